From an optimization exercise on the open Yosys and OpenROAD flow, aimed at a short achievable clock period and few clock cycles; shortcuts taken in it are not production practice.
Function was checked by simulation only, so behaviour that the tests miss may differ from the original.
The runs stand in the order in which they began. Some may have run side by side, so a run need not build on the results above it, and the first need not be the original design.
Some runs may be left out. An edit can pass the tests and still lose a function that they never use.
No activity file was given, so power comes from the tool's default toggle rates.

--- design.v ---
module ALU #(parameter WIDTH = 12) (ALUop, A, B, result);
input wire [2:0] ALUop;
input wire [WIDTH-1:0] A,B;
output reg [WIDTH-1:0] result;
localparam [2:0] 
clr  =  3'd0,    
pass =  3'd1,    
add  =  3'd2,    
sub  =  3'd3,    
mul  =  3'd4,    
inc  =  3'd5,    
idle =  3'd6;    
always @(*) begin
    case (ALUop)
        clr: result = {WIDTH{1'b0}};  
        pass: result = B;
        add: result = A + B;
        sub: result = A - B;
        mul: result = A * B;
        inc: result = A + 1'b1;  
        idle: result = {WIDTH{1'b0}};
        default: result = {WIDTH{1'b0}};
    endcase
end
endmodule
module Bus #(
    parameter MEM_WIDTH = 12,
    parameter INS_WIDTH = 8
) (
    input wire [3:0] selectIn,  
    input wire [MEM_WIDTH-1:0] DataMem, R, RL, RC, RP, RQ, R1, ACC,
    input wire [INS_WIDTH-1:0] IR,
    output reg [MEM_WIDTH-1:0] busOut
);
localparam  [3:0]
    DataMem_sel = 4'b0, 
    R_sel    = 4'd1,
    IR_sel   = 4'd2,
    RL_sel   = 4'd3,
    RC_sel   = 4'd4,
    RP_sel   = 4'd5,
    RQ_sel   = 4'd6,
    R1_sel   = 4'd7,
    ACC_sel   = 4'd8,
    idle     = 4'd9;
always @(*) begin
    case (selectIn)
        DataMem_sel: busOut = DataMem;
        R_sel:  busOut = R;
        IR_sel: busOut =  {{(MEM_WIDTH-INS_WIDTH){1'b0}},IR};  
        RL_sel: busOut =  RL;
        RC_sel: busOut =  RC;
        RP_sel: busOut =  RP;
        RQ_sel: busOut =  RQ;
        R1_sel: busOut =  R1;
        ACC_sel: busOut =  ACC;   
        default: busOut = {(MEM_WIDTH){1'b0}};
    endcase
end
endmodule
module Register #(
    parameter WIDTH = 12
) 
(
    input wire clock,
    input wire rst,
    input wire writeEn,
    input wire [WIDTH-1:0] dataIn,
    output wire [WIDTH-1:0] dataOut
);
reg [WIDTH-1:0] temp;
    always @(posedge clock) begin
        if (rst == 1) temp <= 0;
        else if (writeEn) temp <= dataIn;
    end
assign dataOut = temp;
endmodule
module incRegister 
#(parameter WIDTH = 12 )   
(
    input [WIDTH-1:0]dataIn,
    input writeEn,rst,clock,incEn,
    output [WIDTH-1:0]dataOut
);
reg [WIDTH-1:0]value;
always @(posedge clock) begin
    if (rst)
        value <= 0;
    else if (writeEn)
        value <= dataIn;
    else if (incEn)
        value <= value + 1'b1;
end
assign dataOut = value;
endmodule  
module isZeroReg 
#(parameter WIDTH = 12)
(
    input wire clock,
    input wire rst,
    input wire writeEn,
    input wire [WIDTH-1:0] dataIn,
    output wire dataOut
);
reg temp;
    always @(posedge clock) begin
        if (rst == 1) temp <= 1'b0;
        else if (writeEn == 1) begin
            if (dataIn == 0) temp <= 1;
            else temp <= 0;
        end
        else temp <= dataOut;
    end
assign dataOut = temp;
endmodule
module ControlUnit 
#(
    parameter INS_WIDTH = 8
)
(
    input clk,reset,start,Zout,
    input [INS_WIDTH-1:0]ins,
    output reg [2:0]aluOp,
    output reg [3:0]incReg,     
    output reg [9:0]wrEnReg,    
    output reg [3:0]busSel,
    output reg DataMemWrEn,ZWrEn,
    output done,ready
);
localparam  IDLE = 6'd0,   
            NOP1 = 6'd1,
            ENDOP1 = 6'd2,
            CLAC1 = 6'd3,
            FETCH_DELAY1 = 6'd37,      
            FETCH1 = 6'd4,
            FETCH2 = 6'd5,
            LDIAC_DELAY1 =  6'd38,      
            LDIAC1 = 6'd6,
            LDIAC2 = 6'd7,
            LDIAC_DELAY2 = 6'd39,        
            LDIAC3 = 6'd8,
            LDAC1 = 6'd9,
            LDAC_DELAY1 = 6'd40,        
            LDAC2 = 6'd10,
            STIR_DELAY1 = 6'd41,        
            STIR1 = 6'd11,
            STIR2 = 6'd12,
            STIR_DELAY2 = 6'd42,        
            STIR3 = 6'd13,
            STR1 = 6'd14,
            STR_DELAY1 = 6'd43,          
            STR2 = 6'd15,
            JUMP_DELAY1 = 6'd44,         
            JUMP1 = 6'd16,
            JUMP2 = 6'd17,
            JMPNZY_DILAY1 = 6'd45,       
            JMPNZY1 = 6'd18,
            JMPNZY2 = 6'd19,
            JMPNZN1 = 6'd20,
            JMPZY_DELAY1 = 6'd46,        
            JMPZY1 = 6'd21,
            JMPZY2 = 6'd22,
            JMPZN1 = 6'd23,
            MUL1 = 6'd24,
            ADD1 = 6'd25,
            SUB1 = 6'd26,
            INCAC1 = 6'd27,
            MV_RL_AC1 = 6'd28,
            MV_RP_AC1 = 6'd29,
            MV_RQ_AC1 = 6'd30,
            MV_RC_AC1 = 6'd31,
            MV_R_AC1 = 6'd32,
            MV_R1_AC1 = 6'd33,
            MV_AC_RP1 = 6'd34,
            MV_AC_RQ1 = 6'd35,
            MV_AC_RL1 = 6'd36;
localparam  clr_alu  =  3'd0,    
            pass_alu =  3'd1,
            add_alu  =  3'd2,
            sub_alu  =  3'd3,
            mul_alu  =  3'd4,
            inc_alu  =  3'd5,
            idle_alu =  3'd6;
localparam  DMem_bus = 4'b0,    
            R_bus    = 4'd1,
            IR_bus   = 4'd2,
            RL_bus   = 4'd3,
            RC_bus   = 4'd4,
            RP_bus   = 4'd5,
            RQ_bus   = 4'd6,
            R1_bus   = 4'd7,
            AC_bus   = 4'd8,
            idle_bus = 4'd9;
localparam    
            NOP	     =  8'd0,
            ENDOP    =	8'd1,
            CLAC     =	8'd2,
            LDIAC    =	8'd3,
            LDAC     =	8'd4,
            STR      =	8'd5,
            STIR     =	8'd6,
            JUMP     =	8'd7,
            JMPNZ    =	8'd8,
            JMPZ     =	8'd9,
            MUL	     =  8'd10,
            ADD	     =  8'd11,
            SUB	     =  8'd12,
            INCAC    =  8'd13,
            MV_RL_AC =	{4'd1,4'd15},
            MV_RP_AC =	{4'd2,4'd15},
            MV_RQ_AC =	{4'd3,4'd15},
            MV_RC_AC =	{4'd4,4'd15},
            MV_R_AC  =	{4'd5,4'd15},
            MV_R1_AC =	{4'd6,4'd15},
            MV_AC_RP =	{4'd7,4'd15},
            MV_AC_RQ =	{4'd8,4'd15},
            MV_AC_RL =	{4'd9,4'd15};
localparam [9:0]
    no_wrEn = 10'b0000000000,
    AR_wrEn = 10'b1000000000,
    R_wrEn  = 10'b0100000000,
    PC_wrEn = 10'b0010000000,
    IR_wrEn = 10'b0001000000,
    RL_wrEn = 10'b0000100000,
    RC_wrEn = 10'b0000010000,
    RP_wrEn = 10'b0000001000,
    RQ_wrEn = 10'b0000000100,
    R1_wrEn = 10'b0000000010,
    AC_wrEn = 10'b0000000001;
localparam [3:0]
    no_inc = 4'b0000,
    PC_inc = 4'b1000,
    RC_inc = 4'b0100,
    RP_inc = 4'b0010,
    RQ_inc = 4'b0001,
    RC_RP_RQ_inc = 4'b0111;
reg [5:0]currentState, nextState;
always @(posedge clk) begin
    if (reset) begin
        currentState <= IDLE;
    end
    else begin
        currentState <= nextState;
    end
end
always @(start, Zout, ins, currentState) begin
    case (currentState)    
        IDLE: begin
            aluOp <= idle_alu;
            incReg <= 4'd0;
            wrEnReg <= 10'd0;
            busSel <= idle_bus;
            DataMemWrEn <= 1'b0;
            ZWrEn <= 1'b0;
            if (start)
                nextState <= FETCH1;
            else
                nextState <= IDLE;
        end
        NOP1: begin
            aluOp <= idle_alu;
            incReg <= 4'd0;
            wrEnReg <= 10'd0;
            busSel <= idle_bus;
            DataMemWrEn <= 1'b0;
            ZWrEn <= 1'b0;
            nextState <= FETCH1;
        end
        ENDOP1: begin
            aluOp <= idle_alu;
            incReg <= 4'd0;
            wrEnReg <= 10'd0;
            busSel <= DMem_bus;
            DataMemWrEn <= 1'b0;
            ZWrEn <= 1'b0;
            nextState <= ENDOP1;
        end
        CLAC1: begin
            aluOp <= clr_alu;
            incReg <= 4'd0;
            wrEnReg <= 10'd1;
            busSel <= idle_bus;
            DataMemWrEn <= 1'b0;
            ZWrEn <= 1'b1;
            nextState <= FETCH1;
        end
        FETCH_DELAY1: begin
            aluOp <= idle_alu;
            incReg <= 4'd0;
            wrEnReg <= IR_wrEn;
            busSel <= idle_bus;
            DataMemWrEn <= 1'b0;
            ZWrEn <= 1'b0;
            nextState <= FETCH1;
        end
        FETCH1: begin
            aluOp <= idle_alu;
            incReg <= 4'd0;
            wrEnReg <= IR_wrEn;
            busSel <= idle_bus;
            DataMemWrEn <= 1'b0;
            ZWrEn <= 1'b0;
            nextState <= FETCH2;
        end
        FETCH2: begin
            aluOp <= idle_alu;
            incReg <= PC_inc;
            wrEnReg <= 10'd0;
            busSel <= 4'd0;
            DataMemWrEn <= 1'b0;
            ZWrEn <= 1'b0;
            case (ins)    
                NOP: nextState <= NOP1;
                ENDOP: nextState <= ENDOP1;
                CLAC: nextState <= CLAC1;
                LDIAC: nextState <= LDIAC_DELAY1; 
                LDAC: nextState <= LDAC1;
                STR: nextState <= STR1;
                STIR: nextState <= STIR_DELAY1;   
                JUMP: nextState <= JUMP_DELAY1;  
                JMPNZ: nextState <= (Zout == 0)? JMPNZY_DILAY1 : JMPNZN1; 
                JMPZ: nextState <= (Zout == 1)? JMPZY_DELAY1 : JMPZN1;  
                MUL: nextState <= MUL1;
                ADD: nextState <= ADD1;
                SUB: nextState <= SUB1;
                INCAC: nextState <= INCAC1;
                MV_RL_AC: nextState <= MV_RL_AC1;
                MV_RP_AC: nextState <= MV_RP_AC1;
                MV_RQ_AC: nextState <= MV_RQ_AC1;
                MV_RC_AC: nextState <= MV_RC_AC1;
                MV_R_AC: nextState <= MV_R_AC1;
                MV_R1_AC: nextState <= MV_R1_AC1;
                MV_AC_RP: nextState <= MV_AC_RP1;
                MV_AC_RQ: nextState <= MV_AC_RQ1;
                MV_AC_RL: nextState <= MV_AC_RL1;
                default : nextState <= IDLE;                    
            endcase
        end
        LDIAC_DELAY1: begin
            aluOp <= idle_alu;
            incReg <= 4'd0;
            wrEnReg <= IR_wrEn;
            busSel <= idle_bus;
            DataMemWrEn <= 1'b0;
            ZWrEn <= 1'b0;
            nextState <= LDIAC1;
        end
        LDIAC1: begin
            aluOp <= idle_alu;
            incReg <= 4'd0;
            wrEnReg <= IR_wrEn;
            busSel <= idle_bus;
            DataMemWrEn <= 1'b0;
            ZWrEn <= 1'b0;
            nextState <= LDIAC2;
        end
        LDIAC2: begin
            aluOp <= idle_alu;
            incReg <= PC_inc;
            wrEnReg <= AR_wrEn;
            busSel <= IR_bus;
            DataMemWrEn <= 1'b0;
            ZWrEn <= 1'b0;
            nextState <= LDIAC_DELAY2;
        end
        LDIAC_DELAY2: begin
            aluOp <= pass_alu;
            incReg <= no_inc;
            wrEnReg <= AC_wrEn;
            busSel <= DMem_bus;
            DataMemWrEn <= 1'b0;
            ZWrEn <= 1'b1;
            nextState <= LDIAC3;
        end
        LDIAC3: begin
            aluOp <= pass_alu;
            incReg <= no_inc;
            wrEnReg <= AC_wrEn;
            busSel <= DMem_bus;
            DataMemWrEn <= 1'b0;
            ZWrEn <= 1'b1;
            nextState <= FETCH_DELAY1;
        end
        LDAC1: begin
            aluOp <= idle_alu;
            incReg <= no_inc;
            wrEnReg <= AR_wrEn;
            busSel <= AC_bus;
            DataMemWrEn <= 1'b0;
            ZWrEn <= 1'b0;
            nextState <= LDAC_DELAY1;
        end
        LDAC_DELAY1: begin
            aluOp <= pass_alu;
            incReg <= no_inc;
            wrEnReg <= AC_wrEn;
            busSel <= DMem_bus;
            DataMemWrEn <= 1'b0;
            ZWrEn <= 1'b1;
            nextState <= LDAC2;
        end
        LDAC2: begin
            aluOp <= pass_alu;
            incReg <= no_inc;
            wrEnReg <= AC_wrEn;
            busSel <= DMem_bus;
            DataMemWrEn <= 1'b0;
            ZWrEn <= 1'b1;
            nextState <= FETCH_DELAY1;
        end
        STR1: begin
            aluOp <= idle_alu;
            incReg <= no_inc;
            wrEnReg <= AR_wrEn;
            busSel <= AC_bus;
            DataMemWrEn <= 1'b0;
            ZWrEn <= 1'b0;
            nextState <= STR_DELAY1;
        end
        STR_DELAY1: begin
            aluOp <= idle_alu;
            incReg <= no_inc;
            wrEnReg <= no_wrEn;
            busSel <= idle_bus;
            DataMemWrEn <= 1'b1;
            ZWrEn <= 1'b0;
            nextState <= STR2;
        end
        STR2: begin
            aluOp <= idle_alu;
            incReg <= no_inc;
            wrEnReg <= no_wrEn;
            busSel <= idle_bus;
            DataMemWrEn <= 1'b1;
            ZWrEn <= 1'b0;
            nextState <= FETCH1;
        end
        STIR_DELAY1: begin
            aluOp <= idle_alu;
            incReg <= no_inc;
            wrEnReg <= IR_wrEn;
            busSel <= idle_bus;
            DataMemWrEn <= 1'b0;
            ZWrEn <= 1'b0;
            nextState <= STIR1;
        end
        STIR1: begin
            aluOp <= idle_alu;
            incReg <= no_inc;
            wrEnReg <= IR_wrEn;
            busSel <= idle_bus;
            DataMemWrEn <= 1'b0;
            ZWrEn <= 1'b0;
            nextState <= STIR2;
        end
        STIR2: begin
            aluOp <= idle_alu;
            incReg <= PC_inc;
            wrEnReg <= AR_wrEn;
            busSel <= IR_bus;
            DataMemWrEn <= 1'b0;
            ZWrEn <= 1'b0;
            nextState <= STIR_DELAY2;
        end
        STIR_DELAY2: begin
            aluOp <= idle_alu;
            incReg <= no_inc;
            wrEnReg <= no_wrEn;
            busSel <= idle_bus;
            DataMemWrEn <= 1'b1;
            ZWrEn <= 1'b0;
            nextState <= STIR3;
        end
        STIR3: begin
            aluOp <= idle_alu;
            incReg <= no_inc;
            wrEnReg <= no_wrEn;
            busSel <= idle_bus;
            DataMemWrEn <= 1'b1;
            ZWrEn <= 1'b0;
            nextState <= FETCH_DELAY1;
        end
        JUMP_DELAY1: begin
            aluOp <= idle_alu;
            incReg <= 4'd0;
            wrEnReg <= IR_wrEn;
            busSel <= 4'd0;
            DataMemWrEn <= 1'b0;
            ZWrEn <= 1'b0;
            nextState <= JUMP1;
        end
        JUMP1: begin
            aluOp <= idle_alu;
            incReg <= 4'd0;
            wrEnReg <= IR_wrEn;
            busSel <= 4'd0;
            DataMemWrEn <= 1'b0;
            ZWrEn <= 1'b0;
            nextState <= JUMP2;
        end
        JUMP2: begin
            aluOp <= idle_alu;
            incReg <= 4'd0;
            wrEnReg <= PC_wrEn;
            busSel <= IR_bus;
            DataMemWrEn <= 1'b0;
            ZWrEn <= 1'b0;
            nextState <= FETCH_DELAY1;
        end
        JMPNZY_DILAY1: begin
            aluOp <= idle_alu;
            incReg <= 4'd0;
            wrEnReg <= IR_wrEn;
            busSel <= 4'd0;
            DataMemWrEn <= 1'b0;
            ZWrEn <= 1'b0;
            nextState <= JMPNZY1;
        end
        JMPNZY1: begin
            aluOp <= idle_alu;
            incReg <= 4'd0;
            wrEnReg <= IR_wrEn;
            busSel <= 4'd0;
            DataMemWrEn <= 1'b0;
            ZWrEn <= 1'b0;
            nextState <= JMPNZY2;
        end
        JMPNZY2: begin
            aluOp <= idle_alu;
            incReg <= 4'd0;
            wrEnReg <= PC_wrEn;
            busSel <= IR_bus;
            DataMemWrEn <= 1'b0;
            ZWrEn <= 1'b0;
            nextState <= FETCH_DELAY1;
        end
        JMPNZN1: begin
            aluOp <= idle_alu;
            incReg <= PC_inc;
            wrEnReg <= no_wrEn;
            busSel <= idle_bus;
            DataMemWrEn <= 1'b0;
            ZWrEn <= 1'b0;
            nextState <= FETCH_DELAY1;
        end
        JMPZY_DELAY1: begin
            aluOp <= idle_alu;
            incReg <= 4'd0;
            wrEnReg <= IR_wrEn;
            busSel <= 4'd0;
            DataMemWrEn <= 1'b0;
            ZWrEn <= 1'b0;
            nextState <= JMPZY1;
        end
        JMPZY1: begin
            aluOp <= idle_alu;
            incReg <= 4'd0;
            wrEnReg <= IR_wrEn;
            busSel <= 4'd0;
            DataMemWrEn <= 1'b0;
            ZWrEn <= 1'b0;
            nextState <= JMPZY2;
        end
        JMPZY2: begin
            aluOp <= idle_alu;
            incReg <= 4'd0;
            wrEnReg <= PC_wrEn;
            busSel <= IR_bus;
            DataMemWrEn <= 1'b0;
            ZWrEn <= 1'b0;
            nextState <= FETCH_DELAY1;
        end
        JMPZN1: begin
            aluOp <= idle_alu;
            incReg <= PC_inc;
            wrEnReg <= no_wrEn;
            busSel <= idle_bus;
            DataMemWrEn <= 1'b0;
            ZWrEn <= 1'b0;
            nextState <= FETCH_DELAY1;
        end
        MUL1: begin
            aluOp <= mul_alu;
            incReg <= RC_RP_RQ_inc;
            wrEnReg <= AC_wrEn;
            busSel <= R1_bus;
            DataMemWrEn <= 1'b0;
            ZWrEn <= 1'b1;
            nextState <= FETCH_DELAY1;
        end
        ADD1: begin
            aluOp <= add_alu;
            incReg <= no_inc;
            wrEnReg <= AC_wrEn;
            busSel <= R_bus;
            DataMemWrEn <= 1'b0;
            ZWrEn <= 1'b1;
            nextState <= FETCH_DELAY1;
        end
        SUB1: begin
            aluOp <= sub_alu;
            incReg <= no_inc;
            wrEnReg <= AC_wrEn;
            busSel <= RC_bus;
            DataMemWrEn <= 1'b0;
            ZWrEn <= 1'b1;
            nextState <= FETCH_DELAY1;
        end
        INCAC1: begin
            aluOp <= inc_alu;
            incReg <= no_inc;
            wrEnReg <= AC_wrEn;
            busSel <= idle_bus;
            DataMemWrEn <= 1'b0;
            ZWrEn <= 1'b1;
            nextState <= FETCH_DELAY1;
        end
        MV_RL_AC1: begin
            aluOp <= idle_alu;
            incReg <= no_inc;
            wrEnReg <= RL_wrEn;
            busSel <= AC_bus;
            DataMemWrEn <= 1'b0;
            ZWrEn <= 1'b0;
            nextState <= FETCH_DELAY1;
        end
        MV_RP_AC1: begin
            aluOp <= idle_alu;
            incReg <= no_inc;
            wrEnReg <= RP_wrEn;
            busSel <= AC_bus;
            DataMemWrEn <= 1'b0;
            ZWrEn <= 1'b0;
            nextState <= FETCH_DELAY1;
        end
        MV_RQ_AC1: begin
            aluOp <= idle_alu;
            incReg <= no_inc;
            wrEnReg <= RQ_wrEn;
            busSel <= AC_bus;
            DataMemWrEn <= 1'b0;
            ZWrEn <= 1'b0;
            nextState <= FETCH_DELAY1;
        end
        MV_RC_AC1: begin
            aluOp <= idle_alu;
            incReg <= no_inc;
            wrEnReg <= RC_wrEn;
            busSel <= AC_bus;
            DataMemWrEn <= 1'b0;
            ZWrEn <= 1'b0;
            nextState <= FETCH_DELAY1;
        end
        MV_R_AC1: begin
            aluOp <= idle_alu;
            incReg <= no_inc;
            wrEnReg <= R_wrEn;
            busSel <= AC_bus;
            DataMemWrEn <= 1'b0;
            ZWrEn <= 1'b0;
            nextState <= FETCH_DELAY1;
        end
        MV_R1_AC1: begin
            aluOp <= idle_alu;
            incReg <= no_inc;
            wrEnReg <= R1_wrEn;
            busSel <= AC_bus;
            DataMemWrEn <= 1'b0;
            ZWrEn <= 1'b0;
            nextState <= FETCH_DELAY1;
        end
        MV_AC_RP1: begin
            aluOp <= pass_alu;
            incReg <= no_inc;
            wrEnReg <= AC_wrEn;
            busSel <= RP_bus;
            DataMemWrEn <= 1'b0;
            ZWrEn <= 1'b1;
            nextState <= FETCH_DELAY1;
        end
        MV_AC_RQ1: begin
            aluOp <= pass_alu;
            incReg <= no_inc;
            wrEnReg <= AC_wrEn;
            busSel <= RQ_bus;
            DataMemWrEn <= 1'b0;
            ZWrEn <= 1'b1;
            nextState <= FETCH_DELAY1;
        end
        MV_AC_RL1: begin
            aluOp <= pass_alu;
            incReg <= no_inc;
            wrEnReg <= AC_wrEn;
            busSel <= RL_bus;
            DataMemWrEn <= 1'b0;
            ZWrEn <= 1'b1;
            nextState <= FETCH_DELAY1;
        end
        default : begin
            aluOp <= idle_alu;
            incReg <= 4'd0;
            wrEnReg <= 10'd0;
            busSel <= 4'd0;
            DataMemWrEn <= 1'b0;
            ZWrEn <= 1'b0;
            nextState <= IDLE;
        end            
    endcase
end
assign done = (currentState == ENDOP1)?1'b1:1'b0;
assign ready = (currentState == IDLE)? 1'b1:1'b0;
endmodule  
module Processor #(
    parameter MEM_WIDTH = 12,
    parameter INS_WIDTH = 8,
    parameter MEM_ADDR = 12,
    parameter INS_ADDR = 8
) (
    input wire clock,reset,start,
    input wire [MEM_WIDTH-1:0] fromDataMem,
    input wire [INS_WIDTH-1:0] fromInsMem,
    output wire [MEM_WIDTH-1:0] toDataMem,
    output wire [MEM_ADDR-1:0] MemAddr,
    output wire [INS_ADDR-1:0] InsAddr,
    output wire DataMemoryWriteEnable,
    output wire done,ready
);
wire [MEM_WIDTH-1:0] aluA, aluB, aluOUT;
wire [2:0] aluOP;
wire [3:0] busSel;
wire [MEM_WIDTH-1:0] busOut;
wire [INS_WIDTH-1:0] IRout;
wire [MEM_WIDTH-1:0] Rout, RLout, RCout, RPout, RQout, R1out, ACCout;
wire Zout, ZWrEn;
wire [3:0]  incReg;     
wire [9:0]  wrEnReg;    
ControlUnit #(.INS_WIDTH(INS_WIDTH)) controlUnit(
    .clk(clock), .reset(reset), .start(start), 
    .Zout(Zout), 
    .ins(IRout), 
    .aluOp(aluOP), 
    .incReg(incReg), 
    .wrEnReg(wrEnReg), 
    .busSel(busSel), 
    .DataMemWrEn(DataMemoryWriteEnable), 
    .ZWrEn(ZWrEn), 
    .done(done), .ready(ready)
    );
ALU #(.WIDTH(MEM_WIDTH)) alu(
    .A(aluA), .B(aluB), 
    .ALUop(aluOP), 
    .result(aluOUT)
    );
Bus #(.MEM_WIDTH(MEM_WIDTH), .INS_WIDTH(INS_WIDTH)) bus(
    .selectIn(busSel), 
    .DataMem(fromDataMem), 
    .R(Rout), .RL(RLout), .RC(RCout), .RP(RPout), .RQ(RQout), .R1(R1out), 
    .ACC(ACCout), .IR(IRout), 
    .busOut(busOut)
    );
Register #(.WIDTH(MEM_WIDTH)) AR(
    .dataIn(busOut), 
    .writeEn(wrEnReg[9]), .rst(reset), .clock(clock),
    .dataOut(MemAddr)
    );
Register #(.WIDTH(MEM_WIDTH)) R(
    .dataIn(busOut),
    .writeEn(wrEnReg[8]), .rst(reset), .clock(clock),
    .dataOut(Rout)
    );
incRegister #(.WIDTH(INS_WIDTH)) PC(
    .dataIn(IRout), 
    .writeEn(wrEnReg[7]), .rst(reset), .clock(clock), 
    .incEn(incReg[3]), 
    .dataOut(InsAddr)
    );
Register #(.WIDTH(INS_WIDTH)) IR(
    .dataIn(fromInsMem), 
    .writeEn(wrEnReg[6]), .rst(reset), .clock(clock),
    .dataOut(IRout)
    );    
Register #(.WIDTH(MEM_WIDTH)) RL(
    .dataIn(busOut), 
    .writeEn(wrEnReg[5]), .rst(reset), .clock(clock),
    .dataOut(RLout)
    );
incRegister #(.WIDTH(MEM_WIDTH)) RC(
    .dataIn(busOut), 
    .writeEn(wrEnReg[4]), .rst(reset), .clock(clock), 
    .incEn(incReg[2]), 
    .dataOut(RCout)
    );
incRegister #(.WIDTH(MEM_WIDTH)) RP(
    .dataIn(busOut), 
    .writeEn(wrEnReg[3]), .rst(reset), .clock(clock),
    .incEn(incReg[1]), 
    .dataOut(RPout)
    );
incRegister #(.WIDTH(MEM_WIDTH)) RQ(
    .dataIn(busOut), 
    .writeEn(wrEnReg[2]), .rst(reset), .clock(clock), 
    .incEn(incReg[0]), 
    .dataOut(RQout)
    );
Register #(.WIDTH(MEM_WIDTH)) R1(
    .dataIn(busOut), 
    .writeEn(wrEnReg[1]), .rst(reset), .clock(clock), 
    .dataOut(R1out)
    );
Register #(.WIDTH(MEM_WIDTH)) ACC(
    .dataIn(aluOUT), 
    .writeEn(wrEnReg[0]), .rst(reset), .clock(clock), 
    .dataOut(ACCout)
    );
isZeroReg #(.WIDTH(MEM_WIDTH)) Z(
    .dataIn(aluOUT), 
    .clock(clock), .rst(reset), .writeEn(ZWrEn), 
    .dataOut(Zout)
    );
assign toDataMem = Rout;
assign aluA = ACCout;
assign aluB = busOut;
endmodule
module MultiCore #(
    parameter CORE_COUNT = 3,
    parameter MEM_WIDTH = 12,
    parameter INS_WIDTH = 8,
    parameter MEM_ADDR = 11,
    parameter INS_ADDR = 8
)
(
    input clock,reset,start,
    input [MEM_WIDTH*CORE_COUNT-1:0] ProcessorDataIn,
    input [INS_WIDTH-1:0] InsMemOut,
    output [MEM_WIDTH*CORE_COUNT-1:0] ProcessorDataOut,
    output [INS_ADDR-1:0] InsAddr,
    output [MEM_ADDR-1:0] MemAddr,
    output DataMemoryWriteEnable, ready, done
);
wire core_DataMemWrEn[0:CORE_COUNT-1]; 
wire core_done[0:CORE_COUNT-1];
wire core_ready[0:CORE_COUNT-1];
wire [MEM_ADDR-1:0] core_dataMemAddr[0:CORE_COUNT-1];
wire [INS_ADDR-1:0] core_InsMemAddr[0:CORE_COUNT-1];
genvar i;
generate
    for (i=0;i<CORE_COUNT; i=i+1) begin:core
        Processor #(
            .MEM_WIDTH(MEM_WIDTH), 
            .INS_WIDTH(INS_WIDTH), 
            .MEM_ADDR(MEM_ADDR),
            .INS_ADDR(INS_ADDR) 
            )
             CPU(
            .clock(clock), .reset(reset), .start(start), 
            .fromDataMem(ProcessorDataIn[MEM_WIDTH*i+:MEM_WIDTH]), 
            .fromInsMem(InsMemOut),  
            .MemAddr(core_dataMemAddr[i]), 
            .InsAddr(core_InsMemAddr[i]), 
            .toDataMem(ProcessorDataOut[MEM_WIDTH*i+:MEM_WIDTH]), 
            .DataMemoryWriteEnable(core_DataMemWrEn[i]), 
            .done(core_done[i]), .ready(core_ready[i]) ); 
    end
endgenerate
assign MemAddr = core_dataMemAddr[0];
assign DataMemoryWriteEnable = core_DataMemWrEn[0];
assign InsAddr = core_InsMemAddr[0];
assign ready = core_ready[0];
assign done = core_done[0];
endmodule  
--- run.sh ---
#!/bin/bash
# synth_recipe.tcl (not shown) runs the flow's synth.tcl, then flattens the netlist and writes it again
# the make line also repeats each setting of config.mk as NAME=value (left out here)
make -C /OpenROAD-flow-scripts/flow DESIGN_CONFIG=/design/flow/config.mk WORK_HOME=/design/flow/orfs CLKGATE_MAP_FILE= SYNTH_SCRIPT=/design/flow/synth_recipe.tcl finish
--- config.mk ---
export PLATFORM = sky130hd
export DESIGN_NAME = MultiCore
export DESIGN_NICKNAME = MultiCore
export VERILOG_FILES = /design/flow/design.v
export SDC_FILE = /design/flow/constraint.sdc
export NUM_CORES = 4
export LEC_CHECK = 0
export CAP_MARGIN = 20
export CORE_MARGIN = 2
export CORE_UTILIZATION = 40
export SLEW_MARGIN = 20
--- constraint.sdc ---
create_clock -name core_clock -period 9.0 [get_ports {clock}]
set_input_delay 1.8000 -clock core_clock [delete_from_list [all_inputs] [get_ports {clock}]]
set_output_delay 1.8000 -clock core_clock [all_outputs]
set_load 0.01 [all_outputs]
==> summary.txt, run 1 <==
status=finished clean; WS Path Type=flop to flop; DRC errors left=0; cts bufs inserted=41; P_leak=12.46 nW; pre-CTS setup slack=1.028 ns; Commonest cells post-synth=nor2_1, nand2_1, dfxtp_1; initial antenna violation count=0; placer congestion estimate=0.9640; f_max=0.1242 GHz; WP data required=9.51 ns; DR WL/cell=20.92 um; Pwr Density=145.7 nW/um^2; H-tree levels=2; Mapped Avg Cell Area=7.666 sq um; Die W=267.1 um; critical path fanouts, max=18; fillers=6,865; CTS Root Cell=clkbuf_16; sum of negative setup slack=0 ns; EDFF count, synth=0; top-count cell post-synth=nor2_1; clk slew on worst S/H paths=0.06 ns; critical path endpoint category=flop; Mapped Area=27,680 sq um; warnings from Yosys=10; synthesis-to-layout area growth=12.34%; Clock Skew=0.03219 ns; first-pass GRT wire length=150,200 um; sequential area share after synthesis=0.2285; RSZ-0062 raised after global routing=no; Detailed Place HPWL=69,660 um; CP startpoint kind=flop; worst vdd ir=0.1282 mV; share of cells above drive strength 1=0.06122; Layout Nets=3,893; placed cells=4,481; hold buffers post-CTS=0; CTS tree=yes; fin area=31,100 sq um; post-layout min period=8.051 ns; grt peak-use layer=met2; CP Data Arrival Time=8.56 ns; WHS=0.4816 ns; setup violators final=0; setup bufs post-CTS=0; Unique masters post-synth=97; Most used DFF post-synth=dfxtp_1; PortBufs=104; final period utilization=0.8946; DR vias=26,796; Vias/cell=5.880; Hold Fails Final Rpt=0; relative slew slack=0.1907; drt pass-1 iters=6; GR Util met3=0.04634; DIE AREA=71,320 sq um; total global routing overflow=0; cell count after synthesis=3,611; Clock Tree Buf Depth=3; Clock Sinks=316; final wirelength=95,350 um; Die Ht=267.1 um; Area after DPL=29,650 sq um; ANT cells=0; grt met2 use=0.4063; Initial Util=0.4036; Yosys top cell area share=0.2285; Worst Tran Pin Value=1.183 ns; Worst-Skew Late Latency=0.60 ns; number of global-route vias before repair=25,207; Antenna Nets Post-Route=0; non-filler instance count after layout=4,557; Hold Crit Class=flop to flop; DRT iter0 DRCs=3,249; Core Rows=96; area leader, netlist=dfxtp_1; post_cts resized=0; number of max-cap violations=0; Pins Over Slew Limit=0; final worst setup slack=0.9490 ns; Total GRT Usage=0.2660; largest net degree at the start of global routing=97; core area=68,590 sq um; Async SR Flop Fraction=0; number of synthesized register bits=316; Ports=105; grt met1 use=0.3794; top post-synthesis cells by area=dfxtp_1, fa_1, nor2_1, ha_1, a211oi_1; Syn Nets=3,911
## flip-flops by register name, indices dropped and copies added, names as in the netlist
| name | count |
|---|---|
| core.CPU.R.temp | 36 |
| core.CPU.ACC.temp | 36 |
| core.CPU.RC.value | 36 |
| core.CPU.PC.value | 8 |
| core.CPU.IR.temp | 24 |
| core.CPU.RQ.value | 36 |
| core.CPU.Z.temp | 3 |
| core.CPU.controlUnit.currentState | 18 |
| core.CPU.RP.value | 36 |
| core.CPU.RL.temp | 36 |
| core.CPU.AR.temp | 11 |
| core.CPU.R1.temp | 36 |
## report_power, final
group	leakage [nW]	internal [mW]	switching (mW)	total [mW]
Clock	0.711	1.05	0.732	1.78
Sequential	2.55	1.45	0.139	1.59
Combinational	9.19	0.415	0.740	1.15
## stage by stage
step / util / power [mW]
after floorplan: - / 2.379
after CTS: 0.4534 / 4.524
after global placement: 0.4323 / 2.750
final: 0.4534 / 4.532
after detailed placement: 0.4323 / 2.746
after global routing: 0.4534 / 4.718
## cells in the final DEF, fill, tap and decap left out, types with 13 or more instances in the layout
cell type        synthesis  layout
a2111o_1                17      17
a211oi_1               184     184
a21o_1                  18      18
a21oi_1                182     182
a221oi_1                27      27
a22o_1                  34      34
a22oi_1                 49      49
a311oi_1                14      14
a31oi_1                 52      52
and2_1                  65      65
and3_1                  69      69
buf_4                    3     108
clkbuf_16                0      42
clkdlybuf4s50_1          0     103
dfxtp_1                316     316
fa_1                   120     120
ha_1                   133     133
inv_1                  238     238
mux2i_1                 55      55
nand2_1                361     361
nand2b_1                30      30
nand3_1                 90      90
nand4_1                 45      45
nor2_1                 474     472
nor2b_1                 37      37
nor3_1                  66      66
nor4_1                  18      16
o21a_1                  13      13
o21ai_0                132     132
o22ai_1                 21      21
o31ai_1                 16      16
or3_1                   14      14
xnor2_1                125     125
xor2_1                  71      71
## routing by layer
metal,routed length [um],up-vias
met4,2980,0
met1,42610,12735
met5,0,-
met3,8150,200
met2,41600,1171
li1,-,12690
## worst max-delay path, stage by stage, from the launching register on
cell       delay (ns)
dfxtp_1          0.73
buf_4            0.31
nand2b_1         0.19
nor3_1           0.06
buf_4            0.17
a2111oi_0        1.04
o2111ai_1        0.34
or2_2            0.59
and2_1           0.27
fa_1             0.41
ha_1             0.29
ha_1             0.27
inv_1            0.05
fa_1             0.53
inv_1            0.04
ha_1             0.22
fa_1             0.43
a211oi_1         0.29
o21bai_1         0.13
a21oi_1          0.20
xor2_1           0.30
o22ai_1          0.13
a221oi_1         0.34
nand3_1          0.13
nor3_1           0.20
o311a_1          0.19
a32o_1           0.11
## logic make-up after synthesis
family | count (synthesis) | share of synthesized area
AND/OR/NAND/NOR | 1353 | 0.2299
multiplexers | 58 | 0.02111
XOR/XNOR | 209 | 0.07264
adder cells (fa/ha/maj) | 254 | 0.1473
flip-flops | 316 | 0.2285
buffers and inverters | 517 | 0.07295
AO/OA/AOI/OAI | 904 | 0.2276
## final timing paths
check | startpoint | to | slack [ns] | cells after the start
setup / recovery | core[0].CPU.controlUnit.currentState[4] | core[0].CPU.Z.temp | 0.95 | 26
setup reg to reg | core[0].CPU.controlUnit.currentState[4] | core[0].CPU.Z.temp | 0.95 | 26
hold reg to reg | core[2].CPU.R1.temp[6] | core[2].CPU.R1.temp[6] | 0.48 | 2
hold / removal | core[2].CPU.R1.temp[6] | core[2].CPU.R1.temp[6] | 0.48 | 2
## cell type report
class | instances | area (sq um) | share of cell area
multi-input cells | 2778 | 19390 | 0.6234
flip-flops and latches | 316 | 6326 | 0.2034
repair buffers | 212 | 1857 | 0.05971
clock buffers | 56 | 1184 | 0.03806
well taps | 931 | 1165 | 0.03746
inverters | 244 | 915.9 | 0.02945
clock inverters | 20 | 264.0 | 0.008489
Testbench counts, summed over its fixed seeds: cycles 191,492.
==> inputs of run 2 (changes only) <==
--- a/design.v
+++ b/design.v
@@ -838,33 +838,121 @@
     output DataMemoryWriteEnable, ready, done
 );
-wire core_DataMemWrEn[0:CORE_COUNT-1]; 
-wire core_done[0:CORE_COUNT-1];
-wire core_ready[0:CORE_COUNT-1];
-wire [MEM_ADDR-1:0] core_dataMemAddr[0:CORE_COUNT-1];
-wire [INS_ADDR-1:0] core_InsMemAddr[0:CORE_COUNT-1];
+localparam [7:0]
+    NOP = 8'h00, ENDOP = 8'h01, CLAC = 8'h02, LDIAC = 8'h03, LDAC = 8'h04,
+    STR = 8'h05, STIR = 8'h06, JUMP = 8'h07, JMPNZ = 8'h08, JMPZ = 8'h09,
+    MUL = 8'h0a, ADD = 8'h0b, SUB = 8'h0c, INCAC = 8'h0d,
+    MV_RL_AC = 8'h1f, MV_RP_AC = 8'h2f, MV_RQ_AC = 8'h3f, MV_RC_AC = 8'h4f,
+    MV_R_AC = 8'h5f, MV_R1_AC = 8'h6f, MV_AC_RP = 8'h7f, MV_AC_RQ = 8'h8f,
+    MV_AC_RL = 8'h9f;
+reg [7:0] FA;         
+reg [7:0] IR;         
+reg IRv;              
+reg IRo;              
+reg IRoLd, IRoSt;     
+reg stall_q;          
+reg squash_q;         
+reg LP;               
+reg zv;               
+reg run, rdy, dn;
+wire [7:0] IB = InsMemOut;
+wire op_valid = run & IRv & ~IRo;
+wire ex = op_valid & ~stall_q;
+wire dENDOP = (IR == ENDOP);
+wire dCLAC  = (IR == CLAC);
+wire dLDIAC = (IR == LDIAC);
+wire dLDAC  = (IR == LDAC);
+wire dSTR   = (IR == STR);
+wire dSTIR  = (IR == STIR);
+wire dJUMP  = (IR == JUMP);
+wire dJMPNZ = (IR == JMPNZ);
+wire dJMPZ  = (IR == JMPZ);
+wire dMUL   = (IR == MUL);
+wire dADD   = (IR == ADD);
+wire dSUB   = (IR == SUB);
+wire dINC   = (IR == INCAC);
+wire dRL_AC = (IR == MV_RL_AC);
+wire dRP_AC = (IR == MV_RP_AC);
+wire dRQ_AC = (IR == MV_RQ_AC);
+wire dRC_AC = (IR == MV_RC_AC);
+wire dR_AC  = (IR == MV_R_AC);
+wire dR1_AC = (IR == MV_R1_AC);
+wire dAC_RP = (IR == MV_AC_RP);
+wire dAC_RQ = (IR == MV_AC_RQ);
+wire dAC_RL = (IR == MV_AC_RL);
+wire is2 = dLDIAC | dSTIR | dJUMP | dJMPNZ | dJMPZ;
+wire [11:0] AC0;
+wire Z = zv & (AC0 == 12'd0);
+wire taken = ex & (dJUMP | (dJMPNZ & ~Z) | (dJMPZ & Z));
+wire ir2 = op_valid & is2;                  
+wire ib_opc = ~squash_q & ~ir2;             
+wire load_issue = (ex & dLDAC) | (run & IRv & IRo & IRoLd);
+wire ib_hazard = (IB == LDAC) | (IB == STR) | (IB == MUL) | (IB == ADD) |
+                 (IB == SUB) | (IB == INCAC) | (IB == JMPNZ) | (IB == JMPZ);
+wire stall_n = load_issue & ib_opc & ib_hazard;
+always @(posedge clock) begin
+    if (reset) begin
+        FA <= 8'd0; IR <= 8'd0; IRv <= 1'b0; IRo <= 1'b0; IRoLd <= 1'b0; IRoSt <= 1'b0;
+        stall_q <= 1'b0; squash_q <= 1'b0; LP <= 1'b0; zv <= 1'b0;
+        run <= 1'b0; rdy <= 1'b1; dn <= 1'b0;
+    end else begin
+        if (rdy) begin
+            FA <= start ? 8'd1 : 8'd0;
+            if (start) begin rdy <= 1'b0; run <= 1'b1; end
+        end else if (run) begin
+            if (stall_n) FA <= FA;
+            else if (taken) FA <= IB;
+            else FA <= FA + 8'd1;
+            if (!stall_q) begin
+                IR <= IB;
+                IRv <= ~squash_q;
+                IRo <= ir2;
+                IRoLd <= ir2 & dLDIAC;
+                IRoSt <= ir2 & dSTIR;
+            end
+            if (ex & dENDOP) begin run <= 1'b0; dn <= 1'b1; end
+        end
+        stall_q <= run & stall_n;
+        squash_q <= taken;
+        LP <= load_issue;
+        if ((ex & (dCLAC | dMUL | dADD | dSUB | dINC | dAC_RP | dAC_RQ | dAC_RL)) | LP)
+            zv <= 1'b1;
+    end
+end
 genvar i;
 generate
-    for (i=0;i<CORE_COUNT; i=i+1) begin:core
-        Processor #(
-            .MEM_WIDTH(MEM_WIDTH), 
-            .INS_WIDTH(INS_WIDTH), 
-            .MEM_ADDR(MEM_ADDR),
-            .INS_ADDR(INS_ADDR) 
-            )
-             CPU(
-            .clock(clock), .reset(reset), .start(start), 
-            .fromDataMem(ProcessorDataIn[MEM_WIDTH*i+:MEM_WIDTH]), 
-            .fromInsMem(InsMemOut),  
-            .MemAddr(core_dataMemAddr[i]), 
-            .InsAddr(core_InsMemAddr[i]), 
-            .toDataMem(ProcessorDataOut[MEM_WIDTH*i+:MEM_WIDTH]), 
-            .DataMemoryWriteEnable(core_DataMemWrEn[i]), 
-            .done(core_done[i]), .ready(core_ready[i]) ); 
+    for (i = 0; i < CORE_COUNT; i = i + 1) begin : lane
+        reg [11:0] AC, R, RL, RC, RP, RQ, R1;
+        wire [11:0] DI = ProcessorDataIn[12*i +: 12];
+        wire [11:0] ACc = LP ? DI : AC;
+        always @(posedge clock) begin
+            if (reset) begin
+                AC <= 12'd0; R <= 12'd0; RL <= 12'd0; RC <= 12'd0;
+                RP <= 12'd0; RQ <= 12'd0; R1 <= 12'd0;
+            end else begin
+                if (ex & dCLAC) AC <= 12'd0;
+                else if (ex & dMUL) AC <= AC * R1;
+                else if (ex & dADD) AC <= AC + R;
+                else if (ex & dSUB) AC <= AC - RC;
+                else if (ex & dINC) AC <= AC + 12'd1;
+                else if (ex & dAC_RP) AC <= RP;
+                else if (ex & dAC_RQ) AC <= RQ;
+                else if (ex & dAC_RL) AC <= RL;
+                else if (LP) AC <= DI;
+                if (ex & dRL_AC) RL <= ACc;
+                if (ex & dR_AC) R <= ACc;
+                if (ex & dR1_AC) R1 <= ACc;
+                if (ex & dRC_AC) RC <= ACc; else if (ex & dMUL) RC <= RC + 12'd1;
+                if (ex & dRP_AC) RP <= ACc; else if (ex & dMUL) RP <= RP + 12'd1;
+                if (ex & dRQ_AC) RQ <= ACc; else if (ex & dMUL) RQ <= RQ + 12'd1;
+            end
+        end
+        assign ProcessorDataOut[12*i +: 12] = R;
     end
 endgenerate
-assign MemAddr = core_dataMemAddr[0];
-assign DataMemoryWriteEnable = core_DataMemWrEn[0];
-assign InsAddr = core_InsMemAddr[0];
-assign ready = core_ready[0];
-assign done = core_done[0];
-endmodule  
+assign AC0 = lane[0].AC;
+assign InsAddr = FA;
+assign MemAddr = (IRv & IRo & (IRoLd | IRoSt)) ? {3'b000, IR} : AC0[10:0];
+assign DataMemoryWriteEnable = (ex & dSTR) | (run & IRv & IRo & IRoSt);
+assign ready = rdy;
+assign done = dn;
+endmodule
--- a/config.mk
+++ b/config.mk
@@ -6,6 +6,8 @@
 export NUM_CORES = 4
 export LEC_CHECK = 0
+export ABC_CLOCK_PERIOD_IN_PS = 3500
 export CAP_MARGIN = 20
 export CORE_MARGIN = 2
 export CORE_UTILIZATION = 40
+export SETUP_SLACK_MARGIN = 5
 export SLEW_MARGIN = 20
==> summary.txt, run 2 <==
Ports=105 (unchanged); Pins Over Slew Limit=0 (unchanged); Die Ht=247.8 um (was 267.1 um); WS Path Type=flop to flop (unchanged); Unique masters post-synth=74 (was 97); hold buffers post-CTS=0 (unchanged); CTS Root Cell=clkbuf_16 (unchanged); Mapped Avg Cell Area=7.887 sq um (was 7.666 sq um); Antenna Nets Post-Route=0 (unchanged); cell count after synthesis=3,014 (was 3,611); clk slew on worst S/H paths=0.06 ns (about the same); cts bufs inserted=34 (was 41); share of cells above drive strength 1=0.1355 (was 0.06122); number of global-route vias before repair=22,697 (was 25,207); Mapped Area=23,770 sq um (was 27,680 sq um); EDFF count, synth=0 (unchanged); Vias/cell=5.940 (was 5.880); status=finished clean (unchanged); number of synthesized register bits=279 (was 316); H-tree levels=2 (unchanged); drt pass-1 iters=6 (unchanged); Most used DFF post-synth=dfxtp_1 (unchanged); placer congestion estimate=0.9155 (was 0.9640); relative slew slack=0.2277 (was 0.1907); Syn Nets=3,351 (was 3,911); total global routing overflow=0 (unchanged); commonest non-fill, non-tap cell in the layout=nor2_1 (unchanged); synthesis-to-layout area growth=18.27% (was 12.34%); Clock Skew=0.02358 ns (was 0.03219 ns); DRC errors left=0 (unchanged); Initial Util=0.4036 (about the same); top post-synthesis cells by area=dfxtp_1, fa_1, ha_1, a211oi_1, nor2_1 (was dfxtp_1, fa_1, nor2_1, ha_1, a211oi_1); first-pass GRT wire length=134,100 um (was 150,200 um); Layout Nets=3,432 (was 3,893); top-count cell post-synth=nor2_1 (unchanged); Clock Tree Buf Depth=3 (unchanged); final period utilization=0.4810 (was 0.8946); initial antenna violation count=0 (unchanged); Core Rows=89 (was 96); Clock Sinks=279 (was 316); Hold Fails Final Rpt=0 (unchanged); final wirelength=87,630 um (was 95,350 um); post-layout min period=4.329 ns (was 8.051 ns); Async SR Flop Fraction=0 (unchanged); Worst-Skew Late Latency=0.57 ns (was 0.60 ns); DR vias=23,136 (was 26,796); DRT iter0 DRCs=2,023 (was 3,249); sum of negative setup slack=0 ns (unchanged); DR WL/cell=22.50 um (was 20.92 um); setup violators final=0 (unchanged); f_max=0.2310 GHz (was 0.1242 GHz); Commonest cells post-synth=nor2_1, nand2_1, dfxtp_1 (unchanged); Total GRT Usage=0.2817 (was 0.2660); number of max-cap violations=0 (unchanged); warnings from Yosys=1 (was 10); CP Data Arrival Time=4.73 ns (was 8.56 ns); critical path fanouts, max=2 (was 18); critical path endpoint category=flop (unchanged); Yosys top cell area share=0.2349 (was 0.2285); CTS tree=yes (unchanged); RSZ-0062 raised after global routing=yes (was no); Worst Tran Pin Value=1.126 ns (was 1.183 ns); Die W=247.8 um (was 267.1 um); CP startpoint kind=flop (unchanged); PortBufs=104 (unchanged); WP data required=9.40 ns (was 9.51 ns); area leader, netlist=dfxtp_1 (unchanged); sequential area share after synthesis=0.2349 (was 0.2285); core area=58,910 sq um (was 68,590 sq um); Detailed Place HPWL=59,240 um (was 69,660 um); largest net degree at the start of global routing=102 (was 97); Hold Crit Class=flop to flop (unchanged); most frequent cells in the layout=nor2_1, nand2_1, inv_1 (was nor2_1, nand2_1, dfxtp_1); DIE AREA=61,400 sq um (was 71,320 sq um)
[run 2: cell types whose count changed after synthesis, sizes merged, moves of 29 or more]
cell / previous run / this run
nand2: 361 / 300
a22o: 34 / 1
nor2: 477 / 345
ha: 133 / 167
a31oi: 52 / 12
clkbuf: 217 / 157
dfxtp: 316 / 279
a22oi: 49 / 4
nand3: 91 / 62
[run 2: metal layers]
layer  part of all wire  up-vias  global-route usage
li1                   -    10632                   -
met1               0.43    11257              0.3766
met2               0.45     1037              0.4487
met3              0.076      210             0.04487
met4              0.046        0              0.1213
met5                  0        -                   0
[run 2: final timing paths]
check | startpoint | to | slack (ns) | depth (start not counted)
max | lane[1].AC[7] | lane[1].AC[11] | 4.67 | 16
min | squash_q | IRv | 0.44 | 1
max reg2reg | lane[1].AC[7] | lane[1].AC[11] | 4.67 | 16
min reg2reg | squash_q | IRv | 0.44 | 1
[run 2: what timing repair did]
action | in CTS | in global routing
gates cloned | 0 | 1
buffers inserted | 75 | 19
endpoints found under the setup margin | 27 | 27
pin swaps | 76 | 39
resized for setup | 140 | 51
[run 2: kinds of logic (layout without fill, tap and decap cells)]
group | count (synthesis) | after routing | share of synthesized area
simple gates | 997 | 997 | 0.1956
compound gates | 736 | 736 | 0.2037
buf+inv | 448 | 555 | 0.07332
fa+ha+maj | 290 | 290 | 0.1915
flops | 279 | 279 | 0.2349
xor+xnor | 209 | 209 | 0.07700
mux | 55 | 55 | 0.02400
other cells | 0 | 1 | 0
[run 2: cell type report]
type | count | area [sq um]
antenna | 1 | 2.502
clock buffer | 50 | 1055
clock inverter | 12 | 96.34
fill | 5582 | 30790
inverter | 244 | 920.9
multi-input combinational | 2287 | 17080
sequential | 279 | 5761
tap | 773 | 967.2
timing repair buffer | 249 | 2231
[run 2: per-stage QoR]
stage / instance area [sq um] / setup WS (ns) / cells / util / hold WS [ns]
floorplan: 24210 / 4.848 / 3014 / - / 0.4144
global placement: 25570 / 4.366 / 3737 / 0.4341 / 0.4416
detailed placement: 25580 / 4.356 / 3737 / 0.4342 / 0.4387
CTS: 27740 / 4.696 / 3874 / 0.4709 / 0.4486
global route: 28110 / 4.546 / 3894 / 0.4773 / 0.4663
finish: 28120 / 4.671 / 3895 / 0.4773 / 0.4415
[run 2: worst max-delay path: stages, from the launching register on]
cell,delay (ns)
dfxtp_4,0.38
nand2_2,0.07
fa_1,0.48
fa_1,0.50
inv_1,0.06
fa_1,0.44
fa_1,0.49
inv_1,0.05
fa_2,0.35
xnor2_2,0.15
xnor2_1,0.14
xnor2_1,0.20
xnor2_1,0.16
xnor2_1,0.16
xnor2_1,0.11
xnor2_1,0.31
o32ai_2,0.14
Testbench counts for the RTL of run 2, summed over its fixed seeds: cycles 54,952.
Power of run 2 is not shown: the default activity estimate is doubtful for this run.
==> inputs of run 3 (changes only) <==
--- a/config.mk
+++ b/config.mk
@@ -6,8 +6,6 @@
 export NUM_CORES = 4
 export LEC_CHECK = 0
-export ABC_CLOCK_PERIOD_IN_PS = 3500
 export CAP_MARGIN = 20
 export CORE_MARGIN = 2
 export CORE_UTILIZATION = 40
-export SETUP_SLACK_MARGIN = 5
 export SLEW_MARGIN = 20
==> summary.txt, run 3 <==
Mapped Area=23,770 sq um (unchanged); CP startpoint kind=flop (unchanged); Worst-Skew Late Latency=0.56 ns (was 0.57 ns); grt peak-use layer=met2 (unchanged); most frequent cells in the layout=nor2_1, nand2_1, dfxtp_1 (was nor2_1, nand2_1, inv_1); Pins Over Slew Limit=0 (unchanged); DIE AREA=61,400 sq um (unchanged); Mapped Avg Cell Area=7.887 sq um (unchanged); Syn Nets=3,351 (unchanged); WS Path Type=flop to flop (unchanged); Core Rows=89 (unchanged); CTS tree=yes (unchanged); share of cells above drive strength 1=0.05380 (was 0.1355); clk slew on worst S/H paths=0.06 ns (about the same); most frequent CP cell=xnor2_1 (unchanged); area leader, netlist=dfxtp_1 (unchanged); sequential area share after synthesis=0.2349 (unchanged); core area=58,910 sq um (unchanged); final wirelength=84,550 um (was 87,630 um); post_cts resized=0 (was 140); Layout Nets=3,343 (was 3,432); Unique masters post-synth=74 (unchanged); largest net degree at the start of global routing=88 (was 102); DR WL/cell=22.23 um (was 22.50 um); Hold Crit Start=squash_q (unchanged); critical path, cell by cell=nand2_1, fa_1, fa_1, inv_1, fa_1, fa_1, inv_1, fa_1, xnor2_1, xnor2_1, xnor2_1, xnor2_1, xnor2_1, xnor2_1, xnor2_1, o32ai_1 (was nand2_2, fa_1, fa_1, inv_1, fa_1, fa_1, inv_1, fa_2, xnor2_2, xnor2_1, xnor2_1, xnor2_1, xnor2_1, xnor2_1, xnor2_1, o32ai_2); cts bufs inserted=36 (was 34); worst reg2reg setup slack=3.98 ns (was 4.67 ns); critical path endpoint category=flop (unchanged); commonest non-fill, non-tap cell in the layout=nor2_1 (unchanged); total global routing overflow=0 (unchanged); RR Endpoint=lane[1].AC[11] (unchanged); number of max-cap violations=0 (unchanged); number of global-route vias before repair=21,973 (was 22,697); RSZ-0062 raised after global routing=no (was yes); first-pass GRT wire length=130,300 um (was 134,100 um); Initial Util=0.4036 (unchanged); Clock Tree Buf Depth=3 (unchanged); Ports=105 (unchanged); initial antenna violation count=0 (unchanged); Die W=247.8 um (unchanged); ANT cells=0 (was 1); grt met1 use=0.3689 (was 0.3766); GR Util met3=0.03914 (was 0.04487); Detailed Place HPWL=60,290 um (was 59,240 um); number of synthesized register bits=279 (unchanged); drt pass-1 iters=5 (was 6); grt met2 use=0.4404 (was 0.4487); Antenna Nets Post-Route=0 (unchanged); Die Ht=247.8 um (unchanged); Total GRT Usage=0.2743 (was 0.2817); EDFF count, synth=0 (unchanged); DRC errors left=0 (unchanged); Commonest cells post-synth=nor2_1, nand2_1, dfxtp_1 (unchanged); relative slew slack=0.2785 (was 0.2277); final period utilization=0.5578 (was 0.4810); Min-Delay Path Depth=1 (unchanged); Most used DFF post-synth=dfxtp_1 (unchanged); hold buffers post-CTS=0 (unchanged); post-layout min period=5.020 ns (was 4.329 ns); Worst Tran Pin Value=1.078 ns (was 1.126 ns); Hold Fails Final Rpt=0 (unchanged); sum of negative setup slack=0 ns (unchanged); Clock Skew=0.01885 ns (was 0.02358 ns); CP Data Arrival Time=5.42 ns (was 4.73 ns); Yosys top cell area share=0.2349 (unchanged); Clock Sinks=279 (unchanged); Async SR Flop Fraction=0 (unchanged); CTS Root Cell=clkbuf_16 (unchanged); DR vias=22,545 (was 23,136); WP data required=9.40 ns (about the same); Vias/cell=5.928 (was 5.940); status=finished clean (unchanged); DRT iter0 DRCs=2,187 (was 2,023); Hold Crit Class=flop to flop (unchanged); setup bufs post-CTS=0 (was 75); setup violators final=0 (unchanged); f_max=0.1992 GHz (was 0.2310 GHz); top-count cell post-synth=nor2_1 (unchanged); cell count after synthesis=3,014 (unchanged); placer congestion estimate=0.9326 (was 0.9155); r2r startpoint=lane[1].AC[2] (was lane[1].AC[7]); WHS Endpoint=IRv (unchanged); max incr delay on CP=0.87 ns (was 0.50 ns); r2r worst-path depth=16 (unchanged); critical path fanouts, max=19 (was 2); PortBufs=104 (unchanged); slowest CP cell=dfxtp_1 (was fa_1); H-tree levels=2 (unchanged); top post-synthesis cells by area=dfxtp_1, fa_1, ha_1, a211oi_1, nor2_1 (unchanged); synthesis-to-layout area growth=12.22% (was 18.27%); warnings from Yosys=1 (unchanged)
run 3: worst max path at each step:
stage               depth (start not counted)           from        endpoint  slack (ns)
floorplan                                  18  lane[1].AC[2]  lane[1].AC[11]        4.28
CTS                                        16  lane[1].AC[2]  lane[1].AC[11]        4.02
global route                               16  lane[1].AC[2]  lane[1].AC[11]        3.75
global placement                           16  lane[1].AC[2]  lane[1].AC[11]        4.13
detailed placement                         16  lane[1].AC[2]  lane[1].AC[11]        4.04
finish                                     16  lane[1].AC[2]  lane[1].AC[11]        3.98
run 3: worst max-delay path, delay by kind of cell (launching register included):
kind | cells | cell delay [ns]
adders and majority gates | 5 | 2.48
xor gates and xnor gates | 7 | 1.10
DFF | 1 | 0.87
and+or+nand+nor | 1 | 0.17
AOI/OAI and AO/OA | 1 | 0.12
buffers and inverters | 2 | 0.10
run 3: final cells by class:
type | instances | area (sq um)
clock buffer | 50 | 1065
clock inverter | 12 | 170.2
fill | 5784 | 32230
inverter | 244 | 915.9
multi-input combinational | 2287 | 16520
sequential | 279 | 5587
tap | 773 | 967.2
timing repair buffer | 158 | 1450
run 3: through the flow:
step,utilization,worst slack (ns),std cells,hold WS [ns],area (sq um)
after floorplan,-,4.285,3014,0.4144,23770
after global placement,0.4318,4.125,3741,0.4346,25440
after detailed placement,0.4319,4.036,3741,0.4481,25440
after CTS,0.4528,4.019,3803,0.4566,26680
after global routing,0.4529,3.747,3803,0.4705,26680
final,0.4529,3.980,3803,0.4573,26680
run 3: layer usage:
metal	vias to the layer above	share of wire	routed length (um)
met5	-	0	0
met4	0	0.044	3698
met3	211	0.074	6237
met2	945	0.45	38360
met1	10924	0.43	36260
li1	10465	-	-
run 3: cells by family (layout without fill, tap and decap cells):
kind of cell | Yosys count | in the layout | share of synthesized area
adders and majority gates | 290 | 290 | 0.1915
AOI/OAI and AO/OA | 736 | 736 | 0.2037
and+or+nand+nor | 997 | 997 | 0.1956
buffers and inverters | 448 | 464 | 0.07332
DFF | 279 | 279 | 0.2349
muxes | 55 | 55 | 0.02400
xor gates and xnor gates | 209 | 209 | 0.07700
Power of run 3 is not shown: the default activity estimate is doubtful for this run.
==> inputs of run 4 (changes only) <==
--- a/design.v
+++ b/design.v
@@ -1,26 +1,46 @@
-module ALU #(parameter WIDTH = 12) (ALUop, A, B, result);
-input wire [2:0] ALUop;
-input wire [WIDTH-1:0] A,B;
-output reg [WIDTH-1:0] result;
-localparam [2:0] 
-clr  =  3'd0,    
-pass =  3'd1,    
-add  =  3'd2,    
-sub  =  3'd3,    
-mul  =  3'd4,    
-inc  =  3'd5,    
-idle =  3'd6;    
-always @(*) begin
-    case (ALUop)
-        clr: result = {WIDTH{1'b0}};  
-        pass: result = B;
-        add: result = A + B;
-        sub: result = A - B;
-        mul: result = A * B;
-        inc: result = A + 1'b1;  
-        idle: result = {WIDTH{1'b0}};
-        default: result = {WIDTH{1'b0}};
-    endcase
-end
+module add12 (input [11:0] a, input [11:0] b, input cin, output [11:0] s);
+    wire [11:0] p = a ^ b;
+    reg [11:0] G, P;
+    integer i, d;
+    always @(*) begin
+        G = a & b;
+        P = p;
+        G[0] = G[0] | (p[0] & cin);
+        for (d = 1; d < 12; d = d * 2)
+            for (i = 11; i >= d; i = i - 1) begin
+                G[i] = G[i] | (P[i] & G[i-d]);
+                P[i] = P[i] & P[i-d];
+            end
+    end
+    assign s = p ^ {G[10:0], cin};
+endmodule
+module mul12 (input [11:0] a, input [11:0] r1, input [11:0] m3, input [11:0] m5,
+              input [11:0] m7, output [11:0] p);
+    function [11:0] msel(input [2:0] d, input [11:0] x1, input [11:0] x3,
+                         input [11:0] x5, input [11:0] x7);
+        case (d)
+            3'd0: msel = 12'd0;
+            3'd1: msel = x1;
+            3'd2: msel = {x1[10:0], 1'b0};
+            3'd3: msel = x3;
+            3'd4: msel = {x1[9:0], 2'b0};
+            3'd5: msel = x5;
+            3'd6: msel = {x3[10:0], 1'b0};
+            default: msel = x7;
+        endcase
+    endfunction
+    wire [11:0] t0 = msel(a[2:0], r1, m3, m5, m7);
+    wire [11:0] t1 = msel(a[5:3], r1, m3, m5, m7);
+    wire [11:0] t2 = msel(a[8:6], r1, m3, m5, m7);
+    wire [11:0] t3 = msel(a[11:9], r1, m3, m5, m7);
+    wire [11:0] x0 = t0;
+    wire [11:0] x1 = {t1[8:0], 3'b0};
+    wire [11:0] x2 = {t2[5:0], 6'b0};
+    wire [11:0] x3 = {t3[2:0], 9'b0};
+    wire [11:0] s1 = x0 ^ x1 ^ x2;
+    wire [11:0] c1 = {((x0[10:0] & x1[10:0]) | (x0[10:0] & x2[10:0]) | (x1[10:0] & x2[10:0])), 1'b0};
+    wire [11:0] s2 = s1 ^ c1 ^ x3;
+    wire [11:0] c2 = {((s1[10:0] & c1[10:0]) | (s1[10:0] & x3[10:0]) | (c1[10:0] & x3[10:0])), 1'b0};
+    add12 fin (.a(s2), .b(c2), .cin(1'b0), .s(p));
 endmodule
 module Bus #(
@@ -889,5 +909,5 @@
 wire ib_hazard = (IB == LDAC) | (IB == STR) | (IB == MUL) | (IB == ADD) |
                  (IB == SUB) | (IB == INCAC) | (IB == JMPNZ) | (IB == JMPZ);
-wire stall_n = load_issue & ib_opc & ib_hazard;
+wire stall_n = ib_opc & ((load_issue & ib_hazard) | (ex & dR1_AC & (IB == MUL)));
 always @(posedge clock) begin
     if (reset) begin
@@ -923,6 +943,18 @@
     for (i = 0; i < CORE_COUNT; i = i + 1) begin : lane
         reg [11:0] AC, R, RL, RC, RP, RQ, R1;
+        reg [11:0] M3, M5, M7;
         wire [11:0] DI = ProcessorDataIn[12*i +: 12];
         wire [11:0] ACc = LP ? DI : AC;
+        wire [11:0] m3n, m5n, m7n, prod, sum, dif, inc;
+        add12 a3 (.a(R1), .b({R1[10:0], 1'b0}), .cin(1'b0), .s(m3n));
+        add12 a5 (.a(R1), .b({R1[9:0], 2'b0}), .cin(1'b0), .s(m5n));
+        add12 a7 (.a({R1[8:0], 3'b0}), .b(~R1), .cin(1'b1), .s(m7n));
+        mul12 mu (.a(AC), .r1(R1), .m3(M3), .m5(M5), .m7(M7), .p(prod));
+        add12 aa (.a(AC), .b(R), .cin(1'b0), .s(sum));
+        add12 as (.a(AC), .b(~RC), .cin(1'b1), .s(dif));
+        add12 ai (.a(AC), .b(12'd0), .cin(1'b1), .s(inc));
+        always @(posedge clock) begin
+            M3 <= m3n; M5 <= m5n; M7 <= m7n;
+        end
         always @(posedge clock) begin
             if (reset) begin
@@ -931,8 +963,8 @@
             end else begin
                 if (ex & dCLAC) AC <= 12'd0;
-                else if (ex & dMUL) AC <= AC * R1;
-                else if (ex & dADD) AC <= AC + R;
-                else if (ex & dSUB) AC <= AC - RC;
-                else if (ex & dINC) AC <= AC + 12'd1;
+                else if (ex & dMUL) AC <= prod;
+                else if (ex & dADD) AC <= sum;
+                else if (ex & dSUB) AC <= dif;
+                else if (ex & dINC) AC <= inc;
                 else if (ex & dAC_RP) AC <= RP;
                 else if (ex & dAC_RQ) AC <= RQ;
--- a/config.mk
+++ b/config.mk
@@ -6,6 +6,8 @@
 export NUM_CORES = 4
 export LEC_CHECK = 0
+export ABC_CLOCK_PERIOD_IN_PS = 3500
 export CAP_MARGIN = 20
 export CORE_MARGIN = 2
 export CORE_UTILIZATION = 40
+export SETUP_SLACK_MARGIN = 5
 export SLEW_MARGIN = 20
==> summary.txt, run 4 <==
final wirelength=106,000 um (was 84,550 um); DR vias=28,453 (was 22,545); CP startpoint kind=flop (unchanged); Mapped Avg Cell Area=7.870 sq um (was 7.887 sq um); final worst setup slack=5.066 ns (was 3.980 ns); CP Data Arrival Time=2.13 ns (was 5.42 ns); drt pass-1 iters=6 (was 5); RSZ-0062 raised after global routing=yes (was no); Vias/cell=6.072 (was 5.928); r2r startpoint=lane[0].AC[1] (was lane[1].AC[2]); Syn Nets=3,965 (was 3,351); sum of negative setup slack=0 ns (unchanged); Hold Crit Start=squash_q (unchanged); Core Rows=98 (was 89); PortBufs=104 (unchanged); Ports=105 (unchanged); Area after DPL=30,690 sq um (was 25,440 sq um); Clock Skew=0.02885 ns (was 0.01885 ns); Unique masters post-synth=84 (was 74); clk slew on worst S/H paths=0.06 ns (about the same); Yosys top cell area share=0.2626 (was 0.2349); Pins Over Slew Limit=0 (unchanged); critical path endpoint category=primary output (was flop); Clock Sinks=378 (was 279); EDFF count, synth=0 (unchanged); Hold Fails Final Rpt=0 (unchanged); top-count cell post-synth=nor2_1 (unchanged); most frequent cells in the layout=nor2_1, dfxtp_1, nand2_1 (was nor2_1, nand2_1, dfxtp_1); WS Path Type=flop to primary output (was flop to flop); area leader, netlist=dfxtp_1 (unchanged); sequential area share after synthesis=0.2626 (was 0.2349); f_max=0.2542 GHz (was 0.1992 GHz); first-pass GRT wire length=160,500 um (was 130,300 um); Detailed Place HPWL=72,740 um (was 60,290 um); final period utilization=0.4371 (was 0.5578); number of global-route vias before repair=26,283 (was 21,973); Clock Tree Buf Depth=3 (unchanged); Commonest cells post-synth=nor2_1, dfxtp_1, nand2_1 (was nor2_1, nand2_1, dfxtp_1); number of synthesized register bits=378 (was 279); relative slew slack=0.05604 (was 0.2785); slowest CP cell=mux2_2 (was dfxtp_1); CTS tree=yes (unchanged); ANT cells=0 (unchanged); hold buffers post-CTS=0 (unchanged); warnings from Yosys=3 (was 1); critical path, cell by cell=o211ai_1, buf_6, buf_4, mux2_2, dlygate4sd2_1 (was nand2_1, fa_1, fa_1, inv_1, fa_1, fa_1, inv_1, fa_1, xnor2_1, xnor2_1, xnor2_1, xnor2_1, xnor2_1, xnor2_1, xnor2_1, o32ai_1); Worst Tran Pin Value=1.414 ns (was 1.078 ns); Hold Crit Class=flop to flop (unchanged); setup violators final=0 (unchanged); DRC errors left=0 (unchanged); Worst-Skew Late Latency=0.62 ns (was 0.56 ns); worst reg2reg setup slack=5.11 ns (was 3.98 ns); cell family with most CP delay=buffers and inverters (was adder cells); initial antenna violation count=0 (unchanged); Buf/Inv on CP=3 (was 2); top post-synthesis cells by area=dfxtp_1, ha_1, a211oi_1, nor2_1, xnor2_1 (was dfxtp_1, fa_1, ha_1, a211oi_1, nor2_1); total global routing overflow=0 (unchanged); Initial Util=0.4039 (was 0.4036); number of max-cap violations=0 (unchanged); H-tree levels=2 (unchanged); Die W=272.4 um (was 247.8 um); pre-CTS setup slack=4.311 ns (was 4.036 ns); Mapped Area=28,820 sq um (was 23,770 sq um); status=finished clean (unchanged); largest net degree at the start of global routing=90 (was 88); share of cells above drive strength 1=0.1012 (was 0.05380); WHS Endpoint=IRv (unchanged); commonest non-fill, non-tap cell in the layout=nor2_1 (unchanged); DR WL/cell=22.62 um (was 22.23 um); max incr delay on CP=0.37 ns (was 0.87 ns); Die Ht=272.4 um (was 247.8 um); Most used DFF post-synth=dfxtp_1 (unchanged); Antenna Nets Post-Route=0 (unchanged); fin area=33,070 sq um (was 26,680 sq um); cell count after synthesis=3,662 (was 3,014); CTS Root Cell=clkbuf_16 (unchanged); critical path fanouts, max=6 (was 19); r2r worst-path depth=15 (was 16); RR Endpoint=lane[0].AC[11] (was lane[1].AC[11]); DIE AREA=74,210 sq um (was 61,400 sq um); Crit. path cell count=5 (was 16); synthesis-to-layout area growth=14.76% (was 12.22%); DRT iter0 DRCs=3,092 (was 2,187); Async SR Flop Fraction=0 (unchanged); WP data required=7.20 ns (was 9.40 ns); placer congestion estimate=0.9387 (was 0.9326); core area=71,360 sq um (was 58,910 sq um); Layout Nets=4,006 (was 3,343); Min-Delay Path Depth=1 (unchanged); post-layout min period=3.934 ns (was 5.020 ns); cts bufs inserted=45 (was 36); Total GRT Usage=0.2742 (was 0.2743)
-- run 4: changes by cell type in the layout (fill, tap and decap cells not counted), moves of 61 or more --
| cell | delta |
|---|---|
| a21oi_1 | +90 |
| buf_4 | +61 |
| dfxtp_1 | +64 |
| fa_1 | -91 |
| inv_1 | -84 |
| nor2_1 | +67 |
| o21ai_0 | +113 |
-- run 4: worst max path at each step --
stage	startpoint	to	slack [ns]
floorplan	lane[1].AC[2]	lane[1].AC[11]	4.91
CTS	lane[0].AC[1]	lane[0].AC[11]	4.95
detailed placement	lane[0].AC[2]	lane[0].AC[11]	4.31
global route	lane[2].AC[0]	lane[2].AC[11]	4.94
finish	IRoLd	MemAddr[0]	5.07
global placement	lane[0].AC[2]	lane[0].AC[11]	4.31
-- run 4: per-layer routing --
metal  global-route usage  vias up  wire [um]
met5                    0        -          0
met2               0.4332     1264      46760
li1                     -    13516          -
met1               0.3844    13482      47270
met3              0.03597      191       8520
met4              0.09037        0       3444
-- run 4: area by class of cell --
cell class | instances | area (sq um)
Fill cell | 7085 | 38290
Multi-Input combinational cell | 2875 | 20030
Sequential cell | 378 | 7642
Timing Repair Buffer | 234 | 2105
Clock buffer | 62 | 1303
Tap cell | 950 | 1189
Inverter | 169 | 650.6
Clock inverter | 18 | 153.9
-- run 4: kinds of logic (layout without fill, tap and decap cells) --
logic type | count (synthesis) | in the layout | synth area share
AOI/OAI and AO/OA | 1186 | 1186 | 0.2731
and+or+nand+nor | 1101 | 1103 | 0.1773
buffers and inverters | 411 | 483 | 0.05696
DFF | 378 | 378 | 0.2626
adders and majority gates | 256 | 256 | 0.1205
xor gates and xnor gates | 235 | 235 | 0.07142
muxes | 95 | 95 | 0.03812
-- run 4: per-stage QoR --
step                cells  hold slack (ns)  utilization
global route         4686           0.4729       0.4634
floorplan            3662           0.3861            -
detailed placement   4546           0.4407       0.4301
global placement     4546           0.4354       0.4300
CTS                  4641           0.4500       0.4556
finish               4686           0.4463       0.4634
-- run 4: timing repair --
| item | in CTS | in global routing |
|---|---|---|
| gates cloned | 1 | 3 |
| pin swaps | 6 | 24 |
| endpoints found under the setup margin | 27 | 17 |
| resized for setup | 79 | 66 |
| buffers inserted | 14 | 42 |
Testbench counts for the RTL of run 4, summed over its fixed seeds: cycles 54,952.
Power of run 4 is not shown: the default activity estimate is doubtful for this run.
==> inputs of run 5 (changes only) <==
--- a/design.v
+++ b/design.v
@@ -15,6 +15,7 @@
     assign s = p ^ {G[10:0], cin};
 endmodule
-module mul12 (input [11:0] a, input [11:0] r1, input [11:0] m3, input [11:0] m5,
-              input [11:0] m7, output [11:0] p);
+module mulsel (input [11:0] a, input [11:0] r1, input [11:0] m3, input [11:0] m5,
+               input [11:0] m7, output [11:0] t0, output [11:0] t1, output [11:0] t2,
+               output [11:0] t3);
     function [11:0] msel(input [2:0] d, input [11:0] x1, input [11:0] x3,
                          input [11:0] x5, input [11:0] x7);
@@ -30,8 +31,11 @@
         endcase
     endfunction
-    wire [11:0] t0 = msel(a[2:0], r1, m3, m5, m7);
-    wire [11:0] t1 = msel(a[5:3], r1, m3, m5, m7);
-    wire [11:0] t2 = msel(a[8:6], r1, m3, m5, m7);
-    wire [11:0] t3 = msel(a[11:9], r1, m3, m5, m7);
+    assign t0 = msel(a[2:0], r1, m3, m5, m7);
+    assign t1 = msel(a[5:3], r1, m3, m5, m7);
+    assign t2 = msel(a[8:6], r1, m3, m5, m7);
+    assign t3 = msel(a[11:9], r1, m3, m5, m7);
+endmodule
+module mulsum (input [11:0] t0, input [11:0] t1, input [11:0] t2, input [11:0] t3,
+               input [11:0] c, output [11:0] p);
     wire [11:0] x0 = t0;
     wire [11:0] x1 = {t1[8:0], 3'b0};
@@ -42,5 +46,47 @@
     wire [11:0] s2 = s1 ^ c1 ^ x3;
     wire [11:0] c2 = {((s1[10:0] & c1[10:0]) | (s1[10:0] & x3[10:0]) | (c1[10:0] & x3[10:0])), 1'b0};
-    add12 fin (.a(s2), .b(c2), .cin(1'b0), .s(p));
+    wire [11:0] s3 = s2 ^ c2 ^ c;
+    wire [11:0] c3 = {((s2[10:0] & c2[10:0]) | (s2[10:0] & c[10:0]) | (c2[10:0] & c[10:0])), 1'b0};
+    add12 fin (.a(s3), .b(c3), .cin(1'b0), .s(p));
+endmodule
+module boothpp (input [11:0] a, input [11:0] b, output [11:0] q0, output [11:0] q1,
+                output [11:0] q2, output [11:0] q3, output [11:0] qn);
+    function [11:0] pp(input [2:0] t, input [11:0] x);
+        case (t)
+            3'd1, 3'd2: pp = x;
+            3'd3: pp = {x[10:0], 1'b0};
+            3'd4: pp = ~{x[10:0], 1'b0};
+            3'd5, 3'd6: pp = ~x;
+            default: pp = 12'd0;
+        endcase
+    endfunction
+    wire [12:0] ae = {a, 1'b0};
+    wire [11:0] p0 = pp(ae[2:0], b);
+    wire [11:0] p1 = {pp(ae[4:2], b), 2'b0};
+    wire [11:0] p2 = {pp(ae[6:4], b), 4'b0};
+    wire [11:0] p3 = {pp(ae[8:6], b), 6'b0};
+    wire [11:0] p4 = {pp(ae[10:8], b), 8'b0};
+    wire [11:0] p5 = {pp(ae[12:10], b), 10'b0};
+    function ng(input [2:0] t); ng = t[2] & ~(t[1] & t[0]); endfunction
+    assign qn = {1'b0, ng(ae[12:10]), 1'b0, ng(ae[10:8]), 1'b0, ng(ae[8:6]), 1'b0, ng(ae[6:4]),
+                 1'b0, ng(ae[4:2]), 1'b0, ng(ae[2:0])};
+    assign q0 = p0 ^ p1 ^ p2;
+    assign q1 = {((p0[10:0] & p1[10:0]) | (p0[10:0] & p2[10:0]) | (p1[10:0] & p2[10:0])), 1'b0};
+    assign q2 = p3 ^ p4 ^ p5;
+    assign q3 = {((p3[10:0] & p4[10:0]) | (p3[10:0] & p5[10:0]) | (p4[10:0] & p5[10:0])), 1'b0};
+endmodule
+module boothsum (input [11:0] q0, input [11:0] q1, input [11:0] q2, input [11:0] q3,
+                 input [11:0] qn, input [11:0] c, output [11:0] p);
+    function [11:0] cs(input [11:0] x, input [11:0] y, input [11:0] z);
+        cs = x ^ y ^ z;
+    endfunction
+    function [11:0] cc(input [11:0] x, input [11:0] y, input [11:0] z);
+        cc = {((x[10:0] & y[10:0]) | (x[10:0] & z[10:0]) | (y[10:0] & z[10:0])), 1'b0};
+    endfunction
+    wire [11:0] s1 = cs(q0, q1, q2), c1 = cc(q0, q1, q2);
+    wire [11:0] s2 = cs(q3, qn, c), c2 = cc(q3, qn, c);
+    wire [11:0] s3 = cs(s1, c1, s2), c3 = cc(s1, c1, s2);
+    wire [11:0] s4 = cs(s3, c3, c2), c4 = cc(s3, c3, c2);
+    add12 fin (.a(s4), .b(c4), .cin(1'b0), .s(p));
 endmodule
 module Bus #(
@@ -865,76 +911,239 @@
     MV_R_AC = 8'h5f, MV_R1_AC = 8'h6f, MV_AC_RP = 8'h7f, MV_AC_RQ = 8'h8f,
     MV_AC_RL = 8'h9f;
-reg [7:0] FA;         
-reg [7:0] IR;         
-reg IRv;              
-reg IRo;              
-reg IRoLd, IRoSt;     
-reg stall_q;          
-reg squash_q;         
+function is2 (input [7:0] o); is2 = (o == LDIAC) | (o == STIR) | (o == JUMP) | (o == JMPNZ) | (o == JMPZ); endfunction
+function isW (input [7:0] o); isW = (o == MV_RL_AC) | (o == MV_RP_AC) | (o == MV_RQ_AC) | (o == MV_RC_AC) | (o == MV_R_AC) | (o == MV_R1_AC); endfunction
+function isA (input [7:0] o); isA = (o == CLAC) | (o == MV_AC_RP) | (o == MV_AC_RQ) | (o == MV_AC_RL); endfunction
+function isF (input [7:0] o); isF = (o == MUL) | (o == ADD) | (o == SUB) | (o == INCAC); endfunction
+function isL (input [7:0] o); isL = (o == LDIAC) | (o == LDAC); endfunction
+function isS (input [7:0] o); isS = (o == STR) | (o == STIR); endfunction
+function isCB(input [7:0] o); isCB = (o == JMPNZ) | (o == JMPZ); endfunction
+function isN (input [7:0] o); isN = ~(is2(o) | isW(o) | isA(o) | isF(o) | isL(o) | isS(o) | (o == ENDOP)); endfunction
+function slowL(input [7:0] o); slowL = (o == ADD) | (o == SUB) | (o == INCAC) | (o == LDAC) | (o == STR) | isCB(o); endfunction
+function slowM(input [7:0] o); slowM = slowL(o) | (o == MUL); endfunction
+function wconf(input [7:0] a, input [7:0] b);
+    case (a)
+        MV_RL_AC: wconf = (b == MV_AC_RL) | (b == MV_RL_AC);
+        MV_RP_AC: wconf = (b == MUL) | (b == MV_AC_RP) | (b == MV_RP_AC);
+        MV_RQ_AC: wconf = (b == MUL) | (b == MV_AC_RQ) | (b == MV_RQ_AC);
+        MV_RC_AC: wconf = (b == MUL) | (b == SUB) | (b == MV_RC_AC);
+        MV_R_AC:  wconf = (b == ADD) | (b == STR) | (b == STIR) | (b == MV_R_AC);
+        default:  wconf = (b == MUL) | (b == MV_R1_AC);
+    endcase
+endfunction
+function triple(input [7:0] a, input [7:0] b, input [7:0] c);
+    triple = ~is2(a) & ~isL(a) & ~isS(a) & isA(b) & pairable(a, b) &
+             ((c == LDAC) | ((c == STR) & (a != MV_R_AC)));
+endfunction
+function pairable(input [7:0] a, input [7:0] b);
+    if (b == JUMP) pairable = ~((a == ENDOP) | isCB(a) | (a == JUMP));
+    else if ((a == ENDOP) | isCB(a) | (a == JUMP) | isL(a)) pairable = 1'b0;
+    else if (isW(a)) pairable = ~wconf(a, b);
+    else if (isA(a)) pairable = (b != MUL);
+    else if (isS(a)) pairable = ~(isL(b) | isS(b));
+    else if (a == MUL) pairable = (b == ADD) | isN(b) | (b == STIR) | (b == ENDOP);
+    else if (isF(a)) pairable = isN(b) | isW(b) | (b == ENDOP) | (b == STIR) | (b == LDIAC) | isA(b) | isCB(b);
+    else pairable = 1'b1;    
+endfunction
+reg run, rdy, dn;
 reg LP;               
 reg zv;               
-reg run, rdy, dn;
-wire [7:0] IB = InsMemOut;
-wire op_valid = run & IRv & ~IRo;
-wire ex = op_valid & ~stall_q;
-wire dENDOP = (IR == ENDOP);
-wire dCLAC  = (IR == CLAC);
-wire dLDIAC = (IR == LDIAC);
-wire dLDAC  = (IR == LDAC);
-wire dSTR   = (IR == STR);
-wire dSTIR  = (IR == STIR);
-wire dJUMP  = (IR == JUMP);
-wire dJMPNZ = (IR == JMPNZ);
-wire dJMPZ  = (IR == JMPZ);
-wire dMUL   = (IR == MUL);
-wire dADD   = (IR == ADD);
-wire dSUB   = (IR == SUB);
-wire dINC   = (IR == INCAC);
-wire dRL_AC = (IR == MV_RL_AC);
-wire dRP_AC = (IR == MV_RP_AC);
-wire dRQ_AC = (IR == MV_RQ_AC);
-wire dRC_AC = (IR == MV_RC_AC);
-wire dR_AC  = (IR == MV_R_AC);
-wire dR1_AC = (IR == MV_R1_AC);
-wire dAC_RP = (IR == MV_AC_RP);
-wire dAC_RQ = (IR == MV_AC_RQ);
-wire dAC_RL = (IR == MV_AC_RL);
-wire is2 = dLDIAC | dSTIR | dJUMP | dJMPNZ | dJMPZ;
-wire [11:0] AC0;
-wire Z = zv & (AC0 == 12'd0);
-wire taken = ex & (dJUMP | (dJMPNZ & ~Z) | (dJMPZ & Z));
-wire ir2 = op_valid & is2;                  
-wire ib_opc = ~squash_q & ~ir2;             
-wire load_issue = (ex & dLDAC) | (run & IRv & IRo & IRoLd);
-wire ib_hazard = (IB == LDAC) | (IB == STR) | (IB == MUL) | (IB == ADD) |
-                 (IB == SUB) | (IB == INCAC) | (IB == JMPNZ) | (IB == JMPZ);
-wire stall_n = ib_opc & ((load_issue & ib_hazard) | (ex & dR1_AC & (IB == MUL)));
+reg [7:0] icd [0:63];
+reg [1:0] ict [0:63];
+reg [63:0] icv;       
+reg [63:0] icl;       
+reg [63:0] icj;       
+reg [63:0] icc;       
+reg [63:0] icp;       
+reg [63:0] icq, ics;  
+reg [7:0] hA1, hA2, hA3, hB1, hB2, hB3;    
+reg hv1, hv2, hv3;
+reg [7:0] FP;         
+reg [7:0] FA1;        
+reg fv1;
+reg [7:0] PC;
+reg [1:0] bht [0:15];   
+reg G0v, G1v;
+reg GslowL, GslowM, Gmul, Gst, GsK, GsAC, GsRP, GsRQ, GsRL;
+reg [7:0] Gk;
+reg [5:0] X0W, X1W;           
+reg [2:0] X0S, X1S;           
+reg X0A, X1A, X0F, X1F, XMAC, XF1, XFA, XADD, XSUB, XINC;
+reg Xld, Xend, Xr1, Xzv;
+reg Xbr, Xbnz, Xbp;           
+reg [7:0] Xalt;
+reg [3:0] Xbpc;
+reg [7:0] XZ;                 
+wire [7:0] p1 = PC + 8'd1, p2 = PC + 8'd2, p3 = PC + 8'd3, p4 = PC + 8'd4;
+wire [5:0] i0 = PC[5:0], i1 = p1[5:0], i2 = p2[5:0], i3 = p3[5:0];
+wire [7:0] w0 = icd[i0], w1 = icd[i1], w2 = icd[i2], w3 = icd[i3];
+wire v0 = icv[i0] & (ict[i0] == PC[7:6]);
+wire v1 = icv[i1] & (ict[i1] == p1[7:6]);
+wire v2 = icv[i2] & (ict[i2] == p2[7:6]);
+wire v3 = icv[i3] & (ict[i3] == p3[7:6]);
+wire l0 = icl[i0];
+wire [7:0] op1 = l0 ? w2 : w1;
+wire [7:0] k1 = l0 ? w3 : w2;
+wire vop1 = l0 ? v2 : v1;
+wire vk1 = l0 ? v3 : v2;
+wire l1 = l0 ? icl[i2] : icl[i1];
+wire j1 = l0 ? icj[i2] : icj[i1];
+wire c1 = l0 ? icc[i2] : icc[i1];
+wire ok0 = v0 & (~l0 | v1);
+wire ok1 = ok0 & vop1 & (~l1 | vk1);
+wire [7:0] pc1 = l0 ? p2 : p1;
+wire [7:0] pc1n = l0 ? p4 : p3;           
+wire pred0 = icj[i0] | (icc[i0] & bht[PC[3:0]][1]);
+wire pred1 = j1 | (c1 & bht[pc1[3:0]][1]);
+wire pair = icp[i0];                       
+wire tq = icq[i0], ts = ics[i0];           
+wire trip = tq | ts;
+wire issue = ok0 & (~pair | ok1) & (~trip | v2);
+reg [7:0] ng;
+always @(*) begin
+    if (pred0) ng = w1;
+    else if (!pair) ng = l0 ? p2 : p1;
+    else if (trip) ng = p3;
+    else if (pred1) ng = k1;
+    else case ({l0, l1})
+        2'b00: ng = p2;
+        2'b11: ng = p4;
+        default: ng = p3;
+    endcase
+end
+wire fm1 = pair & (isL(op1) | isS(op1));      
+wire [7:0] fmop = fm1 ? op1 : w0;
+wire fsK = (fmop == LDIAC) | (fmop == STIR);
+wire fa0 = fm1 & isA(w0);
+wire fslowL = slowL(w0) | (pair & ~isA(w0) & (w0 != MUL) & slowL(op1));
+wire fslowM = slowM(w0) | (pair & ~isA(w0) & (w0 != MUL) & slowM(op1));
+wire fmul = (w0 == MUL) | (pair & (op1 == MUL));
+wire fst = isS(w0) | (pair & isS(op1)) | ts;
+function [5:0] wsel(input [7:0] o);
+    wsel = {o == MV_RL_AC, o == MV_R_AC, o == MV_R1_AC, o == MV_RC_AC, o == MV_RP_AC, o == MV_RQ_AC};
+endfunction
+function [2:0] ssel(input [7:0] o);
+    ssel = {o == MV_AC_RP, o == MV_AC_RQ, o == MV_AC_RL};
+endfunction
+wire s1 = pair & ~pred0;
+wire fmac = s1 & (w0 == MUL) & (op1 == ADD);
+wire ff1 = s1 & isF(op1);
+wire [7:0] ffop = ff1 ? op1 : w0;
+wire fbr1 = s1 & isCB(op1);
+reg [7:0] fZ;
+always @(*) begin
+    fZ = 8'b00000001;
+    if (fbr1) case (w0)
+        CLAC: fZ = 8'b00000010;
+        MV_AC_RP: fZ = 8'b00000100;
+        MV_AC_RQ: fZ = 8'b00001000;
+        MV_AC_RL: fZ = 8'b00010000;
+        ADD: fZ = 8'b00100000;
+        SUB: fZ = 8'b01000000;
+        INCAC: fZ = 8'b10000000;
+        default: fZ = 8'b00000001;
+    endcase
+end
+wire miss = run & ~(v0 & v1 & v2 & v3);
+wire [7:0] M = ~v0 ? PC : ~v1 ? p1 : ~v2 ? p2 : p3;
+reg missq;
+reg [7:0] Mq, FA2;
+reg fv2;
+wire redirect_fp = missq & ~(fv1 & (FA1 == Mq)) & ~(fv2 & (FA2 == Mq)) & (FP != Mq);
+wire [7:0] fdist = FP - PC;
+wire fp_adv = redirect_fp | (fdist < 8'd16);
+wire g0 = run & G0v;
+wire g1 = run & G1v;
+wire a0A = X0A;
+reg macp;             
+wire hazard = run & G0v & ((LP & GslowL) | (macp & GslowM));
+wire ex = run & ~hazard;
+wire e0 = ex & G0v;
+wire e1 = ex & G1v;
+wire [11:0] AC0, RP0, RQ0, RL0, R0, RC0;
+wire Zbase = zv & (AC0 == 12'd0);
+wire Zb = (XZ[0] & Zbase) | XZ[1] | (XZ[2] & (RP0 == 12'd0)) | (XZ[3] & (RQ0 == 12'd0)) |
+          (XZ[4] & (RL0 == 12'd0)) | (XZ[5] & ((AC0 ^ R0) == {AC0[10:0] | R0[10:0], 1'b0})) |
+          (XZ[6] & (AC0 == RC0)) | (XZ[7] & (AC0 == 12'hfff));
+wire bex = e0 & Xbr;
+wire bact = Xbnz ? ~Zb : Zb;
+wire bpred = Xbp;
+wire mis = bex & (bact != bpred);
+wire [7:0] balt = Xalt;
+wire [3:0] bpc = Xbpc;
+wire endx = e0 & Xend;
+wire ldx = e0 & Xld;
+wire stx = run & G0v & Gst & ~hazard;
+wire mac = XMAC;
+wire fa = XFA;                                
+integer bi;
 always @(posedge clock) begin
     if (reset) begin
-        FA <= 8'd0; IR <= 8'd0; IRv <= 1'b0; IRo <= 1'b0; IRoLd <= 1'b0; IRoSt <= 1'b0;
-        stall_q <= 1'b0; squash_q <= 1'b0; LP <= 1'b0; zv <= 1'b0;
-        run <= 1'b0; rdy <= 1'b1; dn <= 1'b0;
+        run <= 1'b0; rdy <= 1'b1; dn <= 1'b0; LP <= 1'b0; zv <= 1'b0; macp <= 1'b0;
+        icv <= 64'd0; icp <= 64'd0; icq <= 64'd0; ics <= 64'd0; hv1 <= 1'b0; hv2 <= 1'b0; hv3 <= 1'b0; FP <= 8'd0; FA1 <= 8'd0; fv1 <= 1'b0; missq <= 1'b0; Mq <= 8'd0; FA2 <= 8'd0; fv2 <= 1'b0;
+        PC <= 8'd0;
+        G0v <= 1'b0; G1v <= 1'b0;
+        GslowL <= 1'b0; GslowM <= 1'b0; Gmul <= 1'b0; Gst <= 1'b0; GsK <= 1'b0; GsAC <= 1'b0; GsRP <= 1'b0;
+        GsRQ <= 1'b0; GsRL <= 1'b0; Gk <= 8'd0; 
+        for (bi = 0; bi < 16; bi = bi + 1) bht[bi] <= 2'b10;
     end else begin
-        if (rdy) begin
-            FA <= start ? 8'd1 : 8'd0;
-            if (start) begin rdy <= 1'b0; run <= 1'b1; end
-        end else if (run) begin
-            if (stall_n) FA <= FA;
-            else if (taken) FA <= IB;
-            else FA <= FA + 8'd1;
-            if (!stall_q) begin
-                IR <= IB;
-                IRv <= ~squash_q;
-                IRo <= ir2;
-                IRoLd <= ir2 & dLDIAC;
-                IRoSt <= ir2 & dSTIR;
+        if (fv1) begin
+            icd[FA1[5:0]] <= InsMemOut; ict[FA1[5:0]] <= FA1[7:6]; icv[FA1[5:0]] <= 1'b1;
+            icl[FA1[5:0]] <= is2(InsMemOut); icj[FA1[5:0]] <= (InsMemOut == JUMP); icc[FA1[5:0]] <= isCB(InsMemOut);
+            hA1 <= FA1; hB1 <= InsMemOut; hA2 <= hA1; hB2 <= hB1; hA3 <= hA2; hB3 <= hB2;
+        end
+        hv1 <= fv1; hv2 <= hv1 & fv1; hv3 <= hv2 & fv1;
+        if (hv1 & hv2 & (hA2 == hA1 - 8'd1) & ~is2(hB2)) icp[hA2[5:0]] <= pairable(hB2, hB1);
+        if (hv1 & hv2 & hv3 & (hA2 == hA1 - 8'd1) & (hA3 == hA1 - 8'd2) & is2(hB3)) icp[hA3[5:0]] <= pairable(hB3, hB1);
+        if (hv1 & hv2 & hv3 & (hA2 == hA1 - 8'd1) & (hA3 == hA1 - 8'd2)) begin
+            icq[hA3[5:0]] <= triple(hB3, hB2, hB1) & (hB1 == LDAC);
+            ics[hA3[5:0]] <= triple(hB3, hB2, hB1) & (hB1 == STR);
+        end
+        if (fv1) begin icp[FA1[5:0]] <= 1'b0; icq[FA1[5:0]] <= 1'b0; ics[FA1[5:0]] <= 1'b0; end
+        FA1 <= FP;
+        fv1 <= 1'b1;
+        if (fp_adv) FP <= redirect_fp ? Mq : FP + 8'd1;
+        missq <= miss; Mq <= M; FA2 <= FA1; fv2 <= fv1;
+        if (rdy & start) begin rdy <= 1'b0; run <= 1'b1; end
+        if (endx) begin run <= 1'b0; dn <= 1'b1; end
+        LP <= ldx;
+        macp <= e0 & Gmul;
+        if (LP | (e0 & Xzv)) zv <= 1'b1;
+        if (bex) begin
+            if (bact & (bht[bpc] != 2'b11)) bht[bpc] <= bht[bpc] + 2'd1;
+            if (~bact & (bht[bpc] != 2'b00)) bht[bpc] <= bht[bpc] - 2'd1;
+        end
+        if (run) begin
+            if (mis) begin
+                PC <= balt;
+                G0v <= 1'b0; G1v <= 1'b0;
+            end else if (!hazard) begin
+                G0v <= issue & ~endx;
+                G1v <= issue & pair & ~pred0 & ~endx;
+                if (issue) PC <= ng;
+            end
+            if (!hazard) begin
+                GslowL <= fslowL; GslowM <= fslowM; Gmul <= fmul; Gst <= fst;
+                GsK <= fsK & ~trip; GsAC <= ~fsK & ~fa0 & ~trip;
+                GsRP <= trip ? (op1 == MV_AC_RP) : (~fsK & fa0 & (w0 == MV_AC_RP));
+                GsRQ <= trip ? (op1 == MV_AC_RQ) : (~fsK & fa0 & (w0 == MV_AC_RQ));
+                GsRL <= trip ? (op1 == MV_AC_RL) : (~fsK & fa0 & (w0 == MV_AC_RL));
+                Gk <= fm1 ? k1 : w1;
+                X0W <= wsel(w0); X1W <= wsel(op1); X0S <= ssel(w0); X1S <= ssel(op1);
+                X0A <= isA(w0); X1A <= isA(op1);
+                X0F <= isF(w0) & (w0 != MUL); X1F <= isF(op1) & (op1 != MUL) & ~fmac;
+                XMAC <= fmac; XF1 <= ff1; XFA <= ff1 & isA(w0);
+                XADD <= (ffop == ADD); XSUB <= (ffop == SUB); XINC <= (ffop == INCAC);
+                Xld <= isL(w0) | (s1 & isL(op1)) | tq;
+                Xend <= (w0 == ENDOP) | (s1 & (op1 == ENDOP));
+                Xr1 <= (w0 == MV_R1_AC) | (s1 & (op1 == MV_R1_AC));
+                Xzv <= isA(w0) | isF(w0) | (s1 & (isA(op1) | isF(op1)));
+                Xbr <= isCB(w0) | fbr1;
+                Xbnz <= fbr1 ? (op1 == JMPNZ) : (w0 == JMPNZ);
+                Xbp <= fbr1 ? pred1 : pred0;
+                Xalt <= fbr1 ? (pred1 ? pc1n : k1) : (pred0 ? p2 : w1);
+                Xbpc <= fbr1 ? pc1[3:0] : PC[3:0];
+                XZ <= fZ;
             end
-            if (ex & dENDOP) begin run <= 1'b0; dn <= 1'b1; end
         end
-        stall_q <= run & stall_n;
-        squash_q <= taken;
-        LP <= load_issue;
-        if ((ex & (dCLAC | dMUL | dADD | dSUB | dINC | dAC_RP | dAC_RQ | dAC_RL)) | LP)
-            zv <= 1'b1;
     end
 end
@@ -943,38 +1152,45 @@
     for (i = 0; i < CORE_COUNT; i = i + 1) begin : lane
         reg [11:0] AC, R, RL, RC, RP, RQ, R1;
-        reg [11:0] M3, M5, M7;
         wire [11:0] DI = ProcessorDataIn[12*i +: 12];
-        wire [11:0] ACc = LP ? DI : AC;
-        wire [11:0] m3n, m5n, m7n, prod, sum, dif, inc;
-        add12 a3 (.a(R1), .b({R1[10:0], 1'b0}), .cin(1'b0), .s(m3n));
-        add12 a5 (.a(R1), .b({R1[9:0], 2'b0}), .cin(1'b0), .s(m5n));
-        add12 a7 (.a({R1[8:0], 3'b0}), .b(~R1), .cin(1'b1), .s(m7n));
-        mul12 mu (.a(AC), .r1(R1), .m3(M3), .m5(M5), .m7(M7), .p(prod));
-        add12 aa (.a(AC), .b(R), .cin(1'b0), .s(sum));
-        add12 as (.a(AC), .b(~RC), .cin(1'b1), .s(dif));
-        add12 ai (.a(AC), .b(12'd0), .cin(1'b1), .s(inc));
-        always @(posedge clock) begin
-            M3 <= m3n; M5 <= m5n; M7 <= m7n;
-        end
+        wire [11:0] macres;
+        wire [11:0] ACc = LP ? DI : macp ? macres : AC;
+        wire [11:0] src0 = ({12{X0S[2]}} & RP) | ({12{X0S[1]}} & RQ) | ({12{X0S[0]}} & RL);
+        wire [11:0] src1 = ({12{X1S[2]}} & RP) | ({12{X1S[1]}} & RQ) | ({12{X1S[0]}} & RL);
+        wire [11:0] aa = fa ? src0 : AC;
+        wire [11:0] sum, dif, inc;
+        wire [11:0] t0n, t1n, t2n, t3n, tnn;
+        reg [11:0] T0, T1, T2, T3, TN, TC;
+        wire [11:0] ACm = LP ? DI : AC;
+        boothpp ms (.a(ACm), .b(R1), .q0(t0n), .q1(t1n), .q2(t2n), .q3(t3n), .qn(tnn));
+        boothsum mm (.q0(T0), .q1(T1), .q2(T2), .q3(T3), .qn(TN), .c(TC), .p(macres));
+        add12 aa_ (.a(aa), .b(R), .cin(1'b0), .s(sum));
+        add12 as_ (.a(aa), .b(~RC), .cin(1'b1), .s(dif));
+        add12 ai_ (.a(aa), .b(12'd0), .cin(1'b1), .s(inc));
+        wire [11:0] fres = ({12{XADD}} & sum) | ({12{XSUB}} & dif) | ({12{XINC}} & inc);
+        wire [11:0] v1 = a0A ? src0 : X0F ? fres : ACc;
+        wire w1AC = e1 & (X1A | X1F);
+        wire w0AC = e0 & (X0A | X0F);
+        wire incr = e0 & Gmul;
         always @(posedge clock) begin
+            if (incr) begin
+                T0 <= t0n; T1 <= t1n; T2 <= t2n; T3 <= t3n; TN <= tnn; TC <= mac ? R : 12'd0;
+            end
             if (reset) begin
                 AC <= 12'd0; R <= 12'd0; RL <= 12'd0; RC <= 12'd0;
                 RP <= 12'd0; RQ <= 12'd0; R1 <= 12'd0;
             end else begin
-                if (ex & dCLAC) AC <= 12'd0;
-                else if (ex & dMUL) AC <= prod;
-                else if (ex & dADD) AC <= sum;
-                else if (ex & dSUB) AC <= dif;
-                else if (ex & dINC) AC <= inc;
-                else if (ex & dAC_RP) AC <= RP;
-                else if (ex & dAC_RQ) AC <= RQ;
-                else if (ex & dAC_RL) AC <= RL;
+                if (w1AC) AC <= X1A ? src1 : fres;
+                else if (w0AC) AC <= X0A ? src0 : fres;
                 else if (LP) AC <= DI;
-                if (ex & dRL_AC) RL <= ACc;
-                if (ex & dR_AC) R <= ACc;
-                if (ex & dR1_AC) R1 <= ACc;
-                if (ex & dRC_AC) RC <= ACc; else if (ex & dMUL) RC <= RC + 12'd1;
-                if (ex & dRP_AC) RP <= ACc; else if (ex & dMUL) RP <= RP + 12'd1;
-                if (ex & dRQ_AC) RQ <= ACc; else if (ex & dMUL) RQ <= RQ + 12'd1;
+                else if (macp) AC <= macres;
+                if (e1 & X1W[5]) RL <= v1; else if (e0 & X0W[5]) RL <= ACc;
+                if (e1 & X1W[4]) R <= v1; else if (e0 & X0W[4]) R <= ACc;
+                if (e1 & X1W[3]) R1 <= v1; else if (e0 & X0W[3]) R1 <= ACc;
+                if (e1 & X1W[2]) RC <= v1; else if (e0 & X0W[2]) RC <= ACc;
+                else if (incr) RC <= RC + 12'd1;
+                if (e1 & X1W[1]) RP <= v1; else if (e0 & X0W[1]) RP <= ACc;
+                else if (incr) RP <= RP + 12'd1;
+                if (e1 & X1W[0]) RQ <= v1; else if (e0 & X0W[0]) RQ <= ACc;
+                else if (incr) RQ <= RQ + 12'd1;
             end
         end
@@ -983,7 +1199,13 @@
 endgenerate
 assign AC0 = lane[0].AC;
-assign InsAddr = FA;
-assign MemAddr = (IRv & IRo & (IRoLd | IRoSt)) ? {3'b000, IR} : AC0[10:0];
-assign DataMemoryWriteEnable = (ex & dSTR) | (run & IRv & IRo & IRoSt);
+assign RP0 = lane[0].RP;
+assign RQ0 = lane[0].RQ;
+assign RL0 = lane[0].RL;
+assign R0 = lane[0].R;
+assign RC0 = lane[0].RC;
+assign MemAddr = ({11{GsK}} & {3'd0, Gk}) | ({11{GsAC}} & AC0[10:0]) | ({11{GsRP}} & RP0[10:0]) |
+                 ({11{GsRQ}} & RQ0[10:0]) | ({11{GsRL}} & RL0[10:0]);
+assign DataMemoryWriteEnable = stx;
+assign InsAddr = FP;
 assign ready = rdy;
 assign done = dn;
--- a/config.mk
+++ b/config.mk
@@ -6,8 +6,7 @@
 export NUM_CORES = 4
 export LEC_CHECK = 0
-export ABC_CLOCK_PERIOD_IN_PS = 3500
 export CAP_MARGIN = 20
 export CORE_MARGIN = 2
-export CORE_UTILIZATION = 40
+export CORE_UTILIZATION = 30
 export SETUP_SLACK_MARGIN = 5
 export SLEW_MARGIN = 20
==> summary.txt, run 5 <==
top-count cell post-synth=nand2_1 (was nor2_1); largest net degree at the start of global routing=168 (was 90); final worst setup slack=4.006 ns (was 5.066 ns); cts bufs inserted=195 (was 45); relative slew slack=0.1430 (was 0.05604); Layout Nets=10,995 (was 4,006); clk slew on worst S/H paths=0.07 ns (was 0.06 ns); CP Data Arrival Time=5.83 ns (was 2.13 ns); grt met2 use=0.3451 (was 0.4332); Worst-Skew Late Latency=0.98 ns (was 0.62 ns); Initial Util=0.3007 (was 0.4039); DRC errors left=0 (unchanged); Area after DPL=121,000 sq um (was 30,690 sq um); Min-Delay Path Depth=2 (was 1); total global routing overflow=0 (unchanged); grt met1 use=0.3002 (was 0.3844); Worst Tran Pin Value=1.276 ns (was 1.414 ns); warnings from Yosys=4 (was 3); number of synthesized register bits=1,697 (was 378); initial antenna violation count=36 (was 0); r2r worst-path depth=20 (was 15); Vias/cell=6.259 (was 6.072); Total GRT Usage=0.2355 (was 0.2742); WP data required=9.84 ns (was 7.20 ns); slowest CP cell=mux4_2 (was mux2_2); Commonest cells post-synth=nand2_1, edfxtp_1, mux4_2 (was nor2_1, dfxtp_1, nand2_1); sequential area share after synthesis=0.3929 (was 0.2626); synthesis-to-layout area growth=21.29% (was 14.76%); DR WL/cell=30.22 um (was 22.62 um); top post-synthesis cells by area=edfxtp_1, mux4_2, dfxtp_1, nand2_1, nor2_1 (was dfxtp_1, ha_1, a211oi_1, nor2_1, xnor2_1); f_max=0.2003 GHz (was 0.2542 GHz); Detailed Place HPWL=302,200 um (was 72,740 um); commonest non-fill, non-tap cell in the layout=nand2_1 (was nor2_1); critical path endpoint category=flop (was primary output); DR vias=99,250 (was 28,453); GR Util met3=0.07891 (was 0.03597); non-filler instance count after layout=15,858 (was 4,686); sum of negative setup slack=0 ns (unchanged); post-layout min period=4.994 ns (was 3.934 ns); Pins Over Slew Limit=0 (unchanged); Die W=622.4 um (was 272.4 um); Hold Crit Class=flop to flop (unchanged); Most used DFF post-synth=edfxtp_1 (was dfxtp_1); Pwr Density=146.8 nW/um^2; CTS Root Cell=clkbuf_16 (unchanged); WS Path Type=flop to flop (was flop to primary output); fin area=139,100 sq um (was 33,070 sq um); DRT iter0 DRCs=15,846 (was 3,092); setup violators final=0 (unchanged); final wirelength=479,200 um (was 106,000 um); drt pass-1 iters=10 (was 6); Ports=105 (unchanged); RSZ-0062 raised after global routing=yes (unchanged); most frequent cells in the layout=nand2_1, edfxtp_1, mux4_2 (was nor2_1, dfxtp_1, nand2_1); Mapped Avg Cell Area=11.07 sq um (was 7.870 sq um); placed cells=14,941 (was 4,546); first-pass GRT wire length=677,000 um (was 160,500 um); grt peak-use layer=met2 (unchanged); Core Rows=227 (was 98); Hold Fails Final Rpt=0 (unchanged); Clock Skew=0.1657 ns (was 0.02885 ns); Mapped Area=114,700 sq um (was 28,820 sq um); status=finished clean (unchanged); critical path fanouts, max=7 (was 6); number of global-route vias before repair=92,726 (was 26,283); number of max-cap violations=0 (unchanged); Die Ht=622.4 um (was 272.4 um); EDFF count, synth=1,109 (was 0); hold buffers post-CTS=0 (unchanged); core area=381,400 sq um (was 71,360 sq um); Crit. path cell count=20 (was 5); final period utilization=0.5549 (was 0.4371); cell family with most CP delay=multiplexers (was buffers and inverters); Yosys top cell area share=0.2903 (was 0.2626); share of cells above drive strength 1=0.2836 (was 0.1012); critical path, cell by cell=buf_12, buf_16, mux4_2, mux4_2, nand2_2, a22oi_2, buf_12, mux2i_4, mux2i_1, mux2_4, o2111a_2, a31oi_4, inv_2, ha_4, nor2_2, mux2_2, mux2_4, o311a_1, nand4_1, nand3_2 (was o211ai_1, buf_6, buf_4, mux2_2, dlygate4sd2_1); placer congestion estimate=0.9737 (was 0.9387); P_leak=45.50 nW; Antenna Nets Post-Route=0 (unchanged); Power, Total=20.43 mW; Buf/Inv on CP=4 (was 3); area leader, netlist=edfxtp_1 (was dfxtp_1); cell count after synthesis=10,367 (was 3,662); CP startpoint kind=flop (unchanged); PortBufs=104 (unchanged); Unique masters post-synth=112 (was 84); Syn Nets=10,714 (was 3,965); Async SR Flop Fraction=0 (unchanged); DIE AREA=387,300 sq um (was 74,210 sq um); Largest register FFs=512; fillers=36,552 (was 7,085); Clock Tree Buf Depth=4 (was 3); final core occ=0.3648 (was 0.4634); H-tree levels=4 (was 2); pre-CTS setup slack=2.418 ns (was 4.311 ns); WHS=0.4488 ns (was 0.4463 ns); worst vdd ir=0.1585 mV; CTS tree=yes (unchanged); Clock Sinks=1,697 (was 378); max incr delay on CP=0.57 ns (was 0.37 ns)
run 5: changes by cell type in the layout (fill, tap and decap cells not counted), moves of 113 or more:
cell       before   now
clkbuf_16      48   211
a22o_1          4   191
xnor2_1       168   326
dfxtp_1       342   537
buf_4         115   523
a21oi_1       246   507
o211ai_1       26   139
mux2i_1        61   287
edfxtp_1        0  1109
nand3_1        71   220
nand2_1       282  1189
nor2_1        410   852
mux4_2          9  1037
run 5: cells by family (layout without fill, tap and decap cells):
kind of cell	after synthesis	after routing	share of synthesized area
and+or+nand+nor	3114	3117	0.1192
AOI/OAI and AO/OA	2210	2210	0.1298
DFF	1697	1697	0.3929
muxes	1425	1427	0.2383
buffers and inverters	1117	1550	0.04258
xor gates and xnor gates	503	503	0.03847
adders and majority gates	301	301	0.03870
other	0	15	0
run 5: layout make-up:
type                            instances  area (sq um)  area share
Antenna cell                           15         37.54   0.0002698
Clock buffer                          249          5515     0.03964
Clock inverter                        105          1353    0.009721
Inverter                              260          1039    0.007464
Multi-Input combinational cell       7558         69000      0.4959
Sequential cell                      1697         45170      0.3247
Tap cell                             5038          6304     0.04531
Timing Repair Buffer                  934         10690     0.07684
Timing Repair inverter                  2         17.52   0.0001259
run 5: routing by layer:
metal  wire (um)  up-vias
met5         186        -
met4       35930       24
met1      171600    48860
li1            -    40473
met3       68640     1812
met2      202800     8081
run 5: path summary, 6_finish.rpt:
check	from	slack, ns	endpoint
worst max-delay path	PC[0]	4.01	flop
worst min-delay path	rdy	0.45	run
worst max register to register	PC[0]	4.01	flop
worst min register to register	rdy	0.45	run
run 5: what timing repair did:
action	CTS	global route
gates resized for setup	808	487
pin swaps	282	292
buffers inserted	324	150
endpoints found under the setup margin	645	637
cloned	66	5
run 5: worst min-delay path, delay by kind of cell, from the launching register on:
family | cells | cell delay, ns
AOI/OAI and AO/OA | 2 | 0.20
DFF | 1 | 0.32
run 5: report_power, final:
part	leakage, nW	switching (mW)	total, mW	internal (mW)
sequential	15.0	0.168	8.57	8.40
clock	3.33	3.64	8.79	5.15
combinational	27.2	1.96	3.07	1.11
total	45.5	5.77	20.4	14.7
Testbench counts for the RTL of run 5, summed over its fixed seeds: cycles 23,784.
==> inputs of run 6 (changes only) <==
--- a/design.v
+++ b/design.v
@@ -90,4 +90,29 @@
     add12 fin (.a(s4), .b(c4), .cin(1'b0), .s(p));
 endmodule
+module ALU #(parameter WIDTH = 12) (ALUop, A, B, result);
+input wire [2:0] ALUop;
+input wire [WIDTH-1:0] A,B;
+output reg [WIDTH-1:0] result;
+localparam [2:0] 
+clr  =  3'd0,    
+pass =  3'd1,    
+add  =  3'd2,    
+sub  =  3'd3,    
+mul  =  3'd4,    
+inc  =  3'd5,    
+idle =  3'd6;    
+always @(*) begin
+    case (ALUop)
+        clr: result = {WIDTH{1'b0}};  
+        pass: result = B;
+        add: result = A + B;
+        sub: result = A - B;
+        mul: result = A * B;
+        inc: result = A + 1'b1;  
+        idle: result = {WIDTH{1'b0}};
+        default: result = {WIDTH{1'b0}};
+    endcase
+end
+endmodule
 module Bus #(
     parameter MEM_WIDTH = 12,
@@ -935,4 +960,8 @@
              ((c == LDAC) | ((c == STR) & (a != MV_R_AC)));
 endfunction
+function quad(input [7:0] a, input [7:0] b, input [7:0] c, input [7:0] d);
+    quad = ~is2(a) & (isW(a) | isN(a)) & isA(b) & pairable(a, b) &
+           ((c == ADD) | (c == SUB) | (c == INCAC)) & ~wconf(a, c) & isCB(d);
+endfunction
 function pairable(input [7:0] a, input [7:0] b);
     if (b == JUMP) pairable = ~((a == ENDOP) | isCB(a) | (a == JUMP));
@@ -956,6 +985,7 @@
 reg [63:0] icp;       
 reg [63:0] icq, ics;  
-reg [7:0] hA1, hA2, hA3, hB1, hB2, hB3;    
-reg hv1, hv2, hv3;
+reg [63:0] icr;       
+reg [7:0] hA1, hA2, hA3, hA4, hB1, hB2, hB3, hB4;    
+reg hv1, hv2, hv3, hv4;
 reg [7:0] FP;         
 reg [7:0] FA1;        
@@ -969,12 +999,15 @@
 reg [2:0] X0S, X1S;           
 reg X0A, X1A, X0F, X1F, XMAC, XF1, XFA, XADD, XSUB, XINC;
+reg XQ;                       
 reg Xld, Xend, Xr1, Xzv;
 reg Xbr, Xbnz, Xbp;           
-reg [7:0] Xalt;
+reg [7:0] Xtgt, Xft;         
 reg [3:0] Xbpc;
 reg [7:0] XZ;                 
-wire [7:0] p1 = PC + 8'd1, p2 = PC + 8'd2, p3 = PC + 8'd3, p4 = PC + 8'd4;
+wire [7:0] p1 = PC + 8'd1, p2 = PC + 8'd2, p3 = PC + 8'd3, p4 = PC + 8'd4, p5 = PC + 8'd5;
 wire [5:0] i0 = PC[5:0], i1 = p1[5:0], i2 = p2[5:0], i3 = p3[5:0];
-wire [7:0] w0 = icd[i0], w1 = icd[i1], w2 = icd[i2], w3 = icd[i3];
+wire [5:0] i4 = p4[5:0];
+wire [7:0] w0 = icd[i0], w1 = icd[i1], w2 = icd[i2], w3 = icd[i3], w4 = icd[i4];
+wire v4 = icv[i4] & (ict[i4] == p4[7:6]);
 wire v0 = icv[i0] & (ict[i0] == PC[7:6]);
 wire v1 = icv[i1] & (ict[i1] == p1[7:6]);
@@ -994,9 +1027,12 @@
 wire [7:0] pc1n = l0 ? p4 : p3;           
 wire pred0 = icj[i0] | (icc[i0] & bht[PC[3:0]][1]);
-wire pred1 = j1 | (c1 & bht[pc1[3:0]][1]);
+wire bh1 = bht[p1[3:0]][1], bh2 = bht[p2[3:0]][1];    
+wire pred1 = j1 | (c1 & (l0 ? bh2 : bh1));
 wire pair = icp[i0];                       
 wire tq = icq[i0], ts = ics[i0];           
 wire trip = tq | ts;
-wire issue = ok0 & (~pair | ok1) & (~trip | v2);
+wire qd = icr[i0];                         
+wire pred3 = bht[p3[3:0]][1];
+wire issue = ok0 & (~pair | ok1) & (~trip | v2) & (~qd | (v2 & v3 & v4));
 reg [7:0] ng;
 always @(*) begin
@@ -1004,4 +1040,5 @@
     else if (!pair) ng = l0 ? p2 : p1;
     else if (trip) ng = p3;
+    else if (qd) ng = pred3 ? w4 : p5;
     else if (pred1) ng = k1;
     else case ({l0, l1})
@@ -1028,5 +1065,5 @@
 wire fmac = s1 & (w0 == MUL) & (op1 == ADD);
 wire ff1 = s1 & isF(op1);
-wire [7:0] ffop = ff1 ? op1 : w0;
+wire [7:0] ffop = qd ? w2 : ff1 ? op1 : w0;
 wire fbr1 = s1 & isCB(op1);
 reg [7:0] fZ;
@@ -1060,14 +1097,14 @@
 wire e0 = ex & G0v;
 wire e1 = ex & G1v;
-wire [11:0] AC0, RP0, RQ0, RL0, R0, RC0;
+wire [11:0] AC0, RP0, RQ0, RL0, R0, RC0, AA0;
 wire Zbase = zv & (AC0 == 12'd0);
 wire Zb = (XZ[0] & Zbase) | XZ[1] | (XZ[2] & (RP0 == 12'd0)) | (XZ[3] & (RQ0 == 12'd0)) |
-          (XZ[4] & (RL0 == 12'd0)) | (XZ[5] & ((AC0 ^ R0) == {AC0[10:0] | R0[10:0], 1'b0})) |
-          (XZ[6] & (AC0 == RC0)) | (XZ[7] & (AC0 == 12'hfff));
+          (XZ[4] & (RL0 == 12'd0)) | (XZ[5] & ((AA0 ^ R0) == {AA0[10:0] | R0[10:0], 1'b0})) |
+          (XZ[6] & (AA0 == RC0)) | (XZ[7] & (AA0 == 12'hfff));
 wire bex = e0 & Xbr;
 wire bact = Xbnz ? ~Zb : Zb;
 wire bpred = Xbp;
 wire mis = bex & (bact != bpred);
-wire [7:0] balt = Xalt;
+wire [7:0] balt = Xbp ? Xft : Xtgt;
 wire [3:0] bpc = Xbpc;
 wire endx = e0 & Xend;
@@ -1080,5 +1117,5 @@
     if (reset) begin
         run <= 1'b0; rdy <= 1'b1; dn <= 1'b0; LP <= 1'b0; zv <= 1'b0; macp <= 1'b0;
-        icv <= 64'd0; icp <= 64'd0; icq <= 64'd0; ics <= 64'd0; hv1 <= 1'b0; hv2 <= 1'b0; hv3 <= 1'b0; FP <= 8'd0; FA1 <= 8'd0; fv1 <= 1'b0; missq <= 1'b0; Mq <= 8'd0; FA2 <= 8'd0; fv2 <= 1'b0;
+        icv <= 64'd0; icp <= 64'd0; icq <= 64'd0; ics <= 64'd0; icr <= 64'd0; hv4 <= 1'b0; hv1 <= 1'b0; hv2 <= 1'b0; hv3 <= 1'b0; FP <= 8'd0; FA1 <= 8'd0; fv1 <= 1'b0; missq <= 1'b0; Mq <= 8'd0; FA2 <= 8'd0; fv2 <= 1'b0;
         PC <= 8'd0;
         G0v <= 1'b0; G1v <= 1'b0;
@@ -1090,7 +1127,9 @@
             icd[FA1[5:0]] <= InsMemOut; ict[FA1[5:0]] <= FA1[7:6]; icv[FA1[5:0]] <= 1'b1;
             icl[FA1[5:0]] <= is2(InsMemOut); icj[FA1[5:0]] <= (InsMemOut == JUMP); icc[FA1[5:0]] <= isCB(InsMemOut);
-            hA1 <= FA1; hB1 <= InsMemOut; hA2 <= hA1; hB2 <= hB1; hA3 <= hA2; hB3 <= hB2;
+            hA1 <= FA1; hB1 <= InsMemOut; hA2 <= hA1; hB2 <= hB1; hA3 <= hA2; hB3 <= hB2; hA4 <= hA3; hB4 <= hB3;
         end
-        hv1 <= fv1; hv2 <= hv1 & fv1; hv3 <= hv2 & fv1;
+        hv1 <= fv1; hv2 <= hv1 & fv1; hv3 <= hv2 & fv1; hv4 <= hv3 & fv1;
+        if (hv1 & hv2 & hv3 & hv4 & (hA2 == hA1 - 8'd1) & (hA3 == hA1 - 8'd2) & (hA4 == hA1 - 8'd3))
+            icr[hA4[5:0]] <= quad(hB4, hB3, hB2, hB1);
         if (hv1 & hv2 & (hA2 == hA1 - 8'd1) & ~is2(hB2)) icp[hA2[5:0]] <= pairable(hB2, hB1);
         if (hv1 & hv2 & hv3 & (hA2 == hA1 - 8'd1) & (hA3 == hA1 - 8'd2) & is2(hB3)) icp[hA3[5:0]] <= pairable(hB3, hB1);
@@ -1099,5 +1138,5 @@
             ics[hA3[5:0]] <= triple(hB3, hB2, hB1) & (hB1 == STR);
         end
-        if (fv1) begin icp[FA1[5:0]] <= 1'b0; icq[FA1[5:0]] <= 1'b0; ics[FA1[5:0]] <= 1'b0; end
+        if (fv1) begin icp[FA1[5:0]] <= 1'b0; icq[FA1[5:0]] <= 1'b0; ics[FA1[5:0]] <= 1'b0; icr[FA1[5:0]] <= 1'b0; end
         FA1 <= FP;
         fv1 <= 1'b1;
@@ -1132,5 +1171,5 @@
                 X0A <= isA(w0); X1A <= isA(op1);
                 X0F <= isF(w0) & (w0 != MUL); X1F <= isF(op1) & (op1 != MUL) & ~fmac;
-                XMAC <= fmac; XF1 <= ff1; XFA <= ff1 & isA(w0);
+                XMAC <= fmac; XF1 <= ff1; XFA <= ff1 & isA(w0); XQ <= qd;
                 XADD <= (ffop == ADD); XSUB <= (ffop == SUB); XINC <= (ffop == INCAC);
                 Xld <= isL(w0) | (s1 & isL(op1)) | tq;
@@ -1138,10 +1177,11 @@
                 Xr1 <= (w0 == MV_R1_AC) | (s1 & (op1 == MV_R1_AC));
                 Xzv <= isA(w0) | isF(w0) | (s1 & (isA(op1) | isF(op1)));
-                Xbr <= isCB(w0) | fbr1;
-                Xbnz <= fbr1 ? (op1 == JMPNZ) : (w0 == JMPNZ);
-                Xbp <= fbr1 ? pred1 : pred0;
-                Xalt <= fbr1 ? (pred1 ? pc1n : k1) : (pred0 ? p2 : w1);
-                Xbpc <= fbr1 ? pc1[3:0] : PC[3:0];
-                XZ <= fZ;
+                Xbr <= isCB(w0) | fbr1 | qd;
+                Xbnz <= qd ? (w3 == JMPNZ) : fbr1 ? (op1 == JMPNZ) : (w0 == JMPNZ);
+                Xbp <= qd ? pred3 : fbr1 ? pred1 : pred0;
+                Xtgt <= qd ? w4 : fbr1 ? k1 : w1;
+                Xft <= qd ? p5 : fbr1 ? pc1n : p2;
+                Xbpc <= qd ? p3[3:0] : fbr1 ? pc1[3:0] : PC[3:0];
+                XZ <= qd ? ((w2 == ADD) ? 8'b00100000 : (w2 == SUB) ? 8'b01000000 : 8'b10000000) : fZ;
             end
         end
@@ -1157,5 +1197,5 @@
         wire [11:0] src0 = ({12{X0S[2]}} & RP) | ({12{X0S[1]}} & RQ) | ({12{X0S[0]}} & RL);
         wire [11:0] src1 = ({12{X1S[2]}} & RP) | ({12{X1S[1]}} & RQ) | ({12{X1S[0]}} & RL);
-        wire [11:0] aa = fa ? src0 : AC;
+        wire [11:0] aa = ({12{fa}} & src0) | ({12{XQ}} & src1) | ({12{~fa & ~XQ}} & AC);
         wire [11:0] sum, dif, inc;
         wire [11:0] t0n, t1n, t2n, t3n, tnn;
@@ -1180,5 +1220,6 @@
                 RP <= 12'd0; RQ <= 12'd0; R1 <= 12'd0;
             end else begin
-                if (w1AC) AC <= X1A ? src1 : fres;
+                if (e0 & XQ) AC <= fres;
+                else if (w1AC) AC <= X1A ? src1 : fres;
                 else if (w0AC) AC <= X0A ? src0 : fres;
                 else if (LP) AC <= DI;
@@ -1204,4 +1245,5 @@
 assign R0 = lane[0].R;
 assign RC0 = lane[0].RC;
+assign AA0 = lane[0].aa;
 assign MemAddr = ({11{GsK}} & {3'd0, Gk}) | ({11{GsAC}} & AC0[10:0]) | ({11{GsRP}} & RP0[10:0]) |
                  ({11{GsRQ}} & RQ0[10:0]) | ({11{GsRL}} & RL0[10:0]);
--- a/config.mk
+++ b/config.mk
@@ -9,4 +9,5 @@
 export CORE_MARGIN = 2
 export CORE_UTILIZATION = 30
+export PLACE_DENSITY = 0.45
 export SETUP_SLACK_MARGIN = 5
 export SLEW_MARGIN = 20
==> summary.txt, run 6 <==
relative slew slack=0.1354 (was 0.1430); Flop pwr share=0.393 (was 0.419); Clock Sinks=1,786 (was 1,697); grt met1 use=0.3574 (was 0.3002); number of max-cap violations=0 (unchanged); Post-Synth Simple-Gate Area=0.1232 (was 0.1192); GR Util met3=0.06974 (was 0.07891); P_leak=51.96 nW (was 45.50 nW); Die W=652.3 um (was 622.4 um); Vias/cell=6.346 (was 6.259); total global routing overflow=0 (unchanged); setup violators final=0 (unchanged); Hold Fails Final Rpt=0 (unchanged); internal power=15.91 mW (was 14.66 mW); CP startpoint kind=flop (unchanged); Power, Total=22.89 mW (was 20.43 mW); hold buffers post-CTS=0 (unchanged); clk slew on worst S/H paths=0.07 ns (about the same); DRC errors left=0 (unchanged); Clock Skew=0.09180 ns (was 0.1657 ns); largest net degree at the start of global routing=175 (was 168); WS Path Type=flop to flop (unchanged); Yosys top cell area share=0.2699 (was 0.2903); Unique masters post-synth=102 (was 112); Worst-Skew Late Latency=1.01 ns (was 0.98 ns); RSZ-0062 raised after global routing=yes (unchanged); grt met2 use=0.4249 (was 0.3451); top-count cell post-synth=nand2_1 (unchanged); top post-synthesis cells by area=edfxtp_1, mux4_2, dfxtp_1, nand2_1, nor2_1 (unchanged); grt peak-use layer=met2 (unchanged); drt pass-1 iters=9 (was 10); Hold Crit Start=ics[63] (was rdy); share of cells above drive strength 1=0.3341 (was 0.2836); cell count after synthesis=11,609 (was 10,367); critical path fanouts, max=8 (was 7); commonest non-fill, non-tap cell in the layout=nand2_1 (unchanged); post-synthesis compound-gate area fraction=0.1387 (was 0.1298); area leader, netlist=edfxtp_1 (unchanged); Ports=105 (unchanged); Pins Over Slew Limit=0 (unchanged); Clock Tree Buf Depth=4 (unchanged); EDFF count, synth=1,133 (was 1,109); WHS=0.4466 ns (was 0.4488 ns); post-layout min period=4.892 ns (was 4.994 ns); final wirelength=619,500 um (was 479,200 um); crit path launch=X1S[1] (was PC[0]); Commonest cells post-synth=nand2_1, mux4_2, edfxtp_1 (was nand2_1, edfxtp_1, mux4_2); worst reg2reg setup slack=4.11 ns (was 4.01 ns); Initial Util=0.3007 (about the same); DIE AREA=425,500 sq um (was 387,300 sq um); Total GRT Usage=0.2786 (was 0.2355); Worst Tran Pin Value=1.283 ns (was 1.276 ns); Antenna Nets Post-Route=0 (unchanged); sum of negative setup slack=0 ns (unchanged); Pwr Density=144.4 nW/um^2 (was 146.8 nW/um^2); Largest register FFs=512 (unchanged); clock power share=0.414 (was 0.430); largest family of logic cells by synthesized area=multiplexers (unchanged); Core Rows=238 (was 227); post-synthesis xor/xnor area fraction=0.03408 (was 0.03847); most frequent cells in the layout=nand2_1, mux4_2, edfxtp_1 (was nand2_1, edfxtp_1, mux4_2); Syn Nets=11,964 (was 10,714); Hold Crit Class=flop to flop (unchanged); Mapped Avg Cell Area=10.86 sq um (was 11.07 sq um); WP data required=9.65 ns (was 9.84 ns); number of synthesized register bits=1,786 (was 1,697); DRT iter0 DRCs=16,068 (was 15,846); switching share of power=0.3047 (was 0.2822); CP Data Arrival Time=5.54 ns (was 5.83 ns); H-tree levels=4 (unchanged); Synth Area in Adders=0.03601 (was 0.03870); CTS tree=yes (unchanged); first-pass GRT wire length=855,900 um (was 677,000 um); Detailed Place HPWL=388,800 um (was 302,200 um); PortBufs=104 (unchanged); critical path endpoint category=flop (unchanged); r2r startpoint=X1S[1] (was PC[0]); cts bufs inserted=223 (was 195); f_max=0.2044 GHz (was 0.2003 GHz); Sw Pwr=6.974 mW (was 5.766 mW); Mapped Area=126,100 sq um (was 114,700 sq um); mux contribution to synthesized area=0.2484 (was 0.2383); final core occ=0.3781 (was 0.3648); number of global-route vias before repair=108,325 (was 92,726); synthesis-to-layout area growth=25.74% (was 21.29%); Comb pwr share=0.192 (was 0.150); CTS Root Cell=clkbuf_16 (unchanged); DR vias=113,763 (was 99,250); Most used DFF post-synth=edfxtp_1 (unchanged); sequential area share after synthesis=0.3735 (was 0.3929); initial antenna violation count=21 (was 36); core area=419,300 sq um (was 381,400 sq um); Layout Nets=12,561 (was 10,995); final period utilization=0.5436 (was 0.5549); placer congestion estimate=0.9456 (was 0.9737); warnings from Yosys=4 (unchanged); Die Ht=652.3 um (was 622.4 um); worst vdd ir=0.1592 mV (was 0.1585 mV); status=finished clean (unchanged); DR WL/cell=34.56 um (was 30.22 um); Async SR Flop Fraction=0 (unchanged)
run 6: cell count changes after synthesis, moves of 31 or more:
cell,change
dfxtp_1,+65
a311oi_1,+36
o211ai_1,-67
o21ai_0,+358
a211oi_1,+39
clkbuf_1,+89
a21oi_1,+34
buf_4,+36
mux2i_1,-31
mux4_2,+159
nand2_1,+133
nand4_1,+54
nor3_1,+42
run 6: final cells by class:
cell class,count,area [sq um]
flip-flops and latches,1786,47190
well taps,5520,6907
diodes,13,32.53
clock inverters,118,1315
fillers,40235,260800
clock buffers,295,6150
repair buffers,1377,15450
inverters,289,1195
repair inverters,2,17.52
multi-input cells,8527,80270
run 6: kinds of logic (layout without fill, tap and decap cells):
group | after synthesis | after routing
other | 0 | 13
XOR/XNOR | 488 | 488
AND/OR/NAND/NOR | 3460 | 3464
adder cells (fa/ha/maj) | 309 | 309
buffers and inverters | 1300 | 2081
flip-flops | 1786 | 1786
AO/OA/AOI/OAI | 2684 | 2684
multiplexers | 1582 | 1582
run 6: final timing paths:
check	to	cells after the start
worst max register to register	bht[8][0]	18
worst min-delay path	ics[63]	2
worst max-delay path	bht[8][0]	18
worst min register to register	ics[63]	2
run 6: worst max-delay path: stages, from the launching register on:
cell	delay, ns
edfxtp_1	0.53
buf_12	0.22
a222oi_1	0.35
nor2_1	0.10
a221o_2	0.39
inv_2	0.11
ha_4	0.22
xnor2_4	0.14
nor4_4	0.30
nand4_1	0.18
nor4_2	0.23
a211oi_2	0.20
xnor2_2	0.23
buf_4	0.18
a2111o_1	0.53
buf_6	0.17
nor3_4	0.26
nand2_1	0.11
nand2_2	0.11
run 6: stage by stage:
step | setup WS (ns) | instance area [sq um] | std cells
2_1_floorplan | 3.459 | 126800 | 11609
3_3_place_gp | 1.918 | 133300 | 16593
3_5_place_dp | 1.749 | 133400 | 16598
4_1_cts | 4.274 | 153500 | 17668
5_1_grt | 4.038 | 158500 | 17916
6_report | 4.108 | 158500 | 17927
run 6: timing repair:
action,4_1_cts,5_1_grt
gates cloned,75,15
pin swaps,436,341
setup endpoints to repair,901,784
resized for setup,1388,658
buffers inserted,582,230
run 6: metal layers:
metal / vias to the layer above / wire [um]
met5: - / 79
met4: 12 / 46000
met3: 1852 / 69970
met2: 8113 / 271200
met1: 57553 / 232300
li1: 46233 / -
run 6: power by group through the flow:
stage	registers, mW	clock network [mW]	logic, mW
5_1_grt	9.01	9.87	4.51
3_3_place_gp	9.20	0	3.28
4_1_cts	9.00	9.58	4.04
3_5_place_dp	9.20	0	3.30
2_1_floorplan	9.08	0	2.16
6_report	9.00	9.48	4.40
Testbench counts for the RTL of run 6, summed over its fixed seeds: cycles 21,662.
==> inputs of run 7 (changes only) <==
--- a/design.v
+++ b/design.v
@@ -992,5 +992,10 @@
 reg fv1;
 reg [7:0] PC;
-reg [1:0] bht [0:15];   
+reg [7:0] P1, P2, P3, P4;     
+reg [1:0] bht [0:15];
+reg [3:0] lcnt [0:15];    
+reg [3:0] ltrip [0:15];   
+reg [15:0] ltv;           
+reg [15:0] ptk;           
 reg G0v, G1v;
 reg GslowL, GslowM, Gmul, Gst, GsK, GsAC, GsRP, GsRQ, GsRL;
@@ -1000,4 +1005,7 @@
 reg X0A, X1A, X0F, X1F, XMAC, XF1, XFA, XADD, XSUB, XINC;
 reg XQ;                       
+reg aF, aRP, aRQ, aRL, aN;    
+reg oAC, oRP, oRQ, oRL;       
+reg [5:0] wS0, wF, wA;        
 reg Xld, Xend, Xr1, Xzv;
 reg Xbr, Xbnz, Xbp;           
@@ -1005,5 +1013,6 @@
 reg [3:0] Xbpc;
 reg [7:0] XZ;                 
-wire [7:0] p1 = PC + 8'd1, p2 = PC + 8'd2, p3 = PC + 8'd3, p4 = PC + 8'd4, p5 = PC + 8'd5;
+wire [7:0] p1 = P1, p2 = P2, p3 = P3, p4 = P4, p5 = PC + 8'd5;
+wire [7:0] p6 = PC + 8'd6, p7 = PC + 8'd7, p8 = PC + 8'd8, p9 = PC + 8'd9;
 wire [5:0] i0 = PC[5:0], i1 = p1[5:0], i2 = p2[5:0], i3 = p3[5:0];
 wire [5:0] i4 = p4[5:0];
@@ -1026,6 +1035,6 @@
 wire [7:0] pc1 = l0 ? p2 : p1;
 wire [7:0] pc1n = l0 ? p4 : p3;           
-wire pred0 = icj[i0] | (icc[i0] & bht[PC[3:0]][1]);
-wire bh1 = bht[p1[3:0]][1], bh2 = bht[p2[3:0]][1];    
+wire pred0 = icj[i0] | (icc[i0] & ptk[PC[3:0]]);
+wire bh1 = ptk[p1[3:0]], bh2 = ptk[p2[3:0]];    
 wire pred1 = j1 | (c1 & (l0 ? bh2 : bh1));
 wire pair = icp[i0];                       
@@ -1033,27 +1042,30 @@
 wire trip = tq | ts;
 wire qd = icr[i0];                         
-wire pred3 = bht[p3[3:0]][1];
+wire pred3 = ptk[p3[3:0]];
 wire issue = ok0 & (~pair | ok1) & (~trip | v2) & (~qd | (v2 & v3 & v4));
-reg [7:0] ng;
-always @(*) begin
-    if (pred0) ng = w1;
-    else if (!pair) ng = l0 ? p2 : p1;
-    else if (trip) ng = p3;
-    else if (qd) ng = pred3 ? w4 : p5;
-    else if (pred1) ng = k1;
-    else case ({l0, l1})
-        2'b00: ng = p2;
-        2'b11: ng = p4;
-        default: ng = p3;
-    endcase
-end
-wire fm1 = pair & (isL(op1) | isS(op1));      
-wire [7:0] fmop = fm1 ? op1 : w0;
-wire fsK = (fmop == LDIAC) | (fmop == STIR);
+wire pr2 = pair & ~trip & ~qd;             
+wire ngw1 = pred0, ngp1 = ~pred0 & ~pair & ~l0;
+wire ngp2 = (~pred0 & ~pair & l0) | (pr2 & ~pred1 & ~l0 & ~l1);
+wire ngp3 = (pair & trip) | (pr2 & ~pred1 & (l0 ^ l1));
+wire ngp4 = pr2 & ~pred1 & l0 & l1;
+wire ngp5 = pair & qd & ~pred3, ngw4 = pair & qd & pred3, ngk1 = pr2 & pred1;
+function [7:0] ngd(input [7:0] q1, input [7:0] q2, input [7:0] q3, input [7:0] q4,
+                   input [7:0] q5, input [7:0] x1, input [7:0] x4, input [7:0] xk);
+    ngd = ({8{ngw1}} & x1) | ({8{ngp1}} & q1) | ({8{ngp2}} & q2) | ({8{ngp3}} & q3) |
+          ({8{ngp4}} & q4) | ({8{ngp5}} & q5) | ({8{ngw4}} & x4) | ({8{ngk1}} & xk);
+endfunction
+wire [7:0] ng  = ngd(p1, p2, p3, p4, p5, w1, w4, k1);
+wire [7:0] ng1 = ngd(p2, p3, p4, p5, p6, w1 + 8'd1, w4 + 8'd1, k1 + 8'd1);
+wire [7:0] ng2 = ngd(p3, p4, p5, p6, p7, w1 + 8'd2, w4 + 8'd2, k1 + 8'd2);
+wire [7:0] ng3 = ngd(p4, p5, p6, p7, p8, w1 + 8'd3, w4 + 8'd3, k1 + 8'd3);
+wire [7:0] ng4 = ngd(p5, p6, p7, p8, p9, w1 + 8'd4, w4 + 8'd4, k1 + 8'd4);
+wire fm1 = pair & ((l0 ? isL(w2) : isL(w1)) | (l0 ? isS(w2) : isS(w1)));      
+wire fsK = fm1 ? (l0 ? ((w2 == LDIAC) | (w2 == STIR)) : ((w1 == LDIAC) | (w1 == STIR))) :
+                  ((w0 == LDIAC) | (w0 == STIR));
 wire fa0 = fm1 & isA(w0);
-wire fslowL = slowL(w0) | (pair & ~isA(w0) & (w0 != MUL) & slowL(op1));
-wire fslowM = slowM(w0) | (pair & ~isA(w0) & (w0 != MUL) & slowM(op1));
-wire fmul = (w0 == MUL) | (pair & (op1 == MUL));
-wire fst = isS(w0) | (pair & isS(op1)) | ts;
+wire fslowL = slowL(w0) | (pair & ~isA(w0) & (w0 != MUL) & (l0 ? slowL(w2) : slowL(w1)));
+wire fslowM = slowM(w0) | (pair & ~isA(w0) & (w0 != MUL) & (l0 ? slowM(w2) : slowM(w1)));
+wire fmul = (w0 == MUL) | (pair & (l0 ? (w2 == MUL) : (w1 == MUL)));
+wire fst = isS(w0) | (pair & (l0 ? isS(w2) : isS(w1))) | ts;
 function [5:0] wsel(input [7:0] o);
     wsel = {o == MV_RL_AC, o == MV_R_AC, o == MV_R1_AC, o == MV_RC_AC, o == MV_RP_AC, o == MV_RQ_AC};
@@ -1062,9 +1074,18 @@
     ssel = {o == MV_AC_RP, o == MV_AC_RQ, o == MV_AC_RL};
 endfunction
-wire s1 = pair & ~pred0;
-wire fmac = s1 & (w0 == MUL) & (op1 == ADD);
-wire ff1 = s1 & isF(op1);
-wire [7:0] ffop = qd ? w2 : ff1 ? op1 : w0;
-wire fbr1 = s1 & isCB(op1);
+wire s1 = pair;                           
+wire fmac = s1 & (w0 == MUL) & (l0 ? (w2 == ADD) : (w1 == ADD));
+wire ff1 = s1 & (l0 ? isF(w2) : isF(w1));
+wire fbr1 = s1 & (l0 ? isCB(w2) : isCB(w1));
+wire fx1A = s1 & (l0 ? isA(w2) : isA(w1));
+wire fx1F = s1 & (l0 ? isF(w2) : isF(w1)) & (l0 ? (w2 != MUL) : (w1 != MUL)) & ~fmac;
+wire fx0A = isA(w0);
+wire fx0F = isF(w0) & (w0 != MUL);
+wire faF = qd | fx1F | (fx0F & ~fx1A);
+wire faS1 = fx1A & ~qd;
+wire faS0 = fx0A & ~fx1A & ~fx1F & ~qd;
+wire ffa = ff1 & isA(w0);
+wire [5:0] fwv1 = {6{s1}} & (l0 ? wsel(w2) : wsel(w1));
+wire [5:0] fwv0 = wsel(w0) & ~fwv1;
 reg [7:0] fZ;
 always @(*) begin
@@ -1108,7 +1129,17 @@
 wire [7:0] balt = Xbp ? Xft : Xtgt;
 wire [3:0] bpc = Xbpc;
+wire [1:0] obht = bht[bpc];
+wire [3:0] ocnt = lcnt[bpc];
+wire [1:0] nbht = bact ? ((obht == 2'b11) ? 2'b11 : obht + 2'd1) : ((obht == 2'b00) ? 2'b00 : obht - 2'd1);
+wire [3:0] ncnt = bact ? ((ocnt == 4'hf) ? 4'hf : ocnt + 4'd1) : 4'd0;
+wire [3:0] ntrip = bact ? ltrip[bpc] : ocnt;
+wire ntv = bact ? (ltv[bpc] & (ocnt != 4'hf)) : (ocnt != 4'hf);
 wire endx = e0 & Xend;
 wire ldx = e0 & Xld;
 wire stx = run & G0v & Gst & ~hazard;
+reg WEq;
+wire we_next = run & ~endx & ~mis &
+               (hazard ? (G0v & Gst) :
+                         (issue & fst & ~(ldx & fslowL) & ~(e0 & Gmul & fslowM)));
 wire mac = XMAC;
 wire fa = XFA;                                
@@ -1116,11 +1147,12 @@
 always @(posedge clock) begin
     if (reset) begin
-        run <= 1'b0; rdy <= 1'b1; dn <= 1'b0; LP <= 1'b0; zv <= 1'b0; macp <= 1'b0;
+        run <= 1'b0; rdy <= 1'b1; dn <= 1'b0; LP <= 1'b0; WEq <= 1'b0; zv <= 1'b0; macp <= 1'b0;
         icv <= 64'd0; icp <= 64'd0; icq <= 64'd0; ics <= 64'd0; icr <= 64'd0; hv4 <= 1'b0; hv1 <= 1'b0; hv2 <= 1'b0; hv3 <= 1'b0; FP <= 8'd0; FA1 <= 8'd0; fv1 <= 1'b0; missq <= 1'b0; Mq <= 8'd0; FA2 <= 8'd0; fv2 <= 1'b0;
-        PC <= 8'd0;
+        PC <= 8'd0; P1 <= 8'd1; P2 <= 8'd2; P3 <= 8'd3; P4 <= 8'd4;
         G0v <= 1'b0; G1v <= 1'b0;
         GslowL <= 1'b0; GslowM <= 1'b0; Gmul <= 1'b0; Gst <= 1'b0; GsK <= 1'b0; GsAC <= 1'b0; GsRP <= 1'b0;
         GsRQ <= 1'b0; GsRL <= 1'b0; Gk <= 8'd0; 
-        for (bi = 0; bi < 16; bi = bi + 1) bht[bi] <= 2'b10;
+        for (bi = 0; bi < 16; bi = bi + 1) begin bht[bi] <= 2'b10; lcnt[bi] <= 4'd0; ltrip[bi] <= 4'd0; end
+        ltv <= 16'd0; ptk <= 16'hffff;
     end else begin
         if (fv1) begin
@@ -1146,37 +1178,55 @@
         if (endx) begin run <= 1'b0; dn <= 1'b1; end
         LP <= ldx;
+        WEq <= we_next;
         macp <= e0 & Gmul;
         if (LP | (e0 & Xzv)) zv <= 1'b1;
         if (bex) begin
-            if (bact & (bht[bpc] != 2'b11)) bht[bpc] <= bht[bpc] + 2'd1;
-            if (~bact & (bht[bpc] != 2'b00)) bht[bpc] <= bht[bpc] - 2'd1;
+            bht[bpc] <= nbht;
+            lcnt[bpc] <= ncnt;
+            ltrip[bpc] <= ntrip;
+            ltv[bpc] <= ntv;
+            ptk[bpc] <= nbht[1] & ~(ntv & (ncnt == ntrip));
         end
         if (run) begin
             if (mis) begin
-                PC <= balt;
+                PC <= balt; P1 <= balt + 8'd1; P2 <= balt + 8'd2; P3 <= balt + 8'd3; P4 <= balt + 8'd4;
                 G0v <= 1'b0; G1v <= 1'b0;
             end else if (!hazard) begin
                 G0v <= issue & ~endx;
                 G1v <= issue & pair & ~pred0 & ~endx;
-                if (issue) PC <= ng;
+                if (issue) begin PC <= ng; P1 <= ng1; P2 <= ng2; P3 <= ng3; P4 <= ng4; end
             end
             if (!hazard) begin
                 GslowL <= fslowL; GslowM <= fslowM; Gmul <= fmul; Gst <= fst;
                 GsK <= fsK & ~trip; GsAC <= ~fsK & ~fa0 & ~trip;
-                GsRP <= trip ? (op1 == MV_AC_RP) : (~fsK & fa0 & (w0 == MV_AC_RP));
-                GsRQ <= trip ? (op1 == MV_AC_RQ) : (~fsK & fa0 & (w0 == MV_AC_RQ));
-                GsRL <= trip ? (op1 == MV_AC_RL) : (~fsK & fa0 & (w0 == MV_AC_RL));
+                GsRP <= trip ? (l0 ? (w2 == MV_AC_RP) : (w1 == MV_AC_RP)) : (~fsK & fa0 & (w0 == MV_AC_RP));
+                GsRQ <= trip ? (l0 ? (w2 == MV_AC_RQ) : (w1 == MV_AC_RQ)) : (~fsK & fa0 & (w0 == MV_AC_RQ));
+                GsRL <= trip ? (l0 ? (w2 == MV_AC_RL) : (w1 == MV_AC_RL)) : (~fsK & fa0 & (w0 == MV_AC_RL));
                 Gk <= fm1 ? k1 : w1;
-                X0W <= wsel(w0); X1W <= wsel(op1); X0S <= ssel(w0); X1S <= ssel(op1);
-                X0A <= isA(w0); X1A <= isA(op1);
-                X0F <= isF(w0) & (w0 != MUL); X1F <= isF(op1) & (op1 != MUL) & ~fmac;
+                X0W <= wsel(w0); X1W <= (l0 ? wsel(w2) : wsel(w1)); X0S <= ssel(w0); X1S <= (l0 ? ssel(w2) : ssel(w1));
+                X0A <= isA(w0); X1A <= (l0 ? isA(w2) : isA(w1));
+                X0F <= isF(w0) & (w0 != MUL); X1F <= (l0 ? isF(w2) : isF(w1)) & (l0 ? (w2 != MUL) : (w1 != MUL)) & ~fmac;
                 XMAC <= fmac; XF1 <= ff1; XFA <= ff1 & isA(w0); XQ <= qd;
-                XADD <= (ffop == ADD); XSUB <= (ffop == SUB); XINC <= (ffop == INCAC);
-                Xld <= isL(w0) | (s1 & isL(op1)) | tq;
-                Xend <= (w0 == ENDOP) | (s1 & (op1 == ENDOP));
-                Xr1 <= (w0 == MV_R1_AC) | (s1 & (op1 == MV_R1_AC));
-                Xzv <= isA(w0) | isF(w0) | (s1 & (isA(op1) | isF(op1)));
+                aF <= faF;
+                aRP <= (faS1 & (l0 ? (w2 == MV_AC_RP) : (w1 == MV_AC_RP))) | (faS0 & (w0 == MV_AC_RP));
+                aRQ <= (faS1 & (l0 ? (w2 == MV_AC_RQ) : (w1 == MV_AC_RQ))) | (faS0 & (w0 == MV_AC_RQ));
+                aRL <= (faS1 & (l0 ? (w2 == MV_AC_RL) : (w1 == MV_AC_RL))) | (faS0 & (w0 == MV_AC_RL));
+                aN <= ~(faF | faS1 | faS0);
+                oAC <= ~ffa & ~qd;
+                oRP <= (ffa & (w0 == MV_AC_RP)) | (qd & (l0 ? (w2 == MV_AC_RP) : (w1 == MV_AC_RP)));
+                oRQ <= (ffa & (w0 == MV_AC_RQ)) | (qd & (l0 ? (w2 == MV_AC_RQ) : (w1 == MV_AC_RQ)));
+                oRL <= (ffa & (w0 == MV_AC_RL)) | (qd & (l0 ? (w2 == MV_AC_RL) : (w1 == MV_AC_RL)));
+                wS0 <= fwv1 & {6{fx0A}};
+                wF <= fwv1 & {6{fx0F}};
+                wA <= (fwv1 & {6{~fx0A & ~fx0F}}) | fwv0;
+                XADD <= qd ? (w2 == ADD) : ff1 ? (l0 ? (w2 == ADD) : (w1 == ADD)) : (w0 == ADD);
+                XSUB <= qd ? (w2 == SUB) : ff1 ? (l0 ? (w2 == SUB) : (w1 == SUB)) : (w0 == SUB);
+                XINC <= qd ? (w2 == INCAC) : ff1 ? (l0 ? (w2 == INCAC) : (w1 == INCAC)) : (w0 == INCAC);
+                Xld <= isL(w0) | (s1 & (l0 ? isL(w2) : isL(w1))) | tq;
+                Xend <= (w0 == ENDOP) | (s1 & (l0 ? (w2 == ENDOP) : (w1 == ENDOP)));
+                Xr1 <= (w0 == MV_R1_AC) | (s1 & (l0 ? (w2 == MV_R1_AC) : (w1 == MV_R1_AC)));
+                Xzv <= isA(w0) | isF(w0) | (s1 & ((l0 ? isA(w2) : isA(w1)) | (l0 ? isF(w2) : isF(w1))));
                 Xbr <= isCB(w0) | fbr1 | qd;
-                Xbnz <= qd ? (w3 == JMPNZ) : fbr1 ? (op1 == JMPNZ) : (w0 == JMPNZ);
+                Xbnz <= qd ? (w3 == JMPNZ) : fbr1 ? (l0 ? (w2 == JMPNZ) : (w1 == JMPNZ)) : (w0 == JMPNZ);
                 Xbp <= qd ? pred3 : fbr1 ? pred1 : pred0;
                 Xtgt <= qd ? w4 : fbr1 ? k1 : w1;
@@ -1194,8 +1244,7 @@
         wire [11:0] DI = ProcessorDataIn[12*i +: 12];
         wire [11:0] macres;
-        wire [11:0] ACc = LP ? DI : macp ? macres : AC;
+        wire [11:0] ACc = ({12{LP}} & DI) | ({12{macp & ~LP}} & macres) | ({12{~LP & ~macp}} & AC);
         wire [11:0] src0 = ({12{X0S[2]}} & RP) | ({12{X0S[1]}} & RQ) | ({12{X0S[0]}} & RL);
-        wire [11:0] src1 = ({12{X1S[2]}} & RP) | ({12{X1S[1]}} & RQ) | ({12{X1S[0]}} & RL);
-        wire [11:0] aa = ({12{fa}} & src0) | ({12{XQ}} & src1) | ({12{~fa & ~XQ}} & AC);
+        wire [11:0] aa = ({12{oAC}} & AC) | ({12{oRP}} & RP) | ({12{oRQ}} & RQ) | ({12{oRL}} & RL);
         wire [11:0] sum, dif, inc;
         wire [11:0] t0n, t1n, t2n, t3n, tnn;
@@ -1208,8 +1257,12 @@
         add12 ai_ (.a(aa), .b(12'd0), .cin(1'b1), .s(inc));
         wire [11:0] fres = ({12{XADD}} & sum) | ({12{XSUB}} & dif) | ({12{XINC}} & inc);
-        wire [11:0] v1 = a0A ? src0 : X0F ? fres : ACc;
-        wire w1AC = e1 & (X1A | X1F);
-        wire w0AC = e0 & (X0A | X0F);
         wire incr = e0 & Gmul;
+        wire [11:0] acn = ({12{e0 & aF}} & fres) | ({12{e0 & aRP}} & RP) | ({12{e0 & aRQ}} & RQ) |
+                          ({12{e0 & aRL}} & RL) | ({12{~e0 | aN}} & ACc);
+        function [11:0] wn(input [11:0] x, input s0, input f, input a, input inc1);
+            wn = ({12{e0 & s0}} & src0) | ({12{e0 & f}} & fres) | ({12{e0 & a}} & ACc) |
+                 ({12{inc1 & ~(e0 & (s0 | f | a))}} & (x + 12'd1)) |
+                 ({12{~(e0 & (s0 | f | a)) & ~inc1}} & x);
+        endfunction
         always @(posedge clock) begin
             if (incr) begin
@@ -1220,18 +1273,11 @@
                 RP <= 12'd0; RQ <= 12'd0; R1 <= 12'd0;
             end else begin
-                if (e0 & XQ) AC <= fres;
-                else if (w1AC) AC <= X1A ? src1 : fres;
-                else if (w0AC) AC <= X0A ? src0 : fres;
-                else if (LP) AC <= DI;
-                else if (macp) AC <= macres;
-                if (e1 & X1W[5]) RL <= v1; else if (e0 & X0W[5]) RL <= ACc;
-                if (e1 & X1W[4]) R <= v1; else if (e0 & X0W[4]) R <= ACc;
-                if (e1 & X1W[3]) R1 <= v1; else if (e0 & X0W[3]) R1 <= ACc;
-                if (e1 & X1W[2]) RC <= v1; else if (e0 & X0W[2]) RC <= ACc;
-                else if (incr) RC <= RC + 12'd1;
-                if (e1 & X1W[1]) RP <= v1; else if (e0 & X0W[1]) RP <= ACc;
-                else if (incr) RP <= RP + 12'd1;
-                if (e1 & X1W[0]) RQ <= v1; else if (e0 & X0W[0]) RQ <= ACc;
-                else if (incr) RQ <= RQ + 12'd1;
+                AC <= acn;
+                RL <= wn(RL, wS0[5], wF[5], wA[5], 1'b0);
+                R  <= wn(R,  wS0[4], wF[4], wA[4], 1'b0);
+                R1 <= wn(R1, wS0[3], wF[3], wA[3], 1'b0);
+                RC <= wn(RC, wS0[2], wF[2], wA[2], incr);
+                RP <= wn(RP, wS0[1], wF[1], wA[1], incr);
+                RQ <= wn(RQ, wS0[0], wF[0], wA[0], incr);
             end
         end
@@ -1248,5 +1294,5 @@
 assign MemAddr = ({11{GsK}} & {3'd0, Gk}) | ({11{GsAC}} & AC0[10:0]) | ({11{GsRP}} & RP0[10:0]) |
                  ({11{GsRQ}} & RQ0[10:0]) | ({11{GsRL}} & RL0[10:0]);
-assign DataMemoryWriteEnable = stx;
+assign DataMemoryWriteEnable = WEq;
 assign InsAddr = FP;
 assign ready = rdy;
==> summary.txt, run 7 <==
Worst-Skew Late Latency=0.99 ns (was 1.01 ns); clk slew on worst S/H paths=0.07 ns (about the same); placer congestion estimate=0.9542 (was 0.9456); Detailed Place HPWL=431,400 um (was 388,800 um); top-count cell post-synth=mux4_2 (was nand2_1); Async SR Flop Fraction=0 (unchanged); r2r startpoint=PC[2] (was X1S[1]); DRC errors left=0 (unchanged); Power, Total=25.40 mW (was 22.89 mW); sum of negative setup slack=0 ns (unchanged); Ports=105 (unchanged); initial antenna violation count=49 (was 21); core area=447,800 sq um (was 419,300 sq um); Vias/cell=6.303 (was 6.346); Most used DFF post-synth=edfxtp_1 (unchanged); final period utilization=0.5740 (was 0.5436); Die W=674 um (was 652.3 um); DRT iter0 DRCs=17,165 (was 16,068); Largest register FFs=512 (unchanged); cts bufs inserted=265 (was 223); switching share of power=0.2968 (was 0.3047); sequential area share after synthesis=0.3929 (was 0.3735); worst vdd ir=0.1345 mV (was 0.1592 mV); Area after DPL=142,900 sq um (was 133,400 sq um); number of global-route vias before repair=111,593 (was 108,325); Core Rows=246 (was 238); hold buffers post-CTS=0 (unchanged); Clock Skew=0.08890 ns (was 0.09180 ns); P_leak=55.16 nW (was 51.96 nW); Hold Fails Final Rpt=0 (unchanged); Yosys top cell area share=0.2827 (was 0.2699); Commonest cells post-synth=mux4_2, edfxtp_1, nor2_1 (was nand2_1, mux4_2, edfxtp_1); fin area=167,300 sq um (was 158,500 sq um); number of max-cap violations=0 (unchanged); r2r worst-path depth=19 (was 18); final core occ=0.3735 (was 0.3781); Hold Crit Start=GslowM (was ics[63]); clock power share=0.434 (was 0.414); cell count after synthesis=11,919 (was 11,609); final wirelength=658,000 um (was 619,500 um); Hold Crit Class=flop to flop (unchanged); Worst Tran Pin Value=1.294 ns (was 1.283 ns); Antenna Nets Post-Route=0 (unchanged); Pins Over Slew Limit=0 (unchanged); WS Path Type=flop to flop (unchanged); Die Ht=674 um (was 652.3 um); f_max=0.1936 GHz (was 0.2044 GHz); Initial Util=0.3007 (about the same); Syn Nets=12,307 (was 11,964); DR vias=117,607 (was 113,763); Total GRT Usage=0.2777 (was 0.2786); total global routing overflow=0 (unchanged); Mapped Avg Cell Area=11.30 sq um (was 10.86 sq um); area leader, netlist=edfxtp_1 (unchanged); final worst setup slack=3.834 ns (was 4.108 ns); CP Data Arrival Time=6.04 ns (was 5.54 ns); most frequent cells in the layout=mux4_2, edfxtp_1, nand2_1 (was nand2_1, mux4_2, edfxtp_1); DIE AREA=454,300 sq um (was 425,500 sq um); largest net degree at the start of global routing=162 (was 175); WHS Endpoint=GslowM (was ics[63]); DR WL/cell=35.27 um (was 34.56 um); CTS tree=yes (unchanged); CP startpoint kind=flop (unchanged); status=finished clean (unchanged); Clock Tree Buf Depth=4 (unchanged); WP data required=9.87 ns (was 9.65 ns); synthesis-to-layout area growth=24.19% (was 25.74%); pre-CTS setup slack=0.9863 ns (was 1.749 ns); setup violators final=0 (unchanged); Pwr Density=151.8 nW/um^2 (was 144.4 nW/um^2); grt met1 use=0.3698 (was 0.3574); grt met2 use=0.4201 (was 0.4249); Mapped Area=134,700 sq um (was 126,100 sq um); Clock Sinks=2,009 (was 1,786); commonest non-fill, non-tap cell in the layout=mux4_2 (was nand2_1); Comb pwr share=0.166 (was 0.192); drt pass-1 iters=10 (was 9); Sw Pwr=7.537 mW (was 6.974 mW); share of cells above drive strength 1=0.3263 (was 0.3341); GR Util met3=0.07722 (was 0.06974); warnings from Yosys=4 (unchanged); post-layout min period=5.166 ns (was 4.892 ns); first-pass GRT wire length=901,000 um (was 855,900 um); Min-Delay Path Depth=2 (unchanged); worst reg2reg setup slack=3.83 ns (was 4.11 ns); H-tree levels=5 (was 4); Unique masters post-synth=98 (was 102); CTS Root Cell=clkbuf_16 (unchanged); critical path endpoint category=flop (unchanged); RSZ-0062 raised after global routing=yes (unchanged); top post-synthesis cells by area=edfxtp_1, mux4_2, dfxtp_1, nor2_1, nand2_1 (was edfxtp_1, mux4_2, dfxtp_1, nand2_1, nor2_1); grt peak-use layer=met2 (unchanged); number of synthesized register bits=2,009 (was 1,786); internal power=17.86 mW (was 15.91 mW); relative slew slack=0.1281 (was 0.1354); Layout Nets=12,860 (was 12,561); critical path fanouts, max=23 (was 8); Flop pwr share=0.400 (was 0.393); EDFF count, synth=1,268 (was 1,133); PortBufs=104 (unchanged)
==> run 7: stage by stage <==
step | instances | hold WS, ns
4_1_cts | 18381 | 0.4553
2_1_floorplan | 11919 | 0.4244
3_3_place_gp | 17368 | 0.4450
6_report | 18658 | 0.4517
5_1_grt | 18638 | 0.4723
3_5_place_dp | 17371 | 0.4429
==> run 7: kinds of logic (layout without fill, tap and decap cells) <==
family / Yosys count / in the layout / synth area share
buffers and inverters: 1294 / 2044 / 0.03859
other: 0 / 23 / 0
flip-flops: 2009 / 2009 / 0.3929
AND/OR/NAND/NOR: 3290 / 3300 / 0.1082
adder cells (fa/ha/maj): 343 / 343 / 0.03685
XOR/XNOR: 515 / 515 / 0.03349
AO/OA/AOI/OAI: 2755 / 2756 / 0.1373
multiplexers: 1713 / 1716 / 0.2526
==> run 7: worst max path at each step <==
stage | from | endpoint | slack (ns) | cells after the start
3_3_place_gp | PC[0] | flop | 0.97 | 16
3_5_place_dp | PC[0] | flop | 0.99 | 16
5_1_grt | PC[0] | P2[5] | 3.79 | 22
6_report | PC[2] | flop | 3.83 | 19
2_1_floorplan | flop | P4[7] | 4.44 | 18
4_1_cts | PC[0] | P2[5] | 3.94 | 21
==> run 7: critical path, cell delays in order (launching register included) <==
cell and delay, ns:
dfxtp_4 0.53, buf_4 0.35, buf_4 0.57, mux4_2 0.54
mux4_2 0.54, buf_12 0.17, nor2_4 0.14, buf_12 0.15
nand2_4 0.07, buf_12 0.13, or3_4 0.35, o32ai_4 0.26
a21oi_2 0.10, o32ai_4 0.30, buf_12 0.16, buf_12 0.13
buf_4 0.11, mux2i_2 0.07, and3_4 0.18, a21oi_4 0.12
==> run 7: power by group through the flow <==
| stage | registers [mW] | clock network (mW) | logic, mW |
|---|---|---|---|
| 3_3_place_gp | 10.4 | 0 | 3.13 |
| 6_report | 10.2 | 11.0 | 4.21 |
| 4_1_cts | 10.2 | 11.2 | 3.86 |
| 2_1_floorplan | 10.2 | 0 | 1.85 |
| 5_1_grt | 10.2 | 11.5 | 4.30 |
| 3_5_place_dp | 10.4 | 0 | 3.14 |
==> run 7: layout make-up <==
cell class | count | area (sq um)
diodes | 23 | 57.56
flip-flops and latches | 2009 | 53110
repair buffers | 1269 | 14040
inverters | 297 | 1180
fillers | 42994 | 280600
clock inverters | 133 | 1530
clock buffers | 345 | 7247
well taps | 5952 | 7447
multi-input cells | 8630 | 82630
==> run 7: what timing repair did <==
item                                     CTS  global route
endpoints found under the setup margin  1438          1127
gates cloned                              61            12
gates resized for setup                 1066           717
endpoints found under the hold margin      0             0
pin swaps                                242           355
buffers inserted                         471           237
==> run 7: per-layer routing <==
layer  wire length [um]  vias up
li1                   -    47711
met1             259100    60047
met2             284700     8068
met3              75410     1751
met4              38550       30
met5                255        -
Testbench counts for the RTL of run 7, summed over its fixed seeds: cycles 21,157.
==> inputs of run 8 (changes only) <==
--- a/design.v
+++ b/design.v
@@ -984,4 +984,6 @@
 reg [63:0] icc;       
 reg [63:0] icp;       
+reg [63:0] ipl3, ipl4;    
+reg [63:0] isj, isc;      
 reg [63:0] icq, ics;  
 reg [63:0] icr;       
@@ -1017,5 +1019,5 @@
 wire [5:0] i0 = PC[5:0], i1 = p1[5:0], i2 = p2[5:0], i3 = p3[5:0];
 wire [5:0] i4 = p4[5:0];
-wire [7:0] w0 = icd[i0], w1 = icd[i1], w2 = icd[i2], w3 = icd[i3], w4 = icd[i4];
+wire [7:0] a_w0 = icd[i0], a_w1 = icd[i1], a_w2 = icd[i2], a_w3 = icd[i3], a_w4 = icd[i4];
 wire v4 = icv[i4] & (ict[i4] == p4[7:6]);
 wire v0 = icv[i0] & (ict[i0] == PC[7:6]);
@@ -1023,31 +1025,33 @@
 wire v2 = icv[i2] & (ict[i2] == p2[7:6]);
 wire v3 = icv[i3] & (ict[i3] == p3[7:6]);
-wire l0 = icl[i0];
-wire [7:0] op1 = l0 ? w2 : w1;
-wire [7:0] k1 = l0 ? w3 : w2;
-wire vop1 = l0 ? v2 : v1;
-wire vk1 = l0 ? v3 : v2;
-wire l1 = l0 ? icl[i2] : icl[i1];
-wire j1 = l0 ? icj[i2] : icj[i1];
-wire c1 = l0 ? icc[i2] : icc[i1];
-wire ok0 = v0 & (~l0 | v1);
-wire ok1 = ok0 & vop1 & (~l1 | vk1);
-wire [7:0] pc1 = l0 ? p2 : p1;
-wire [7:0] pc1n = l0 ? p4 : p3;           
-wire pred0 = icj[i0] | (icc[i0] & ptk[PC[3:0]]);
+wire a_l0 = icl[i0];
+wire [7:0] a_op1 = a_l0 ? a_w2 : a_w1;
+wire [7:0] a_k1 = a_l0 ? a_w3 : a_w2;
+wire vop1 = a_l0 ? v2 : v1;
+wire vk1 = a_l0 ? v3 : v2;
+wire a_l1 = a_l0 ? icl[i2] : icl[i1];
+wire a_j1 = a_l0 ? icj[i2] : icj[i1];
+wire a_c1 = a_l0 ? icc[i2] : icc[i1];
+wire ok0 = v0 & (~a_l0 | v1);
+wire ok1 = ok0 & vop1 & (~a_l1 | vk1);
+wire [7:0] a_pc1 = a_l0 ? p2 : p1;
+wire [7:0] a_pc1n = a_l0 ? p4 : p3;           
+wire a_pred0 = icj[i0] | (icc[i0] & ptk[PC[3:0]]);
 wire bh1 = ptk[p1[3:0]], bh2 = ptk[p2[3:0]];    
-wire pred1 = j1 | (c1 & (l0 ? bh2 : bh1));
-wire pair = icp[i0];                       
-wire tq = icq[i0], ts = ics[i0];           
-wire trip = tq | ts;
-wire qd = icr[i0];                         
-wire pred3 = ptk[p3[3:0]];
-wire issue = ok0 & (~pair | ok1) & (~trip | v2) & (~qd | (v2 & v3 & v4));
-wire pr2 = pair & ~trip & ~qd;             
-wire ngw1 = pred0, ngp1 = ~pred0 & ~pair & ~l0;
-wire ngp2 = (~pred0 & ~pair & l0) | (pr2 & ~pred1 & ~l0 & ~l1);
-wire ngp3 = (pair & trip) | (pr2 & ~pred1 & (l0 ^ l1));
-wire ngp4 = pr2 & ~pred1 & l0 & l1;
-wire ngp5 = pair & qd & ~pred3, ngw4 = pair & qd & pred3, ngk1 = pr2 & pred1;
+wire pl3 = ipl3[i0], pl4 = ipl4[i0];
+wire a_pred1 = isj[i0] | (isc[i0] & (a_l0 ? bh2 : bh1));
+wire a_pair = icp[i0];                       
+wire a_tq = icq[i0], a_ts = ics[i0];           
+wire a_trip = a_tq | a_ts;
+wire a_qd = icr[i0];                         
+wire a_pred3 = ptk[p3[3:0]];
+wire a_issue = v0 & (~a_l0 | v1) & (~a_pair | (v1 & (~(pl3 | pl4) | v2) & (~pl4 | v3))) &
+               (~a_trip | v2) & (~a_qd | (v2 & v3 & v4));
+wire a_pr2 = a_pair & ~a_trip & ~a_qd;             
+wire ngw1 = a_pred0, ngp1 = ~a_pred0 & ~a_pair & ~a_l0;
+wire ngp2 = (~a_pred0 & ~a_pair & a_l0) | (a_pr2 & ~a_pred1 & ~pl3 & ~pl4);
+wire ngp3 = (a_pair & a_trip) | (a_pr2 & ~a_pred1 & pl3);
+wire ngp4 = a_pr2 & ~a_pred1 & pl4;
+wire ngp5 = a_pair & a_qd & ~a_pred3, ngw4 = a_pair & a_qd & a_pred3, ngk1 = a_pr2 & a_pred1;
 function [7:0] ngd(input [7:0] q1, input [7:0] q2, input [7:0] q3, input [7:0] q4,
                    input [7:0] q5, input [7:0] x1, input [7:0] x4, input [7:0] xk);
@@ -1055,9 +1059,19 @@
           ({8{ngp4}} & q4) | ({8{ngp5}} & q5) | ({8{ngw4}} & x4) | ({8{ngk1}} & xk);
 endfunction
-wire [7:0] ng  = ngd(p1, p2, p3, p4, p5, w1, w4, k1);
-wire [7:0] ng1 = ngd(p2, p3, p4, p5, p6, w1 + 8'd1, w4 + 8'd1, k1 + 8'd1);
-wire [7:0] ng2 = ngd(p3, p4, p5, p6, p7, w1 + 8'd2, w4 + 8'd2, k1 + 8'd2);
-wire [7:0] ng3 = ngd(p4, p5, p6, p7, p8, w1 + 8'd3, w4 + 8'd3, k1 + 8'd3);
-wire [7:0] ng4 = ngd(p5, p6, p7, p8, p9, w1 + 8'd4, w4 + 8'd4, k1 + 8'd4);
+wire [7:0] ng  = ngd(p1, p2, p3, p4, p5, a_w1, a_w4, a_k1);
+wire [7:0] ng1 = ngd(p2, p3, p4, p5, p6, a_w1 + 8'd1, a_w4 + 8'd1, a_k1 + 8'd1);
+wire [7:0] ng2 = ngd(p3, p4, p5, p6, p7, a_w1 + 8'd2, a_w4 + 8'd2, a_k1 + 8'd2);
+wire [7:0] ng3 = ngd(p4, p5, p6, p7, p8, a_w1 + 8'd3, a_w4 + 8'd3, a_k1 + 8'd3);
+wire [7:0] ng4 = ngd(p5, p6, p7, p8, p9, a_w1 + 8'd4, a_w4 + 8'd4, a_k1 + 8'd4);
+reg Dv;
+reg [7:0] Dw0, Dw1, Dw2, Dw3, Dw4, DPC;
+reg Dl0, Dpair, Dtq, Dts, Dqd, Dp0, Dp1, Dp3;
+wire [7:0] w0 = Dw0, w1 = Dw1, w2 = Dw2, w3 = Dw3, w4 = Dw4;
+wire l0 = Dl0, pair = Dpair, tq = Dtq, ts = Dts, trip = Dtq | Dts, qd = Dqd;
+wire pred0 = Dp0, pred1 = Dp1, pred3 = Dp3;
+wire [7:0] k1 = l0 ? w3 : w2;
+wire [7:0] dp1 = DPC + 8'd1, dp2 = DPC + 8'd2, dp3 = DPC + 8'd3, dp4 = DPC + 8'd4, dp5 = DPC + 8'd5;
+wire [7:0] pc1 = l0 ? dp2 : dp1;
+wire [7:0] pc1n = l0 ? dp4 : dp3;           
 wire fm1 = pair & ((l0 ? isL(w2) : isL(w1)) | (l0 ? isS(w2) : isS(w1)));      
 wire fsK = fm1 ? (l0 ? ((w2 == LDIAC) | (w2 == STIR)) : ((w1 == LDIAC) | (w1 == STIR))) :
@@ -1141,5 +1155,5 @@
 wire we_next = run & ~endx & ~mis &
                (hazard ? (G0v & Gst) :
-                         (issue & fst & ~(ldx & fslowL) & ~(e0 & Gmul & fslowM)));
+                         (Dv & fst & ~(ldx & fslowL) & ~(e0 & Gmul & fslowM)));
 wire mac = XMAC;
 wire fa = XFA;                                
@@ -1150,5 +1164,5 @@
         icv <= 64'd0; icp <= 64'd0; icq <= 64'd0; ics <= 64'd0; icr <= 64'd0; hv4 <= 1'b0; hv1 <= 1'b0; hv2 <= 1'b0; hv3 <= 1'b0; FP <= 8'd0; FA1 <= 8'd0; fv1 <= 1'b0; missq <= 1'b0; Mq <= 8'd0; FA2 <= 8'd0; fv2 <= 1'b0;
         PC <= 8'd0; P1 <= 8'd1; P2 <= 8'd2; P3 <= 8'd3; P4 <= 8'd4;
-        G0v <= 1'b0; G1v <= 1'b0;
+        G0v <= 1'b0; G1v <= 1'b0; Dv <= 1'b0;
         GslowL <= 1'b0; GslowM <= 1'b0; Gmul <= 1'b0; Gst <= 1'b0; GsK <= 1'b0; GsAC <= 1'b0; GsRP <= 1'b0;
         GsRQ <= 1'b0; GsRL <= 1'b0; Gk <= 8'd0; 
@@ -1164,6 +1178,14 @@
         if (hv1 & hv2 & hv3 & hv4 & (hA2 == hA1 - 8'd1) & (hA3 == hA1 - 8'd2) & (hA4 == hA1 - 8'd3))
             icr[hA4[5:0]] <= quad(hB4, hB3, hB2, hB1);
-        if (hv1 & hv2 & (hA2 == hA1 - 8'd1) & ~is2(hB2)) icp[hA2[5:0]] <= pairable(hB2, hB1);
-        if (hv1 & hv2 & hv3 & (hA2 == hA1 - 8'd1) & (hA3 == hA1 - 8'd2) & is2(hB3)) icp[hA3[5:0]] <= pairable(hB3, hB1);
+        if (hv1 & hv2 & (hA2 == hA1 - 8'd1) & ~is2(hB2)) begin
+            icp[hA2[5:0]] <= pairable(hB2, hB1);
+            ipl3[hA2[5:0]] <= is2(hB1); ipl4[hA2[5:0]] <= 1'b0;
+            isj[hA2[5:0]] <= (hB1 == JUMP); isc[hA2[5:0]] <= isCB(hB1);
+        end
+        if (hv1 & hv2 & hv3 & (hA2 == hA1 - 8'd1) & (hA3 == hA1 - 8'd2) & is2(hB3)) begin
+            icp[hA3[5:0]] <= pairable(hB3, hB1);
+            ipl3[hA3[5:0]] <= ~is2(hB1); ipl4[hA3[5:0]] <= is2(hB1);
+            isj[hA3[5:0]] <= (hB1 == JUMP); isc[hA3[5:0]] <= isCB(hB1);
+        end
         if (hv1 & hv2 & hv3 & (hA2 == hA1 - 8'd1) & (hA3 == hA1 - 8'd2)) begin
             icq[hA3[5:0]] <= triple(hB3, hB2, hB1) & (hB1 == LDAC);
@@ -1191,11 +1213,15 @@
             if (mis) begin
                 PC <= balt; P1 <= balt + 8'd1; P2 <= balt + 8'd2; P3 <= balt + 8'd3; P4 <= balt + 8'd4;
-                G0v <= 1'b0; G1v <= 1'b0;
+                G0v <= 1'b0; G1v <= 1'b0; Dv <= 1'b0;
             end else if (!hazard) begin
-                G0v <= issue & ~endx;
-                G1v <= issue & pair & ~pred0 & ~endx;
-                if (issue) begin PC <= ng; P1 <= ng1; P2 <= ng2; P3 <= ng3; P4 <= ng4; end
+                G0v <= Dv & ~endx;
+                G1v <= Dv & pair & ~pred0 & ~endx;
+                Dv <= a_issue & ~endx;
+                if (a_issue) begin PC <= ng; P1 <= ng1; P2 <= ng2; P3 <= ng3; P4 <= ng4; end
             end
             if (!hazard) begin
+                Dw0 <= a_w0; Dw1 <= a_w1; Dw2 <= a_w2; Dw3 <= a_w3; Dw4 <= a_w4; DPC <= PC;
+                Dl0 <= a_l0; Dpair <= a_pair; Dtq <= a_tq; Dts <= a_ts; Dqd <= a_qd;
+                Dp0 <= a_pred0; Dp1 <= a_pred1; Dp3 <= a_pred3;
                 GslowL <= fslowL; GslowM <= fslowM; Gmul <= fmul; Gst <= fst;
                 GsK <= fsK & ~trip; GsAC <= ~fsK & ~fa0 & ~trip;
@@ -1231,6 +1257,6 @@
                 Xbp <= qd ? pred3 : fbr1 ? pred1 : pred0;
                 Xtgt <= qd ? w4 : fbr1 ? k1 : w1;
-                Xft <= qd ? p5 : fbr1 ? pc1n : p2;
-                Xbpc <= qd ? p3[3:0] : fbr1 ? pc1[3:0] : PC[3:0];
+                Xft <= qd ? dp5 : fbr1 ? pc1n : dp2;
+                Xbpc <= qd ? dp3[3:0] : fbr1 ? pc1[3:0] : DPC[3:0];
                 XZ <= qd ? ((w2 == ADD) ? 8'b00100000 : (w2 == SUB) ? 8'b01000000 : 8'b10000000) : fZ;
             end
==> summary.txt, run 8 <==
Largest register FFs=512 (unchanged); Total GRT Usage=0.2739 (was 0.2777); PortBufs=104 (unchanged); Ports=105 (unchanged); Hold Crit Class=flop to flop (unchanged); CTS Root Cell=clkbuf_16 (unchanged); Async SR Flop Fraction=0 (unchanged); WS Path Type=flop to flop (unchanged); RSZ-0062 raised after global routing=yes (unchanged); WHS=0.4459 ns (was 0.4517 ns); Vias/cell=6.298 (was 6.303); most frequent cells in the layout=edfxtp_1, mux4_2, nand2_1 (was mux4_2, edfxtp_1, nand2_1); Worst Tran Pin Value=1.377 ns (was 1.294 ns); drt pass-1 iters=9 (was 10); clk slew on worst S/H paths=0.06 ns (was 0.07 ns); total global routing overflow=0 (unchanged); DR WL/cell=35.27 um (about the same); number of synthesized register bits=2,321 (was 2,009); Area after DPL=158,900 sq um (was 142,900 sq um); Pins Over Slew Limit=0 (unchanged); Yosys top cell area share=0.3163 (was 0.2827); WP data required=9.90 ns (was 9.87 ns); cell count after synthesis=13,441 (was 11,919); Buf/Inv on CP=3 (was 8); DIE AREA=505,300 sq um (was 454,300 sq um); Layout Nets=14,284 (was 12,860); Power, Total=27.45 mW (was 25.40 mW); pre-CTS setup slack=2.067 ns (was 0.9863 ns); critical path endpoint category=flop (unchanged); Die W=710.9 um (was 674 um); share of cells above drive strength 1=0.3204 (was 0.3263); Core Rows=259 (was 246); core area=497,800 sq um (was 447,800 sq um); Commonest cells post-synth=edfxtp_1, nand2_1, mux4_2 (was mux4_2, edfxtp_1, nor2_1); CP Data Arrival Time=5.73 ns (was 6.04 ns); number of global-route vias before repair=122,202 (was 111,593); warnings from Yosys=4 (unchanged); Worst-Skew Late Latency=1.02 ns (was 0.99 ns); cts bufs inserted=290 (was 265); final core occ=0.3742 (was 0.3735); sequential area share after synthesis=0.4154 (was 0.3929); EDFF count, synth=1,579 (was 1,268); non-filler instance count after layout=20,799 (was 18,658); Mapped Area=149,900 sq um (was 134,700 sq um); DR vias=131,001 (was 117,607); final period utilization=0.5362 (was 0.5740); final wirelength=733,500 um (was 658,000 um); number of max-cap violations=0 (unchanged); Clock Skew=0.09537 ns (was 0.08890 ns); sum of negative setup slack=0 ns (unchanged); f_max=0.2072 GHz (was 0.1936 GHz); setup violators final=0 (unchanged); CP startpoint kind=flop (unchanged); DRC errors left=0 (unchanged); P_leak=61.65 nW (was 55.16 nW); worst vdd ir=0.1379 mV (was 0.1345 mV); final worst setup slack=4.174 ns (was 3.834 ns); status=finished clean (unchanged); commonest non-fill, non-tap cell in the layout=edfxtp_1 (was mux4_2); critical path fanouts, max=8 (was 23); critical path, cell by cell=inv_2, nor2_1, a32oi_1, and3_1, o21ai_0, nor4b_4, nand4_1, a221oi_4, and2_4, buf_12, nor2_4, a22oi_1, a311oi_2, buf_4 (was buf_4, buf_4, mux4_2, mux4_2, buf_12, nor2_4, buf_12, nand2_4, buf_12, or3_4, o32ai_4, a21oi_2, o32ai_4, buf_12, buf_12, buf_4, mux2i_2, and3_4, a21oi_4); post-layout min period=4.826 ns (was 5.166 ns); fin area=186,200 sq um (was 167,300 sq um); synthesis-to-layout area growth=24.25% (was 24.19%); Initial Util=0.3012 (was 0.3007); top post-synthesis cells by area=edfxtp_1, mux4_2, dfxtp_1, nand2_1, nor2_1 (was edfxtp_1, mux4_2, dfxtp_1, nor2_1, nand2_1); Antenna Nets Post-Route=0 (unchanged); initial antenna violation count=39 (was 49); Clock Tree Buf Depth=4 (unchanged); placed cells=19,537 (was 17,371); DRT iter0 DRCs=19,076 (was 17,165); max incr delay on CP=0.98 ns (was 0.57 ns); largest net degree at the start of global routing=155 (was 162); Hold Fails Final Rpt=0 (unchanged); Unique masters post-synth=104 (was 98); placer congestion estimate=0.9686 (was 0.9542); first-pass GRT wire length=997,700 um (was 901,000 um); Die Ht=710.9 um (was 674 um); top-count cell post-synth=edfxtp_1 (was mux4_2); Syn Nets=13,830 (was 12,307); Mapped Avg Cell Area=11.15 sq um (was 11.30 sq um); CTS tree=yes (unchanged); Pwr Density=147.4 nW/um^2 (was 151.8 nW/um^2); area leader, netlist=edfxtp_1 (unchanged); hold buffers post-CTS=0 (unchanged); cell family with most CP delay=simple AND/OR/NAND/NOR gates (was buffers and inverters); relative slew slack=0.07994 (was 0.1281); Clock Sinks=2,321 (was 2,009); Most used DFF post-synth=edfxtp_1 (unchanged); Detailed Place HPWL=482,700 um (was 431,400 um); H-tree levels=5 (unchanged); slowest CP cell=nor2_1 (was buf_4)
[run 8: changes by cell type after synthesis, moves of 90 or more]
cell       change
mux4_2       -122
edfxtp_1     +311
mux2i_1      +122
a22oi_1       -90
o2bb2ai_1    +102
nand2_1      +349
o21ai_0      +232
a21oi_1      +117
[run 8: logic make-up (layout without fill, tap and decap cells)]
logic type	count (synthesis)	in the layout	share of synthesized area
AOI/OAI and AO/OA	3356	3356	0.1509
xor gates and xnor gates	479	479	0.02809
adders and majority gates	344	344	0.03319
buffers and inverters	1425	2098	0.03901
DFF	2321	2321	0.4154
muxes	1730	1730	0.2208
other	0	13	0
and+or+nand+nor	3786	3803	0.1126
[run 8: what timing repair did]
item / CTS / global route
buffers inserted: 414 / 226
gates cloned: 52 / 25
hold endpoints to repair: 0 / 0
setup endpoints to repair: 1340 / 1286
pin swaps: 351 / 579
resized for setup: 1421 / 1405
[run 8: report_power, final]
group	total (mW)	switching [mW]	internal (mW)
logic	3.35	2.20	1.16
registers	11.9	0.255	11.6
clock network	12.2	5.24	6.99
total	27.4	7.70	19.8
[run 8: metal layers]
| layer | GRT usage | share of wire | vias up | routed length (um) |
|---|---|---|---|---|
| met1 | 0.3723 | 0.40 | 66655 | 290100 |
| met4 | 0.1287 | 0.060 | 18 | 43850 |
| met2 | 0.4100 | 0.43 | 8831 | 316600 |
| met3 | 0.06678 | 0.11 | 2055 | 82870 |
| li1 | - | - | 53442 | - |
| met5 | 0 | 0.00017 | - | 127 |
[run 8: worst reg2reg max path, cell delays in order, from the launching register on]
cell      delay (ns)
dfxtp_1         0.45
inv_2           0.28
nor2_1          0.99
a32oi_1         0.22
and3_1          0.31
o21ai_0         0.21
nor4b_4         0.44
nand4_1         0.37
a221oi_4        0.43
and2_4          0.28
buf_12          0.15
nor2_4          0.07
a22oi_1         0.20
a311oi_2        0.12
buf_4           0.19
[run 8: path summary, 6_finish.rpt]
path              start  slack (ns)     to  depth (start not counted)
hold / removal      hv2        0.45    hv3                          1
hold reg to reg     hv2        0.45    hv3                          1
setup reg to reg   flop        4.17  PC[0]                         14
setup / recovery   flop        4.17  PC[0]                         14
[run 8: cell type report]
type	instances	area (sq um)
diodes	13	32.53
repair buffers	1230	14200
well taps	6655	8327
multi-input cells	9712	90330
fillers	48366	311500
clock buffers	391	8123
flip-flops and latches	2321	62430
clock inverters	137	1473
inverters	340	1339
Testbench counts for the RTL of run 8, summed over its fixed seeds: cycles 21,337.
==> inputs of run 9 (changes only) <==
--- a/design.v
+++ b/design.v
@@ -988,4 +988,7 @@
 reg [63:0] icq, ics;  
 reg [63:0] icr;       
+reg [63:0] df1, df2, df3, df4, df5, db0, db1, db3, dbj;
+reg uQv, uQval, uPv, uPval, uPl, uPj, uPc, uPg, uRv, uRval, uTv, uTq, uTs, uCv;
+reg [5:0] uQi, uPi, uRi, uCi;
 reg [7:0] hA1, hA2, hA3, hA4, hB1, hB2, hB3, hB4;    
 reg hv1, hv2, hv3, hv4;
@@ -1026,32 +1029,16 @@
 wire v3 = icv[i3] & (ict[i3] == p3[7:6]);
 wire a_l0 = icl[i0];
-wire [7:0] a_op1 = a_l0 ? a_w2 : a_w1;
-wire [7:0] a_k1 = a_l0 ? a_w3 : a_w2;
-wire vop1 = a_l0 ? v2 : v1;
-wire vk1 = a_l0 ? v3 : v2;
-wire a_l1 = a_l0 ? icl[i2] : icl[i1];
-wire a_j1 = a_l0 ? icj[i2] : icj[i1];
-wire a_c1 = a_l0 ? icc[i2] : icc[i1];
-wire ok0 = v0 & (~a_l0 | v1);
-wire ok1 = ok0 & vop1 & (~a_l1 | vk1);
-wire [7:0] a_pc1 = a_l0 ? p2 : p1;
-wire [7:0] a_pc1n = a_l0 ? p4 : p3;           
-wire a_pred0 = icj[i0] | (icc[i0] & ptk[PC[3:0]]);
 wire bh1 = ptk[p1[3:0]], bh2 = ptk[p2[3:0]];    
-wire pl3 = ipl3[i0], pl4 = ipl4[i0];
-wire a_pred1 = isj[i0] | (isc[i0] & (a_l0 ? bh2 : bh1));
 wire a_pair = icp[i0];                       
 wire a_tq = icq[i0], a_ts = ics[i0];           
-wire a_trip = a_tq | a_ts;
 wire a_qd = icr[i0];                         
-wire a_pred3 = ptk[p3[3:0]];
-wire a_issue = v0 & (~a_l0 | v1) & (~a_pair | (v1 & (~(pl3 | pl4) | v2) & (~pl4 | v3))) &
-               (~a_trip | v2) & (~a_qd | (v2 & v3 & v4));
-wire a_pr2 = a_pair & ~a_trip & ~a_qd;             
-wire ngw1 = a_pred0, ngp1 = ~a_pred0 & ~a_pair & ~a_l0;
-wire ngp2 = (~a_pred0 & ~a_pair & a_l0) | (a_pr2 & ~a_pred1 & ~pl3 & ~pl4);
-wire ngp3 = (a_pair & a_trip) | (a_pr2 & ~a_pred1 & pl3);
-wire ngp4 = a_pr2 & ~a_pred1 & pl4;
-wire ngp5 = a_pair & a_qd & ~a_pred3, ngw4 = a_pair & a_qd & a_pred3, ngk1 = a_pr2 & a_pred1;
+wire f1 = df1[i0], f2 = df2[i0], f3 = df3[i0], f4 = df4[i0], f5 = df5[i0];
+wire b0 = db0[i0], b1 = db1[i0], b3 = db3[i0], bj = dbj[i0];
+wire taken = bj | (b0 & ptk[PC[3:0]]) | (b1 & (a_l0 ? bh2 : bh1)) | (b3 & ptk[p3[3:0]]);
+wire a_pred0 = b0 & taken, a_pred1 = b1 & taken, a_pred3 = b3 & taken;
+wire a_issue = v0 & (v1 | f1) & (v2 | f1 | f2) & (v3 | ~(f4 | f5)) & (v4 | ~f5);
+wire [7:0] a_k1 = a_l0 ? a_w3 : a_w2;
+wire ngw1 = taken & b0, ngk1 = taken & b1, ngw4 = taken & b3;
+wire ngp1 = ~taken & f1, ngp2 = ~taken & f2, ngp3 = ~taken & f3, ngp4 = ~taken & f4, ngp5 = ~taken & f5;
 function [7:0] ngd(input [7:0] q1, input [7:0] q2, input [7:0] q3, input [7:0] q4,
                    input [7:0] q5, input [7:0] x1, input [7:0] x4, input [7:0] xk);
@@ -1116,4 +1103,9 @@
     endcase
 end
+wire fresh = fv1 & ~(hv1 & (FA1 == hA1));
+wire heldF = icv[FA1[5:0]] & (ict[FA1[5:0]] == FA1[7:6]);
+wire held2 = icv[hA2[5:0]] & (ict[hA2[5:0]] == hA2[7:6]);
+wire held3 = icv[hA3[5:0]] & (ict[hA3[5:0]] == hA3[7:6]);
+wire held4 = icv[hA4[5:0]] & (ict[hA4[5:0]] == hA4[7:6]);
 wire miss = run & ~(v0 & v1 & v2 & v3);
 wire [7:0] M = ~v0 ? PC : ~v1 ? p1 : ~v2 ? p2 : p3;
@@ -1162,5 +1154,6 @@
     if (reset) begin
         run <= 1'b0; rdy <= 1'b1; dn <= 1'b0; LP <= 1'b0; WEq <= 1'b0; zv <= 1'b0; macp <= 1'b0;
-        icv <= 64'd0; icp <= 64'd0; icq <= 64'd0; ics <= 64'd0; icr <= 64'd0; hv4 <= 1'b0; hv1 <= 1'b0; hv2 <= 1'b0; hv3 <= 1'b0; FP <= 8'd0; FA1 <= 8'd0; fv1 <= 1'b0; missq <= 1'b0; Mq <= 8'd0; FA2 <= 8'd0; fv2 <= 1'b0;
+        icv <= 64'd0; icp <= 64'd0; icq <= 64'd0; ics <= 64'd0; icr <= 64'd0; hv4 <= 1'b0; hv1 <= 1'b0; hv2 <= 1'b0; hv3 <= 1'b0;
+        uQv <= 1'b0; uPv <= 1'b0; uRv <= 1'b0; uTv <= 1'b0; uCv <= 1'b0; FP <= 8'd0; FA1 <= 8'd0; fv1 <= 1'b0; missq <= 1'b0; Mq <= 8'd0; FA2 <= 8'd0; fv2 <= 1'b0;
         PC <= 8'd0; P1 <= 8'd1; P2 <= 8'd2; P3 <= 8'd3; P4 <= 8'd4;
         G0v <= 1'b0; G1v <= 1'b0; Dv <= 1'b0;
@@ -1173,24 +1166,59 @@
             icd[FA1[5:0]] <= InsMemOut; ict[FA1[5:0]] <= FA1[7:6]; icv[FA1[5:0]] <= 1'b1;
             icl[FA1[5:0]] <= is2(InsMemOut); icj[FA1[5:0]] <= (InsMemOut == JUMP); icc[FA1[5:0]] <= isCB(InsMemOut);
+        end
+        if (fresh) begin
             hA1 <= FA1; hB1 <= InsMemOut; hA2 <= hA1; hB2 <= hB1; hA3 <= hA2; hB3 <= hB2; hA4 <= hA3; hB4 <= hB3;
+            hv1 <= 1'b1; hv2 <= hv1; hv3 <= hv2; hv4 <= hv3;
+        end
+        uQv <= hv1 & hv2 & hv3 & hv4 & (hA2 == hA1 - 8'd1) & (hA3 == hA1 - 8'd2) & (hA4 == hA1 - 8'd3) & held4;
+        uQi <= hA4[5:0]; uQval <= quad(hB4, hB3, hB2, hB1);
+        uPv <= hv1 & hv2 & (hA2 == hA1 - 8'd1) & ~is2(hB2) & held2;
+        uPi <= hA2[5:0]; uPval <= pairable(hB2, hB1); uPl <= is2(hB1);
+        uPj <= (hB1 == JUMP); uPc <= isCB(hB1);
+        uPg <= ~(icq[hA2[5:0]] | ics[hA2[5:0]] | icr[hA2[5:0]]);
+        uRv <= hv1 & hv2 & hv3 & (hA2 == hA1 - 8'd1) & (hA3 == hA1 - 8'd2) & is2(hB3) & held3;
+        uTv <= hv1 & hv2 & hv3 & (hA2 == hA1 - 8'd1) & (hA3 == hA1 - 8'd2) & held3;
+        uRi <= hA3[5:0]; uRval <= pairable(hB3, hB1);
+        uTq <= triple(hB3, hB2, hB1) & (hB1 == LDAC); uTs <= triple(hB3, hB2, hB1) & (hB1 == STR);
+        uCv <= fv1 & ~heldF; uCi <= FA1[5:0];
+        if (uQv & ~(uCv & (uCi == uQi))) begin
+            icr[uQi] <= uQval;
+            if (uQval) begin
+                df1[uQi] <= 1'b0; df2[uQi] <= 1'b0; df3[uQi] <= 1'b0; df4[uQi] <= 1'b0; df5[uQi] <= 1'b1;
+                db0[uQi] <= 1'b0; db1[uQi] <= 1'b0; db3[uQi] <= 1'b1; dbj[uQi] <= 1'b0;
+            end
+        end
+        if (uPv & ~(uCv & (uCi == uPi))) begin
+            icp[uPi] <= uPval;
+            ipl3[uPi] <= uPl; ipl4[uPi] <= 1'b0;
+            isj[uPi] <= uPj; isc[uPi] <= uPc;
+            if (uPval & uPg) begin
+                df1[uPi] <= 1'b0; df2[uPi] <= ~uPl; df3[uPi] <= uPl; df4[uPi] <= 1'b0; df5[uPi] <= 1'b0;
+                db0[uPi] <= 1'b0; db1[uPi] <= uPj | uPc; db3[uPi] <= 1'b0; dbj[uPi] <= uPj;
+            end
+        end
+        if (uRv & ~(uCv & (uCi == uRi))) begin
+            icp[uRi] <= uRval;
+            ipl3[uRi] <= ~uPl; ipl4[uRi] <= uPl;
+            isj[uRi] <= uPj; isc[uRi] <= uPc;
+            if (uRval) begin
+                df1[uRi] <= 1'b0; df2[uRi] <= 1'b0; df3[uRi] <= ~uPl; df4[uRi] <= uPl; df5[uRi] <= 1'b0;
+                db0[uRi] <= 1'b0; db1[uRi] <= uPj | uPc; db3[uRi] <= 1'b0; dbj[uRi] <= uPj;
+            end
+        end
+        if (uTv & ~(uCv & (uCi == uRi))) begin
+            icq[uRi] <= uTq; ics[uRi] <= uTs;
+            if (uTq | uTs) begin
+                df1[uRi] <= 1'b0; df2[uRi] <= 1'b0; df3[uRi] <= 1'b1; df4[uRi] <= 1'b0; df5[uRi] <= 1'b0;
+                db0[uRi] <= 1'b0; db1[uRi] <= 1'b0; db3[uRi] <= 1'b0; dbj[uRi] <= 1'b0;
+            end
         end
-        hv1 <= fv1; hv2 <= hv1 & fv1; hv3 <= hv2 & fv1; hv4 <= hv3 & fv1;
-        if (hv1 & hv2 & hv3 & hv4 & (hA2 == hA1 - 8'd1) & (hA3 == hA1 - 8'd2) & (hA4 == hA1 - 8'd3))
-            icr[hA4[5:0]] <= quad(hB4, hB3, hB2, hB1);
-        if (hv1 & hv2 & (hA2 == hA1 - 8'd1) & ~is2(hB2)) begin
-            icp[hA2[5:0]] <= pairable(hB2, hB1);
-            ipl3[hA2[5:0]] <= is2(hB1); ipl4[hA2[5:0]] <= 1'b0;
-            isj[hA2[5:0]] <= (hB1 == JUMP); isc[hA2[5:0]] <= isCB(hB1);
-        end
-        if (hv1 & hv2 & hv3 & (hA2 == hA1 - 8'd1) & (hA3 == hA1 - 8'd2) & is2(hB3)) begin
-            icp[hA3[5:0]] <= pairable(hB3, hB1);
-            ipl3[hA3[5:0]] <= ~is2(hB1); ipl4[hA3[5:0]] <= is2(hB1);
-            isj[hA3[5:0]] <= (hB1 == JUMP); isc[hA3[5:0]] <= isCB(hB1);
-        end
-        if (hv1 & hv2 & hv3 & (hA2 == hA1 - 8'd1) & (hA3 == hA1 - 8'd2)) begin
-            icq[hA3[5:0]] <= triple(hB3, hB2, hB1) & (hB1 == LDAC);
-            ics[hA3[5:0]] <= triple(hB3, hB2, hB1) & (hB1 == STR);
+        if (fv1 & ~heldF) begin
+            icp[FA1[5:0]] <= 1'b0; icq[FA1[5:0]] <= 1'b0; ics[FA1[5:0]] <= 1'b0; icr[FA1[5:0]] <= 1'b0;
+            df1[FA1[5:0]] <= ~is2(InsMemOut); df2[FA1[5:0]] <= is2(InsMemOut); df3[FA1[5:0]] <= 1'b0;
+            df4[FA1[5:0]] <= 1'b0; df5[FA1[5:0]] <= 1'b0;
+            db0[FA1[5:0]] <= (InsMemOut == JUMP) | isCB(InsMemOut); db1[FA1[5:0]] <= 1'b0;
+            db3[FA1[5:0]] <= 1'b0; dbj[FA1[5:0]] <= (InsMemOut == JUMP);
         end
-        if (fv1) begin icp[FA1[5:0]] <= 1'b0; icq[FA1[5:0]] <= 1'b0; ics[FA1[5:0]] <= 1'b0; icr[FA1[5:0]] <= 1'b0; end
         FA1 <= FP;
         fv1 <= 1'b1;
==> summary.txt, run 9 <==
top post-synthesis cells by area=edfxtp_1, mux4_2, dfxtp_1, nor2_1, nand2_1 (was edfxtp_1, mux4_2, dfxtp_1, nand2_1, nor2_1); Yosys top cell area share=0.3147 (was 0.3163); EDFF count, synth=1,804 (was 1,579); final period utilization=0.5388 (was 0.5362); core area=572,500 sq um (was 497,800 sq um); sum of negative setup slack=0 ns (unchanged); Min-Delay Path Depth=2 (was 1); sequential area share after synthesis=0.4038 (was 0.4154); final worst setup slack=4.151 ns (was 4.174 ns); WS Path Type=flop to flop (unchanged); final wirelength=959,700 um (was 733,500 um); placed cells=22,547 (was 19,537); fillers=55,524 (was 48,366); area leader, netlist=edfxtp_1 (unchanged); DR WL/cell=39.88 um (was 35.27 um); P_leak=70.70 nW (was 61.65 nW); Core Rows=278 (was 259); WP data required=9.90 ns (about the same); RSZ-0062 raised after global routing=yes (unchanged); Clock Tree Buf Depth=4 (unchanged); drt pass-1 iters=11 (was 9); DR vias=160,726 (was 131,001); Pins Over Slew Limit=0 (unchanged); CP Data Arrival Time=5.75 ns (was 5.73 ns); worst reg2reg setup slack=4.15 ns (was 4.17 ns); DIE AREA=579,800 sq um (was 505,300 sq um); status=finished clean (unchanged); Total GRT Usage=0.3140 (was 0.2739); Pwr Density=158.7 nW/um^2 (was 147.4 nW/um^2); Hold Crit Class=flop to flop (unchanged); cell count after synthesis=15,500 (was 13,441); Worst-Skew Late Latency=1.12 ns (was 1.02 ns); Commonest cells post-synth=edfxtp_1, nor2_1, mux4_2 (was edfxtp_1, nand2_1, mux4_2); critical path endpoint category=flop (unchanged); Metal-1 WL=356,600 um (was 290,100 um); Clock Sinks=2,570 (was 2,321); setup violators final=0 (unchanged); largest net degree at the start of global routing=160 (was 155); commonest non-fill, non-tap cell in the layout=edfxtp_1 (unchanged); Initial Util=0.3006 (was 0.3012); Mapped Area=172,100 sq um (was 149,900 sq um); initial antenna violation count=92 (was 39); Hold Fails Final Rpt=0 (unchanged); total global routing overflow=0 (unchanged); crit path launch=PC[1]; synthesis-to-layout area growth=24.25% (about the same); met2 wire length=393,200 um (was 316,600 um); Vias/cell=6.679 (was 6.298); Ports=105 (unchanged); Largest register FFs=512 (unchanged); Most used DFF post-synth=edfxtp_1 (unchanged); Unique masters post-synth=97 (was 104); Async SR Flop Fraction=0 (unchanged); WHS Endpoint=GslowL (was hv3); metal3 WL=139,000 um (was 82,870 um); Mapped Avg Cell Area=11.11 sq um (was 11.15 sq um); post-layout min period=4.849 ns (was 4.826 ns); warnings from Yosys=4 (unchanged); number of synthesized register bits=2,570 (was 2,321); Die Ht=761.5 um (was 710.9 um); Layout Nets=16,551 (was 14,284); critical path fanouts, max=6 (was 8); r2r startpoint=PC[1]; Power, Total=33.94 mW (was 27.45 mW); DRT iter0 DRCs=27,815 (was 19,076); PortBufs=104 (unchanged); cts bufs inserted=325 (was 290); number of max-cap violations=0 (unchanged); top-count cell post-synth=edfxtp_1 (unchanged); Detailed Place HPWL=640,200 um (was 482,700 um); Worst Tran Pin Value=1.412 ns (was 1.377 ns); r2r worst-path depth=14 (unchanged); highest routed metal layer=met5 (unchanged); CTS Root Cell=clkbuf_16 (unchanged); worst vdd ir=0.1640 mV (was 0.1379 mV); CTS tree=yes (unchanged); CP startpoint kind=flop (unchanged); most frequent cells in the layout=edfxtp_1, mux4_2, nor2_1 (was edfxtp_1, mux4_2, nand2_1); Hold Crit Start=GslowL (was hv2); share of cells above drive strength 1=0.3152 (was 0.3204); clk slew on worst S/H paths=0.06 ns (about the same); pre-CTS setup slack=2.231 ns (was 2.067 ns); non-filler instance count after layout=24,065 (was 20,799); number of global-route vias before repair=147,374 (was 122,202); placer congestion estimate=1.058 (was 0.9686); f_max=0.2062 GHz (was 0.2072 GHz); H-tree levels=5 (unchanged); DRC errors left=0 (unchanged); first-pass GRT wire length=1,280,000 um (was 997,700 um); relative slew slack=0.05518 (was 0.07994); Antenna Nets Post-Route=0 (unchanged); WHS=0.4579 ns (was 0.4459 ns); Syn Nets=15,888 (was 13,830); Clock Skew=0.1473 ns (was 0.09537 ns); Die W=761.5 um (was 710.9 um)
## run 9: changes by cell type after synthesis, sizes merged, moves of 56 or more
cell     change
clkbuf     +141
a22oi      +326
mux2i      -104
nor2       +544
mux4       +318
a21oi      +109
nand2      -141
buf         +57
edfxtp     +225
o2bb2ai     -92
o22ai       +56
nor3       +159
## run 9: layout make-up
class	instances	area (sq um)	area share
antenna	64	160.2	0.0007488
inverter	346	1399	0.006540
timing repair buffer	1601	17480	0.08174
clock buffer	417	8859	0.04142
sequential	2570	69730	0.3260
tap	7560	9459	0.04423
multi-input combinational	11318	104800	0.4902
timing repair inverter	1	7.507	0.00003510
clock inverter	188	1946	0.009097
## run 9: per-layer routing
metal | vias up | global-route usage
li1 | 62735 | -
met1 | 81432 | 0.4078
met2 | 13399 | 0.4466
met3 | 3072 | 0.1212
met4 | 88 | 0.1736
met5 | - | 0.004014
## run 9: repair_timing
| action | in CTS | in global routing |
|---|---|---|
| hold buffers | 0 | 0 |
| pin swaps | 267 | 590 |
| cloned | 60 | 20 |
| resized for setup | 1506 | 1118 |
| hold endpoints to repair | 0 | 0 |
| setup endpoints to repair | 2104 | 1536 |
| setup buffers | 477 | 288 |
## run 9: cell families after synthesis
group	Yosys count	synth area share
AO/OA/AOI/OAI	4016	0.1600
XOR/XNOR	515	0.02628
adder cells (fa/ha/maj)	343	0.02883
buffers and inverters	1629	0.03777
flip-flops	2570	0.4038
multiplexers	1933	0.2266
AND/OR/NAND/NOR	4494	0.1167
## run 9: worst max-delay path by stage
stage | to | slack, ns | depth (start not counted)
3_3_place_gp | PC[2] | 2.26 | 13
4_1_cts | PC[2] | 4.34 | 16
6_report | flop | 4.15 | 14
5_1_grt | flop | 4.19 | 15
3_5_place_dp | df1[33] | 2.23 | 14
2_1_floorplan | bht[10][0] | 4.19 | 6
## run 9: critical path: stages (launching register included)
cell and delay (ns):
dfxtp_4 0.39, buf_16 0.19, buf_4 0.16, buf_16 0.17, mux4_2 0.63, mux4_2 0.51, mux4_2 0.70, o21bai_4 0.29
a21oi_4 0.20, inv_4 0.10, o211a_4 0.28, buf_12 0.14, a22o_1 0.21, or4_4 0.50, a22o_1 0.21
## run 9: per-stage QoR
stage	instance area, sq um	util
detailed placement	183400	0.3203
floorplan	172200	-
global placement	183300	0.3201
CTS	206200	0.3601
global route	213700	0.3733
finish	213900	0.3736
## run 9: power breakdown
part           switching (mW)  internal [mW]
combinational            4.17           2.55
clock                    6.02           7.74
sequential              0.442           13.0
Testbench counts for the RTL of run 9, summed over its fixed seeds: cycles 20,810.
==> inputs of run 10 (changes only) <==
--- a/design.v
+++ b/design.v
@@ -944,6 +944,6 @@
 function isCB(input [7:0] o); isCB = (o == JMPNZ) | (o == JMPZ); endfunction
 function isN (input [7:0] o); isN = ~(is2(o) | isW(o) | isA(o) | isF(o) | isL(o) | isS(o) | (o == ENDOP)); endfunction
-function slowL(input [7:0] o); slowL = (o == ADD) | (o == SUB) | (o == INCAC) | (o == LDAC) | (o == STR) | isCB(o); endfunction
-function slowM(input [7:0] o); slowM = slowL(o) | (o == MUL); endfunction
+function slowL(input [7:0] o); slowL = (o == ADD) | (o == SUB) | (o == LDAC) | (o == STR) | isCB(o); endfunction
+function slowM(input [7:0] o); slowM = slowL(o) | (o == INCAC) | (o == MUL); endfunction
 function wconf(input [7:0] a, input [7:0] b);
     case (a)
@@ -997,5 +997,6 @@
 reg fv1;
 reg [7:0] PC;
-reg [7:0] P1, P2, P3, P4;     
+reg [7:0] P1, P2, P3, P4;
+reg [5:0] PCa, PCb;     
 reg [1:0] bht [0:15];
 reg [3:0] lcnt [0:15];    
@@ -1022,17 +1023,18 @@
 wire [5:0] i0 = PC[5:0], i1 = p1[5:0], i2 = p2[5:0], i3 = p3[5:0];
 wire [5:0] i4 = p4[5:0];
-wire [7:0] a_w0 = icd[i0], a_w1 = icd[i1], a_w2 = icd[i2], a_w3 = icd[i3], a_w4 = icd[i4];
+wire [5:0] ia = PCa ^ 6'h2a, ib = PCb ^ 6'h15;
+wire [7:0] a_w0 = icd[ib], a_w1 = icd[i1], a_w2 = icd[i2], a_w3 = icd[i3], a_w4 = icd[i4];
 wire v4 = icv[i4] & (ict[i4] == p4[7:6]);
-wire v0 = icv[i0] & (ict[i0] == PC[7:6]);
+wire v0 = icv[ia] & (ict[ia] == PC[7:6]);
 wire v1 = icv[i1] & (ict[i1] == p1[7:6]);
 wire v2 = icv[i2] & (ict[i2] == p2[7:6]);
 wire v3 = icv[i3] & (ict[i3] == p3[7:6]);
-wire a_l0 = icl[i0];
+wire a_l0 = icl[ia];
 wire bh1 = ptk[p1[3:0]], bh2 = ptk[p2[3:0]];    
-wire a_pair = icp[i0];                       
-wire a_tq = icq[i0], a_ts = ics[i0];           
-wire a_qd = icr[i0];                         
-wire f1 = df1[i0], f2 = df2[i0], f3 = df3[i0], f4 = df4[i0], f5 = df5[i0];
-wire b0 = db0[i0], b1 = db1[i0], b3 = db3[i0], bj = dbj[i0];
+wire a_pair = icp[ib];                       
+wire a_tq = icq[ib], a_ts = ics[ib];           
+wire a_qd = icr[ib];                         
+wire f1 = df1[ia], f2 = df2[ia], f3 = df3[ia], f4 = df4[ia], f5 = df5[ia];
+wire b0 = db0[ia], b1 = db1[ia], b3 = db3[ia], bj = dbj[ia];
 wire taken = bj | (b0 & ptk[PC[3:0]]) | (b1 & (a_l0 ? bh2 : bh1)) | (b3 & ptk[p3[3:0]]);
 wire a_pred0 = b0 & taken, a_pred1 = b1 & taken, a_pred3 = b3 & taken;
@@ -1043,6 +1045,10 @@
 function [7:0] ngd(input [7:0] q1, input [7:0] q2, input [7:0] q3, input [7:0] q4,
                    input [7:0] q5, input [7:0] x1, input [7:0] x4, input [7:0] xk);
-    ngd = ({8{ngw1}} & x1) | ({8{ngp1}} & q1) | ({8{ngp2}} & q2) | ({8{ngp3}} & q3) |
-          ({8{ngp4}} & q4) | ({8{ngp5}} & q5) | ({8{ngw4}} & x4) | ({8{ngk1}} & xk);
+    reg [7:0] ft, tg;
+    begin
+        ft = ({8{f1}} & q1) | ({8{f2}} & q2) | ({8{f3}} & q3) | ({8{f4}} & q4) | ({8{f5}} & q5);
+        tg = ({8{b0}} & x1) | ({8{b1}} & xk) | ({8{b3}} & x4);
+        ngd = taken ? tg : ft;
+    end
 endfunction
 wire [7:0] ng  = ngd(p1, p2, p3, p4, p5, a_w1, a_w4, a_k1);
@@ -1124,5 +1130,5 @@
 wire e0 = ex & G0v;
 wire e1 = ex & G1v;
-wire [11:0] AC0, RP0, RQ0, RL0, R0, RC0, AA0;
+wire [11:0] AC0, RP0, RQ0, RL0, R0, RC0, AA0, AI0;
 wire Zbase = zv & (AC0 == 12'd0);
 wire Zb = (XZ[0] & Zbase) | XZ[1] | (XZ[2] & (RP0 == 12'd0)) | (XZ[3] & (RQ0 == 12'd0)) |
@@ -1135,10 +1141,12 @@
 wire [7:0] balt = Xbp ? Xft : Xtgt;
 wire [3:0] bpc = Xbpc;
-wire [1:0] obht = bht[bpc];
-wire [3:0] ocnt = lcnt[bpc];
-wire [1:0] nbht = bact ? ((obht == 2'b11) ? 2'b11 : obht + 2'd1) : ((obht == 2'b00) ? 2'b00 : obht - 2'd1);
-wire [3:0] ncnt = bact ? ((ocnt == 4'hf) ? 4'hf : ocnt + 4'd1) : 4'd0;
-wire [3:0] ntrip = bact ? ltrip[bpc] : ocnt;
-wire ntv = bact ? (ltv[bpc] & (ocnt != 4'hf)) : (ocnt != 4'hf);
+reg ubex, ubact;
+reg [3:0] ubpc;
+wire [1:0] obht = bht[ubpc];
+wire [3:0] ocnt = lcnt[ubpc];
+wire [1:0] nbht = ubact ? ((obht == 2'b11) ? 2'b11 : obht + 2'd1) : ((obht == 2'b00) ? 2'b00 : obht - 2'd1);
+wire [3:0] ncnt = ubact ? ((ocnt == 4'hf) ? 4'hf : ocnt + 4'd1) : 4'd0;
+wire [3:0] ntrip = ubact ? ltrip[ubpc] : ocnt;
+wire ntv = ubact ? (ltv[ubpc] & (ocnt != 4'hf)) : (ocnt != 4'hf);
 wire endx = e0 & Xend;
 wire ldx = e0 & Xld;
@@ -1156,10 +1164,10 @@
         icv <= 64'd0; icp <= 64'd0; icq <= 64'd0; ics <= 64'd0; icr <= 64'd0; hv4 <= 1'b0; hv1 <= 1'b0; hv2 <= 1'b0; hv3 <= 1'b0;
         uQv <= 1'b0; uPv <= 1'b0; uRv <= 1'b0; uTv <= 1'b0; uCv <= 1'b0; FP <= 8'd0; FA1 <= 8'd0; fv1 <= 1'b0; missq <= 1'b0; Mq <= 8'd0; FA2 <= 8'd0; fv2 <= 1'b0;
-        PC <= 8'd0; P1 <= 8'd1; P2 <= 8'd2; P3 <= 8'd3; P4 <= 8'd4;
+        PC <= 8'd0; PCa <= 6'h2a; PCb <= 6'h15; P1 <= 8'd1; P2 <= 8'd2; P3 <= 8'd3; P4 <= 8'd4;
         G0v <= 1'b0; G1v <= 1'b0; Dv <= 1'b0;
         GslowL <= 1'b0; GslowM <= 1'b0; Gmul <= 1'b0; Gst <= 1'b0; GsK <= 1'b0; GsAC <= 1'b0; GsRP <= 1'b0;
         GsRQ <= 1'b0; GsRL <= 1'b0; Gk <= 8'd0; 
         for (bi = 0; bi < 16; bi = bi + 1) begin bht[bi] <= 2'b10; lcnt[bi] <= 4'd0; ltrip[bi] <= 4'd0; end
-        ltv <= 16'd0; ptk <= 16'hffff;
+        ltv <= 16'd0; ptk <= 16'hffff; ubex <= 1'b0;
     end else begin
         if (fv1) begin
@@ -1231,14 +1239,15 @@
         macp <= e0 & Gmul;
         if (LP | (e0 & Xzv)) zv <= 1'b1;
-        if (bex) begin
-            bht[bpc] <= nbht;
-            lcnt[bpc] <= ncnt;
-            ltrip[bpc] <= ntrip;
-            ltv[bpc] <= ntv;
-            ptk[bpc] <= nbht[1] & ~(ntv & (ncnt == ntrip));
+        ubex <= bex; ubact <= bact; ubpc <= bpc;
+        if (ubex) begin
+            bht[ubpc] <= nbht;
+            lcnt[ubpc] <= ncnt;
+            ltrip[ubpc] <= ntrip;
+            ltv[ubpc] <= ntv;
+            ptk[ubpc] <= nbht[1] & ~(ntv & (ncnt == ntrip));
         end
         if (run) begin
             if (mis) begin
-                PC <= balt; P1 <= balt + 8'd1; P2 <= balt + 8'd2; P3 <= balt + 8'd3; P4 <= balt + 8'd4;
+                PC <= balt; PCa <= balt[5:0] ^ 6'h2a; PCb <= balt[5:0] ^ 6'h15; P1 <= balt + 8'd1; P2 <= balt + 8'd2; P3 <= balt + 8'd3; P4 <= balt + 8'd4;
                 G0v <= 1'b0; G1v <= 1'b0; Dv <= 1'b0;
             end else if (!hazard) begin
@@ -1246,5 +1255,5 @@
                 G1v <= Dv & pair & ~pred0 & ~endx;
                 Dv <= a_issue & ~endx;
-                if (a_issue) begin PC <= ng; P1 <= ng1; P2 <= ng2; P3 <= ng3; P4 <= ng4; end
+                if (a_issue) begin PC <= ng; PCa <= ng[5:0] ^ 6'h2a; PCb <= ng[5:0] ^ 6'h15; P1 <= ng1; P2 <= ng2; P3 <= ng3; P4 <= ng4; end
             end
             if (!hazard) begin
@@ -1301,13 +1310,14 @@
         wire [11:0] src0 = ({12{X0S[2]}} & RP) | ({12{X0S[1]}} & RQ) | ({12{X0S[0]}} & RL);
         wire [11:0] aa = ({12{oAC}} & AC) | ({12{oRP}} & RP) | ({12{oRQ}} & RQ) | ({12{oRL}} & RL);
+        wire [11:0] ACm = LP ? DI : AC;
+        wire [11:0] ai = ({12{oAC}} & ACm) | ({12{oRP}} & RP) | ({12{oRQ}} & RQ) | ({12{oRL}} & RL);
         wire [11:0] sum, dif, inc;
         wire [11:0] t0n, t1n, t2n, t3n, tnn;
         reg [11:0] T0, T1, T2, T3, TN, TC;
-        wire [11:0] ACm = LP ? DI : AC;
         boothpp ms (.a(ACm), .b(R1), .q0(t0n), .q1(t1n), .q2(t2n), .q3(t3n), .qn(tnn));
         boothsum mm (.q0(T0), .q1(T1), .q2(T2), .q3(T3), .qn(TN), .c(TC), .p(macres));
         add12 aa_ (.a(aa), .b(R), .cin(1'b0), .s(sum));
         add12 as_ (.a(aa), .b(~RC), .cin(1'b1), .s(dif));
-        add12 ai_ (.a(aa), .b(12'd0), .cin(1'b1), .s(inc));
+        add12 ai_ (.a(ai), .b(12'd0), .cin(1'b1), .s(inc));
         wire [11:0] fres = ({12{XADD}} & sum) | ({12{XSUB}} & dif) | ({12{XINC}} & inc);
         wire incr = e0 & Gmul;
@@ -1346,4 +1356,5 @@
 assign RC0 = lane[0].RC;
 assign AA0 = lane[0].aa;
+assign AI0 = lane[0].ai;
 assign MemAddr = ({11{GsK}} & {3'd0, Gk}) | ({11{GsAC}} & AC0[10:0]) | ({11{GsRP}} & RP0[10:0]) |
                  ({11{GsRQ}} & RQ0[10:0]) | ({11{GsRL}} & RL0[10:0]);
==> summary.txt, run 10 <==
status=finished clean (unchanged); DIE AREA=581,800 sq um (was 579,800 sq um); top post-synthesis cells by area=edfxtp_1, mux4_2, dfxtp_1, nor2_1, nand2_1 (unchanged); largest net degree at the start of global routing=145 (was 160); register area=69,890 sq um (was 69,730 sq um); Worst-Skew Late Latency=1.07 ns (was 1.12 ns); Layout Nets=16,523 (was 16,551); CTS Root Cell=clkbuf_16 (unchanged); non-filler instance count after layout=24,013 (was 24,065); sequential area share after synthesis=0.4034 (was 0.4038); post-synthesis compound-gate area fraction=0.1599 (was 0.1600); Most used DFF post-synth=edfxtp_1 (unchanged); critical path, cell by cell=buf_4, nor2_1, a22oi_1, nand3b_1, a21oi_4, a221oi_1, xor2_1, a211o_1, or4_4, buf_6, nor3_4, a32o_2, a221o_1 (was buf_16, buf_4, buf_16, mux4_2, mux4_2, mux4_2, o21bai_4, a21oi_4, inv_4, o211a_4, buf_12, a22o_1, or4_4, a22o_1); number of max-cap violations=0 (unchanged); Largest register FFs=512 (unchanged); Yosys top cell area share=0.3145 (was 0.3147); critical path fanouts, max=26 (was 6); total global routing overflow=0 (unchanged); grt met2 use=0.4428 (was 0.4466); max incr delay on CP=0.82 ns (was 0.70 ns); placer congestion estimate=1.034 (was 1.058); Clock Tree Buf Depth=4 (unchanged); Mapped Area=172,700 sq um (was 172,100 sq um); Core Rows=278 (unchanged); DRC errors left=0 (unchanged); Buf/Inv on CP=2 (was 5); Clock Sinks=2,576 (was 2,570); first-pass GRT wire length=1,259,000 um (was 1,280,000 um); H-tree levels=5 (unchanged); number of global-route vias before repair=147,219 (was 147,374); DRT iter0 DRCs=26,313 (was 27,815); grt met1 use=0.4007 (was 0.4078); mux contribution to synthesized area=0.2253 (was 0.2266); Area after DPL=184,200 sq um (was 183,400 sq um); largest family of logic cells by synthesized area=multiplexers (unchanged); Pins Over Slew Limit=0 (unchanged); DR WL/cell=38.94 um (was 39.88 um); Vias/cell=6.616 (was 6.679); Hold Fails Final Rpt=0 (unchanged); number of synthesized register bits=2,576 (was 2,570); CP Data Arrival Time=5.58 ns (was 5.75 ns); Synth Area in Adders=0.02886 (was 0.02883); initial antenna violation count=66 (was 92); setup violators final=0 (unchanged); CP startpoint kind=flop (unchanged); top-count cell post-synth=edfxtp_1 (unchanged); Worst Tran Pin Value=1.363 ns (was 1.412 ns); final worst setup slack=4.295 ns (was 4.151 ns); f_max=0.2125 GHz (was 0.2062 GHz); commonest non-fill, non-tap cell in the layout=edfxtp_1 (unchanged); cts bufs inserted=325 (unchanged); Clock Skew=0.1217 ns (was 0.1473 ns); cell count after synthesis=15,600 (was 15,500); P_leak=70.46 nW (was 70.70 nW); warnings from Yosys=4 (unchanged); Initial Util=0.3013 (was 0.3006); RSZ-0062 raised after global routing=yes (unchanged); Ports=105 (unchanged); Hold Crit Class=flop to flop (unchanged); fin area=210,200 sq um (was 213,900 sq um); pre-CTS setup slack=2.665 ns (was 2.231 ns); final wirelength=935,100 um (was 959,700 um); core area=573,200 sq um (was 572,500 sq um); EDFF count, synth=1,809 (was 1,804); fillers=56,213 (was 55,524); area leader, netlist=edfxtp_1 (unchanged); CTS tree=yes (unchanged); multi-input logic area=103,300 sq um (was 104,800 sq um); Antenna Nets Post-Route=0 (unchanged); WS Path Type=flop to flop (unchanged); grt peak-use layer=met2 (unchanged); most frequent cells in the layout=edfxtp_1, nor2_1, mux4_2 (was edfxtp_1, mux4_2, nor2_1); final period utilization=0.5228 (was 0.5388); worst vdd ir=0.1418 mV (was 0.1640 mV); Die W=762.8 um (was 761.5 um); slowest CP cell=nor2_1 (was mux4_2); Total GRT Usage=0.3066 (was 0.3140); Unique masters post-synth=95 (was 97); Commonest cells post-synth=edfxtp_1, nor2_1, mux4_2 (unchanged); Async SR Flop Fraction=0 (unchanged); Syn Nets=15,989 (was 15,888); DR vias=158,878 (was 160,726); Mapped Avg Cell Area=11.07 sq um (was 11.11 sq um); share of cells above drive strength 1=0.2944 (was 0.3152); critical path endpoint category=flop (unchanged); cell family with most CP delay=simple AND/OR/NAND/NOR gates (was multiplexers); relative slew slack=0.09012 (was 0.05518); Post-Synth Simple-Gate Area=0.1206 (was 0.1167); clk slew on worst S/H paths=0.06 ns (about the same); WP data required=9.87 ns (was 9.90 ns); synthesis-to-layout area growth=21.69% (was 24.25%); Die Ht=762.8 um (was 761.5 um); Pwr Density=156.5 nW/um^2 (was 158.7 nW/um^2); drt pass-1 iters=15 (was 11); post-layout min period=4.705 ns (was 4.849 ns); placed cells=22,685 (was 22,547); PortBufs=104 (unchanged); post-synthesis xor/xnor area fraction=0.02482 (was 0.02628); Detailed Place HPWL=640,100 um (was 640,200 um); sum of negative setup slack=0 ns (unchanged); GR Util met3=0.1136 (was 0.1212)
-- run 10: cell types whose count changed in the layout (fill, tap and decap cells not counted), sizes merged, moves of 42 or more --
| cell | before | now |
|---|---|---|
| a222oi | 134 | 194 |
| nand2 | 1338 | 1380 |
| buf | 1479 | 1327 |
| nor2 | 1662 | 1787 |
| a31oi | 107 | 149 |
| nand3 | 341 | 298 |
| a21oi | 869 | 787 |
-- run 10: area by class of cell --
| class | instances | share of cell area |
|---|---|---|
| clock buffer | 434 | 0.04321 |
| clock inverter | 168 | 0.008024 |
| antenna | 44 | 0.0005238 |
| multi-input combinational | 11434 | 0.4915 |
| tap | 7560 | 0.04500 |
| timing repair buffer | 1454 | 0.07274 |
| sequential | 2576 | 0.3325 |
| inverter | 343 | 0.006500 |
-- run 10: worst register-to-register path, stage by stage (launching register included) --
cell	delay, ns
dfxtp_4	0.44
buf_4	0.35
nor2_1	0.82
a22oi_1	0.18
nand3b_1	0.23
a21oi_4	0.11
a221oi_1	0.28
xor2_1	0.11
a211o_1	0.42
or4_4	0.70
buf_6	0.17
nor3_4	0.21
a32o_2	0.28
a221o_1	0.24
-- run 10: path summary, 6_finish.rpt --
check	start	endpoint	slack [ns]	depth (start not counted)
worst max-delay path	PCa[2]	PCa[0]	4.29	13
worst min-delay path	Xbpc[1]	ubpc[1]	0.45	0
worst max register to register	PCa[2]	PCa[0]	4.29	13
worst min register to register	Xbpc[1]	ubpc[1]	0.45	0
-- run 10: stage by stage --
step	hold slack [ns]	power (mW)	utilization
6_report	0.4496	32.89	0.3667
5_1_grt	0.4806	33.52	0.3665
4_1_cts	0.4591	32.29	0.3570
3_5_place_dp	0.4386	17.99	0.3213
3_3_place_gp	0.4405	17.99	0.3210
2_1_floorplan	0.4064	15.95	-
-- run 10: report_power, final --
| group | internal (mW) | switching, mW |
|---|---|---|
| sequential | 13.0 | 0.367 |
| combinational | 1.97 | 3.81 |
| clock | 7.78 | 5.94 |
| total | 22.8 | 10.1 |
-- run 10: timing repair --
action | CTS | global route
pin swaps | 181 | 298
setup endpoints to repair | 1778 | 1127
setup buffers | 406 | 209
hold buffers | 0 | 0
cloned | 47 | 16
resized for setup | 1202 | 786
-- run 10: layer usage --
metal | part of all wire | wire length, um
met5 | 0.0011 | 995
met4 | 0.066 | 62150
met3 | 0.14 | 131300
met2 | 0.42 | 388400
met1 | 0.38 | 352300
-- run 10: kinds of logic (layout without fill, tap and decap cells) --
kind of cell / after synthesis / after routing
AND/OR/NAND/NOR: 4682 / 4688
AO/OA/AOI/OAI: 3986 / 3987
flip-flops: 2576 / 2576
other: 0 / 44
buffers and inverters: 1597 / 2399
XOR/XNOR: 488 / 488
multiplexers: 1926 / 1926
adder cells (fa/ha/maj): 345 / 345
Testbench counts for the RTL of run 10, summed over its fixed seeds: cycles 20,221.
==> inputs of run 11 (changes only) <==
--- a/config.mk
+++ b/config.mk
@@ -6,8 +6,8 @@
 export NUM_CORES = 4
 export LEC_CHECK = 0
-export CAP_MARGIN = 20
+export CAP_MARGIN = 40
 export CORE_MARGIN = 2
 export CORE_UTILIZATION = 30
 export PLACE_DENSITY = 0.45
 export SETUP_SLACK_MARGIN = 5
-export SLEW_MARGIN = 20
+export SLEW_MARGIN = 40
==> summary.txt, run 11 <==
status=finished clean (unchanged); final wirelength=936,700 um (was 935,100 um); Largest register FFs=512 (unchanged); RSZ-0062 raised after global routing=yes (unchanged); drt pass-1 iters=14 (was 15); Core Rows=278 (unchanged); post-layout min period=4.710 ns (was 4.705 ns); share of cells above drive strength 1=0.2962 (was 0.2944); final period utilization=0.5233 (was 0.5228); Power, Total=33.15 mW (was 32.89 mW); most frequent cells in the layout=edfxtp_1, nor2_1, mux4_2 (unchanged); warnings from Yosys=4 (unchanged); WS Path Type=flop to flop (unchanged); Layout Nets=16,539 (was 16,523); Clock Skew=0.07549 ns (was 0.1217 ns); Hold Fails Final Rpt=0 (unchanged); Mapped Area=172,700 sq um (unchanged); relative slew slack=0.3209 (was 0.09012); top-count cell post-synth=edfxtp_1 (unchanged); Yosys top cell area share=0.3145 (unchanged); Area after DPL=185,000 sq um (was 184,200 sq um); placer congestion estimate=1.034 (unchanged); DRC errors left=0 (unchanged); r2r startpoint=PCa[0] (was PCa[2]); total global routing overflow=0 (unchanged); Worst-Skew Late Latency=1.04 ns (was 1.07 ns); CTS Root Cell=clkbuf_16 (unchanged); CTS tree=yes (unchanged); worst vdd ir=0.1901 mV (was 0.1418 mV); core area=573,200 sq um (unchanged); PortBufs=104 (unchanged); Clock Tree Buf Depth=4 (unchanged); Detailed Place HPWL=640,900 um (was 640,100 um); Pins Over Slew Limit=0 (unchanged); Min-Delay Path Depth=0 (unchanged); DRT iter0 DRCs=25,806 (was 26,313); critical path fanouts, max=8 (was 26); Antenna Nets Post-Route=0 (unchanged); sequential area share after synthesis=0.4034 (unchanged); Async SR Flop Fraction=0 (unchanged); WP data required=9.89 ns (was 9.87 ns); Pwr Density=157.4 nW/um^2 (was 156.5 nW/um^2); Commonest cells post-synth=edfxtp_1, nor2_1, mux4_2 (unchanged); f_max=0.2123 GHz (was 0.2125 GHz); critical path endpoint category=flop (unchanged); Vias/cell=6.614 (was 6.616); DR vias=158,978 (was 158,878); WHS=0.4486 ns (was 0.4496 ns); Total GRT Usage=0.3079 (was 0.3066); Mapped Avg Cell Area=11.07 sq um (unchanged); fillers=56,268 (was 56,213); number of max-cap violations=0 (unchanged); DIE AREA=581,800 sq um (unchanged); initial antenna violation count=70 (was 66); Ports=105 (unchanged); fin area=210,600 sq um (was 210,200 sq um); P_leak=70.57 nW (was 70.46 nW); top post-synthesis cells by area=edfxtp_1, mux4_2, dfxtp_1, nor2_1, nand2_1 (unchanged); EDFF count, synth=1,809 (unchanged); Die Ht=762.8 um (unchanged); Most used DFF post-synth=edfxtp_1 (unchanged); Initial Util=0.3013 (unchanged); H-tree levels=5 (unchanged); DR WL/cell=38.97 um (was 38.94 um); hold buffers post-CTS=0 (unchanged); synthesis-to-layout area growth=21.94% (was 21.69%); area leader, netlist=edfxtp_1 (unchanged); sum of negative setup slack=0 ns (unchanged); number of global-route vias before repair=148,312 (was 147,219); r2r worst-path depth=14 (was 13); CP Data Arrival Time=5.60 ns (was 5.58 ns); clk slew on worst S/H paths=0.06 ns (about the same); Unique masters post-synth=95 (unchanged); first-pass GRT wire length=1,264,000 um (was 1,259,000 um); crit path launch=PCa[0] (was PCa[2]); Syn Nets=15,989 (unchanged); setup violators final=0 (unchanged); largest net degree at the start of global routing=145 (unchanged); CP startpoint kind=flop (unchanged); cell count after synthesis=15,600 (unchanged); Hold Crit Start=Xbpc[2] (was Xbpc[1]); Hold Crit Class=flop to flop (unchanged); Clock Sinks=2,576 (unchanged); Die W=762.8 um (unchanged); cts bufs inserted=326 (was 325); commonest non-fill, non-tap cell in the layout=edfxtp_1 (unchanged); Worst Tran Pin Value=1.015 ns (was 1.363 ns); number of synthesized register bits=2,576 (unchanged)
==> run 11: kinds of logic after synthesis <==
group	count (synthesis)	synth area share
muxes	1926	0.2253
buffers and inverters	1597	0.03708
xor gates and xnor gates	488	0.02482
AOI/OAI and AO/OA	3986	0.1599
adders and majority gates	345	0.02886
DFF	2576	0.4034
and+or+nand+nor	4682	0.1206
==> run 11: path summary, 6_finish.rpt <==
path | slack (ns) | endpoint
max | 4.29 | PCa[0]
min | 0.45 | ubpc[2]
max reg2reg | 4.29 | PCa[0]
min reg2reg | 0.45 | ubpc[2]
==> run 11: routing by layer <==
metal  share of wire  vias up  track usage
met5          0.0014        -     0.008601
met2            0.41    12551       0.4401
met4           0.068       44       0.1664
met3            0.14     2717       0.1189
li1                -    62877            -
met1            0.38    80789       0.3990
==> run 11: worst max-delay path, cell delays in order, from the launching register on <==
cell and delay [ns]:
dfxtp_4 0.45, buf_12 0.20, buf_16 0.17, mux4_2 0.67
mux4_2 0.51, a22o_4 0.29, a221o_4 0.44, buf_12 0.18
nor2_4 0.11, o21ai_4 0.08, or4_4 0.52, buf_6 0.16
nor3_4 0.22, a32o_2 0.29, a221o_1 0.24
==> run 11: timing repair <==
item / 4_1_cts / 5_1_grt
cloned: 57 / 10
pin swaps: 206 / 262
setup endpoints to repair: 1621 / 1138
buffers inserted: 409 / 185
resized for setup: 1194 / 608
hold endpoints to repair: 0 / 0
==> run 11: area by class of cell <==
type                       count  area (sq um)  share of cell area
multi-input combinational  11433        103300              0.4903
sequential                  2576         69890              0.3318
timing repair buffer        1470         15490             0.07356
tap                         7560          9459             0.04491
clock buffer                 423          9119             0.04329
clock inverter               175          1877            0.008911
inverter                     343          1386            0.006582
antenna                       55         137.6           0.0006535
==> run 11: metrics by stage <==
| stage | setup slack [ns] | utilization | std cells |
|---|---|---|---|
| floorplan | 4.328 | - | 15600 |
| global placement | 2.225 | 0.3210 | 22671 |
| detailed placement | 2.698 | 0.3228 | 22718 |
| CTS | 4.460 | 0.3592 | 23782 |
| global route | 4.362 | 0.3672 | 23987 |
| finish | 4.290 | 0.3674 | 24035 |
==> run 11: power breakdown <==
group	internal [mW]	total (mW)	switching (mW)
logic	1.98	5.79	3.81
clock network	8.02	14.0	5.95
registers	13.0	13.4	0.364
total	23.0	33.1	10.1

## what the ideal ports hide
The flow's constraints put no driver on any port. The routed layouts listed below were extracted and timed again, unchanged, in two steps. Step 1, drivers: a clkbuf_16 drives clock and a buf_2 each remaining input, both assumed. Step 2, shift: input delay + t, output delay - t, t = (earliest + latest rising clock arrival at the registers) / 2. This alone moves slack from input paths to output paths. Slacks: ideal / step 1 / step 2; pairs: ideal / step 1.
run | t (ns) | setup WS [ns] | hold WS [ns]
run 1 | 0.649 | 0.949 / 0.949 / 0.949 | 0.482 / 0.482 / 0.482
run 2 | 0.619 | 4.671 / 4.671 / 4.671 | 0.441 / 0.441 / 0.441
run 3 | 0.611 | 3.980 / 3.980 / 3.980 | 0.457 / 0.457 / 0.457
run 4 | 0.663 | 5.066 / 5.004 / 4.896 | 0.446 / 0.446 / 0.446
run 5 | 0.999 | 4.006 / 4.006 / 4.006 | 0.449 / 0.449 / 0.449
run 6 | 1.075 | 4.108 / 4.108 / 3.927 | 0.447 / 0.447 / 0.447
run 7 | 1.077 | 3.834 / 3.834 / 3.834 | 0.452 / 0.452 / 0.452
run 8 | 1.099 | 4.174 / 4.174 / 3.962 | 0.446 / 0.446 / 0.446
run 9 | 1.160 | 4.151 / 4.151 / 3.804 | 0.458 / 0.458 / 0.458
run 10 | 1.130 | 4.295 / 4.295 / 3.925 | 0.450 / 0.450 / 0.450
run 11 | 1.126 | 4.290 / 4.290 / 3.901 | 0.449 / 0.449 / 0.449
After both steps setup and hold are still met in every run listed. For run 11, which loses most, drivers alone change the setup slack by 0.000 ns; drivers and shift together by -0.389 ns.
